This design comes from an exercise in tuning for small area, a short achievable clock period and few clock cycles on the open sky130 flow, not from production work. In this exercise RTL edits were held to simulation tests only and were not proved equivalent to the original. Runs are listed by start time; runs that overlapped did not see each other's results, and the first one shown may already differ from the original design. Some runs may be left out. An edit can pass the tests and still lose a function that they never use. No activity file was given, so power comes from the tool's default toggle rates.

## design.v

```verilog
module multi_core_wb #(
    parameter N = 2,
    parameter IMG_SIZE = 64,
    parameter OUTPUT_SIZE = 32
)(
    input clk,
    input rst,
    input         i_wb_cyc,
    input         i_wb_stb,
    input         i_wb_we,
    input  [3:0]  i_wb_sel,
    input  [31:0] i_wb_addr,
    input  [31:0] i_wb_data,
    output reg [31:0] o_wb_data,
    output reg        o_wb_ack,
    output reg        o_wb_stall
);
reg [2:0] cnt;
always @(posedge clk) begin
  if (rst) cnt <= 3'd0;
  else     cnt <= cnt + 3'd1;
end
wire [2:0] cnt_n = cnt + 3'd1;
wire req       = i_wb_cyc & i_wb_stb & ~o_wb_stall;
wire a9        = i_wb_addr[9];
wire acc_pix   = req &  i_wb_we & ~a9;
wire acc_start = req &  i_wb_we &  a9;
wire acc_stat  = req & ~i_wb_we &  a9;
reg       busy;       
reg       done_flag;  
reg       st_wait;    
reg       waitst;     
reg       act;        
reg [1:0] rv;         
wire finish        = act & (rv == 2'd3) & (cnt == 3'd1);
wire start_pending = acc_start | waitst;
wire hold_stat     = acc_stat & busy & ~finish;
wire st_wait_n     = hold_stat | (st_wait & ~finish);
always @(posedge clk) begin
  if (rst) begin
    busy      <= 1'b0;
    done_flag <= 1'b0;
    st_wait   <= 1'b0;
    waitst    <= 1'b0;
    act       <= 1'b0;
  end else begin
    busy      <= (busy | acc_start) & ~finish;
    done_flag <= acc_start ? 1'b0 : (done_flag | finish);
    st_wait   <= st_wait_n;
    waitst    <= start_pending & (cnt != 3'd7);
    act       <= (start_pending & (cnt == 3'd7)) | (act & ~finish);
  end
end
always @(posedge clk) begin
  if (!act)            rv <= 2'd0;
  else if (cnt == 3'd7) rv <= rv + 2'd1;
end
reg        w_pend;
reg        w_core;
reg [2:0]  w_row;
reg [2:0]  w_col;
reg [31:0] w_data;
wire ins_now  = w_pend & (w_col == cnt);
wire w_pend_n = o_wb_stall ? (w_pend & ~ins_now) : acc_pix;
wire [2:0] w_col_n = o_wb_stall ? w_col : i_wb_addr[2:0];
always @(posedge clk) begin
  if (!o_wb_stall) begin
    w_core <= i_wb_addr[8];
    w_row  <= i_wb_addr[5:3];
    w_col  <= i_wb_addr[2:0];
    w_data <= i_wb_data;
  end
end
always @(posedge clk) begin
  if (rst) begin
    w_pend     <= 1'b0;
    o_wb_stall <= 1'b0;
    o_wb_ack   <= 1'b0;
  end else begin
    w_pend     <= w_pend_n;
    o_wb_stall <= st_wait_n | (w_pend_n & (w_col_n != cnt_n));
    o_wb_ack   <= (req & ~hold_stat) | (st_wait & finish);
  end
end
wire [31:0] tap [0:15];    
genvar k, i;
generate
for (k = 0; k < 2; k = k + 1) begin : core_mem
  for (i = 0; i < 8; i = i + 1) begin : row
    reg [255:0] r;
    wire ins = ins_now & (w_core == k) & (w_row == i);
    always @(posedge clk)
      r <= {r[223:0], ins ? w_data : r[255:224]};
    assign tap[8*k + i] = r[255:224];
  end
end
endgenerate
reg e_clr, e_x2, o_clr, o_x2;
reg f_selo;
always @(posedge clk) begin
  e_clr  <= (cnt_n == 3'd1) | (cnt_n == 3'd5);
  e_x2   <= cnt_n[1];                        
  o_clr  <= (cnt_n == 3'd3);
  o_x2   <= (cnt_n == 3'd4) | (cnt_n == 3'd5);
  f_selo <= (cnt_n == 3'd7);
end
wire f_en_c  = act & ((cnt == 3'd5) | (cnt == 3'd7) | ((cnt == 3'd1) & (rv != 2'd0)));
wire f_clr_c = (rv == 2'd0) & (cnt == 3'd5);
wire [31:0] pred [0:1];
generate
for (k = 0; k < 2; k = k + 1) begin : core
  reg [31:0] q0, q1, q2, q3;
  always @(*) begin
    case (rv)
      2'd0:    begin q0 = tap[8*k+0]; q1 = tap[8*k+1]; q2 = tap[8*k+2]; q3 = tap[8*k+3]; end
      2'd1:    begin q0 = tap[8*k+2]; q1 = tap[8*k+3]; q2 = tap[8*k+4]; q3 = tap[8*k+5]; end
      default: begin q0 = tap[8*k+4]; q1 = tap[8*k+5]; q2 = tap[8*k+6]; q3 = tap[8*k+7]; end
    endcase
  end
  wire [31:0] n0 = ~q0;
  wire [31:0] n1 = ~q1;
  wire [31:0] s1 = q2 ^ q3 ^ n0;
  wire [31:0] m1 = (q2 & q3) | (q2 & n0) | (q3 & n0);
  wire [31:0] c1 = {m1[30:0], 1'b1};
  wire [31:0] s2 = s1 ^ c1 ^ n1;
  wire [31:0] m2 = (s1 & c1) | (s1 & n1) | (c1 & n1);
  reg  [31:0] ts, tc;
  always @(posedge clk) begin
    ts <= s2;
    tc <= {m2[30:0], 1'b1};
  end
  reg  [31:0] E, O;
  wire [31:0] tse = e_x2 ? {ts[30:0], 1'b0} : ts;
  wire [31:0] tce = e_x2 ? {tc[30:0], 1'b0} : tc;
  wire [31:0] tso = o_x2 ? {ts[30:0], 1'b0} : ts;
  wire [31:0] tco = o_x2 ? {tc[30:0], 1'b0} : tc;
  wire [31:0] ea  = e_clr ? 32'd0 : E;
  wire [31:0] oa  = o_clr ? 32'd0 : O;
  wire [31:0] es  = ea ^ tse ^ tce;
  wire [31:0] em  = (ea & tse) | (ea & tce) | (tse & tce);
  wire [31:0] ec  = {em[30:0], 1'b0};
  wire [31:0] os  = oa ^ tso ^ tco;
  wire [31:0] om  = (oa & tso) | (oa & tco) | (tso & tco);
  wire [31:0] oc  = {om[30:0], 1'b0};
  always @(posedge clk) begin
    E <= es + ec;
    O <= os + oc;
  end
  reg  [31:0] F;
  reg  [31:0] P;
  wire [31:0] X   = f_selo ? O : E;
  wire [31:0] sum = (f_clr_c ? 32'd0 : F) + {{2{X[31]}}, X[31:2]};
  always @(posedge clk) begin
    if (f_en_c) F <= sum;
    if (finish) P <= sum[31] ? 32'd0 : sum;
  end
  assign pred[k] = P;
end
endgenerate
always @(posedge clk) begin
  if (st_wait)  o_wb_data <= 32'd1;
  else if (a9)  o_wb_data <= {31'b0, done_flag | finish};
  else          o_wb_data <= pred[i_wb_addr[0]];
end
endmodule
```

## run.sh

```bash
#!/bin/bash
# synth_recipe.tcl (not shown) runs the flow's synth.tcl, then flattens the netlist and writes it again
# the make line also repeats each setting of config.mk as NAME=value (left out here)
make -C /OpenROAD-flow-scripts/flow DESIGN_CONFIG=/design/flow/config.mk WORK_HOME=/design/flow/orfs CLKGATE_MAP_FILE= SYNTH_SCRIPT=/design/flow/synth_recipe.tcl finish
```

## config.mk

```make
export PLATFORM = sky130hd
export DESIGN_NAME = multi_core_wb
export DESIGN_NICKNAME = multi_core_wb
export VERILOG_FILES = /design/flow/design.v
export SDC_FILE = /design/flow/constraint.sdc
export NUM_CORES = 4
export LEC_CHECK = 0
export ABC_CLOCK_PERIOD_IN_PS = 3000
export CAP_MARGIN = 20
export CORE_MARGIN = 2
export CORE_UTILIZATION = 50
export PLACE_DENSITY = 0.65
export SETUP_SLACK_MARGIN = 5
export SLEW_MARGIN = 20
```

## constraint.sdc

```tcl
create_clock -name core_clock -period 10.0 [get_ports {clk}]
set_input_delay 2.0000 -clock core_clock [delete_from_list [all_inputs] [get_ports {clk}]]
set_output_delay 2.0000 -clock core_clock [all_outputs]
set_load 0.01 [all_outputs]
```

==> results of run 1 <==
timing repair:
item,in CTS,in global routing
setup buffers,5,0
resized for setup,7,12
setup endpoints to repair,41,49
gates cloned,0,1
logic make-up after synthesis:
kind of cell             share of synthesized area, %
AO/OA/AOI/OAI                                    5.21
XOR/XNOR                                         1.38
adder cells (fa/ha/maj)                          5.96
buffers and inverters                            1.68
flip-flops                                       74.6
multiplexers                                     7.37
other                                         0.00301
AND/OR/NAND/NOR                                  3.78
power groups by stage:
stage	sequential (mW)	clock [mW]	combinational (mW)
CTS	19.1	16.2	6.59
finish	19.1	15.9	6.68
global route	19.1	16.9	7.39
floorplan	19.4	0	4.96
global placement	19.5	0	6.45
detailed placement	19.5	0	6.54
flip-flops by register name (all words and copies together) (netlist names), 2 cells and up:
name	cells
cnt	3
core.E	64
core.F	64
core.O	64
core.P	62
core.tc	62
core.ts	64
core_mem.row.r	4096
o_wb_data	31
rv	2
w_col	3
w_data	32
w_row	3
final cells by class:
| class | instances | share of cell area, % |
|---|---|---|
| Sequential cell | 4564 | 65.0 |
| Clock buffer | 576 | 8.35 |
| Antenna cell | 4 | 0.00699 |
| Timing Repair Buffer | 134 | 0.921 |
| Inverter | 262 | 0.688 |
| Tap cell | 3330 | 2.91 |
| Multi-Input combinational cell | 3418 | 20.8 |
| Clock inverter | 163 | 1.39 |
layer usage:
layer / vias up / global-route usage, %
li1: 29000 / -
met1: 29700 / 29.0
met2: 1197 / 29.3
met3: 401 / 2.69
met4: 2 / 5.32
met5: - / 0
cell usage after synthesis (5+ instances only):
cell | number | share of area [%]
nor2b_1 | 47 | 0.24
o21ai_0 | 102 | 0.41
mux2i_1 | 244 | 2.0
a211o_1 | 8 | 0.056
nand3_1 | 43 | 0.17
a21oi_1 | 314 | 1.3
o221ai_1 | 5 | 0.035
buf_2 | 17 | 0.068
a21o_1 | 96 | 0.58
and3_1 | 16 | 0.080
a211oi_1 | 28 | 0.17
dfxtp_1 | 4402 | 71
ha_1 | 197 | 2.0
edfxtp_1 | 162 | 3.9
or3_1 | 6 | 0.030
a41oi_1 | 5 | 0.035
a22oi_1 | 125 | 0.75
and4_1 | 5 | 0.035
mux2_2 | 599 | 5.4
xnor2_1 | 140 | 0.98
o21bai_1 | 21 | 0.13
a22o_1 | 128 | 0.90
nand4_1 | 26 | 0.13
fa_1 | 248 | 4.0
nand2b_1 | 132 | 0.66
o21a_1 | 27 | 0.16
nand2_1 | 352 | 1.1
o31ai_1 | 13 | 0.078
or2_2 | 7 | 0.035
nor3_1 | 30 | 0.12
o211ai_1 | 10 | 0.060
xor2_1 | 55 | 0.39
buf_1 | 25 | 0.075
and2_1 | 128 | 0.64
a31oi_1 | 23 | 0.12
clkbuf_1 | 247 | 0.74
a221oi_1 | 5 | 0.035
inv_1 | 262 | 0.79
a21boi_0 | 8 | 0.048
nor2_1 | 152 | 0.46
metrics by stage:
stage	util, %	hold slack, ns	setup WS [ns]	std cells	power (mW)
global placement	52.0	0.310	4.47	11700	26.0
CTS	57.6	0.248	5.03	12400	41.9
floorplan	-	0.310	5.28	8534	24.3
global route	57.7	0.247	4.98	12400	43.5
finish	57.7	0.251	5.12	12500	41.7
detailed placement	52.0	0.312	4.43	11700	26.1
worst reg2reg max path: stages (launching register included):
cell	delay, ns
dfxtp_4	0.59
buf_6	0.63
mux2i_1	0.31
fa_1	0.58
inv_1	0.04
ha_1	0.41
nand3_1	0.11
nor3_1	0.29
nor4bb_1	0.69
o41ai_1	0.22
nand3b_1	0.29
nor4_1	0.38
a211oi_1	0.11
xnor2_1	0.13
worst max path at each step:
stage          startpoint             to  depth (start not counted)
6_report             e_x2  core[0].E[28]                         13
5_1_grt              e_x2  core[0].E[28]                         13
4_1_cts              o_x2  core[0].O[31]                         15
3_5_place_dp         o_x2  core[0].O[31]                         15
3_3_place_gp         o_x2  core[0].O[31]                         15
2_1_floorplan        e_x2  core[0].E[29]                         17
placed cells by master (no fill, tap or decap), types with 37 or more instances in the layout:
master / n
dfxtp_1: 4397
mux2_2: 599
clkbuf_16: 426
nand2_1: 351
a21oi_1: 314
inv_1: 261
fa_1: 248
mux2i_1: 244
ha_1: 195
edfxtp_1: 162
nor2_1: 142
xnor2_1: 140
nand2b_1: 132
and2_1: 128
a22o_1: 128
a22oi_1: 125
o21ai_0: 101
a21o_1: 96
clkinv_2: 78
clkbuf_8: 76
clkdlybuf4s50_1: 76
clkbuf_1: 75
xor2_1: 55
nor2b_1: 47
buf_4: 47
nand3_1: 42
bufinv_16: 37
==> summary.md, run 1 <==
| Metric | Value |
|---|---|
| CTS tree | `built` |
| Vias in the first global route | `about 62,000` |
| Remaining DRCs | `0` |
| H-tree depth | `5` |
| Worst hold endpoint | `core_mem[0].row[3].r[220]` |
| IO buf count | `slightly below 80` |
| Ys flop type | `dfxtp_1` |
| TNS Setup | `0 ns` |
| Fill cells | `around 19,000` |
| Worst hold-check path type | `reg -> reg` |
| Maximum clock insertion buffer count | `4` |
| Die Wd | `503 um` |
| Metal-1 WL | `125,000 um` |
| Post-DRT Antenna Nets | `0` |
| Endpoints failing setup | `0` |
| Power per cell area | `291 mW/mm2` |
| Startpoint types | `register` |
| Worst vdd ir | `0.204 mV` |
| R2R depth | `13` |
| RD Place Congestion | `0.873` |
| Syn avg cell area | `14.6 um2` |
| TritonCTS sink count | `between 4,000 and 5,000` |
| Initial drt markers | `roughly 3,800` |
| Slew Limit Headroom | `between 20% and 30%` |
| Initial cell density of the core | `approximately 50%` |
| Clock-pin transition on the worst setup and hold timing paths | `~0.06 ns` |
| Clk root buf | `clkbuf_16` |
| WL/cell | `19.6 um` |
| 1st-pass router iterations | `5` |
| Sw Ratio | `25.7%` |
| Max Fanout on Critical Path | `~60` |
| Met3 WL | `9380 um` |
| Slowest CP cell | `nor4bb_1` |
| Via count | `about 60,000` |
| Combinational Power Share | `roughly 16%` |
| Flop pwr share | `45.9%` |
| Clk Latency, worst-skew pair | `1.00 ns` |
| Final worst clock skew | `around 0.12 ns` |
| Hold wc startpoint | `core_mem[0].row[3].r[188]` |
| Synthesis-to-finish area growth | `14.8%` |
| Worst reg2reg path startpoint | `e_x2` |
| Row cnt | `around 180` |
| Core area | `0.248 mm2` |
| Vias per inst | `around 4.8` |
| Mapped Nets | `9,052` |
| P_sw | `about 11 mW` |
| Nets | `9,314` |
| Period Utilization, post-route | `around half` |
| Status | `no timing/DRC/antenna violations` |
| Full die area | `around 0.25 mm2` |
| Pin count of the biggest net entering global routing | `91` |
| Max-Cap Viols | `0` |
| Hold path depth | `0` |
| CP required | `10.80 ns` |
| Async SR Flop Fraction | `0%` |
| Chip Height | `503 um` |
| Post-Syn Instances | `8,534` |
| Minimum clock period | `4.88 ns` |
| CTS buffer count | `between 400 and 500` |
| Internal power | `31.0 mW` |
| F_max | `205 MHz` |
| Worst path buffer plus inverter count | `2` |
| Part of the Yosys area used for sequential elements | `74.6%` |
| Placed Area | `0.129 mm2` |
| Routed WL | `245,000 um` |
| Yosys reg bits | `about 4,600` |
| Critical R2R Capture | `core[0].E[28]` |
| Register area | `0.0930 mm2` |
| Max Slew Vio Count | `0` |
| Worst slew pin tran | `1.14 ns` |
| Clock share of power | `a little under two fifths` |
| Critical path cell sequence | `buf_6 -> mux2i_1 -> fa_1 -> inv_1 -> ha_1 -> nand3_1 -> nor3_1 -> nor4bb_1 -> o41ai_1 -> nand3b_1 -> nor4_1 -> a211oi_1 -> xnor2_1` |
| Setup crit end kind | `register` |
| Highest Signal Layer | `met5` |
| GRT Total Usage | `19.3%` |
| Post-route cell area | `between 0.1 and 0.15 mm2` |
| Area of the multi-input gates | `0.0297 mm2` |
| Hold Vio Cnt, Final | `0` |
| Post-CTS Hold Buffers | `0` |
| # IOs | `107` |
| Share of layout cells above drive strength 1 | `~15%` |
| Synth cell types | `between 70 and 80` |
| Grt ovf | `0` |
| Dpl hpwl | `155,000 um` |
| CP peak stage delay | `0.69 ns` |
| Top delay family on crit path | `simple AND/OR/NAND/NOR gates` |
| P_leak | `58.6 nW` |
| Mapped cell area | `between 0.1 and 0.15 mm2` |
| R2R Setup Slk | `5.12 ns` |
| Post-synth EDFFs | `162` |
| First-pass GRT wire length | `roughly 370,000 um` |
| Endpoint arrival time on the critical path | `5.68 ns` |
| Initial antenna violation count | `10` |
| Warnings, synthesis | `1` |
| RSZ-0062 raised after global routing | `true` |
| Met2 wire len | `105,000 um` |
| Critical path class | `reg -> reg` |
Testbench counts, summed over its fixed seeds: cycles 8,104.
==> run 2: changes to the inputs <==
--- a/design.v
+++ b/design.v
@@ -15,12 +15,18 @@
     output reg        o_wb_ack,
     output reg        o_wb_stall
 );
-reg [2:0] cnt;
+reg [3:0] cnt;    
+reg [2:0] cc;     
 always @(posedge clk) begin
-  if (rst) cnt <= 3'd0;
-  else     cnt <= cnt + 3'd1;
+  if (rst) begin
+    cnt <= 4'd7;
+    cc  <= 3'd6;
+  end else begin
+    cnt <= cnt + 4'd1;
+    cc  <= cnt[2:0];
+  end
 end
-wire [2:0] cnt_n = cnt + 3'd1;
+wire [3:0] cnt_n = cnt + 4'd1;
 wire req       = i_wb_cyc & i_wb_stb & ~o_wb_stall;
 wire a9        = i_wb_addr[9];
 wire acc_pix   = req &  i_wb_we & ~a9;
@@ -32,7 +38,7 @@
 reg       waitst;     
 reg       act;        
 reg [1:0] rv;         
-wire finish        = act & (rv == 2'd3) & (cnt == 3'd1);
+wire finish        = act & (rv == 2'd3) & (cc == 3'd1);
 wire start_pending = acc_start | waitst;
 wire hold_stat     = acc_stat & busy & ~finish;
 wire st_wait_n     = hold_stat | (st_wait & ~finish);
@@ -47,27 +53,27 @@
     busy      <= (busy | acc_start) & ~finish;
     done_flag <= acc_start ? 1'b0 : (done_flag | finish);
     st_wait   <= st_wait_n;
-    waitst    <= start_pending & (cnt != 3'd7);
-    act       <= (start_pending & (cnt == 3'd7)) | (act & ~finish);
+    waitst    <= start_pending & (cc != 3'd7);
+    act       <= (start_pending & (cc == 3'd7)) | (act & ~finish);
   end
 end
 always @(posedge clk) begin
   if (!act)            rv <= 2'd0;
-  else if (cnt == 3'd7) rv <= rv + 2'd1;
+  else if (cc == 3'd7) rv <= rv + 2'd1;
 end
 reg        w_pend;
 reg        w_core;
-reg [2:0]  w_row;
-reg [2:0]  w_col;
+reg [1:0]  w_pair;    
+reg [3:0]  w_slot;    
 reg [31:0] w_data;
-wire ins_now  = w_pend & (w_col == cnt);
+wire ins_now  = w_pend & (w_slot == cnt);
 wire w_pend_n = o_wb_stall ? (w_pend & ~ins_now) : acc_pix;
-wire [2:0] w_col_n = o_wb_stall ? w_col : i_wb_addr[2:0];
+wire [3:0] w_slot_n = o_wb_stall ? w_slot : i_wb_addr[3:0];
 always @(posedge clk) begin
   if (!o_wb_stall) begin
     w_core <= i_wb_addr[8];
-    w_row  <= i_wb_addr[5:3];
-    w_col  <= i_wb_addr[2:0];
+    w_pair <= i_wb_addr[5:4];
+    w_slot <= i_wb_addr[3:0];
     w_data <= i_wb_data;
   end
 end
@@ -78,7 +84,7 @@
     o_wb_ack   <= 1'b0;
   end else begin
     w_pend     <= w_pend_n;
-    o_wb_stall <= st_wait_n | (w_pend_n & (w_col_n != cnt_n));
+    o_wb_stall <= st_wait_n | (w_pend_n & (w_slot_n != cnt_n));
     o_wb_ack   <= (req & ~hold_stat) | (st_wait & finish);
   end
 end
@@ -86,26 +92,27 @@
 genvar k, i;
 generate
 for (k = 0; k < 2; k = k + 1) begin : core_mem
-  for (i = 0; i < 8; i = i + 1) begin : row
-    reg [255:0] r;
-    wire ins = ins_now & (w_core == k) & (w_row == i);
+  for (i = 0; i < 4; i = i + 1) begin : pair
+    reg [511:0] r;
+    wire ins = ins_now & (w_core == k) & (w_pair == i);
     always @(posedge clk)
-      r <= {r[223:0], ins ? w_data : r[255:224]};
-    assign tap[8*k + i] = r[255:224];
+      r <= {r[479:0], ins ? w_data : r[511:480]};
+    assign tap[8*k + 2*i]     = r[31:0];
+    assign tap[8*k + 2*i + 1] = r[287:256];
   end
 end
 endgenerate
 reg e_clr, e_x2, o_clr, o_x2;
 reg f_selo;
 always @(posedge clk) begin
-  e_clr  <= (cnt_n == 3'd1) | (cnt_n == 3'd5);
-  e_x2   <= cnt_n[1];                        
-  o_clr  <= (cnt_n == 3'd3);
-  o_x2   <= (cnt_n == 3'd4) | (cnt_n == 3'd5);
-  f_selo <= (cnt_n == 3'd7);
+  e_clr  <= (cnt[2:0] == 3'd1) | (cnt[2:0] == 3'd5);    
+  e_x2   <= cnt[1];                                     
+  o_clr  <= (cnt[2:0] == 3'd3);
+  o_x2   <= (cnt[2:0] == 3'd4) | (cnt[2:0] == 3'd5);
+  f_selo <= (cnt[2:0] == 3'd7);
 end
-wire f_en_c  = act & ((cnt == 3'd5) | (cnt == 3'd7) | ((cnt == 3'd1) & (rv != 2'd0)));
-wire f_clr_c = (rv == 2'd0) & (cnt == 3'd5);
+wire f_en_c  = act & ((cc == 3'd5) | (cc == 3'd7) | ((cc == 3'd1) & (rv != 2'd0)));
+wire f_clr_c = (rv == 2'd0) & (cc == 3'd5);
 wire [31:0] pred [0:1];
 generate
 for (k = 0; k < 2; k = k + 1) begin : core
@@ -147,14 +154,12 @@
     O <= os + oc;
   end
   reg  [31:0] F;
-  reg  [31:0] P;
   wire [31:0] X   = f_selo ? O : E;
   wire [31:0] sum = (f_clr_c ? 32'd0 : F) + {{2{X[31]}}, X[31:2]};
   always @(posedge clk) begin
     if (f_en_c) F <= sum;
-    if (finish) P <= sum[31] ? 32'd0 : sum;
   end
-  assign pred[k] = P;
+  assign pred[k] = F[31] ? 32'd0 : F;
 end
 endgenerate
 always @(posedge clk) begin
==> run 2 against run 1 <==
- critical path type unchanged
- critical path depth down 2
- die area down 4.5%
- via count down 5.8%
- sequential cell count down 58
- sequential power about the same
- hold slack better by 0.013 ns
- count of clock-buffer cells in the layout up 15
- first-iteration DRC count down 13%
- still clean on timing, DRC and antenna
==> summary.md, run 2 <==
| Metric | Value |
|---|---|
| CP required | `10.66 ns (was 10.80 ns)` |
| Adder-cell share of the synthesized area | `6.23% (was 5.96%)` |
| Synth cell types | `87 (was 76)` |
| Fill cells | `18,100 (was 19,200)` |
| Max-Cap Viols | `0 (unchanged)` |
| Post-route cell area | `0.137 mm2 (was 0.143 mm2)` |
| Dpl hpwl | `142,000 um (was 155,000 um)` |
| TritonCTS sink count | `4,506 (was 4,564)` |
| Mapped Nets | `8,547 (was 9,052)` |
| Clk Latency, worst-skew pair | `1.00 ns (about the same)` |
| Max Slew Vio Count | `0 (unchanged)` |
| Largest reg by FF count | `core_mem.pair.r (was core_mem.row.r)` |
| Worst vdd ir | `0.202 mV (was 0.204 mV)` |
| Row cnt | `179 (was 183)` |
| Ranking of synthesized cells by area | `dfxtp_1, fa_1, mux2_2, edfxtp_1, ha_1 (was dfxtp_1, mux2_2, fa_1, edfxtp_1, ha_1)` |
| First-pass GRT wire length | `342,000 um (was 374,000 um)` |
| Endpoint arrival time on the critical path | `5.36 ns (was 5.68 ns)` |
| Initial drt markers | `3,292 (was 3,771)` |
| Max reg flops | `4,096 (unchanged)` |
| Power per cell area | `301 mW/mm2 (was 291 mW/mm2)` |
| Final worst clock skew | `0.127 ns (was 0.122 ns)` |
| Compound-Gate Fraction of Synth Area | `5.45% (was 5.21%)` |
| TNS Setup | `0 ns (unchanged)` |
| Main combinational cell family by area after synthesis | `adder cells (was multiplexers)` |
| XOR/XNOR Fraction of Synth Area | `1.41% (was 1.38%)` |
| Status | `no timing/DRC/antenna violations (unchanged)` |
| RD Place Congestion | `0.876 (was 0.873)` |
| Syn avg cell area | `14.8 um2 (was 14.6 um2)` |
| Worst slew pin tran | `0.993 ns (was 1.14 ns)` |
| # IOs | `107 (unchanged)` |
| Full die area | `0.242 mm2 (was 0.253 mm2)` |
| Slew Limit Headroom | `33.8% (was 23.7%)` |
| Area of the multi-input gates | `0.0261 mm2 (was 0.0297 mm2)` |
| WL/cell | `18.9 um (was 19.6 um)` |
| H-tree depth | `5 (unchanged)` |
| Post-DRT Antenna Nets | `0 (unchanged)` |
| Post-synth EDFFs | `99 (was 162)` |
| Hold path depth | `0 (unchanged)` |
| Most frequent cell after synthesis | `dfxtp_1 (unchanged)` |
| Initial antenna violation count | `18 (was 10)` |
| RSZ-0062 raised after global routing | `false (was true)` |
| Routed WL | `224,000 um (was 245,000 um)` |
| Startpoint types | `register (unchanged)` |
| 1st-pass router iterations | `8 (was 5)` |
| CTS tree | `built (unchanged)` |
| Minimum clock period | `4.70 ns (was 4.88 ns)` |
| Period Utilization, post-route | `47.0% (was 48.8%)` |
| Setup crit end kind | `register (unchanged)` |
| F_max | `213 MHz (was 205 MHz)` |
| Vias per inst | `4.79 (was 4.84)` |
| Endpoints failing setup | `0 (unchanged)` |
| Synthesis-to-finish area growth | `15.3% (was 14.8%)` |
| Chip Height | `492 um (was 503 um)` |
| Core area | `0.237 mm2 (was 0.248 mm2)` |
| Critical path class | `reg -> reg (unchanged)` |
| Grt ovf | `0 (unchanged)` |
| CTS buffer count | `409 (was 416)` |
| Via count | `56,800 (was 60,300)` |
| Register area | `0.0912 mm2 (was 0.0930 mm2)` |
| Mapped cell area | `0.119 mm2 (was 0.125 mm2)` |
| Part of the Yosys area used for sequential elements | `76.6% (was 74.6%)` |
| Remaining DRCs | `0 (unchanged)` |
| Clock-pin transition on the worst setup and hold timing paths | `0.06 ns (about the same)` |
| IO buf count | `77 (unchanged)` |
| GRT Total Usage | `18.4% (was 19.3%)` |
| Vias in the first global route | `58,000 (was 61,600)` |
| Hold Vio Cnt, Final | `0 (unchanged)` |
| Pin count of the biggest net entering global routing | `145 (was 91)` |
| Nets | `8,875 (was 9,314)` |
| Async SR Flop Fraction | `0% (unchanged)` |
| Commonest cells after routing, fill and taps aside | `dfxtp_1, clkbuf_16, mux2_2 (was dfxtp_1, mux2_2, clkbuf_16)` |
| Commonest non-fill, non-tap cell in the layout | `dfxtp_1 (unchanged)` |
| Clk root buf | `clkbuf_16 (unchanged)` |
| Share of layout cells above drive strength 1 | `12.5% (was 15.0%)` |
| Warnings, synthesis | `1 (unchanged)` |
| Die Wd | `492 um (was 503 um)` |
| Top cell type by total area after synthesis | `dfxtp_1 (unchanged)` |
| R2R depth | `11 (was 13)` |
| Ys flop type | `dfxtp_1 (unchanged)` |
| Mux share of post-synthesis cell area | `5.08% (was 7.37%)` |
| Initial cell density of the core | `50.2% (about the same)` |
| Worst hold-check path type | `reg -> reg (unchanged)` |
| Max Fanout on Critical Path | `52 (was 61)` |
| Placed Area | `0.123 mm2 (was 0.129 mm2)` |
| Synth Area in Simple Gates | `3.64% (was 3.78%)` |
| Post-synth top area share | `74.1% (was 70.7%)` |
| Most instantiated cells after synthesis | `dfxtp_1, mux2_2, nand2_1, inv_1, a21oi_1 (was dfxtp_1, mux2_2, nand2_1, a21oi_1, inv_1)` |
| Maximum clock insertion buffer count | `4 (unchanged)` |
| P_leak | `56.6 nW (was 58.6 nW)` |
| Yosys reg bits | `4,506 (was 4,564)` |
| Post-Syn Instances | `8,030 (was 8,534)` |
## run 2: worst paths after layout
kind | from | to | slack, ns
setup reg to reg | f_selo | core[1].F[29] | 5.30
hold reg to reg | core_mem[1].pair[2].r[128] | core_mem[1].pair[2].r[160] | 0.26
setup / recovery | f_selo | core[1].F[29] | 5.30
hold / removal | core_mem[1].pair[2].r[128] | core_mem[1].pair[2].r[160] | 0.26
## run 2: worst max-delay path, stage by stage, from the launching register on
cell and delay [ns]:
dfxtp_2 0.53, buf_4 0.77, mux2_2 0.43, ha_1 0.34, a2111oi_0 0.44, o21ai_0 0.29, a32oi_1 0.45, o21ai_1 0.23
a21oi_1 0.48, nor3_1 0.13, nor3_1 0.23, xnor2_1 0.08
## run 2: metrics by stage
stage	hold slack, ns	cells	utilization [%]	power [mW]	setup WS (ns)
floorplan	0.310	8030	-	24.3	5.43
global placement	0.310	11100	52.0	25.8	4.61
detailed placement	0.312	11100	52.0	25.9	4.52
CTS	0.263	11800	57.8	41.5	5.02
global route	0.271	11800	57.9	43.1	5.05
finish	0.264	11900	57.9	41.3	5.30
## run 2: area by class of cell
cell class	instances	area share, %
Antenna cell	6	0.0109
Timing Repair Buffer	116	0.837
Sequential cell	4506	66.5
Clock inverter	142	1.30
Tap cell	3167	2.89
Multi-Input combinational cell	3039	19.0
Clock buffer	591	8.71
Inverter	286	0.783
## run 2: where the power goes
part	switching, mW	total (mW)	internal, mW
Clock	6.44	15.6	9.17
Combinational	3.99	6.91	2.92
Sequential	0.238	18.8	18.5
Total	10.7	41.3	30.6
## run 2: timing repair
action / 4_1_cts / 5_1_grt
gates resized for setup: 4 / 4
pin swaps: 0 / 1
buffers inserted: 1 / 4
endpoints found under the setup margin: 16 / 13
hold buffers: 0 / 0
hold endpoints to repair: 0 / 0
## run 2: cell families after synthesis
kind of cell | after synthesis
xor+xnor | 192
other cells | 1
mux | 561
compound gates | 941
flops | 4506
buf+inv | 485
fa+ha+maj | 444
simple gates | 900
## run 2: metal layers
metal	vias to the layer above	track usage [%]	wire, um
met4	0	5.47	5350
li1	27300	-	-
met1	27900	27.7	115000
met5	-	0	0
met2	1168	27.3	95400
met3	413	2.71	8640
Testbench counts for the RTL of run 2, summed over its fixed seeds: cycles 7,736.
==> run 3: changes to the inputs <==
==> design.v (replaced) <==
module multi_core_wb #(
    parameter N = 2,
    parameter IMG_SIZE = 64,
    parameter OUTPUT_SIZE = 32
)(
    input clk,
    input rst,
    input         i_wb_cyc,
    input         i_wb_stb,
    input         i_wb_we,
    input  [3:0]  i_wb_sel,
    input  [31:0] i_wb_addr,
    input  [31:0] i_wb_data,
    output reg [31:0] o_wb_data,
    output reg        o_wb_ack,
    output reg        o_wb_stall
);
reg [3:0] cnt;    
reg [2:0] cc;     
always @(posedge clk) begin
  if (rst) begin
    cnt <= 4'd7;
    cc  <= 3'd6;
  end else begin
    cnt <= cnt + 4'd1;
    cc  <= cnt[2:0];
  end
end
wire [3:0] cnt_n = cnt + 4'd1;
reg  stall_i, w_hold;
wire req       = i_wb_cyc & i_wb_stb & ~stall_i;
wire a9        = i_wb_addr[9];
wire acc_pix   = req &  i_wb_we & ~a9;
wire acc_start = req &  i_wb_we &  a9;
wire acc_stat  = req & ~i_wb_we &  a9;
reg       busy;       
reg       done_flag;  
reg       st_wait;    
reg       waitst;     
reg       act;        
reg [1:0] rv;         
wire finish        = act & (rv == 2'd3) & (cc == 3'd1);
wire start_pending = acc_start | waitst;
wire hold_stat     = acc_stat & busy & ~finish;
wire st_wait_n     = hold_stat | (st_wait & ~finish);
always @(posedge clk) begin
  if (rst) begin
    busy      <= 1'b0;
    done_flag <= 1'b0;
    st_wait   <= 1'b0;
    waitst    <= 1'b0;
    act       <= 1'b0;
  end else begin
    busy      <= (busy | acc_start) & ~finish;
    done_flag <= acc_start ? 1'b0 : (done_flag | finish);
    st_wait   <= st_wait_n;
    waitst    <= start_pending & (cc != 3'd7);
    act       <= act_n;
  end
end
wire       act_n = (start_pending & (cc == 3'd7)) | (act & ~finish);
wire [1:0] rv_n  = !act ? 2'd0 : (cc == 3'd7) ? rv + 2'd1 : rv;
always @(posedge clk) rv <= rv_n;
reg        w_pend;
reg        w_core;
reg [1:0]  w_pair;    
reg [3:0]  w_slot;    
reg [31:0] w_data;
wire ins_now  = w_pend & (w_slot == cnt);
wire w_pend_n = stall_i ? (w_pend & ~ins_now) : acc_pix;
wire [3:0] w_slot_n = w_hold ? w_slot : i_wb_addr[3:0];
wire w_mis_n  = w_slot_n != cnt_n;
always @(posedge clk) begin
  if (!w_hold) begin
    w_core <= i_wb_addr[8];
    w_pair <= i_wb_addr[5:4];
    w_slot <= i_wb_addr[3:0];
    w_data <= i_wb_data;
  end
end
always @(posedge clk) begin
  if (rst) begin
    w_pend     <= 1'b0;
    w_hold     <= 1'b0;
    stall_i    <= 1'b0;
    o_wb_stall <= 1'b0;
    o_wb_ack   <= 1'b0;
  end else begin
    w_pend     <= w_pend_n;
    w_hold     <= w_pend_n & w_mis_n;
    stall_i    <= (st_wait_n | w_pend_n) & (st_wait_n | w_mis_n);
    o_wb_stall <= st_wait_n | (w_pend_n & w_mis_n);
    o_wb_ack   <= (req & ~hold_stat) | (st_wait & finish);
  end
end
wire [31:0] tap [0:15];    
genvar k, i;
generate
for (k = 0; k < 2; k = k + 1) begin : core_mem
  for (i = 0; i < 4; i = i + 1) begin : pair
    reg [511:0] r;
    wire ins = ins_now & (w_core == k) & (w_pair == i);
    always @(posedge clk)
      r <= {r[479:0], ins ? w_data : r[511:480]};
    assign tap[8*k + 2*i]     = r[31:0];
    assign tap[8*k + 2*i + 1] = r[287:256];
  end
end
endgenerate
wire [31:0] pred [0:1];
wire f_en_c  = act & ((cc == 3'd5) | (cc == 3'd7) | ((cc == 3'd1) & (rv != 2'd0)));
wire f_clr_c = (rv == 2'd0) & (cc == 3'd5);
wire [2:0] cc_n = cnt[2:0];
generate
for (k = 0; k < 2; k = k + 1) begin : core
  localparam P = (k == 1);
  reg       oh0, oh1;    
  reg [1:0] rb;          
  reg       x2u;         
  reg       x2v;         
  reg       eclr, oclr;  
  reg       fso;         
  always @(posedge clk) begin
    oh0  <= (rv_n == 2'd0) ^ P;
    oh1  <= (rv_n == 2'd1) ^ P;
    rb   <= rv_n ^ {2{P}};
    x2u  <= (cc_n[0] ^ cc_n[1]) ^ P;
    x2v  <= P ? ~((cc_n == 3'd0) | (cc_n == 3'd3) | (cc_n == 3'd4))
              :  ((cc_n == 3'd3) | (cc_n == 3'd4));
    eclr <= ((cnt[2:0] == 3'd1) | (cnt[2:0] == 3'd5)) ^ P;
    oclr <= (cnt[2:0] == 3'd3) ^ P;
    fso  <= (cnt[2:0] == 3'd7) ^ P;
  end
  wire s0 = oh0 ^ P;
  wire s1 = oh1 ^ P;
  wire [1:0] r = rb ^ {2{P}};
  wire [31:0] q0 = s0 ? tap[8*k+0] : s1 ? tap[8*k+2] : tap[8*k+4];
  wire [31:0] q1 = s0 ? tap[8*k+1] : s1 ? tap[8*k+3] : tap[8*k+5];
  wire [31:0] q2 = r[1] ? tap[8*k+6] : r[0] ? tap[8*k+4] : tap[8*k+2];
  wire [31:0] q3 = r[1] ? tap[8*k+7] : r[0] ? tap[8*k+5] : tap[8*k+3];
  wire [31:0] n0 = ~q0;
  wire [31:0] n1 = ~q1;
  wire [31:0] s1v = q2 ^ q3 ^ n0;
  wire [31:0] m1  = (q2 & q3) | (q2 & n0) | (q3 & n0);
  wire [31:0] c1  = {m1[30:0], 1'b1};
  wire [31:0] ts  = s1v ^ c1 ^ n1;
  wire [31:0] m2  = (s1v & c1) | (s1v & n1) | (c1 & n1);
  wire [31:0] tc  = {m2[30:0], 1'b1};
  wire wu = x2u ^ P;
  wire wv = P ? ~x2v : x2v;
  reg  [31:0] us, uc, vs, vc;
  always @(posedge clk) begin
    us <= wu ? {ts[30:0], 1'b0} : ts;
    uc <= wu ? {tc[30:0], 1'b0} : tc;
    vs <= wv ? {ts[30:0], 1'b0} : ts;
    vc <= wv ? {tc[30:0], 1'b0} : tc;
  end
  reg  [31:0] E, O;
  wire [31:0] ea  = (eclr ^ P) ? 32'd0 : E;
  wire [31:0] oa  = (oclr ^ P) ? 32'd0 : O;
  wire [31:0] es  = ea ^ us ^ uc;
  wire [31:0] em  = (ea & us) | (ea & uc) | (us & uc);
  wire [31:0] os  = oa ^ vs ^ vc;
  wire [31:0] om  = (oa & vs) | (oa & vc) | (vs & vc);
  always @(posedge clk) begin
    E <= es + {em[30:0], 1'b0};
    O <= os + {om[30:0], 1'b0};
  end
  reg  [31:0] F;
  wire [31:0] X   = (fso ^ P) ? O : E;
  wire [31:0] sum = (f_clr_c ? 32'd0 : F) + {{2{X[31]}}, X[31:2]};
  always @(posedge clk) begin
    if (f_en_c) F <= sum;
  end
  assign pred[k] = F[31] ? 32'd0 : F;
end
endgenerate
always @(posedge clk) begin
  if (st_wait)  o_wb_data <= 32'd1;
  else if (a9)  o_wb_data <= {31'b0, done_flag | finish};
  else          o_wb_data <= pred[i_wb_addr[0]];
end
endmodule
--- a/config.mk
+++ b/config.mk
@@ -5,7 +5,7 @@
 export SDC_FILE = /design/flow/constraint.sdc
 export NUM_CORES = 4
 export LEC_CHECK = 0
-export ABC_CLOCK_PERIOD_IN_PS = 3000
+export ABC_CLOCK_PERIOD_IN_PS = 1500
 export CAP_MARGIN = 20
 export CORE_MARGIN = 2
 export CORE_UTILIZATION = 50
==> run 3 against run 2 <==
- still clean on timing, DRC and antenna
- sequential cell count increased by 143
- via count rose by 4.0%
- utilization rose by 0.063 points
==> summary.md, run 3 <==
| Metric | Value |
|---|---|
| WL/cell | `18.1 um (was 18.9 um)` |
| Slew Limit Headroom | `27.5% (was 33.8%)` |
| Main combinational cell family by area after synthesis | `multiplexers (was adder cells)` |
| Initial drt markers | `3,245 (was 3,292)` |
| Commonest non-fill, non-tap cell in the layout | `dfxtp_1 (unchanged)` |
| Startpoint types | `register (unchanged)` |
| Part of the Yosys area used for sequential elements | `75.6% (was 76.6%)` |
| Post-CTS Hold Buffers | `0 (unchanged)` |
| Core area | `0.248 mm2 (was 0.237 mm2)` |
| F_max | `222 MHz (was 213 MHz)` |
| RSZ-0062 raised after global routing | `false (unchanged)` |
| Share of layout cells above drive strength 1 | `14.2% (was 12.5%)` |
| Adder-cell share of the synthesized area | `5.98% (was 6.23%)` |
| Synth cell types | `78 (was 87)` |
| Top cell type by total area after synthesis | `dfxtp_1 (unchanged)` |
| Max-Cap Viols | `0 (unchanged)` |
| Post-synth EDFFs | `99 (unchanged)` |
| Metal-1 WL | `113,000 um (was 115,000 um)` |
| CP required | `10.68 ns (was 10.66 ns)` |
| Row cnt | `183 (was 179)` |
| Mapped cell area | `0.124 mm2 (was 0.119 mm2)` |
| Yosys reg bits | `4,649 (was 4,506)` |
| P_leak | `60.0 nW (was 56.6 nW)` |
| Clk root buf | `clkbuf_16 (unchanged)` |
| Worst slew pin tran | `1.09 ns (was 0.993 ns)` |
| Power per cell area | `301 mW/mm2 (about the same)` |
| Initial antenna violation count | `11 (was 18)` |
| Die Wd | `503 um (was 492 um)` |
| Critical path class | `reg -> reg (unchanged)` |
| Async SR Flop Fraction | `0% (unchanged)` |
| Met3 WL | `8650 um (was 8640 um)` |
| Pin count of the biggest net entering global routing | `83 (was 145)` |
| Minimum clock period | `4.51 ns (was 4.70 ns)` |
| Tot Pwr | `43.3 mW (was 41.3 mW)` |
| TritonCTS sink count | `4,649 (was 4,506)` |
| Nets | `9,497 (was 8,875)` |
| 1st-pass router iterations | `6 (was 8)` |
| Routed WL | `229,000 um (was 224,000 um)` |
| Max Slew Vio Count | `0 (unchanged)` |
| RD Place Congestion | `0.881 (was 0.876)` |
| Grt ovf | `0 (unchanged)` |
| Status | `no timing/DRC/antenna violations (unchanged)` |
| Max Fanout on Critical Path | `64 (was 52)` |
| Worst vdd ir | `0.215 mV (was 0.202 mV)` |
| Chip Height | `503 um (was 492 um)` |
| IO buf count | `77 (unchanged)` |
| Endpoint arrival time on the critical path | `5.19 ns (was 5.36 ns)` |
| Post-Syn Instances | `8,664 (was 8,030)` |
| Met2 wire len | `100,000 um (was 95,400 um)` |
| Warnings, synthesis | `1 (unchanged)` |
| CTS tree | `built (unchanged)` |
| Endpoints failing setup | `0 (unchanged)` |
| Mux share of post-synthesis cell area | `7.09% (was 5.08%)` |
| H-tree depth | `5 (unchanged)` |
| Final WS setup | `5.49 ns (was 5.30 ns)` |
| First-pass GRT wire length | `353,000 um (was 342,000 um)` |
| Post-synth top area share | `73.2% (was 74.1%)` |
| Max reg flops | `4,096 (unchanged)` |
| Commonest cells after routing, fill and taps aside | `dfxtp_1, inv_1, mux2_2 (was dfxtp_1, clkbuf_16, mux2_2)` |
| Vias per inst | `4.67 (was 4.79)` |
| Highest Signal Layer | `met4 (unchanged)` |
| Ys flop type | `dfxtp_1 (unchanged)` |
| Worst hold-check path type | `reg -> reg (unchanged)` |
| Most frequent cell after synthesis | `dfxtp_1 (unchanged)` |
| XOR/XNOR Fraction of Synth Area | `1.38% (was 1.41%)` |
| Period Utilization, post-route | `45.1% (was 47.0%)` |
| Setup crit end kind | `register (unchanged)` |
| Compound-Gate Fraction of Synth Area | `4.19% (was 5.45%)` |
| Clock-pin transition on the worst setup and hold timing paths | `0.07 ns (was 0.06 ns)` |
| CTS buffer count | `423 (was 409)` |
| Synthesis-to-finish area growth | `15.4% (was 15.3%)` |
| Min Hold Slack | `0.254 ns (was 0.264 ns)` |
| GRT Total Usage | `18.1% (was 18.4%)` |
| Clk Latency, worst-skew pair | `0.99 ns (was 1.00 ns)` |
| Full die area | `0.253 mm2 (was 0.242 mm2)` |
| Ranking of synthesized cells by area | `dfxtp_1, mux2_2, fa_1, edfxtp_1, mux2i_1 (was dfxtp_1, fa_1, mux2_2, edfxtp_1, ha_1)` |
| Mapped Nets | `9,180 (was 8,547)` |
| # IOs | `107 (unchanged)` |
| Pre-CTS setup slack | `5.19 ns (was 4.52 ns)` |
| Dpl hpwl | `146,000 um (was 142,000 um)` |
| Vias in the first global route | `60,400 (was 58,000)` |
| TNS Setup | `0 ns (unchanged)` |
| Initial cell density of the core | `50.2% (about the same)` |
| Largest reg by FF count | `core_mem.pair.r (unchanged)` |
| Post-DRT Antenna Nets | `0 (unchanged)` |
| Syn avg cell area | `14.4 um2 (was 14.8 um2)` |
| Most instantiated cells after synthesis | `dfxtp_1, inv_1, mux2_2, nand2_1, a21oi_1 (was dfxtp_1, mux2_2, nand2_1, inv_1, a21oi_1)` |
| Synth Area in Simple Gates | `3.43% (was 3.64%)` |
| Remaining DRCs | `0 (unchanged)` |
| Maximum clock insertion buffer count | `4 (unchanged)` |
| Final worst clock skew | `0.105 ns (was 0.127 ns)` |
| Via count | `59,100 (was 56,800)` |
| Hold Vio Cnt, Final | `0 (unchanged)` |
[run 3: cell count changes in the layout (fill, tap and decap cells not counted), sizes merged, moves of 17 or more]
cell and change:
a21oi +28, a22o -133, a22oi -124, bufinv +20
clkinv +17, dfxtp +143, inv +252, mux2 +197
mux2i +56, nand2b -54, nor2 +129, nor2b -27
o21ai +147
[run 3: final timing paths]
path,slack (ns),to,start,cells past startpoint
min,0.25,core_mem[1].pair[1].r[183],core_mem[1].pair[1].r[151],0
min reg2reg,0.25,core_mem[1].pair[1].r[183],core_mem[1].pair[1].r[151],0
max reg2reg,5.49,core[0].F[29],core[0].rb[1],14
max,5.49,core[0].F[29],core[0].rb[1],14
[run 3: cell type report]
cell class              instances  area, um2
fillers                     19200     104000
flip-flops and latches       4649      94100
multi-input cells            3247      27500
clock buffers                 579      12300
well taps                    3330       4170
clock inverters               176       2430
inverters                     546       2050
repair buffers                114       1060
diodes                          7       17.5
[run 3: per-layer routing]
metal	global-route usage (%)	vias up
met5	0	-
met4	5.71	0
met3	2.68	402
met2	27.9	1082
met1	26.3	28700
li1	-	28900
[run 3: cell families (layout without fill, tap and decap cells)]
logic type               Yosys count  after routing
multiplexers                     814            814
XOR/XNOR                         196            196
AO/OA/AOI/OAI                    857            857
AND/OR/NAND/NOR                  936            936
adder cells (fa/ha/maj)          443            443
buffers and inverters            768           1415
other                              1              8
flip-flops                      4649           4649
[run 3: timing repair]
item / 4_1_cts / 5_1_grt
gates resized for setup: 0 / 1
endpoints found under the setup margin: 0 / 7
setup buffers: 0 / 1
[run 3: power by group]
| group | leakage [nW] | total (mW) | internal, mW | switching, mW |
|---|---|---|---|---|
| sequential | 37.7 | 19.4 | 19.1 | 0.271 |
| combinational | 15.2 | 7.23 | 3.05 | 4.18 |
| clock | 7.23 | 16.6 | 9.98 | 6.66 |
| total | 60.0 | 43.3 | 32.2 | 11.1 |
[run 3: metrics by stage]
step,instances,util (%),area [um2]
after floorplan,8664,-,124000
after global placement,11900,52.0,129000
after detailed placement,11900,52.0,129000
after CTS,12600,57.9,144000
after global routing,12600,57.9,144000
final,12600,57.9,144000
[run 3: worst max-delay path, cell delays in order, from the launching register on]
cell	delay [ns]
dfxtp_4	0.76
inv_1	0.11
ha_1	0.22
nand4b_1	0.13
buf_6	0.38
and2_1	0.21
ha_1	0.19
nand2_1	0.12
o31ai_2	0.40
o2111ai_2	0.23
a21oi_1	0.22
o22ai_1	0.16
nor4_1	0.57
a221oi_1	0.24
xnor2_1	0.18
Testbench counts for the RTL of run 3, summed over its fixed seeds: cycles 7,736.
==> run 4: changes to the inputs <==
==> flow/run.sh (new file) <==
#!/bin/bash
set -euo pipefail
export SETUP_SLACK_MARGIN=6.6
export TNS_END_PERCENT=100
bash standard.sh > standard_flow.log 2>&1
==> standard.sh (new file) <==
#!/bin/bash
# synth_recipe.tcl (not shown) runs the flow's synth.tcl, then flattens the netlist and writes it again
# the make line also repeats each setting of config.mk as NAME=value (left out here)
make -C /OpenROAD-flow-scripts/flow DESIGN_CONFIG=/design/flow/config.mk WORK_HOME=/design/flow/orfs CLKGATE_MAP_FILE= SYNTH_SCRIPT=/design/flow/synth_recipe.tcl "${@:-finish}"
==> config.mk (replaced) <==
export PLATFORM = sky130hd
export DESIGN_NAME = multi_core_wb
export DESIGN_NICKNAME = multi_core_wb
export VERILOG_FILES = /design/flow/design.v
export SDC_FILE = /design/flow/constraint.sdc
export NUM_CORES = 4
export LEC_CHECK = 0
export CAP_MARGIN = 20
export CORE_MARGIN = 2
export CORE_UTILIZATION = 60
export CTS_BUF_LIST = sky130_fd_sc_hd__clkbuf_8
export CTS_CLUSTER_DIAMETER = 40
export CTS_CLUSTER_SIZE = 16
export PLACE_DENSITY = 0.7
export SLEW_MARGIN = 20
removed: run.sh
==> run 4 against run 3 <==
- design area is 1.7% lower
- die area is 17% lower
- still clean
- hold slack better by 0.024 ns
- count of clock-buffer cells in the layout is 85 lower
- first-iteration DRC count is 6.1% higher
- worst setup slack better by 0.90 ns
- non-clock buffer count is 105 higher
- sequential cell count stayed put
- synthesized cell count stayed put
- utilization is 10 points higher
- clock power is 23% lower
- critical path depth is 13 lower
==> summary.md, run 4 <==
| Metric | Value |
|---|---|
| Post-synth top area share | `73.2% (unchanged)` |
| Startpoint types | `register (unchanged)` |
| R2R depth | `15 (was 14)` |
| Slowest CP cell | `dfxtp_2 (was dfxtp_4)` |
| Clock share of power | `31.0% (was 38.4%)` |
| Post-DRT Antenna Nets | `0 (unchanged)` |
| Max reg flops | `4,096 (unchanged)` |
| Commonest cells after routing, fill and taps aside | `dfxtp_1, inv_1, mux2_2 (unchanged)` |
| RD Place Congestion | `0.898 (was 0.881)` |
| Hold Vio Cnt, Final | `0 (unchanged)` |
| Slew Limit Headroom | `28.4% (was 27.5%)` |
| Endpoints failing setup | `0 (unchanged)` |
| Power per cell area | `290 mW/mm2 (was 301 mW/mm2)` |
| Mapped Nets | `9,180 (unchanged)` |
| Hold path depth | `0 (unchanged)` |
| P_leak | `59.0 nW (was 60.0 nW)` |
| Initial cell density of the core | `60.2% (was 50.2%)` |
| Syn avg cell area | `14.4 um2 (unchanged)` |
| Final worst clock skew | `0.0715 ns (was 0.105 ns)` |
| Endpoint arrival time on the critical path | `1.60 ns (was 5.19 ns)` |
| Vias per inst | `4.93 (was 4.67)` |
| Setup crit end kind | `output pin (was register)` |
| Share of layout cells above drive strength 1 | `19.0% (was 14.2%)` |
| TNS Setup | `0 ns (unchanged)` |
| Remaining DRCs | `0 (unchanged)` |
| Clk Latency, worst-skew pair | `1.13 ns (was 0.99 ns)` |
| Yosys reg bits | `4,649 (unchanged)` |
| R2R Setup Slk | `6.46 ns (was 5.49 ns)` |
| GRT Total Usage | `22.7% (was 18.1%)` |
| Full die area | `0.211 mm2 (was 0.253 mm2)` |
| Sw Ratio | `29.0% (was 25.7%)` |
| CTS tree | `built (unchanged)` |
| Initial drt markers | `3,443 (was 3,245)` |
| Worst path buffer plus inverter count | `1 (was 2)` |
| Flop pwr share | `47.4% (was 44.9%)` |
| Maximum clock insertion buffer count | `4 (unchanged)` |
| Core area | `0.207 mm2 (was 0.248 mm2)` |
| Placed Area | `0.128 mm2 (was 0.129 mm2)` |
| CP Depth | `1 (was 14)` |
| Top delay family on crit path | `flip-flops (was compound AO/OA/AOI/OAI gates)` |
| Row cnt | `167 (was 183)` |
| Post-CTS Hold Buffers | `0 (unchanged)` |
| First-pass GRT wire length | `362,000 um (was 353,000 um)` |
| # IOs | `107 (unchanged)` |
| Period Utilization, post-route | `36.0% (was 45.1%)` |
| H-tree depth | `5 (unchanged)` |
| Max Slew Vio Count | `0 (unchanged)` |
| Top cell type by total area after synthesis | `dfxtp_1 (unchanged)` |
| Dpl hpwl | `151,000 um (was 146,000 um)` |
| Initial antenna violation count | `14 (was 11)` |
| Ranking of synthesized cells by area | `dfxtp_1, mux2_2, fa_1, edfxtp_1, mux2i_1 (unchanged)` |
| Async SR Flop Fraction | `0% (unchanged)` |
| Combinational Power Share | `21.6% (was 16.7%)` |
| WL/cell | `19.7 um (was 18.1 um)` |
| Grt ovf | `0 (unchanged)` |
| RSZ-0062 raised after global routing | `true (was false)` |
| CTS buffer count | `455 (was 423)` |
| TritonCTS sink count | `4,649 (unchanged)` |
| Clk root buf | `clkbuf_8 (was clkbuf_16)` |
| Pin count of the biggest net entering global routing | `97 (was 83)` |
| Vias in the first global route | `61,500 (was 60,400)` |
| Largest reg by FF count | `core_mem.pair.r (unchanged)` |
| Max Fanout on Critical Path | `1 (was 64)` |
| 1st-pass router iterations | `6 (unchanged)` |
| Worst vdd ir | `0.210 mV (was 0.215 mV)` |
| Worst hold-check path type | `reg -> reg (unchanged)` |
| Die Wd | `459 um (was 503 um)` |
| Warnings, synthesis | `1 (unchanged)` |
| Most frequent cell after synthesis | `dfxtp_1 (unchanged)` |
| Clock-pin transition on the worst setup and hold timing paths | `0.09 ns (was 0.07 ns)` |
| Synth cell types | `78 (unchanged)` |
| Max-Cap Viols | `0 (unchanged)` |
| Minimum clock period | `3.60 ns (was 4.51 ns)` |
| Chip Height | `459 um (was 503 um)` |
| Post-synth EDFFs | `99 (unchanged)` |
| Critical path cell sequence | `buf_6 (was inv_1 -> ha_1 -> nand4b_1 -> buf_6 -> and2_1 -> ha_1 -> nand2_1 -> o31ai_2 -> o2111ai_2 -> a21oi_1 -> o22ai_1 -> nor4_1 -> a221oi_1 -> xnor2_1)` |
| Commonest non-fill, non-tap cell in the layout | `dfxtp_1 (unchanged)` |
| Crit path to | `o_wb_data[0] (was core[0].F[29])` |
| Crit. Startpoint | `o_wb_data[0] (was core[0].rb[1])` |
| Worst reg2reg path startpoint | `core[0].eclr (was core[0].rb[1])` |
| Internal power | `29.1 mW (was 32.2 mW)` |
| CP required | `8.00 ns (was 10.68 ns)` |
| Min Hold Slack | `0.278 ns (was 0.254 ns)` |
| Critical path class | `reg -> out (was reg -> reg)` |
| Worst slew pin tran | `1.07 ns (was 1.09 ns)` |
| Ys flop type | `dfxtp_1 (unchanged)` |
| Post-route cell area | `0.141 mm2 (was 0.144 mm2)` |
| Routed WL | `240,000 um (was 229,000 um)` |
| F_max | `277 MHz (was 222 MHz)` |
| IO buf count | `77 (unchanged)` |
| Part of the Yosys area used for sequential elements | `75.6% (unchanged)` |
| Synthesis-to-finish area growth | `13.5% (was 15.4%)` |
| Post-Syn Instances | `8,664 (unchanged)` |
| Status | `no timing/DRC/antenna violations (unchanged)` |
| Critical R2R Capture | `core[0].E[25] (was core[0].F[29])` |
| Nets | `9,634 (was 9,497)` |
| P_sw | `11.9 mW (was 11.1 mW)` |
| Most instantiated cells after synthesis | `dfxtp_1, inv_1, mux2_2, nand2_1, a21oi_1 (unchanged)` |
| CP peak stage delay | `0.37 ns (was 0.76 ns)` |
| Mapped cell area | `0.124 mm2 (unchanged)` |
| Via count | `60,000 (was 59,100)` |
==> run 4: how the worst min path moves through the flow <==
stage          slack, ns                        from                          to
2_1_floorplan       0.31   core_mem[0].pair[0].r[68]  core_mem[0].pair[0].r[100]
3_3_place_gp        0.31  core_mem[0].pair[0].r[313]  core_mem[0].pair[0].r[345]
3_5_place_dp        0.31  core_mem[0].pair[0].r[466]  core_mem[0].pair[0].r[498]
4_1_cts             0.26   core_mem[1].pair[0].r[40]   core_mem[1].pair[0].r[72]
5_1_grt             0.28   core_mem[1].pair[0].r[40]   core_mem[1].pair[0].r[72]
6_report            0.28  core_mem[0].pair[1].r[206]  core_mem[0].pair[1].r[238]
==> run 4: cell type report <==
class,instances,area (um2)
tap,2704,3380
timing repair buffer,219,2250
clock buffer,494,6800
fill,14100,65400
sequential,4649,94100
antenna,2,5.00
inverter,546,2050
clock inverter,303,3580
multi-input combinational,3247,29000
==> run 4: through the flow <==
stage | total power [mW] | std cells | util [%] | setup WS (ns)
3_3_place_gp | 27.0 | 11300 | 62.0 | 5.19
6_report | 41.0 | 12200 | 68.4 | 6.40
3_5_place_dp | 27.1 | 11300 | 62.0 | 5.30
2_1_floorplan | 25.3 | 8664 | - | 6.60
4_1_cts | 40.3 | 12100 | 67.8 | 6.25
5_1_grt | 42.8 | 12200 | 68.4 | 6.30
==> run 4: logic make-up (layout without fill, tap and decap cells) <==
group	Yosys count	after routing	share of synthesized area, %
compound gates	857	857	4.19
xor+xnor	196	196	1.38
other cells	1	3	0.00301
flops	4649	4649	75.6
fa+ha+maj	443	443	5.98
simple gates	936	936	3.43
buf+inv	768	1562	2.32
mux	814	814	7.09
==> run 4: timing repair <==
item | CTS | global route
gates cloned | 4 | 0
gates resized for setup | 338 | 212
setup buffers | 73 | 31
pin swaps | 65 | 87
setup endpoints to repair | 326 | 138
==> run 4: power by group through the flow <==
stage | registers [mW] | clock network, mW | logic [mW]
4_1_cts | 19.4 | 13.0 | 7.94
3_3_place_gp | 19.8 | 0 | 7.14
3_5_place_dp | 19.8 | 0 | 7.26
5_1_grt | 19.4 | 13.7 | 9.65
6_report | 19.4 | 12.7 | 8.85
2_1_floorplan | 19.7 | 0 | 5.63
==> run 4: per-layer routing <==
layer / vias to the layer above / global-route usage (%) / wire length [um]
met5: - / 0 / 13
met4: 2 / 9.32 / 8990
met3: 363 / 3.69 / 10300
met2: 1246 / 35.1 / 107000
met1: 29200 / 32.2 / 114000
li1: 29100 / - / -
==> run 4: worst register-to-register path, cell delays in order (launching register included) <==
cell      delay, ns
dfxtp_4        0.37
buf_12         0.13
nand2b_4       0.13
fa_1           0.48
inv_1          0.05
ha_2           0.20
fa_2           0.38
a211oi_2       0.18
o21a_1         0.17
o31ai_1        0.07
buf_4          0.16
nand4_1        0.12
nand3_2        0.10
o41a_1         0.40
a311oi_2       0.35
xnor2_1        0.16
==> run 5: changes to the inputs <==
==> run.sh (new file) <==
#!/bin/bash
# synth_recipe.tcl (not shown) runs the flow's synth.tcl, then flattens the netlist and writes it again
# the make line also repeats each setting of config.mk as NAME=value (left out here)
make -C /OpenROAD-flow-scripts/flow DESIGN_CONFIG=/design/flow/config.mk WORK_HOME=/design/flow/orfs CLKGATE_MAP_FILE= SYNTH_SCRIPT=/design/flow/synth_recipe.tcl finish
--- a/config.mk
+++ b/config.mk
@@ -12,4 +12,5 @@
 export CTS_CLUSTER_DIAMETER = 40
 export CTS_CLUSTER_SIZE = 16
 export PLACE_DENSITY = 0.7
+export SETUP_SLACK_MARGIN = 5
 export SLEW_MARGIN = 20
removed: flow/run.sh
removed: standard.sh
==> run 5 against run 4 <==
- sequential cell count is the same
- combinational power shrank 18%
- count of clock-buffer cells in the layout shrank 19
- critical path depth grew 13
- via count shrank 1.6%
- sequential share of layout area grew 1.6 points
- design area shrank 2.4%
- register-to-register slack lost 1.1 ns
- fmax shrank 23%
- synthesized cell count is the same
- hold slack lost 0.026 ns
- critical path type is now reg -> reg
==> summary.md, run 5 <==
| Metric | Value |
|---|---|
| Status | `no timing/DRC/antenna violations (unchanged)` |
| Most instantiated cells after synthesis | `dfxtp_1, inv_1, mux2_2, nand2_1, a21oi_1 (unchanged)` |
| Warnings, synthesis | `1 (unchanged)` |
| Post-DRT Antenna Nets | `0 (unchanged)` |
| Mapped Nets | `9,180 (unchanged)` |
| Critical path class | `reg -> reg (was reg -> out)` |
| Post-Syn Instances | `8,664 (unchanged)` |
| Worst reg2reg path startpoint | `core[0].oclr (was core[0].eclr)` |
| 1st-pass router iterations | `5 (was 6)` |
| Synth cell types | `78 (unchanged)` |
| Core area | `0.207 mm2 (unchanged)` |
| GRT Total Usage | `21.7% (was 22.7%)` |
| Top cell type by total area after synthesis | `dfxtp_1 (unchanged)` |
| Syn avg cell area | `14.4 um2 (unchanged)` |
| Fill cells | `14,600 (was 14,100)` |
| Power per cell area | `281 mW/mm2 (was 290 mW/mm2)` |
| Worst hold endpoint | `core_mem[0].pair[0].r[255] (was core_mem[0].pair[1].r[238])` |
| Via count | `59,000 (was 60,000)` |
| Clk Latency, worst-skew pair | `1.15 ns (was 1.13 ns)` |
| Synthesis-to-finish area growth | `10.8% (was 13.5%)` |
| Ranking of synthesized cells by area | `dfxtp_1, mux2_2, fa_1, edfxtp_1, mux2i_1 (unchanged)` |
| Post-route cell area | `0.138 mm2 (was 0.141 mm2)` |
| First-pass GRT wire length | `348,000 um (was 362,000 um)` |
| Top delay family on crit path | `compound AO/OA/AOI/OAI gates (was flip-flops)` |
| Post-synth top area share | `73.2% (unchanged)` |
| F_max | `214 MHz (was 277 MHz)` |
| Worst hold-check path type | `reg -> reg (unchanged)` |
| Endpoint arrival time on the critical path | `5.64 ns (was 1.60 ns)` |
| R2R depth | `14 (was 15)` |
| Slowest CP cell | `a221oi_2 (was dfxtp_2)` |
| Grt ovf | `0 (unchanged)` |
| Async SR Flop Fraction | `0% (unchanged)` |
| Worst slew pin tran | `1.17 ns (was 1.07 ns)` |
| Utilization after layout | `66.7% (was 68.4%)` |
| Clock-pin transition on the worst setup and hold timing paths | `0.09 ns (about the same)` |
| Critical R2R Capture | `core[0].O[29] (was core[0].E[25])` |
| CP required | `10.96 ns (was 8.00 ns)` |
| Max reg flops | `4,096 (unchanged)` |
| Mapped cell area | `0.124 mm2 (unchanged)` |
| CTS buffer count | `442 (was 455)` |
| Hold path depth | `0 (unchanged)` |
| Critical path cell sequence | `buf_4 -> nand2b_1 -> fa_1 -> inv_1 -> ha_1 -> fa_1 -> a21o_1 -> a211oi_1 -> o31ai_1 -> a221oi_2 -> nor2_1 -> a31oi_1 -> o221ai_1 -> xnor2_1 (was buf_6)` |
| Crit-path most repeated cell | `fa_1` |
| Vias in the first global route | `59,800 (was 61,500)` |
| Most frequent cell after synthesis | `dfxtp_1 (unchanged)` |
| Post-synth EDFFs | `99 (unchanged)` |
| Placed Area | `0.128 mm2 (about the same)` |
| Chip Height | `459 um (unchanged)` |
| Pin count of the biggest net entering global routing | `73 (was 97)` |
| Part of the Yosys area used for sequential elements | `75.6% (unchanged)` |
| Max-Cap Viols | `0 (unchanged)` |
| P_leak | `57.9 nW (was 59.0 nW)` |
| Endpoints failing setup | `0 (unchanged)` |
| Worst vdd ir | `0.226 mV (was 0.210 mV)` |
| GR peak layer | `met2 (unchanged)` |
| Routed WL | `228,000 um (was 240,000 um)` |
| Tot Pwr | `38.8 mW (was 41.0 mW)` |
| TNS Setup | `0 ns (unchanged)` |
| Initial cell density of the core | `60.2% (unchanged)` |
| Max Fanout on Critical Path | `32 (was 1)` |
| Initial drt markers | `3,516 (was 3,443)` |
| Minimum clock period | `4.68 ns (was 3.60 ns)` |
| Worst path buffer plus inverter count | `2 (was 1)` |
| Initial antenna violation count | `14 (unchanged)` |
| R2R Setup Slk | `5.32 ns (was 6.46 ns)` |
| Ys flop type | `dfxtp_1 (unchanged)` |
| IO buf count | `77 (unchanged)` |
| CP peak stage delay | `0.61 ns (was 0.37 ns)` |
| Row cnt | `167 (unchanged)` |
| H-tree depth | `5 (unchanged)` |
| Nets | `9,513 (was 9,634)` |
| Period Utilization, post-route | `46.8% (was 36.0%)` |
| Full die area | `0.211 mm2 (unchanged)` |
| Die Wd | `459 um (unchanged)` |
| Share of layout cells above drive strength 1 | `14.3% (was 19.0%)` |
| Hold Vio Cnt, Final | `0 (unchanged)` |
| Largest reg by FF count | `core_mem.pair.r (unchanged)` |
| Met3 Track Usage GR | `3.57% (was 3.69%)` |
| Commonest non-fill, non-tap cell in the layout | `dfxtp_1 (unchanged)` |
| Clk root buf | `clkbuf_8 (unchanged)` |
| Commonest cells after routing, fill and taps aside | `dfxtp_1, inv_1, mux2_2 (unchanged)` |
| RD Place Congestion | `0.930 (was 0.898)` |
| Met2 Use GR | `33.7% (was 35.1%)` |
| Dpl hpwl | `150,000 um (was 151,000 um)` |
| TritonCTS sink count | `4,649 (unchanged)` |
| RSZ-0062 raised after global routing | `false (was true)` |
| Slew Limit Headroom | `21.9% (was 28.4%)` |
| Setup crit end kind | `register (was output pin)` |
| Yosys reg bits | `4,649 (unchanged)` |
| Remaining DRCs | `0 (unchanged)` |
| Vias per inst | `4.91 (was 4.93)` |
| # IOs | `107 (unchanged)` |
| CTS tree | `built (unchanged)` |
| Hold wc startpoint | `core_mem[0].pair[0].r[223] (was core_mem[0].pair[1].r[206])` |
| Maximum clock insertion buffer count | `4 (unchanged)` |
| WL/cell | `19.0 um (was 19.7 um)` |
| Final worst clock skew | `0.109 ns (was 0.0715 ns)` |
| Max Slew Vio Count | `0 (unchanged)` |
| Routing usage on met1 | `30.9% (was 32.2%)` |
| Startpoint types | `register (unchanged)` |
## run 5: cell counts after synthesis
Identical to the previous run, type by type.
## run 5: layout make-up
type	instances	area [um2]	area share, %
Antenna cell	12	30.0	0.0218
Tap cell	2704	3380	2.45
Clock inverter	282	3190	2.32
Inverter	546	2050	1.49
Clock buffer	475	6540	4.74
Timing Repair Buffer	111	1050	0.765
Sequential cell	4649	94100	68.2
Multi-Input combinational cell	3247	27500	20.0
## run 5: power by group
part	total [mW]	internal [mW]	switching, mW
clock network	12.2	5.82	6.37
registers	19.4	19.1	0.269
logic	7.23	3.06	4.18
total	38.8	28.0	10.8
## run 5: what timing repair did
action | in CTS | in global routing
setup buffers | 0 | 1
endpoints found under the setup margin | 0 | 3
hold buffers | 0 | 0
gates resized for setup | 0 | 1
## run 5: logic make-up after synthesis
family,after synthesis,share of synthesized area (%)
buf+inv,768,2.32
fa+ha+maj,443,5.98
simple gates,936,3.43
compound gates,857,4.19
xor+xnor,196,1.38
flops,4649,75.6
mux,814,7.09
other cells,1,0.00301
## run 5: metrics by stage
step,worst slack [ns],hold slack (ns),std cells
after floorplan,5.53,0.310,8664
after global placement,5.33,0.310,11300
after detailed placement,5.26,0.312,11300
after CTS,5.16,0.244,12000
after global routing,5.10,0.242,12000
final,5.32,0.253,12000
## run 5: worst max-delay path by stage
stage | startpoint | end | depth (start not counted)
after floorplan | core[0].rb[1] | core[0].F[0] | 7
after global placement | core[0].rb[0] | core[0].F[29] | 14
after detailed placement | core[0].rb[0] | core[0].F[29] | 14
after CTS | core[0].rb[0] | core[0].F[29] | 14
after global routing | core[0].rb[0] | core[0].F[29] | 14
final | core[0].oclr | core[0].O[29] | 14
## run 5: routing by layer
layer	vias up	wire [um]	part of all wire, %
li1	28900	-	-
met1	28500	110000	48
met2	1222	102000	45
met3	432	9630	4.2
met4	0	7280	3.2
met5	-	0	0
## run 5: worst reg2reg max path: stages (launching register included)
cell,delay [ns]
dfxtp_1,0.30
buf_4,0.23
nand2b_1,0.23
fa_1,0.50
inv_1,0.04
ha_1,0.23
fa_1,0.48
a21o_1,0.20
a211oi_1,0.41
o31ai_1,0.27
a221oi_2,0.61
nor2_1,0.24
a31oi_1,0.44
o221ai_1,0.20
xnor2_1,0.16
==> run 6: changes to the inputs <==
--- a/design.v
+++ b/design.v
@@ -16,33 +16,38 @@
     output reg        o_wb_stall
 );
 reg [3:0] cnt;    
-reg [2:0] cc;     
 always @(posedge clk) begin
-  if (rst) begin
-    cnt <= 4'd7;
-    cc  <= 3'd6;
-  end else begin
-    cnt <= cnt + 4'd1;
-    cc  <= cnt[2:0];
-  end
+  if (rst) cnt <= 4'd7;
+  else     cnt <= cnt + 4'd1;
 end
 wire [3:0] cnt_n = cnt + 4'd1;
+wire [2:0] cc    = cnt[2:0];      
+wire [2:0] cc_n  = cnt_n[2:0];    
 reg  stall_i, w_hold;
 wire req       = i_wb_cyc & i_wb_stb & ~stall_i;
 wire a9        = i_wb_addr[9];
 wire acc_pix   = req &  i_wb_we & ~a9;
 wire acc_start = req &  i_wb_we &  a9;
 wire acc_stat  = req & ~i_wb_we &  a9;
+reg        w_pend;
+reg        w_core;
+reg [1:0]  w_pair;    
+reg [3:0]  w_slot;    
+reg [31:0] w_data;
+wire ins_now  = w_pend & (w_slot == cnt);
 reg       busy;       
 reg       done_flag;  
 reg       st_wait;    
 reg       waitst;     
 reg       act;        
 reg [1:0] rv;         
-wire finish        = act & (rv == 2'd3) & (cc == 3'd1);
 wire start_pending = acc_start | waitst;
+wire k0            = start_pending & (cc == 3'd0) & ~ins_now;   
+wire finish        = act & (rv == 2'd3) & (cc == 3'd2);
 wire hold_stat     = acc_stat & busy & ~finish;
 wire st_wait_n     = hold_stat | (st_wait & ~finish);
+wire act_n         = k0 | (act & ~finish);
+wire [1:0] rv_n    = !act_n ? 2'd0 : (cc == 3'd7) ? rv + 2'd1 : rv;
 always @(posedge clk) begin
   if (rst) begin
     busy      <= 1'b0;
@@ -50,23 +55,16 @@
     st_wait   <= 1'b0;
     waitst    <= 1'b0;
     act       <= 1'b0;
+    rv        <= 2'd0;
   end else begin
     busy      <= (busy | acc_start) & ~finish;
     done_flag <= acc_start ? 1'b0 : (done_flag | finish);
     st_wait   <= st_wait_n;
-    waitst    <= start_pending & (cc != 3'd7);
+    waitst    <= start_pending & ~k0;
     act       <= act_n;
+    rv        <= rv_n;
   end
 end
-wire       act_n = (start_pending & (cc == 3'd7)) | (act & ~finish);
-wire [1:0] rv_n  = !act ? 2'd0 : (cc == 3'd7) ? rv + 2'd1 : rv;
-always @(posedge clk) rv <= rv_n;
-reg        w_pend;
-reg        w_core;
-reg [1:0]  w_pair;    
-reg [3:0]  w_slot;    
-reg [31:0] w_data;
-wire ins_now  = w_pend & (w_slot == cnt);
 wire w_pend_n = stall_i ? (w_pend & ~ins_now) : acc_pix;
 wire [3:0] w_slot_n = w_hold ? w_slot : i_wb_addr[3:0];
 wire w_mis_n  = w_slot_n != cnt_n;
@@ -102,15 +100,12 @@
     wire ins = ins_now & (w_core == k) & (w_pair == i);
     always @(posedge clk)
       r <= {r[479:0], ins ? w_data : r[511:480]};
-    assign tap[8*k + 2*i]     = r[31:0];
-    assign tap[8*k + 2*i + 1] = r[287:256];
+    assign tap[8*k + 2*i]     = r[511:480];
+    assign tap[8*k + 2*i + 1] = r[255:224];
   end
 end
 endgenerate
 wire [31:0] pred [0:1];
-wire f_en_c  = act & ((cc == 3'd5) | (cc == 3'd7) | ((cc == 3'd1) & (rv != 2'd0)));
-wire f_clr_c = (rv == 2'd0) & (cc == 3'd5);
-wire [2:0] cc_n = cnt[2:0];
 generate
 for (k = 0; k < 2; k = k + 1) begin : core
   localparam P = (k == 1);
@@ -120,6 +115,7 @@
   reg       x2v;         
   reg       eclr, oclr;  
   reg       fso;         
+  reg       fen, fclr;   
   always @(posedge clk) begin
     oh0  <= (rv_n == 2'd0) ^ P;
     oh1  <= (rv_n == 2'd1) ^ P;
@@ -127,9 +123,11 @@
     x2u  <= (cc_n[0] ^ cc_n[1]) ^ P;
     x2v  <= P ? ~((cc_n == 3'd0) | (cc_n == 3'd3) | (cc_n == 3'd4))
               :  ((cc_n == 3'd3) | (cc_n == 3'd4));
-    eclr <= ((cnt[2:0] == 3'd1) | (cnt[2:0] == 3'd5)) ^ P;
-    oclr <= (cnt[2:0] == 3'd3) ^ P;
-    fso  <= (cnt[2:0] == 3'd7) ^ P;
+    eclr <= ((cc_n == 3'd1) | (cc_n == 3'd5)) ^ P;
+    oclr <= (cc_n == 3'd3) ^ P;
+    fso  <= (cc_n == 3'd7) ^ P;
+    fen  <= (act_n & ((cc_n == 3'd6) | (((cc_n == 3'd0) | (cc_n == 3'd2)) & (rv_n != 2'd0)))) ^ P;
+    fclr <= ((rv_n == 2'd0) & (cc_n == 3'd6)) ^ P;
   end
   wire s0 = oh0 ^ P;
   wire s1 = oh1 ^ P;
@@ -138,8 +136,8 @@
   wire [31:0] q1 = s0 ? tap[8*k+1] : s1 ? tap[8*k+3] : tap[8*k+5];
   wire [31:0] q2 = r[1] ? tap[8*k+6] : r[0] ? tap[8*k+4] : tap[8*k+2];
   wire [31:0] q3 = r[1] ? tap[8*k+7] : r[0] ? tap[8*k+5] : tap[8*k+3];
-  wire [31:0] n0 = ~q0;
-  wire [31:0] n1 = ~q1;
+  wire [31:0] n0  = ~q0;
+  wire [31:0] n1  = ~q1;
   wire [31:0] s1v = q2 ^ q3 ^ n0;
   wire [31:0] m1  = (q2 & q3) | (q2 & n0) | (q3 & n0);
   wire [31:0] c1  = {m1[30:0], 1'b1};
@@ -155,22 +153,33 @@
     vs <= wv ? {ts[30:0], 1'b0} : ts;
     vc <= wv ? {tc[30:0], 1'b0} : tc;
   end
-  reg  [31:0] E, O;
-  wire [31:0] ea  = (eclr ^ P) ? 32'd0 : E;
-  wire [31:0] oa  = (oclr ^ P) ? 32'd0 : O;
-  wire [31:0] es  = ea ^ us ^ uc;
-  wire [31:0] em  = (ea & us) | (ea & uc) | (us & uc);
-  wire [31:0] os  = oa ^ vs ^ vc;
-  wire [31:0] om  = (oa & vs) | (oa & vc) | (vs & vc);
+  reg  [31:0] es, ec, os, oc;
+  wire [31:0] ea  = (eclr ^ P) ? 32'd0 : es;
+  wire [31:0] eb  = (eclr ^ P) ? 32'd0 : ec;
+  wire [31:0] oa  = (oclr ^ P) ? 32'd0 : os;
+  wire [31:0] ob  = (oclr ^ P) ? 32'd0 : oc;
+  wire [31:0] e1s = ea ^ eb ^ us;
+  wire [31:0] e1m = (ea & eb) | (ea & us) | (eb & us);
+  wire [31:0] e1c = {e1m[30:0], 1'b0};
+  wire [31:0] e2m = (e1s & e1c) | (e1s & uc) | (e1c & uc);
+  wire [31:0] o1s = oa ^ ob ^ vs;
+  wire [31:0] o1m = (oa & ob) | (oa & vs) | (ob & vs);
+  wire [31:0] o1c = {o1m[30:0], 1'b0};
+  wire [31:0] o2m = (o1s & o1c) | (o1s & vc) | (o1c & vc);
   always @(posedge clk) begin
-    E <= es + {em[30:0], 1'b0};
-    O <= os + {om[30:0], 1'b0};
+    es <= e1s ^ e1c ^ uc;
+    ec <= {e2m[30:0], 1'b0};
+    os <= o1s ^ o1c ^ vc;
+    oc <= {o2m[30:0], 1'b0};
   end
+  reg  [31:0] X;
+  wire [31:0] xs = (fso ^ P) ? os : es;
+  wire [31:0] xc = (fso ^ P) ? oc : ec;
+  always @(posedge clk) X <= xs + xc;
   reg  [31:0] F;
-  wire [31:0] X   = (fso ^ P) ? O : E;
-  wire [31:0] sum = (f_clr_c ? 32'd0 : F) + {{2{X[31]}}, X[31:2]};
+  wire [31:0] sum = ((fclr ^ P) ? 32'd0 : F) + {{2{X[31]}}, X[31:2]};
   always @(posedge clk) begin
-    if (f_en_c) F <= sum;
+    if (fen ^ P) F <= sum;
   end
   assign pred[k] = F[31] ? 32'd0 : F;
 end
==> flow/run.sh (new file) <==
#!/bin/bash
set -euo pipefail
export SETUP_SLACK_MARGIN=6.6
export TNS_END_PERCENT=100
bash standard.sh > standard_flow.log 2>&1
==> standard.sh (new file) <==
#!/bin/bash
# synth_recipe.tcl (not shown) runs the flow's synth.tcl, then flattens the netlist and writes it again
# the make line also repeats each setting of config.mk as NAME=value (left out here)
make -C /OpenROAD-flow-scripts/flow DESIGN_CONFIG=/design/flow/config.mk WORK_HOME=/design/flow/orfs CLKGATE_MAP_FILE= SYNTH_SCRIPT=/design/flow/synth_recipe.tcl "${@:-finish}"
--- a/config.mk
+++ b/config.mk
@@ -12,5 +12,4 @@
 export CTS_CLUSTER_DIAMETER = 40
 export CTS_CLUSTER_SIZE = 16
 export PLACE_DENSITY = 0.7
-export SETUP_SLACK_MARGIN = 5
 export SLEW_MARGIN = 20
removed: run.sh
==> run 6 against run 5 <==
- still clean
- clock power rose by 6%
- sequential cell count rose by 187
- total power rose by 4.7%
- sequential power rose by 7%
- first-iteration DRC count fell by 17%
- fmax rose by 29%
==> summary.md, run 6 <==
| Metric | Value |
|---|---|
| Status | `no timing/DRC/antenna violations (unchanged)` |
| Slew Limit Headroom | `20.7% (was 21.9%)` |
| Power per cell area | `282 mW/mm2 (was 281 mW/mm2)` |
| Mapped Nets | `9,113 (was 9,180)` |
| WL/cell | `18.8 um (was 19.0 um)` |
| Largest reg by FF count | `core_mem.pair.r (unchanged)` |
| Commonest non-fill, non-tap cell in the layout | `dfxtp_1 (unchanged)` |
| Vias in the first global route | `60,900 (was 59,800)` |
| Setup crit end kind | `output pin (was register)` |
| Most frequent cell after synthesis | `dfxtp_1 (unchanged)` |
| RD Place Congestion | `0.856 (was 0.930)` |
| Maximum clock insertion buffer count | `4 (unchanged)` |
| CP required | `8.00 ns (was 10.96 ns)` |
| Vias per inst | `4.85 (was 4.91)` |
| Most instantiated cells after synthesis | `dfxtp_1, mux2_2, inv_1, fa_1, nand2_1 (was dfxtp_1, inv_1, mux2_2, nand2_1, a21oi_1)` |
| Max Slew Vio Count | `0 (unchanged)` |
| Post-DRT Antenna Nets | `0 (unchanged)` |
| P_leak | `59.2 nW (was 57.9 nW)` |
| TritonCTS sink count | `4,836 (was 4,649)` |
| Remaining DRCs | `0 (unchanged)` |
| Register area | `0.0980 mm2 (was 0.0941 mm2)` |
| Clk root buf | `clkbuf_8 (unchanged)` |
| Ys flop type | `dfxtp_1 (unchanged)` |
| Die Wd | `466 um (was 459 um)` |
| Endpoints failing setup | `0 (unchanged)` |
| Minimum clock period | `3.62 ns (was 4.68 ns)` |
| Nets | `9,520 (was 9,513)` |
| H-tree depth | `5 (unchanged)` |
| Area of the multi-input gates | `0.0285 mm2 (was 0.0275 mm2)` |
| Routed WL | `228,000 um (about the same)` |
| Grt ovf | `0 (unchanged)` |
| Worst vdd ir | `0.210 mV (was 0.226 mV)` |
| Max-Cap Viols | `0 (unchanged)` |
| Clk Latency, worst-skew pair | `1.11 ns (was 1.15 ns)` |
| Startpoint types | `register (unchanged)` |
| Syn avg cell area | `15.0 um2 (was 14.4 um2)` |
| GRT Total Usage | `21.0% (was 21.7%)` |
| Synthesis-to-finish area growth | `12.4% (was 10.8%)` |
| Chip Height | `466 um (was 459 um)` |
| Initial cell density of the core | `60.4% (was 60.2%)` |
| # IOs | `107 (unchanged)` |
| Post-synth EDFFs | `99 (unchanged)` |
| 1st-pass router iterations | `5 (unchanged)` |
| Max reg flops | `4,096 (unchanged)` |
| Top delay family on crit path | `flip-flops (was compound AO/OA/AOI/OAI gates)` |
| Post-synth top area share | `74.1% (was 73.2%)` |
| Slowest CP cell | `dfxtp_4 (was a221oi_2)` |
| RSZ-0062 raised after global routing | `true (was false)` |
| Share of layout cells above drive strength 1 | `17.7% (was 14.3%)` |
| Dpl hpwl | `144,000 um (was 150,000 um)` |
| Fill cells | `14,400 (was 14,600)` |
| Core area | `0.212 mm2 (was 0.207 mm2)` |
| Synth cell types | `74 (was 78)` |
| First-pass GRT wire length | `351,000 um (was 348,000 um)` |
| Post-Syn Instances | `8,537 (was 8,664)` |
| Worst slew pin tran | `1.18 ns (was 1.17 ns)` |
| Top cell type by total area after synthesis | `dfxtp_1 (unchanged)` |
| Post-CTS Hold Buffers | `0 (unchanged)` |
| Via count | `58,800 (was 59,000)` |
| Max Fanout on Critical Path | `1 (was 32)` |
| Worst path buffer plus inverter count | `1 (was 2)` |
| Ranking of synthesized cells by area | `dfxtp_1, fa_1, mux2_2, edfxtp_1, mux2i_1 (was dfxtp_1, mux2_2, fa_1, edfxtp_1, mux2i_1)` |
| Final worst clock skew | `0.0767 ns (was 0.109 ns)` |
| Post-route cell area | `0.144 mm2 (was 0.138 mm2)` |
| Period Utilization, post-route | `36.2% (was 46.8%)` |
| Yosys reg bits | `4,836 (was 4,649)` |
| Worst hold-check path type | `reg -> reg (unchanged)` |
| Async SR Flop Fraction | `0% (unchanged)` |
| CTS buffer count | `458 (was 442)` |
| Critical path class | `reg -> out (was reg -> reg)` |
| Mapped cell area | `0.128 mm2 (was 0.124 mm2)` |
| Initial drt markers | `2,929 (was 3,516)` |
| Critical path cell sequence | `buf_6 (was buf_4 -> nand2b_1 -> fa_1 -> inv_1 -> ha_1 -> fa_1 -> a21o_1 -> a211oi_1 -> o31ai_1 -> a221oi_2 -> nor2_1 -> a31oi_1 -> o221ai_1 -> xnor2_1)` |
| Pin count of the biggest net entering global routing | `74 (was 73)` |
| Part of the Yosys area used for sequential elements | `76.4% (was 75.6%)` |
| Hold Vio Cnt, Final | `0 (unchanged)` |
| Endpoint arrival time on the critical path | `1.62 ns (was 5.64 ns)` |
| TNS Setup | `0 ns (unchanged)` |
| Initial antenna violation count | `5 (was 14)` |
| Clock-pin transition on the worst setup and hold timing paths | `0.09 ns (about the same)` |
| CP peak stage delay | `0.41 ns (was 0.61 ns)` |
| Warnings, synthesis | `1 (unchanged)` |
| Commonest cells after routing, fill and taps aside | `dfxtp_1, mux2_2, clkbuf_8 (was dfxtp_1, inv_1, mux2_2)` |
| Placed Area | `0.132 mm2 (was 0.128 mm2)` |
| Row cnt | `169 (was 167)` |
| F_max | `276 MHz (was 214 MHz)` |
| IO buf count | `77 (unchanged)` |
| CTS tree | `built (unchanged)` |
| Full die area | `0.217 mm2 (was 0.211 mm2)` |
==> run 6: cell families (layout without fill, tap and decap cells) <==
kind of cell / after synthesis / after routing / share of synthesized area, %
DFF: 4836 / 4836 / 76.4
and+or+nand+nor: 899 / 899 / 3.27
muxes: 857 / 857 / 7.28
AOI/OAI and AO/OA: 665 / 665 / 3.13
buffers and inverters: 627 / 1371 / 1.85
adders and majority gates: 503 / 503 / 7.06
xor gates and xnor gates: 149 / 149 / 1.02
other: 1 / 10 / 0.00293
==> run 6: final timing paths <==
kind | startpoint | end | slack [ns] | cells after the start
min | core_mem[1].pair[3].r[46] | core_mem[1].pair[3].r[78] | 0.29 | 0
max | o_wb_data[21] | o_wb_data[21] | 6.38 | 1
min reg2reg | core_mem[1].pair[3].r[46] | core_mem[1].pair[3].r[78] | 0.29 | 0
max reg2reg | core[1].fso | core[1].X[31] | 6.56 | 11
==> run 6: area by class of cell <==
class,count,share of cell area (%)
clock buffers,504,4.82
flip-flops and latches,4836,68.1
clock inverters,293,2.42
inverters,405,1.06
diodes,9,0.0156
repair buffers,169,1.35
multi-input cells,3074,19.8
well taps,2821,2.45
==> run 6: through the flow <==
stage	setup slack (ns)	utilization, %	power, mW	std cells	hold slack (ns)
after detailed placement	5.79	62.2	27.5	11200	0.312
final	6.38	67.9	40.7	12100	0.290
after global routing	6.28	67.9	42.7	12100	0.277
after floorplan	6.62	-	25.8	8537	0.310
after CTS	6.26	67.5	40.6	12100	0.271
after global placement	5.79	62.2	27.2	11200	0.310
==> run 6: repair_timing <==
| action | in CTS | in global routing |
|---|---|---|
| gates cloned | 6 | 4 |
| resized for setup | 302 | 77 |
| pin swaps | 15 | 33 |
| endpoints found under the setup margin | 324 | 131 |
| buffers inserted | 24 | 25 |
==> run 6: power breakdown <==
part	total, mW	internal [mW]	switching (mW)
sequential	20.8	20.3	0.535
clock	12.9	6.25	6.69
combinational	6.90	3.17	3.74
total	40.7	29.7	11.0
==> run 6: per-layer routing <==
layer	GRT usage, %	wire (um)	vias up
met1	30.2	111000	28800
met3	3.06	7990	460
met5	0	0	-
met2	32.7	102000	1052
li1	-	-	28400
met4	7.72	7260	0
Testbench counts for the RTL of run 6, summed over its fixed seeds: cycles 7,736.
==> run 7: changes to the inputs <==
==> flow/run.sh (replaced) <==
#!/bin/bash
set -euo pipefail
export SETUP_SLACK_MARGIN=7.2
export TNS_END_PERCENT=100
bash standard.sh > standard_flow.log 2>&1
==> run 7 against run 6 <==
- still clean
- first-iteration DRC count grew 17%
- sequential power is essentially flat
- synthesized cell count is the same
- sequential share of layout area shrank 1.4 points
- non-clock buffer count grew 168
- critical endpoint is now o_wb_data[3]
==> summary.md, run 7 <==
| Metric | Value |
|---|---|
| Period Utilization, post-route | `35.7% (was 36.2%)` |
| WL/cell | `19.6 um (was 18.8 um)` |
| R2R Setup Slk | `6.62 ns (was 6.56 ns)` |
| Power per cell area | `286 mW/mm2 (was 282 mW/mm2)` |
| Part of the Yosys area used for sequential elements | `76.4% (unchanged)` |
| CP required | `8.00 ns (about the same)` |
| Full die area | `0.217 mm2 (unchanged)` |
| Most instantiated cells after synthesis | `dfxtp_1, mux2_2, inv_1, fa_1, nand2_1 (unchanged)` |
| Final worst clock skew | `0.0732 ns (was 0.0767 ns)` |
| CTS buffer count | `461 (was 458)` |
| RD Place Congestion | `0.858 (was 0.856)` |
| Worst vdd ir | `0.198 mV (was 0.210 mV)` |
| Hold wc startpoint | `core_mem[1].pair[3].r[156] (was core_mem[1].pair[3].r[46])` |
| Slowest CP cell | `dfxtp_4 (unchanged)` |
| Nets | `9,691 (was 9,520)` |
| Core area | `0.212 mm2 (unchanged)` |
| Top cell type by total area after synthesis | `dfxtp_1 (unchanged)` |
| TNS Setup | `0 ns (unchanged)` |
| Tot Pwr | `42.1 mW (was 40.7 mW)` |
| Critical R2R Capture | `core[0].X[30] (was core[1].X[31])` |
| CTS tree | `built (unchanged)` |
| Critical path class | `reg -> out (unchanged)` |
| Vias per inst | `4.93 (was 4.85)` |
| Mapped Nets | `9,113 (unchanged)` |
| Vias in the first global route | `62,400 (was 60,900)` |
| Post-synth EDFFs | `99 (unchanged)` |
| GRT Total Usage | `22.0% (was 21.0%)` |
| Clk Latency, worst-skew pair | `1.09 ns (was 1.11 ns)` |
| Initial antenna violation count | `8 (was 5)` |
| Commonest non-fill, non-tap cell in the layout | `dfxtp_1 (unchanged)` |
| Hold path depth | `0 (unchanged)` |
| Worst hold-check path type | `reg -> reg (unchanged)` |
| Worst reg2reg path startpoint | `core[0].fso (was core[1].fso)` |
| 1st-pass router iterations | `6 (was 5)` |
| F_max | `280 MHz (was 276 MHz)` |
| Synthesis-to-finish area growth | `14.8% (was 12.4%)` |
| CP peak stage delay | `0.37 ns (was 0.41 ns)` |
| Clk root buf | `clkbuf_8 (unchanged)` |
| Ys flop type | `dfxtp_1 (unchanged)` |
| Endpoints failing setup | `0 (unchanged)` |
| Post-DRT Antenna Nets | `0 (unchanged)` |
| Yosys reg bits | `4,836 (unchanged)` |
| Routed WL | `241,000 um (was 228,000 um)` |
| Die Wd | `466 um (unchanged)` |
| Worst slew pin tran | `1.11 ns (was 1.18 ns)` |
| Top delay family on crit path | `flip-flops (unchanged)` |
| Worst path buffer plus inverter count | `1 (unchanged)` |
| Clock-pin transition on the worst setup and hold timing paths | `0.09 ns (about the same)` |
| Maximum clock insertion buffer count | `4 (unchanged)` |
| Pre-CTS setup slack | `5.63 ns (was 5.79 ns)` |
| Chip Height | `466 um (unchanged)` |
| Share of layout cells above drive strength 1 | `21.0% (was 17.7%)` |
| Setup crit end kind | `output pin (unchanged)` |
| H-tree depth | `5 (unchanged)` |
| # IOs | `107 (unchanged)` |
| Max reg flops | `4,096 (unchanged)` |
| Dpl hpwl | `145,000 um (was 144,000 um)` |
| Initial cell density of the core | `60.4% (unchanged)` |
| Hold Vio Cnt, Final | `0 (unchanged)` |
| Synth cell types | `74 (unchanged)` |
| Pin count of the biggest net entering global routing | `77 (was 74)` |
| Commonest cells after routing, fill and taps aside | `dfxtp_1, mux2_2, clkbuf_8 (unchanged)` |
| Via count | `60,500 (was 58,800)` |
| First-pass GRT wire length | `363,000 um (was 351,000 um)` |
| Warnings, synthesis | `1 (unchanged)` |
| Max Fanout on Critical Path | `1 (unchanged)` |
| Endpoint arrival time on the critical path | `1.57 ns (was 1.62 ns)` |
| R2R depth | `12 (was 11)` |
| Post-synth top area share | `74.1% (unchanged)` |
| Row cnt | `169 (unchanged)` |
| Syn avg cell area | `15.0 um2 (unchanged)` |
| Worst hold endpoint | `core_mem[1].pair[3].r[188] (was core_mem[1].pair[3].r[78])` |
| Max Slew Vio Count | `0 (unchanged)` |
| Largest reg by FF count | `core_mem.pair.r (unchanged)` |
| Critical path cell sequence | `buf_6 (unchanged)` |
| Final WS setup | `6.43 ns (was 6.38 ns)` |
| Placed Area | `0.132 mm2 (about the same)` |
| Slew Limit Headroom | `26.1% (was 20.7%)` |
| Post-CTS Hold Buffers | `0 (unchanged)` |
| TritonCTS sink count | `4,836 (unchanged)` |
| Initial drt markers | `3,438 (was 2,929)` |
| Status | `no timing/DRC/antenna violations (unchanged)` |
| Grt ovf | `0 (unchanged)` |
| Max-Cap Viols | `0 (unchanged)` |
| Mapped cell area | `0.128 mm2 (unchanged)` |
| Startpoint types | `register (unchanged)` |
| Post-route cell area | `0.147 mm2 (was 0.144 mm2)` |
| Ranking of synthesized cells by area | `dfxtp_1, fa_1, mux2_2, edfxtp_1, mux2i_1 (unchanged)` |
| Most frequent cell after synthesis | `dfxtp_1 (unchanged)` |
| Minimum clock period | `3.57 ns (was 3.62 ns)` |
| P_leak | `60.5 nW (was 59.2 nW)` |
| RSZ-0062 raised after global routing | `true (unchanged)` |
| Async SR Flop Fraction | `0% (unchanged)` |
| Post-Syn Instances | `8,537 (unchanged)` |
| IO buf count | `77 (unchanged)` |
| Remaining DRCs | `0 (unchanged)` |
-- run 7: cell counts after synthesis --
Identical to the previous run, type by type.
-- run 7: worst max path at each step --
stage / start / cells after the start / endpoint
floorplan: i_wb_cyc / 9 / core[1].fen
global placement: core[1].fso / 12 / core[1].X[29]
detailed placement: core[1].fso / 12 / core[1].X[29]
CTS: o_wb_data[3] / 1 / o_wb_data[3]
global route: o_wb_data[27] / 1 / o_wb_data[27]
finish: o_wb_data[3] / 1 / o_wb_data[3]
-- run 7: timing repair --
action | 4_1_cts | 5_1_grt
endpoints found under the setup margin | 506 | 307
resized for setup | 491 | 151
setup buffers | 148 | 60
gates cloned | 9 | 5
pin swaps | 111 | 115
-- run 7: cell families (layout without fill, tap and decap cells) --
kind of cell | Yosys count | after routing | share of synthesized area (%)
AOI/OAI and AO/OA | 665 | 665 | 3.13
and+or+nand+nor | 899 | 899 | 3.27
xor gates and xnor gates | 149 | 149 | 1.02
other | 1 | 6 | 0.00293
adders and majority gates | 503 | 503 | 7.06
muxes | 857 | 857 | 7.28
DFF | 4836 | 4836 | 76.4
buffers and inverters | 627 | 1547 | 1.85
-- run 7: per-stage QoR --
step / std cells / utilization (%) / hold slack, ns
detailed placement: 11300 / 62.4 / 0.312
CTS: 12200 / 68.6 / 0.297
global route: 12300 / 69.3 / 0.305
global placement: 11300 / 62.4 / 0.310
floorplan: 8537 / - / 0.310
finish: 12300 / 69.3 / 0.289
-- run 7: cell type report --
type / count / area [um2]
clock inverter: 295 / 3050
inverter: 405 / 1520
fill: 14100 / 65100
sequential: 4836 / 98000
tap: 2821 / 3530
clock buffer: 510 / 7020
antenna: 5 / 12.5
timing repair buffer: 337 / 3820
multi-input combinational: 3074 / 30000
-- run 7: power breakdown --
group | switching, mW | internal, mW | leakage [nW]
clock network | 6.72 | 5.83 | 5.24
registers | 0.588 | 20.3 | 39.2
logic | 4.49 | 4.18 | 16.0
total | 11.8 | 30.3 | 60.5
-- run 7: metal layers --
layer	up-vias	GRT usage [%]	routed length (um)
met2	1290	33.9	108000
met5	-	0	0
met3	469	3.52	11000
met1	30000	31.3	114000
met4	0	8.49	7850
li1	28800	-	-
==> run 8: changes to the inputs <==
--- a/design.v
+++ b/design.v
@@ -35,34 +35,39 @@
 reg [3:0]  w_slot;    
 reg [31:0] w_data;
 wire ins_now  = w_pend & (w_slot == cnt);
+reg  [1:0] lr;        
+wire [1:0] lr_n = (cc == 3'd7) ? ((lr == 2'd2) ? 2'd0 : lr + 2'd1) : lr;
+wire dirty_now  = ins_now & ({1'b0, w_pair} <= {1'b0, lr} + 3'd1);
+reg  clean;           
+reg  clean_done;      
+wire it_first   = (lr == 2'd0) & (cc == 3'd0);    
+wire it_end     = (lr == 2'd0) & (cc == 3'd2);    
+always @(posedge clk) begin
+  if (rst) begin
+    lr         <= 2'd2;
+    clean      <= 1'b0;
+    clean_done <= 1'b0;
+  end else begin
+    lr         <= lr_n;
+    clean      <= (it_first | clean) & ~dirty_now;
+    clean_done <= (it_first ? clean : clean_done) & ~ins_now;
+  end
+end
 reg       busy;       
 reg       done_flag;  
 reg       st_wait;    
-reg       waitst;     
-reg       act;        
-reg [1:0] rv;         
-wire start_pending = acc_start | waitst;
-wire k0            = start_pending & (cc == 3'd0) & ~ins_now;   
-wire finish        = act & (rv == 2'd3) & (cc == 3'd2);
+wire finish        = busy & it_end & clean_done & ~ins_now;
 wire hold_stat     = acc_stat & busy & ~finish;
 wire st_wait_n     = hold_stat | (st_wait & ~finish);
-wire act_n         = k0 | (act & ~finish);
-wire [1:0] rv_n    = !act_n ? 2'd0 : (cc == 3'd7) ? rv + 2'd1 : rv;
 always @(posedge clk) begin
   if (rst) begin
     busy      <= 1'b0;
     done_flag <= 1'b0;
     st_wait   <= 1'b0;
-    waitst    <= 1'b0;
-    act       <= 1'b0;
-    rv        <= 2'd0;
   end else begin
     busy      <= (busy | acc_start) & ~finish;
     done_flag <= acc_start ? 1'b0 : (done_flag | finish);
     st_wait   <= st_wait_n;
-    waitst    <= start_pending & ~k0;
-    act       <= act_n;
-    rv        <= rv_n;
   end
 end
 wire w_pend_n = stall_i ? (w_pend & ~ins_now) : acc_pix;
@@ -117,17 +122,17 @@
   reg       fso;         
   reg       fen, fclr;   
   always @(posedge clk) begin
-    oh0  <= (rv_n == 2'd0) ^ P;
-    oh1  <= (rv_n == 2'd1) ^ P;
-    rb   <= rv_n ^ {2{P}};
+    oh0  <= (lr_n == 2'd0) ^ P;
+    oh1  <= (lr_n == 2'd1) ^ P;
+    rb   <= lr_n ^ {2{P}};
     x2u  <= (cc_n[0] ^ cc_n[1]) ^ P;
     x2v  <= P ? ~((cc_n == 3'd0) | (cc_n == 3'd3) | (cc_n == 3'd4))
               :  ((cc_n == 3'd3) | (cc_n == 3'd4));
     eclr <= ((cc_n == 3'd1) | (cc_n == 3'd5)) ^ P;
     oclr <= (cc_n == 3'd3) ^ P;
     fso  <= (cc_n == 3'd7) ^ P;
-    fen  <= (act_n & ((cc_n == 3'd6) | (((cc_n == 3'd0) | (cc_n == 3'd2)) & (rv_n != 2'd0)))) ^ P;
-    fclr <= ((rv_n == 2'd0) & (cc_n == 3'd6)) ^ P;
+    fen  <= ((cc_n == 3'd6) | (cc_n == 3'd0) | (cc_n == 3'd2)) ^ P;
+    fclr <= ((lr_n == 2'd0) & (cc_n == 3'd6)) ^ P;
   end
   wire s0 = oh0 ^ P;
   wire s1 = oh1 ^ P;
@@ -176,12 +181,13 @@
   wire [31:0] xs = (fso ^ P) ? os : es;
   wire [31:0] xc = (fso ^ P) ? oc : ec;
   always @(posedge clk) X <= xs + xc;
-  reg  [31:0] F;
+  reg  [31:0] F, PR;
   wire [31:0] sum = ((fclr ^ P) ? 32'd0 : F) + {{2{X[31]}}, X[31:2]};
   always @(posedge clk) begin
-    if (fen ^ P) F <= sum;
+    if (fen ^ P) F  <= sum;
+    if (finish)  PR <= sum[31] ? 32'd0 : sum;
   end
-  assign pred[k] = F[31] ? 32'd0 : F;
+  assign pred[k] = PR;
 end
 endgenerate
 always @(posedge clk) begin
==> flow/run.sh (replaced) <==
#!/bin/bash
set -euo pipefail
export SETUP_SLACK_MARGIN=6.6
export TNS_END_PERCENT=100
bash standard.sh > standard_flow.log 2>&1
==> run 8 against run 7 <==
- still clean
- non-clock buffer count shrank 198
- via count shrank 1.5%
- worst setup slack gained 0.044 ns
- cell count grew 0.20%
- critical path depth is the same
- sequential cell count grew 62
- clock skew shrank 0.013 ns
- total power grew 9.9%
- sequential power grew 6%
- routed wire length shrank 7.4%
- global-route usage shrank 1.9 points
- critical path type unchanged
- critical endpoint is now o_wb_data[0]
==> summary.md, run 8 <==
| Metric | Value |
|---|---|
| Syn avg cell area | `15.0 um2 (about the same)` |
| Final worst clock skew | `0.0600 ns (was 0.0732 ns)` |
| Hold path depth | `0 (unchanged)` |
| Critical path class | `reg -> out (unchanged)` |
| Initial cell density of the core | `60.3% (was 60.4%)` |
| Slowest CP cell | `dfxtp_2 (was dfxtp_4)` |
| Max Slew Vio Count | `0 (unchanged)` |
| Part of the Yosys area used for sequential elements | `76.3% (was 76.4%)` |
| Endpoints failing setup | `0 (unchanged)` |
| Yosys reg bits | `4,898 (was 4,836)` |
| Max-Cap Viols | `0 (unchanged)` |
| Clk Latency, worst-skew pair | `1.10 ns (was 1.09 ns)` |
| Remaining DRCs | `0 (unchanged)` |
| Top cell type by total area after synthesis | `dfxtp_1 (unchanged)` |
| Chip Height | `471 um (was 466 um)` |
| Worst hold-check path type | `reg -> reg (unchanged)` |
| GRT Total Usage | `20.1% (was 22.0%)` |
| RSZ-0062 raised after global routing | `true (unchanged)` |
| Mapped cell area | `0.131 mm2 (was 0.128 mm2)` |
| R2R depth | `10 (was 12)` |
| Critical path cell sequence | `buf_6 (unchanged)` |
| Top delay family on crit path | `flip-flops (unchanged)` |
| Grt ovf | `0 (unchanged)` |
| Post-DRT Antenna Nets | `0 (unchanged)` |
| Clock-pin transition on the worst setup and hold timing paths | `0.09 ns (about the same)` |
| F_max | `283 MHz (was 280 MHz)` |
| Most frequent cell after synthesis | `dfxtp_1 (unchanged)` |
| Ranking of synthesized cells by area | `dfxtp_1, fa_1, mux2_2, edfxtp_1, mux2i_1 (unchanged)` |
| Routed WL | `223,000 um (was 241,000 um)` |
| Max Fanout on Critical Path | `1 (unchanged)` |
| Mapped Nets | `9,273 (was 9,113)` |
| H-tree depth | `5 (unchanged)` |
| Initial antenna violation count | `7 (was 8)` |
| Post-Syn Instances | `8,691 (was 8,537)` |
| Worst vdd ir | `0.160 mV (was 0.198 mV)` |
| CP peak stage delay | `0.33 ns (was 0.37 ns)` |
| Largest reg by FF count | `core_mem.pair.r (unchanged)` |
| Share of layout cells above drive strength 1 | `17.2% (was 21.0%)` |
| Post-CTS Hold Buffers | `0 (unchanged)` |
| Period Utilization, post-route | `35.3% (was 35.7%)` |
| Max reg flops | `4,096 (unchanged)` |
| Via count | `59,600 (was 60,500)` |
| Row cnt | `171 (was 169)` |
| Full die area | `0.221 mm2 (was 0.217 mm2)` |
| Mux share of post-synthesis cell area | `7.47% (was 7.28%)` |
| TritonCTS sink count | `4,898 (was 4,836)` |
| Vias per inst | `4.84 (was 4.93)` |
| Die Wd | `471 um (was 466 um)` |
| Endpoint arrival time on the critical path | `1.53 ns (was 1.57 ns)` |
| P_leak | `60.5 nW (about the same)` |
| Most instantiated cells after synthesis | `dfxtp_1, mux2_2, inv_1, fa_1, nand2_1 (unchanged)` |
| WL/cell | `18.1 um (was 19.6 um)` |
| Startpoint types | `register (unchanged)` |
| Maximum clock insertion buffer count | `4 (unchanged)` |
| TNS Setup | `0 ns (unchanged)` |
| 1st-pass router iterations | `5 (was 6)` |
| Placed Area | `0.135 mm2 (was 0.132 mm2)` |
| Compound-Gate Fraction of Synth Area | `2.80% (was 3.13%)` |
| Worst path buffer plus inverter count | `1 (unchanged)` |
| Clk root buf | `clkbuf_8 (unchanged)` |
| Dpl hpwl | `139,000 um (was 145,000 um)` |
| CTS tree | `built (unchanged)` |
| Slew Limit Headroom | `28.2% (was 26.1%)` |
| IO buf count | `77 (unchanged)` |
| Nets | `9,674 (was 9,691)` |
| Adder-cell share of the synthesized area | `6.98% (was 7.06%)` |
| Setup crit end kind | `output pin (unchanged)` |
| Commonest non-fill, non-tap cell in the layout | `dfxtp_1 (unchanged)` |
| Synth Area in Simple Gates | `3.67% (was 3.27%)` |
| XOR/XNOR Fraction of Synth Area | `0.931% (was 1.02%)` |
| Main combinational cell family by area after synthesis | `multiplexers (unchanged)` |
| Warnings, synthesis | `1 (unchanged)` |
| Async SR Flop Fraction | `0% (unchanged)` |
| Synth cell types | `79 (was 74)` |
| CP required | `8.00 ns (about the same)` |
| # IOs | `107 (unchanged)` |
| CTS buffer count | `472 (was 461)` |
| First-pass GRT wire length | `346,000 um (was 363,000 um)` |
| Post-route cell area | `0.146 mm2 (was 0.147 mm2)` |
| Power per cell area | `317 mW/mm2 (was 286 mW/mm2)` |
| Post-synth top area share | `72.6% (was 74.1%)` |
| Post-synth EDFFs | `161 (was 99)` |
| Core area | `0.217 mm2 (was 0.212 mm2)` |
| Status | `no timing/DRC/antenna violations (unchanged)` |
| CP Depth | `1 (unchanged)` |
| Ys flop type | `dfxtp_1 (unchanged)` |
| Pin count of the biggest net entering global routing | `69 (was 77)` |
| Synthesis-to-finish area growth | `11.7% (was 14.8%)` |
| Hold Vio Cnt, Final | `0 (unchanged)` |
| RD Place Congestion | `0.863 (was 0.858)` |
| Worst slew pin tran | `1.08 ns (was 1.11 ns)` |
| Initial drt markers | `3,256 (was 3,438)` |
| Minimum clock period | `3.53 ns (was 3.57 ns)` |
| Commonest cells after routing, fill and taps aside | `dfxtp_1, mux2_2, clkbuf_8 (unchanged)` |
| Vias in the first global route | `61,500 (was 62,400)` |
## run 8: cell types whose count changed after synthesis, sizes merged, moves of 13 or more
cell,change
nor3,+14
edfxtp,+62
mux2i,+27
a22oi,-30
inv,+18
a21o,-20
nor2b,+55
a21oi,-13
mux2,+15
## run 8: timing repair
action | CTS | global route
resized for setup | 191 | 86
buffers inserted | 8 | 13
pin swaps | 4 | 14
setup endpoints to repair | 320 | 188
gates cloned | 3 | 5
## run 8: logic make-up after synthesis
logic type               after synthesis
multiplexers                         899
AO/OA/AOI/OAI                        611
AND/OR/NAND/NOR                     1000
other                                  1
adder cells (fa/ha/maj)              509
XOR/XNOR                             138
flip-flops                          4898
buffers and inverters                635
## run 8: worst reg2reg max path, cell delays in order, from the launching register on
cell       delay (ns)
dfxtp_4          0.44
bufbuf_16        0.35
mux2_2           0.36
ha_1             0.24
a21o_1           0.22
or4_4            0.46
nand2_1          0.12
o21bai_1         0.12
a31o_2           0.30
a2111oi_1        0.54
nand3b_1         0.18
## run 8: stage by stage
stage | util (%) | worst slack, ns | hold WS [ns] | instances | total power, mW
6_report | 67.3 | 6.47 | 0.290 | 12300 | 46.2
2_1_floorplan | - | 6.50 | 0.310 | 8691 | 30.1
5_1_grt | 67.3 | 6.35 | 0.275 | 12300 | 48.9
4_1_cts | 67.1 | 6.33 | 0.276 | 12300 | 46.3
3_3_place_gp | 62.1 | 5.72 | 0.309 | 11400 | 32.8
3_5_place_dp | 62.1 | 5.74 | 0.312 | 11400 | 33.2
## run 8: area by class of cell
type / instances / area [um2]
inverter: 421 / 1580
timing repair buffer: 139 / 1590
tap: 2854 / 3570
clock buffer: 518 / 7130
fill: 15000 / 70800
multi-input combinational: 3160 / 28900
clock inverter: 310 / 3390
sequential: 4898 / 99700
antenna: 8 / 20.0
## run 8: power breakdown
group | leakage [nW] | internal [mW] | switching, mW | total, mW
combinational | 15.2 | 4.87 | 6.29 | 11.2
sequential | 39.9 | 21.3 | 0.803 | 22.1
clock | 5.42 | 6.10 | 6.85 | 13.0
total | 60.5 | 32.3 | 14.0 | 46.2
## run 8: per-layer routing
layer  vias to the layer above  part of all wire [%]  global-route usage [%]
met1                     29200                    50                    30.0
met4                         0                   3.0                    6.98
li1                      29000                     -                       -
met2                      1039                    43                    29.7
met5                         -                     0                       0
met3                       421                   4.1                    3.22
## run 8: worst paths after layout
check | startpoint | slack (ns) | endpoint
setup / recovery | o_wb_data[0] | 6.47 | o_wb_data[0]
hold / removal | core_mem[1].pair[0].r[169] | 0.29 | core_mem[1].pair[0].r[201]
setup reg to reg | core[1].fso | 6.59 | core[1].X[14]
hold reg to reg | core_mem[1].pair[0].r[169] | 0.29 | core_mem[1].pair[0].r[201]
Testbench counts for the RTL of run 8, summed over its fixed seeds: cycles 6,968.
==> run 9: changes to the inputs <==
==> config.mk (replaced) <==
export PLATFORM = sky130hd
export DESIGN_NAME = multi_core_wb
export DESIGN_NICKNAME = multi_core_wb
export VERILOG_FILES = /design/flow/design.v
export SDC_FILE = /design/flow/constraint.sdc
export NUM_CORES = 4
export LEC_CHECK = 0
export CAP_MARGIN = 20
export CORE_MARGIN = 2
export CORE_UTILIZATION = 72
export CTS_BUF_LIST = sky130_fd_sc_hd__clkbuf_16
export CTS_CLUSTER_DIAMETER = 60
export CTS_CLUSTER_SIZE = 30
export PLACE_DENSITY = 0.8
export SLEW_MARGIN = 20
==> run 9 against run 8 <==
- first-iteration DRC count up 18%
- global-route usage up 4.7 points
- sequential share of layout area up 2.5 points
- clock skew down 0.026 ns
- clock power down 24%
- die area down 17%
- design area down 3.5%
- fmax up 5.6%
- via count down 1.5%
- critical path type unchanged
- largest cell class unchanged
==> summary.md, run 9 <==
| Metric | Value |
|---|---|
| Status | `no timing/DRC/antenna violations (unchanged)` |
| Routed WL | `229,000 um (was 223,000 um)` |
| GRT Total Usage | `24.7% (was 20.1%)` |
| Largest reg by FF count | `core_mem.pair.r (unchanged)` |
| Chip Height | `430 um (was 471 um)` |
| First-pass GRT wire length | `350,000 um (was 346,000 um)` |
| Core area | `0.181 mm2 (was 0.217 mm2)` |
| Nets | `9,411 (was 9,674)` |
| P_sw | `13.0 mW (was 14.0 mW)` |
| Hold Vio Cnt, Final | `0 (unchanged)` |
| Yosys reg bits | `4,898 (unchanged)` |
| Hold wc startpoint | `core_mem[1].pair[2].r[24] (was core_mem[1].pair[0].r[169])` |
| Die Wd | `430 um (was 471 um)` |
| Commonest cells after routing, fill and taps aside | `dfxtp_1, mux2_2, inv_1 (was dfxtp_1, mux2_2, clkbuf_8)` |
| Vias per inst | `5.20 (was 4.84)` |
| Dpl hpwl | `142,000 um (was 139,000 um)` |
| CP required | `8.00 ns (about the same)` |
| TritonCTS sink count | `4,898 (unchanged)` |
| Worst slew pin tran | `1.05 ns (was 1.08 ns)` |
| Initial cell density of the core | `72.4% (was 60.3%)` |
| Worst vdd ir | `0.239 mV (was 0.160 mV)` |
| Power per cell area | `307 mW/mm2 (was 317 mW/mm2)` |
| Clk Latency, worst-skew pair | `0.90 ns (was 1.10 ns)` |
| P_leak | `58.2 nW (was 60.5 nW)` |
| Synth cell types | `79 (unchanged)` |
| R2R depth | `7 (was 10)` |
| Worst hold-check path type | `reg -> reg (unchanged)` |
| Top delay family on crit path | `flip-flops (unchanged)` |
| Clock share of power | `22.8% (was 28.0%)` |
| Via count | `58,700 (was 59,600)` |
| Share of layout cells above drive strength 1 | `12.3% (was 17.2%)` |
| WL/cell | `20.3 um (was 18.1 um)` |
| Internal power | `30.1 mW (was 32.3 mW)` |
| 1st-pass router iterations | `6 (was 5)` |
| Area of the multi-input gates | `0.0289 mm2 (about the same)` |
| Utilization after layout | `78.0% (was 67.3%)` |
| Max Slew Vio Count | `0 (unchanged)` |
| CTS tree | `built (unchanged)` |
| Slew Limit Headroom | `30.3% (was 28.2%)` |
| Endpoints failing setup | `0 (unchanged)` |
| Endpoint arrival time on the critical path | `1.34 ns (was 1.53 ns)` |
| Commonest non-fill, non-tap cell in the layout | `dfxtp_1 (unchanged)` |
| Most frequent cell after synthesis | `dfxtp_1 (unchanged)` |
| Warnings, synthesis | `1 (unchanged)` |
| Post-route cell area | `0.141 mm2 (was 0.146 mm2)` |
| Max Fanout on Critical Path | `1 (unchanged)` |
| Pre-CTS setup slack | `5.75 ns (was 5.74 ns)` |
| Flop pwr share | `51.1% (was 47.8%)` |
| Remaining DRCs | `0 (unchanged)` |
| Max-Cap Viols | `0 (unchanged)` |
| F_max | `299 MHz (was 283 MHz)` |
| Top cell type by total area after synthesis | `dfxtp_1 (unchanged)` |
| Startpoint types | `register (unchanged)` |
| Initial drt markers | `3,829 (was 3,256)` |
| Critical path cell sequence | `buf_2 (was buf_6)` |
| Mapped cell area | `0.131 mm2 (unchanged)` |
| Final WS setup | `6.66 ns (was 6.47 ns)` |
| RSZ-0062 raised after global routing | `true (unchanged)` |
| IO buf count | `77 (unchanged)` |
| Grt ovf | `0 (unchanged)` |
| Placed Area | `0.134 mm2 (was 0.135 mm2)` |
| Fill cells | `9,998 (was 15,000)` |
| Placed instance count | `11,000 (was 11,400)` |
| Mapped Nets | `9,273 (unchanged)` |
| Syn avg cell area | `15.0 um2 (unchanged)` |
| Post-DRT Antenna Nets | `0 (unchanged)` |
| Clock-pin transition on the worst setup and hold timing paths | `0.11 ns (was 0.09 ns)` |
| Post-Syn Instances | `8,691 (unchanged)` |
| Full die area | `0.185 mm2 (was 0.221 mm2)` |
| Hold path depth | `0 (unchanged)` |
| Critical path class | `reg -> out (unchanged)` |
| Register area | `0.0997 mm2 (about the same)` |
| R2R Setup Slk | `6.66 ns (was 6.59 ns)` |
| Worst reg2reg path startpoint | `core[0].rb[0] (was core[1].fso)` |
| Maximum clock insertion buffer count | `3 (was 4)` |
| Clk root buf | `clkbuf_16 (was clkbuf_8)` |
| RD Place Congestion | `0.886 (was 0.863)` |
| Async SR Flop Fraction | `0% (unchanged)` |
| Finished Layout Cells | `11,300 (was 12,300)` |
| Part of the Yosys area used for sequential elements | `76.3% (unchanged)` |
| Row cnt | `156 (was 171)` |
| Most instantiated cells after synthesis | `dfxtp_1, mux2_2, inv_1, fa_1, nand2_1 (unchanged)` |
| Worst path buffer plus inverter count | `1 (unchanged)` |
| CP peak stage delay | `0.33 ns (about the same)` |
| H-tree depth | `4 (was 5)` |
| Combinational Power Share | `26.1% (was 24.2%)` |
| Final worst clock skew | `0.0336 ns (was 0.0600 ns)` |
| Post-synth EDFFs | `161 (unchanged)` |
| Ranking of synthesized cells by area | `dfxtp_1, fa_1, mux2_2, edfxtp_1, mux2i_1 (unchanged)` |
| CTS buffer count | `201 (was 472)` |
| Minimum clock period | `3.34 ns (was 3.53 ns)` |
| Sw Ratio | `30.2% (about the same)` |
| Synthesis-to-finish area growth | `7.84% (was 11.7%)` |
| Initial antenna violation count | `8 (was 7)` |
| # IOs | `107 (unchanged)` |
| Pin count of the biggest net entering global routing | `80 (was 69)` |
| Worst hold endpoint | `core_mem[1].pair[2].r[56] (was core_mem[1].pair[0].r[201])` |
| Period Utilization, post-route | `33.4% (was 35.3%)` |
| Slowest CP cell | `dfxtp_2 (unchanged)` |
| Setup crit end kind | `output pin (unchanged)` |
| TNS Setup | `0 ns (unchanged)` |
| Vias in the first global route | `61,000 (was 61,500)` |
| Post-synth top area share | `72.6% (unchanged)` |
| Max reg flops | `4,096 (unchanged)` |
| Ys flop type | `dfxtp_1 (unchanged)` |
| Critical R2R Capture | `core[0].vs[26] (was core[1].X[14])` |
## run 9: cell counts after synthesis
Identical to the previous run, type by type.
## run 9: logic make-up after synthesis
| group | share of synthesized area [%] |
|---|---|
| compound gates | 2.80 |
| xor+xnor | 0.931 |
| fa+ha+maj | 6.98 |
| buf+inv | 1.85 |
| flops | 76.3 |
| mux | 7.47 |
| other cells | 0.00287 |
| simple gates | 3.67 |
## run 9: final cells by class
type | count | share of cell area (%)
timing repair buffer | 148 | 1.08
tap | 2370 | 2.10
clock inverter | 96 | 0.802
antenna | 1 | 0.00178
clock buffer | 203 | 3.61
sequential | 4898 | 70.8
multi-input combinational | 3159 | 20.5
inverter | 421 | 1.12
## run 9: worst max-delay path by stage
| stage | start | end | slack (ns) | cells past startpoint |
|---|---|---|---|---|
| final | o_wb_data[14] | o_wb_data[14] | 6.66 | 1 |
| after global routing | core[0].fso | core[0].X[28] | 6.56 | 11 |
| after CTS | o_wb_data[12] | o_wb_data[12] | 6.59 | 1 |
| after detailed placement | core[1].fclr | core[1].PR[10] | 5.75 | 10 |
| after global placement | core[1].fclr | core[1].PR[27] | 5.85 | 10 |
| after floorplan | i_wb_addr[0] | o_wb_stall | 6.50 | 7 |
## run 9: power by group through the flow
stage | logic (mW) | clock network [mW] | registers (mW)
floorplan | 8.02 | 0 | 22.1
global placement | 10.2 | 0 | 22.5
detailed placement | 10.7 | 0 | 22.6
CTS | 10.9 | 9.96 | 22.1
global route | 12.6 | 10.6 | 22.2
finish | 11.3 | 9.83 | 22.1
## run 9: stage by stage
step	hold slack, ns	power, mW
floorplan	0.310	30.1
global placement	0.310	32.7
detailed placement	0.312	33.2
CTS	0.312	43.0
global route	0.312	45.5
finish	0.308	43.2
## run 9: what timing repair did
action	CTS	global route
cloned	3	3
hold buffers	0	0
setup buffers	5	26
pin swaps	2	14
hold endpoints to repair	0	0
gates resized for setup	198	61
endpoints found under the setup margin	332	206
## run 9: layer usage
metal  up-vias  wire length (um)  GRT usage [%]
li1      28200                 -              -
met1     29100            109000           36.0
met2      1074            105000           39.5
met3       356              9380           3.32
met4         2              5840           6.87
met5         -                13              0
==> run 10: changes to the inputs <==
--- a/design.v
+++ b/design.v
@@ -125,9 +125,9 @@
     oh0  <= (lr_n == 2'd0) ^ P;
     oh1  <= (lr_n == 2'd1) ^ P;
     rb   <= lr_n ^ {2{P}};
-    x2u  <= (cc_n[0] ^ cc_n[1]) ^ P;
-    x2v  <= P ? ~((cc_n == 3'd0) | (cc_n == 3'd3) | (cc_n == 3'd4))
-              :  ((cc_n == 3'd3) | (cc_n == 3'd4));
+    x2u  <= (cc[0] ^ cc[1]) ^ P;
+    x2v  <= P ? ~((cc == 3'd0) | (cc == 3'd3) | (cc == 3'd4))
+              :  ((cc == 3'd3) | (cc == 3'd4));
     eclr <= ((cc_n == 3'd1) | (cc_n == 3'd5)) ^ P;
     oclr <= (cc_n == 3'd3) ^ P;
     fso  <= (cc_n == 3'd7) ^ P;
@@ -148,16 +148,17 @@
   wire [31:0] c1  = {m1[30:0], 1'b1};
   wire [31:0] ts  = s1v ^ c1 ^ n1;
   wire [31:0] m2  = (s1v & c1) | (s1v & n1) | (c1 & n1);
-  wire [31:0] tc  = {m2[30:0], 1'b1};
+  reg  [31:0] tsr, tcr;
+  always @(posedge clk) begin
+    tsr <= ts;
+    tcr <= {m2[30:0], 1'b1};
+  end
   wire wu = x2u ^ P;
   wire wv = P ? ~x2v : x2v;
-  reg  [31:0] us, uc, vs, vc;
-  always @(posedge clk) begin
-    us <= wu ? {ts[30:0], 1'b0} : ts;
-    uc <= wu ? {tc[30:0], 1'b0} : tc;
-    vs <= wv ? {ts[30:0], 1'b0} : ts;
-    vc <= wv ? {tc[30:0], 1'b0} : tc;
-  end
+  wire [31:0] us = wu ? {tsr[30:0], 1'b0} : tsr;
+  wire [31:0] uc = wu ? {tcr[30:0], 1'b0} : tcr;
+  wire [31:0] vs = wv ? {tsr[30:0], 1'b0} : tsr;
+  wire [31:0] vc = wv ? {tcr[30:0], 1'b0} : tcr;
   reg  [31:0] es, ec, os, oc;
   wire [31:0] ea  = (eclr ^ P) ? 32'd0 : es;
   wire [31:0] eb  = (eclr ^ P) ? 32'd0 : ec;
==> run 10 against run 9 <==
- register-to-register slack worse by 0.10 ns
- largest cell class unchanged
- synthesized cell count is 3.1% lower
- die area is 2.4% lower
- clock skew is 0.0013 ns higher
- combinational power hardly changed
- routed wire length is 0.98% lower
- non-clock buffer count is 16 higher
- via count is 1.8% lower
- first-iteration DRC count is 3.1% lower
- cell count is 2.5% lower
- sequential cell count is 130 lower
- fmax is 3.0% lower
==> summary.md, run 10 <==
| Metric | Value |
|---|---|
| Max Slew Vio Count | `0 (unchanged)` |
| Maximum clock insertion buffer count | `3 (unchanged)` |
| Share of layout cells above drive strength 1 | `11.9% (was 12.3%)` |
| Core area | `0.176 mm2 (was 0.181 mm2)` |
| R2R Setup Slk | `6.55 ns (was 6.66 ns)` |
| RSZ-0062 raised after global routing | `true (unchanged)` |
| # IOs | `107 (unchanged)` |
| Ant diodes | `0 (was 1)` |
| Clock-pin transition on the worst setup and hold timing paths | `0.10 ns (was 0.11 ns)` |
| WL/cell | `20.6 um (was 20.3 um)` |
| 1st-pass router iterations | `5 (was 6)` |
| Clk Latency, worst-skew pair | `0.88 ns (was 0.90 ns)` |
| Worst reg2reg path startpoint | `core[1].fso (was core[0].rb[0])` |
| Warnings, synthesis | `1 (unchanged)` |
| IO buf count | `77 (unchanged)` |
| Commonest non-fill, non-tap cell in the layout | `dfxtp_1 (unchanged)` |
| Yosys reg bits | `4,768 (was 4,898)` |
| Post-CTS Hold Buffers | `0 (unchanged)` |
| Commonest cells after routing, fill and taps aside | `dfxtp_1, mux2_2, mux2i_1 (was dfxtp_1, mux2_2, inv_1)` |
| Part of the Yosys area used for sequential elements | `76.2% (was 76.3%)` |
| CTS buffer count | `198 (was 201)` |
| Chip Height | `425 um (was 430 um)` |
| GRT Total Usage | `25.2% (was 24.7%)` |
| Setup crit end kind | `register (was output pin)` |
| Vias per inst | `5.23 (was 5.20)` |
| Die Wd | `425 um (was 430 um)` |
| Syn avg cell area | `15.1 um2 (was 15.0 um2)` |
| Largest reg by FF count | `core_mem.pair.r (unchanged)` |
| P_leak | `56.9 nW (was 58.2 nW)` |
| Minimum clock period | `3.45 ns (was 3.34 ns)` |
| Row cnt | `154 (was 156)` |
| Post-Syn Instances | `8,420 (was 8,691)` |
| Via count | `57,600 (was 58,700)` |
| Ys flop type | `dfxtp_1 (unchanged)` |
| Remaining DRCs | `0 (unchanged)` |
| Slew Limit Headroom | `23.3% (was 30.3%)` |
| Max-Cap Viols | `0 (unchanged)` |
| F_max | `290 MHz (was 299 MHz)` |
| Status | `no timing/DRC/antenna violations (unchanged)` |
| Mapped Nets | `9,003 (was 9,273)` |
| Mapped cell area | `0.127 mm2 (was 0.131 mm2)` |
| Initial cell density of the core | `72.4% (about the same)` |
| Initial antenna violation count | `4 (was 8)` |
| Met2 wire len | `105,000 um (about the same)` |
| Final worst clock skew | `0.0348 ns (was 0.0336 ns)` |
| Initial drt markers | `3,710 (was 3,829)` |
| Grt ovf | `0 (unchanged)` |
| Hold wc startpoint | `core_mem[0].pair[1].r[359] (was core_mem[1].pair[2].r[24])` |
| Worst hold endpoint | `core_mem[0].pair[1].r[391] (was core_mem[1].pair[2].r[56])` |
| Most frequent cell after synthesis | `dfxtp_1 (unchanged)` |
| Worst slew pin tran | `1.15 ns (was 1.05 ns)` |
| Pin count of the biggest net entering global routing | `83 (was 80)` |
| Post-synth EDFFs | `161 (unchanged)` |
| Period Utilization, post-route | `34.5% (was 33.4%)` |
| R2R depth | `14 (was 7)` |
| Hold path depth | `0 (unchanged)` |
| RD Place Congestion | `0.894 (was 0.886)` |
| Top cell type by total area after synthesis | `dfxtp_1 (unchanged)` |
| Critical R2R Capture | `core[1].X[26] (was core[0].vs[26])` |
| Max reg flops | `4,096 (unchanged)` |
| Endpoint arrival time on the critical path | `4.23 ns (was 1.34 ns)` |
| Nets | `9,155 (was 9,411)` |
| Power per cell area | `307 mW/mm2 (about the same)` |
| Startpoint types | `register (unchanged)` |
| Worst hold-check path type | `reg -> reg (unchanged)` |
| Dpl hpwl | `139,000 um (was 142,000 um)` |
| Most instantiated cells after synthesis | `dfxtp_1, mux2_2, mux2i_1, fa_1, nand2_1 (was dfxtp_1, mux2_2, inv_1, fa_1, nand2_1)` |
| Synthesis-to-finish area growth | `8.44% (was 7.84%)` |
| Met3 WL | `8680 um (was 9380 um)` |
| Critical path class | `reg -> reg (was reg -> out)` |
| Metal-1 WL | `105,000 um (was 109,000 um)` |
| Endpoints failing setup | `0 (unchanged)` |
| Clk root buf | `clkbuf_16 (unchanged)` |
| Highest Signal Layer | `met4 (was met5)` |
| Async SR Flop Fraction | `0% (unchanged)` |
| Post-DRT Antenna Nets | `0 (unchanged)` |
| Hold Vio Cnt, Final | `0 (unchanged)` |
| Full die area | `0.180 mm2 (was 0.185 mm2)` |
| Max Fanout on Critical Path | `8 (was 1)` |
| H-tree depth | `4 (unchanged)` |
| First-pass GRT wire length | `348,000 um (was 350,000 um)` |
| Post-synth top area share | `72.4% (was 72.6%)` |
| CP required | `10.78 ns (was 8.00 ns)` |
| Fill cells | `9,531 (was 9,998)` |
| CTS tree | `built (unchanged)` |
| TritonCTS sink count | `4,768 (was 4,898)` |
| Routed WL | `227,000 um (was 229,000 um)` |
| Worst vdd ir | `0.207 mV (was 0.239 mV)` |
| TNS Setup | `0 ns (unchanged)` |
| Vias in the first global route | `60,700 (was 61,000)` |
| Ranking of synthesized cells by area | `dfxtp_1, fa_1, mux2_2, edfxtp_1, mux2i_1 (unchanged)` |
| Tot Pwr | `42.4 mW (was 43.2 mW)` |
| Synth cell types | `85 (was 79)` |
==> run 10: routing by layer <==
| layer | GRT usage (%) | vias to the layer above |
|---|---|---|
| met5 | 0 | - |
| li1 | - | 27500 |
| met1 | 35.8 | 28600 |
| met3 | 3.21 | 394 |
| met2 | 40.7 | 1091 |
| met4 | 8.04 | 0 |
==> run 10: power breakdown <==
part           total, mW  leakage [nW]  switching (mW)  internal [mW]
logic               11.1          15.0            6.17           4.88
registers           21.5          38.8           0.896           20.7
clock network       9.76          3.12            5.75           4.01
total               42.4          56.9            12.8           29.5
==> run 10: layout make-up <==
class                   instances  area [um2]  area share [%]
well taps                    2340        2930            2.12
clock buffers                 202        5050            3.66
clock inverters                99        1180           0.856
repair buffers                164        1560            1.13
inverters                     306        1150           0.831
multi-input cells            3134       29100            21.1
flip-flops and latches       4768       97100            70.3
==> run 10: worst max-delay path by stage <==
stage | from | depth (start not counted) | slack (ns) | endpoint
floorplan | i_wb_addr[1] | 6 | 6.46 | o_wb_stall
global placement | core[1].fso | 12 | 5.85 | core[1].X[30]
detailed placement | core[1].fso | 12 | 5.73 | core[1].X[30]
CTS | core[1].fso | 13 | 6.60 | core[1].X[26]
global route | core[1].fclr | 13 | 6.47 | core[1].PR[19]
finish | core[1].fso | 14 | 6.55 | core[1].X[26]
==> run 10: what timing repair did <==
action / 4_1_cts / 5_1_grt
buffers inserted: 23 / 21
setup endpoints to repair: 167 / 117
gates cloned: 6 / 5
pin swaps: 12 / 47
gates resized for setup: 204 / 105
==> run 10: per-stage QoR <==
stage / hold WS [ns] / instances / util (%) / instance area (um2) / setup slack, ns
finish: 0.314 / 11000 / 78.5 / 138000 / 6.55
CTS: 0.314 / 11000 / 78.1 / 137000 / 6.60
global placement: 0.310 / 10700 / 74.3 / 131000 / 5.85
global route: 0.318 / 11000 / 78.5 / 138000 / 6.47
floorplan: 0.310 / 8420 / - / 127000 / 6.46
detailed placement: 0.312 / 10700 / 74.3 / 131000 / 5.73
==> run 10: logic make-up (layout without fill, tap and decap cells) <==
kind of cell	count (synthesis)	count (layout)	synth area share, %
flip-flops	4768	4768	76.2
AND/OR/NAND/NOR	959	959	3.62
multiplexers	905	905	7.60
AO/OA/AOI/OAI	619	619	2.90
buffers and inverters	518	771	1.55
adder cells (fa/ha/maj)	510	510	7.17
XOR/XNOR	140	140	0.973
other	1	1	0.00294
==> run 10: worst max-delay path: stages, from the launching register on <==
cell      delay [ns]
dfxtp_4         0.41
buf_12          0.14
buf_12          0.14
mux2_4          0.33
ha_4            0.26
a21bo_4         0.23
a211oi_4        0.28
o21bai_2        0.13
a311oi_2        0.24
buf_4           0.17
a221oi_4        0.09
o31a_1          0.33
buf_6           0.14
o41ai_4         0.32
xnor2_1         0.15
Testbench counts for the RTL of run 10, summed over its fixed seeds: cycles 6,968.
==> run 11: changes to the inputs <==
--- a/design.v
+++ b/design.v
@@ -125,9 +125,9 @@
     oh0  <= (lr_n == 2'd0) ^ P;
     oh1  <= (lr_n == 2'd1) ^ P;
     rb   <= lr_n ^ {2{P}};
-    x2u  <= (cc[0] ^ cc[1]) ^ P;
-    x2v  <= P ? ~((cc == 3'd0) | (cc == 3'd3) | (cc == 3'd4))
-              :  ((cc == 3'd3) | (cc == 3'd4));
+    x2u  <= (cc_n[0] ^ cc_n[1]) ^ P;
+    x2v  <= P ? ~((cc_n == 3'd0) | (cc_n == 3'd3) | (cc_n == 3'd4))
+              :  ((cc_n == 3'd3) | (cc_n == 3'd4));
     eclr <= ((cc_n == 3'd1) | (cc_n == 3'd5)) ^ P;
     oclr <= (cc_n == 3'd3) ^ P;
     fso  <= (cc_n == 3'd7) ^ P;
@@ -148,17 +148,16 @@
   wire [31:0] c1  = {m1[30:0], 1'b1};
   wire [31:0] ts  = s1v ^ c1 ^ n1;
   wire [31:0] m2  = (s1v & c1) | (s1v & n1) | (c1 & n1);
-  reg  [31:0] tsr, tcr;
-  always @(posedge clk) begin
-    tsr <= ts;
-    tcr <= {m2[30:0], 1'b1};
-  end
+  wire [31:0] tc  = {m2[30:0], 1'b1};
   wire wu = x2u ^ P;
   wire wv = P ? ~x2v : x2v;
-  wire [31:0] us = wu ? {tsr[30:0], 1'b0} : tsr;
-  wire [31:0] uc = wu ? {tcr[30:0], 1'b0} : tcr;
-  wire [31:0] vs = wv ? {tsr[30:0], 1'b0} : tsr;
-  wire [31:0] vc = wv ? {tcr[30:0], 1'b0} : tcr;
+  reg  [31:0] us, uc, vs, vc;
+  always @(posedge clk) begin
+    us <= wu ? {ts[30:0], 1'b0} : ts;
+    uc <= wu ? {tc[30:0], 1'b0} : tc;
+    vs <= wv ? {ts[30:0], 1'b0} : ts;
+    vc <= wv ? {tc[30:0], 1'b0} : tc;
+  end
   reg  [31:0] es, ec, os, oc;
   wire [31:0] ea  = (eclr ^ P) ? 32'd0 : es;
   wire [31:0] eb  = (eclr ^ P) ? 32'd0 : ec;
--- a/config.mk
+++ b/config.mk
@@ -8,8 +8,8 @@
 export CAP_MARGIN = 20
 export CORE_MARGIN = 2
 export CORE_UTILIZATION = 72
-export CTS_BUF_LIST = sky130_fd_sc_hd__clkbuf_16
-export CTS_CLUSTER_DIAMETER = 60
-export CTS_CLUSTER_SIZE = 30
+export CTS_BUF_LIST = sky130_fd_sc_hd__clkbuf_4 sky130_fd_sc_hd__clkbuf_8
+export CTS_CLUSTER_DIAMETER = 40
+export CTS_CLUSTER_SIZE = 12
 export PLACE_DENSITY = 0.8
 export SLEW_MARGIN = 20
==> run 11 against run 10 <==
- cell count grew 6.3%
- routed wire length grew 2.8%
- fmax shrank 1.4%
- critical path depth shrank 13
- register-to-register slack gained 0.13 ns
- hold slack lost 0.045 ns
- via count grew 5.1%
- non-clock buffer count shrank 28
- total power grew 7.4%
==> summary.md, run 11 <==
| Metric | Value |
|---|---|
| Async SR Flop Fraction | `0% (unchanged)` |
| Row cnt | `156 (was 154)` |
| RD Place Congestion | `0.886 (was 0.894)` |
| Syn avg cell area | `15.0 um2 (was 15.1 um2)` |
| Pre-CTS setup slack | `5.75 ns (was 5.73 ns)` |
| Final worst clock skew | `0.0706 ns (was 0.0348 ns)` |
| H-tree depth | `6 (was 4)` |
| Met3 Track Usage GR | `4.47% (was 3.21%)` |
| Utilization after layout | `79.7% (was 78.5%)` |
| Share of layout cells above drive strength 1 | `16.4% (was 11.9%)` |
| Post-synth EDFFs | `161 (unchanged)` |
| Max Fanout on Critical Path | `1 (was 8)` |
| Chip Height | `430 um (was 425 um)` |
| Most frequent cell after synthesis | `dfxtp_1 (unchanged)` |
| WL/cell | `19.9 um (was 20.6 um)` |
| Vias per inst | `5.18 (was 5.23)` |
| Critical path class | `reg -> out (was reg -> reg)` |
| Maximum clock insertion buffer count | `4 (was 3)` |
| Initial antenna violation count | `9 (was 4)` |
| Routed WL | `233,000 um (was 227,000 um)` |
| 1st-pass router iterations | `5 (unchanged)` |
| RSZ-0062 raised after global routing | `true (unchanged)` |
| Mapped Nets | `9,273 (was 9,003)` |
| Startpoint types | `register (unchanged)` |
| Core area | `0.181 mm2 (was 0.176 mm2)` |
| TritonCTS sink count | `4,898 (was 4,768)` |
| Clk Latency, worst-skew pair | `1.08 ns (was 0.88 ns)` |
| Power per cell area | `316 mW/mm2 (was 307 mW/mm2)` |
| F_max | `286 MHz (was 290 MHz)` |
| Slowest CP cell | `dfxtp_1 (was dfxtp_4)` |
| GRT Total Usage | `25.2% (about the same)` |
| Status | `no timing/DRC/antenna violations (unchanged)` |
| Nets | `9,728 (was 9,155)` |
| Max reg flops | `4,096 (unchanged)` |
| Synthesis-to-finish area growth | `10.2% (was 8.44%)` |
| Worst hold-check path type | `reg -> reg (unchanged)` |
| Commonest non-fill, non-tap cell in the layout | `dfxtp_1 (unchanged)` |
| Full die area | `0.185 mm2 (was 0.180 mm2)` |
| Critical path cell sequence | `buf_2 (was buf_12 -> buf_12 -> mux2_4 -> ha_4 -> a21bo_4 -> a211oi_4 -> o21bai_2 -> a311oi_2 -> buf_4 -> a221oi_4 -> o31a_1 -> buf_6 -> o41ai_4 -> xnor2_1)` |
| IO buf count | `77 (unchanged)` |
| Period Utilization, post-route | `34.9% (was 34.5%)` |
| Synth cell types | `79 (was 85)` |
| Post-DRT Antenna Nets | `0 (unchanged)` |
| Tot Pwr | `45.5 mW (was 42.4 mW)` |
| Grt ovf | `0 (unchanged)` |
| Most instantiated cells after synthesis | `dfxtp_1, mux2_2, inv_1, fa_1, nand2_1 (was dfxtp_1, mux2_2, mux2i_1, fa_1, nand2_1)` |
| Top delay family on crit path | `flip-flops (was compound AO/OA/AOI/OAI gates)` |
| Largest reg by FF count | `core_mem.pair.r (unchanged)` |
| Worst vdd ir | `0.256 mV (was 0.207 mV)` |
| Slew Limit Headroom | `28.7% (was 23.3%)` |
| Max Slew Vio Count | `0 (unchanged)` |
| CP required | `8.00 ns (was 10.78 ns)` |
| Endpoints failing setup | `0 (unchanged)` |
| Setup crit end kind | `output pin (was register)` |
| CTS buffer count | `530 (was 198)` |
| Max-Cap Viols | `0 (unchanged)` |
| Ys flop type | `dfxtp_1 (unchanged)` |
| Pin count of the biggest net entering global routing | `80 (was 83)` |
| Top cell type by total area after synthesis | `dfxtp_1 (unchanged)` |
| Hold Vio Cnt, Final | `0 (unchanged)` |
| Dpl hpwl | `142,000 um (was 139,000 um)` |
| Mapped cell area | `0.131 mm2 (was 0.127 mm2)` |
| Register area | `0.0997 mm2 (was 0.0971 mm2)` |
| Initial cell density of the core | `72.4% (about the same)` |
| Yosys reg bits | `4,898 (was 4,768)` |
| Area of the multi-input gates | `0.0289 mm2 (was 0.0291 mm2)` |
| Clk root buf | `clkbuf_8 (was clkbuf_16)` |
| CTS tree | `built (unchanged)` |
| Post-Syn Instances | `8,691 (was 8,420)` |
| Die Wd | `430 um (was 425 um)` |
| Commonest cells after routing, fill and taps aside | `dfxtp_1, mux2_2, clkbuf_8 (was dfxtp_1, mux2_2, mux2i_1)` |
| Final WS setup | `6.51 ns (was 6.55 ns)` |
| Warnings, synthesis | `1 (unchanged)` |
| Worst path buffer plus inverter count | `1 (was 4)` |
| Via count | `60,600 (was 57,600)` |
| Worst slew pin tran | `1.07 ns (was 1.15 ns)` |
| Min Hold Slack | `0.269 ns (was 0.314 ns)` |
| CP peak stage delay | `0.32 ns (was 0.41 ns)` |
| # IOs | `107 (unchanged)` |
| Ranking of synthesized cells by area | `dfxtp_1, fa_1, mux2_2, edfxtp_1, mux2i_1 (unchanged)` |
| Part of the Yosys area used for sequential elements | `76.3% (was 76.2%)` |
| First-pass GRT wire length | `357,000 um (was 348,000 um)` |
| Vias in the first global route | `64,100 (was 60,700)` |
| Routing usage on met1 | `35.7% (was 35.8%)` |
| Post-synth top area share | `72.6% (was 72.4%)` |
| Fill cells | `9,531 (unchanged)` |
| P_leak | `59.8 nW (was 56.9 nW)` |
| Met2 Use GR | `39.5% (was 40.7%)` |
| Minimum clock period | `3.49 ns (was 3.45 ns)` |
| Initial drt markers | `3,537 (was 3,710)` |
| TNS Setup | `0 ns (unchanged)` |
| Clock-pin transition on the worst setup and hold timing paths | `0.08 ns (was 0.10 ns)` |
| GR peak layer | `met2 (unchanged)` |
| Remaining DRCs | `0 (unchanged)` |
| Post-CTS Hold Buffers | `0 (unchanged)` |
| Endpoint arrival time on the critical path | `1.49 ns (was 4.23 ns)` |
[run 11: cell count changes after synthesis, sizes merged, moves of 11 or more]
cell	delta
mux2i	-116
inv	+115
nand2	+16
dfxtp	+130
mux2	+110
nor2	+11
[run 11: worst register-to-register path: cells and delay by family (launching register included)]
kind,cells,cell delay (ns)
flip-flops,1,0.81
multiplexers,2,0.63
AO/OA/AOI/OAI,1,0.13
adder cells (fa/ha/maj),2,1.11
buffers and inverters,1,0.50
[run 11: timing repair]
action                     CTS  global route
setup buffers                5            13
hold endpoints to repair     0             0
cloned                       3             4
setup endpoints to repair  323           253
pin swaps                    2            10
resized for setup          197            82
[run 11: kinds of logic after synthesis]
kind of cell	synth area share [%]
simple gates	3.67
buf+inv	1.85
xor+xnor	0.931
flops	76.3
mux	7.47
other cells	0.00287
fa+ha+maj	6.98
compound gates	2.80
[run 11: final cells by class]
| type | count | share of cell area, % |
|---|---|---|
| clock inverter | 94 | 0.719 |
| clock buffer | 616 | 5.70 |
| tap | 2370 | 2.06 |
| sequential | 4898 | 69.3 |
| multi-input combinational | 3159 | 20.1 |
| timing repair buffer | 136 | 1.06 |
| inverter | 421 | 1.10 |
| antenna | 9 | 0.0156 |
[run 11: power by group]
part	switching, mW	internal (mW)	total (mW)
Combinational	6.43	4.86	11.3
Sequential	0.781	21.3	22.1
Clock	6.30	5.77	12.1
Total	13.5	32.0	45.5
[run 11: per-stage QoR]
| stage | instances | area (um2) |
|---|---|---|
| after floorplan | 8691 | 131000 |
| after global placement | 11000 | 134000 |
| after detailed placement | 11000 | 134000 |
| after CTS | 11700 | 143000 |
| after global routing | 11700 | 144000 |
| final | 11700 | 144000 |
[run 11: path summary, 6_finish.rpt]
path                                                 from                   endpoint  slack [ns]  cells after the start
worst max-delay path                         o_wb_data[0]               o_wb_data[0]        6.51                      1
worst min-delay path            core_mem[1].pair[1].r[43]  core_mem[1].pair[1].r[75]        0.27                      0
worst max register to register              core[1].rb[0]             core[1].vs[14]        6.68                      6
worst min register to register  core_mem[1].pair[1].r[43]  core_mem[1].pair[1].r[75]        0.27                      0
[run 11: metal layers]
layer	up-vias	wire, um
met3	431	11000
met1	29900	108000
li1	28900	-
met5	-	0
met4	0	7450
met2	1405	106000
Testbench counts for the RTL of run 11, summed over its fixed seeds: cycles 6,968.
==> run 12: changes to the inputs <==
--- a/design.v
+++ b/design.v
@@ -116,21 +116,18 @@
   localparam P = (k == 1);
   reg       oh0, oh1;    
   reg [1:0] rb;          
-  reg       x2u;         
-  reg       x2v;         
-  reg       eclr, oclr;  
-  reg       fso;         
+  reg       aclr, amv, ax2;  
+  reg       bclr, bx2;       
   reg       fen, fclr;   
   always @(posedge clk) begin
     oh0  <= (lr_n == 2'd0) ^ P;
     oh1  <= (lr_n == 2'd1) ^ P;
     rb   <= lr_n ^ {2{P}};
-    x2u  <= (cc_n[0] ^ cc_n[1]) ^ P;
-    x2v  <= P ? ~((cc_n == 3'd0) | (cc_n == 3'd3) | (cc_n == 3'd4))
-              :  ((cc_n == 3'd3) | (cc_n == 3'd4));
-    eclr <= ((cc_n == 3'd1) | (cc_n == 3'd5)) ^ P;
-    oclr <= (cc_n == 3'd3) ^ P;
-    fso  <= (cc_n == 3'd7) ^ P;
+    aclr <= (cc == 3'd0) ^ P;
+    amv  <= ((cc == 3'd4) | (cc == 3'd6)) ^ P;
+    ax2  <= ((cc == 3'd1) | (cc == 3'd2) | (cc == 3'd4) | (cc == 3'd6)) ^ P;
+    bclr <= ((cc == 3'd2) | (cc == 3'd4)) ^ P;
+    bx2  <= P ? ~(cc[0] & (cc[1] | cc[2])) : (cc[0] & (cc[1] ^ cc[2]));   
     fen  <= ((cc_n == 3'd6) | (cc_n == 3'd0) | (cc_n == 3'd2)) ^ P;
     fclr <= ((lr_n == 2'd0) & (cc_n == 3'd6)) ^ P;
   end
@@ -148,39 +145,38 @@
   wire [31:0] c1  = {m1[30:0], 1'b1};
   wire [31:0] ts  = s1v ^ c1 ^ n1;
   wire [31:0] m2  = (s1v & c1) | (s1v & n1) | (c1 & n1);
-  wire [31:0] tc  = {m2[30:0], 1'b1};
-  wire wu = x2u ^ P;
-  wire wv = P ? ~x2v : x2v;
-  reg  [31:0] us, uc, vs, vc;
+  reg  [31:0] tsr, tcr;
   always @(posedge clk) begin
-    us <= wu ? {ts[30:0], 1'b0} : ts;
-    uc <= wu ? {tc[30:0], 1'b0} : tc;
-    vs <= wv ? {ts[30:0], 1'b0} : ts;
-    vc <= wv ? {tc[30:0], 1'b0} : tc;
+    tsr <= ts;
+    tcr <= {m2[30:0], 1'b1};
   end
-  reg  [31:0] es, ec, os, oc;
-  wire [31:0] ea  = (eclr ^ P) ? 32'd0 : es;
-  wire [31:0] eb  = (eclr ^ P) ? 32'd0 : ec;
-  wire [31:0] oa  = (oclr ^ P) ? 32'd0 : os;
-  wire [31:0] ob  = (oclr ^ P) ? 32'd0 : oc;
-  wire [31:0] e1s = ea ^ eb ^ us;
-  wire [31:0] e1m = (ea & eb) | (ea & us) | (eb & us);
-  wire [31:0] e1c = {e1m[30:0], 1'b0};
-  wire [31:0] e2m = (e1s & e1c) | (e1s & uc) | (e1c & uc);
-  wire [31:0] o1s = oa ^ ob ^ vs;
-  wire [31:0] o1m = (oa & ob) | (oa & vs) | (ob & vs);
-  wire [31:0] o1c = {o1m[30:0], 1'b0};
-  wire [31:0] o2m = (o1s & o1c) | (o1s & vc) | (o1c & vc);
+  wire wa = ax2 ^ P;
+  wire wb = bx2 ^ P;
+  wire [31:0] ua = wa ? {tsr[30:0], 1'b0} : tsr;
+  wire [31:0] va = wa ? {tcr[30:0], 1'b0} : tcr;
+  wire [31:0] ub = wb ? {tsr[30:0], 1'b0} : tsr;
+  wire [31:0] vb = wb ? {tcr[30:0], 1'b0} : tcr;
+  reg  [31:0] as, ac, bs, bc;
+  wire [31:0] a0s = (aclr ^ P) ? 32'd0 : (amv ^ P) ? bs : as;
+  wire [31:0] a0c = (aclr ^ P) ? 32'd0 : (amv ^ P) ? bc : ac;
+  wire [31:0] b0s = (bclr ^ P) ? 32'd0 : bs;
+  wire [31:0] b0c = (bclr ^ P) ? 32'd0 : bc;
+  wire [31:0] a1s = a0s ^ a0c ^ ua;
+  wire [31:0] a1m = (a0s & a0c) | (a0s & ua) | (a0c & ua);
+  wire [31:0] a1c = {a1m[30:0], 1'b0};
+  wire [31:0] a2m = (a1s & a1c) | (a1s & va) | (a1c & va);
+  wire [31:0] b1s = b0s ^ b0c ^ ub;
+  wire [31:0] b1m = (b0s & b0c) | (b0s & ub) | (b0c & ub);
+  wire [31:0] b1c = {b1m[30:0], 1'b0};
+  wire [31:0] b2m = (b1s & b1c) | (b1s & vb) | (b1c & vb);
   always @(posedge clk) begin
-    es <= e1s ^ e1c ^ uc;
-    ec <= {e2m[30:0], 1'b0};
-    os <= o1s ^ o1c ^ vc;
-    oc <= {o2m[30:0], 1'b0};
+    as <= a1s ^ a1c ^ va;
+    ac <= {a2m[30:0], 1'b0};
+    bs <= b1s ^ b1c ^ vb;
+    bc <= {b2m[30:0], 1'b0};
   end
   reg  [31:0] X;
-  wire [31:0] xs = (fso ^ P) ? os : es;
-  wire [31:0] xc = (fso ^ P) ? oc : ec;
-  always @(posedge clk) X <= xs + xc;
+  always @(posedge clk) X <= as + ac;
   reg  [31:0] F, PR;
   wire [31:0] sum = ((fclr ^ P) ? 32'd0 : F) + {{2{X[31]}}, X[31:2]};
   always @(posedge clk) begin
--- a/config.mk
+++ b/config.mk
@@ -8,8 +8,8 @@
 export CAP_MARGIN = 20
 export CORE_MARGIN = 2
 export CORE_UTILIZATION = 72
-export CTS_BUF_LIST = sky130_fd_sc_hd__clkbuf_4 sky130_fd_sc_hd__clkbuf_8
-export CTS_CLUSTER_DIAMETER = 40
-export CTS_CLUSTER_SIZE = 12
+export CTS_BUF_LIST = sky130_fd_sc_hd__clkbuf_16
+export CTS_CLUSTER_DIAMETER = 60
+export CTS_CLUSTER_SIZE = 30
 export PLACE_DENSITY = 0.8
 export SLEW_MARGIN = 20
==> run 12 against run 11 <==
- sequential power is 2% lower
- first-iteration DRC count is 0.37% lower
- clock power is about 20% lower
- total power is 7.5% lower
- utilization is 1.8 points lower
- combinational power is 4% lower
- area after synthesis is 2.9% lower
- fmax is 2.8% higher
- sequential cell count is 130 lower
- critical path depth is 9 higher
- design area is 5.0% lower
- critical endpoint is now core[0].X[30]
- highest routed layer is now met5
==> summary.md, run 12 <==
| Metric | Value |
|---|---|
| Worst hold-check path type | `reg -> reg (unchanged)` |
| Flop pwr share | `51.3% (was 48.6%)` |
| P_leak | `55.9 nW (was 59.8 nW)` |
| Clk Latency, worst-skew pair | `0.88 ns (was 1.08 ns)` |
| Most frequent cell after synthesis | `dfxtp_1 (unchanged)` |
| Minimum clock period | `3.40 ns (was 3.49 ns)` |
| Syn avg cell area | `15.3 um2 (was 15.0 um2)` |
| RD Place Congestion | `0.908 (was 0.886)` |
| Row cnt | `154 (was 156)` |
| Top cell type by total area after synthesis | `dfxtp_1 (unchanged)` |
| Post-DRT Antenna Nets | `0 (unchanged)` |
| Core area | `0.176 mm2 (was 0.181 mm2)` |
| Max Fanout on Critical Path | `5 (was 1)` |
| Endpoint arrival time on the critical path | `3.99 ns (was 1.49 ns)` |
| Max-Cap Viols | `0 (unchanged)` |
| Mapped cell area | `0.127 mm2 (was 0.131 mm2)` |
| Clock share of power | `22.9% (was 26.6%)` |
| Post-Syn Instances | `8,305 (was 8,691)` |
| Part of the Yosys area used for sequential elements | `76.5% (was 76.3%)` |
| Setup crit end kind | `register (was output pin)` |
| Clock-pin transition on the worst setup and hold timing paths | `0.10 ns (was 0.08 ns)` |
| Internal power | `29.1 mW (was 32.0 mW)` |
| Register area | `0.0971 mm2 (was 0.0997 mm2)` |
| Placed Area | `0.130 mm2 (was 0.134 mm2)` |
| WL/cell | `21.0 um (was 19.9 um)` |
| First-pass GRT wire length | `349,000 um (was 357,000 um)` |
| Async SR Flop Fraction | `0% (unchanged)` |
| Full die area | `0.180 mm2 (was 0.185 mm2)` |
| Mapped Nets | `8,888 (was 9,273)` |
| Period Utilization, post-route | `34.0% (was 34.9%)` |
| F_max | `294 MHz (was 286 MHz)` |
| Worst vdd ir | `0.216 mV (was 0.256 mV)` |
| Remaining DRCs | `0 (unchanged)` |
| Power per cell area | `308 mW/mm2 (was 316 mW/mm2)` |
| Combinational Power Share | `25.7% (was 24.8%)` |
| Chip Height | `424 um (was 430 um)` |
| Largest reg by FF count | `core_mem.pair.r (unchanged)` |
| Hold Vio Cnt, Final | `0 (unchanged)` |
| Initial drt markers | `3,524 (was 3,537)` |
| RSZ-0062 raised after global routing | `true (unchanged)` |
| Vias per inst | `5.23 (was 5.18)` |
| Maximum clock insertion buffer count | `3 (was 4)` |
| Slew Limit Headroom | `20.9% (was 28.7%)` |
| Endpoints failing setup | `0 (unchanged)` |
| Worst slew pin tran | `1.19 ns (was 1.07 ns)` |
| CTS buffer count | `198 (was 530)` |
| H-tree depth | `4 (was 6)` |
| Startpoint types | `register (unchanged)` |
| CTS tree | `built (unchanged)` |
| Critical path class | `reg -> reg (was reg -> out)` |
| Commonest non-fill, non-tap cell in the layout | `dfxtp_1 (unchanged)` |
| Die Wd | `424 um (was 430 um)` |
| Clk root buf | `clkbuf_16 (was clkbuf_8)` |
| Most instantiated cells after synthesis | `dfxtp_1, mux2i_1, mux2_2, fa_1, nor2_1 (was dfxtp_1, mux2_2, inv_1, fa_1, nand2_1)` |
| Vias in the first global route | `59,600 (was 64,100)` |
| P_sw | `12.9 mW (was 13.5 mW)` |
| Max reg flops | `4,096 (unchanged)` |
| Ys flop type | `dfxtp_1 (unchanged)` |
| IO buf count | `77 (unchanged)` |
| Pin count of the biggest net entering global routing | `98 (was 80)` |
| Post-synth top area share | `72.7% (was 72.6%)` |
| Final worst clock skew | `0.0366 ns (was 0.0706 ns)` |
| Yosys reg bits | `4,768 (was 4,898)` |
| Sw Ratio | `30.7% (was 29.7%)` |
| Warnings, synthesis | `1 (unchanged)` |
| TNS Setup | `0 ns (unchanged)` |
| Initial cell density of the core | `72.2% (was 72.4%)` |
| Post-route cell area | `0.137 mm2 (was 0.144 mm2)` |
| Synth cell types | `72 (was 79)` |
| TritonCTS sink count | `4,768 (was 4,898)` |
| Initial antenna violation count | `16 (was 9)` |
| CP required | `10.59 ns (was 8.00 ns)` |
| Status | `no timing/DRC/antenna violations (unchanged)` |
| Post-CTS Hold Buffers | `0 (unchanged)` |
| Commonest cells after routing, fill and taps aside | `dfxtp_1, mux2i_1, mux2_2 (was dfxtp_1, mux2_2, clkbuf_8)` |
| GRT Total Usage | `25.6% (was 25.2%)` |
| Ranking of synthesized cells by area | `dfxtp_1, fa_1, mux2_2, edfxtp_1, mux2i_1 (unchanged)` |
| Post-synth EDFFs | `161 (unchanged)` |
| Grt ovf | `0 (unchanged)` |
| Area of the multi-input gates | `0.0286 mm2 (was 0.0289 mm2)` |
| Routed WL | `228,000 um (was 233,000 um)` |
| Synthesis-to-finish area growth | `7.80% (was 10.2%)` |
| Fill cells | `9,746 (was 9,531)` |
| Via count | `56,900 (was 60,600)` |
| Max Slew Vio Count | `0 (unchanged)` |
| Nets | `9,020 (was 9,728)` |
| # IOs | `107 (unchanged)` |
| 1st-pass router iterations | `5 (unchanged)` |
| Dpl hpwl | `146,000 um (was 142,000 um)` |
| Share of layout cells above drive strength 1 | `10.6% (was 16.4%)` |
-- run 12: layer usage --
layer | vias to the layer above | GRT usage, % | share of wire (%)
li1 | 27200 | - | -
met1 | 28400 | 36.6 | 47
met2 | 1017 | 41.6 | 47
met3 | 304 | 3.42 | 3.9
met4 | 4 | 7.22 | 2.6
met5 | - | 0 | 0.012
-- run 12: kinds of logic (layout without fill, tap and decap cells) --
logic type                 after synthesis  after routing  synth area share (%)
AOI/OAI and AO/OA                      626            627                  2.95
xor gates and xnor gates               139            140                 0.960
adders and majority gates              510            510                  7.20
buffers and inverters                  406            637                  1.22
DFF                                   4768           4768                  76.5
muxes                                  907            907                  7.59
other                                    1              2               0.00296
and+or+nand+nor                        948            948                  3.54
-- run 12: what timing repair did --
action	in CTS	in global routing
setup buffers	9	20
endpoints found under the setup margin	247	121
cloned	2	1
gates resized for setup	179	39
pin swaps	12	26
-- run 12: final cells by class --
class	instances	share of cell area, %
multi-input cells	3133	20.9
clock buffers	201	3.68
clock inverters	100	0.770
flip-flops and latches	4768	71.1
inverters	192	0.527
diodes	1	0.00183
repair buffers	144	0.903
well taps	2340	2.14
-- run 12: power by group through the flow --
| stage | Clock [mW] | Sequential (mW) | Combinational (mW) |
|---|---|---|---|
| 6_report | 9.65 | 21.6 | 10.8 |
| 5_1_grt | 10.4 | 21.7 | 12.1 |
| 4_1_cts | 9.79 | 21.6 | 10.4 |
| 3_5_place_dp | 0 | 22.0 | 10.1 |
| 3_3_place_gp | 0 | 22.0 | 9.63 |
| 2_1_floorplan | 0 | 21.5 | 7.32 |
-- run 12: worst max-delay path, cell delays in order (launching register included) --
cell       delay (ns)
dfxtp_1          0.36
ha_1             0.38
a2111oi_0        0.48
o21ai_0          0.18
o2bb2ai_1        0.23
o21ai_1          0.20
nor3_1           0.24
nor2_1           0.12
a41oi_1          0.31
mux2i_1          0.24
o211ai_1         0.38
-- run 12: worst paths after layout --
| check | from | end | slack [ns] | cells after the start |
|---|---|---|---|---|
| setup / recovery | core[0].as[17] | core[0].X[30] | 6.60 | 10 |
| hold / removal | core_mem[0].pair[3].r[153] | core_mem[0].pair[3].r[185] | 0.31 | 0 |
| setup reg to reg | core[0].as[17] | core[0].X[30] | 6.60 | 10 |
| hold reg to reg | core_mem[0].pair[3].r[153] | core_mem[0].pair[3].r[185] | 0.31 | 0 |
-- run 12: metrics by stage --
| stage | power, mW | cells | utilization (%) | hold slack, ns | setup WS [ns] |
|---|---|---|---|---|---|
| 4_1_cts | 41.8 | 10900 | 77.7 | 0.313 | 6.59 |
| 2_1_floorplan | 28.8 | 8305 | - | 0.310 | 6.55 |
| 5_1_grt | 44.2 | 10900 | 77.9 | 0.319 | 6.50 |
| 3_5_place_dp | 32.1 | 10500 | 74.1 | 0.312 | 5.94 |
| 3_3_place_gp | 31.6 | 10500 | 74.1 | 0.310 | 5.96 |
| 6_report | 42.0 | 10900 | 77.9 | 0.309 | 6.60 |
Testbench counts for the RTL of run 12, summed over its fixed seeds: cycles 6,968.
==> run 13: changes to the inputs <==
--- a/config.mk
+++ b/config.mk
@@ -7,9 +7,9 @@
 export LEC_CHECK = 0
 export CAP_MARGIN = 20
 export CORE_MARGIN = 2
-export CORE_UTILIZATION = 72
+export CORE_UTILIZATION = 76
 export CTS_BUF_LIST = sky130_fd_sc_hd__clkbuf_16
 export CTS_CLUSTER_DIAMETER = 60
 export CTS_CLUSTER_SIZE = 30
-export PLACE_DENSITY = 0.8
+export PLACE_DENSITY = 0.84
 export SLEW_MARGIN = 20
==> run 13 against run 12 <==
- largest cell class unchanged
- utilization increased by 4.6 points
- highest routed layer unchanged
- fmax fell by 1.6%
- non-clock buffer count decreased by 4
- critical endpoint is now core[0].PR[28]
- clock skew increased by 0.0023 ns
- synthesized cell count stayed put
- clock power fell by 0.4%
- sequential share of layout area grew 0.19 points
- register-to-register slack lost 0.05 ns
- still clean on timing, DRC and antenna
==> summary.md, run 13 <==
| Metric | Value |
|---|---|
| Status | `no timing/DRC/antenna violations (unchanged)` |
| Worst slew pin tran | `1.15 ns (was 1.19 ns)` |
| Maximum clock insertion buffer count | `3 (unchanged)` |
| Via count | `58,400 (was 56,900)` |
| GRT Total Usage | `28.6% (was 25.6%)` |
| Hold Vio Cnt, Final | `0 (unchanged)` |
| Most frequent cell after synthesis | `dfxtp_1 (unchanged)` |
| Clock-pin transition on the worst setup and hold timing paths | `0.10 ns (about the same)` |
| Worst hold endpoint | `core_mem[0].pair[1].r[91] (was core_mem[0].pair[3].r[185])` |
| Utilization after layout | `82.4% (was 77.9%)` |
| Clk root buf | `clkbuf_16 (unchanged)` |
| Ys flop type | `dfxtp_1 (unchanged)` |
| Ranking of synthesized cells by area | `dfxtp_1, fa_1, mux2_2, edfxtp_1, mux2i_1 (unchanged)` |
| RD Place Congestion | `0.882 (was 0.908)` |
| Part of the Yosys area used for sequential elements | `76.5% (unchanged)` |
| CTS buffer count | `195 (was 198)` |
| Critical path cell sequence | `buf_12 -> nor2b_4 -> ha_4 -> fa_2 -> a211oi_2 -> o21ai_1 -> a31oi_2 -> o31ai_2 -> a221o_2 -> a22oi_2 -> buf_4 -> a21o_1 -> xnor2_2 -> nor2b_2 (was ha_1 -> a2111oi_0 -> o21ai_0 -> o2bb2ai_1 -> o21ai_1 -> nor3_1 -> nor2_1 -> a41oi_1 -> mux2i_1 -> o211ai_1)` |
| # IOs | `107 (unchanged)` |
| Full die area | `0.170 mm2 (was 0.180 mm2)` |
| R2R depth | `14 (was 10)` |
| TNS Setup | `0 ns (unchanged)` |
| TritonCTS sink count | `4,768 (unchanged)` |
| CTS tree | `built (unchanged)` |
| Vias per inst | `5.45 (was 5.23)` |
| Clk Latency, worst-skew pair | `0.88 ns (about the same)` |
| Minimum clock period | `3.45 ns (was 3.40 ns)` |
| 1st-pass router iterations | `7 (was 5)` |
| Max Fanout on Critical Path | `8 (was 5)` |
| Endpoint arrival time on the critical path | `4.08 ns (was 3.99 ns)` |
| Warnings, synthesis | `1 (unchanged)` |
| Worst hold-check path type | `reg -> reg (unchanged)` |
| Syn avg cell area | `15.3 um2 (unchanged)` |
| Worst vdd ir | `0.235 mV (was 0.216 mV)` |
| Critical R2R Capture | `core[0].PR[28] (was core[0].X[30])` |
| R2R Setup Slk | `6.55 ns (was 6.60 ns)` |
| Initial antenna violation count | `10 (was 16)` |
| Main combinational cell family by area after synthesis | `multiplexers (unchanged)` |
| Grt ovf | `0 (unchanged)` |
| Async SR Flop Fraction | `0% (unchanged)` |
| Dpl hpwl | `146,000 um (about the same)` |
| Post-CTS Hold Buffers | `0 (unchanged)` |
| Yosys reg bits | `4,768 (unchanged)` |
| Max Slew Vio Count | `0 (unchanged)` |
| Pin count of the biggest net entering global routing | `75 (was 98)` |
| Hold wc startpoint | `core_mem[0].pair[1].r[59] (was core_mem[0].pair[3].r[153])` |
| Row cnt | `149 (was 154)` |
| Adder-cell share of the synthesized area | `7.20% (unchanged)` |
| Vias in the first global route | `61,700 (was 59,600)` |
| Ant diodes | `0 (was 1)` |
| Nets | `9,013 (was 9,020)` |
| Startpoint types | `register (unchanged)` |
| Hold path depth | `0 (unchanged)` |
| Top cell type by total area after synthesis | `dfxtp_1 (unchanged)` |
| IO buf count | `77 (unchanged)` |
| CP peak stage delay | `0.43 ns (was 0.48 ns)` |
| Share of layout cells above drive strength 1 | `10.4% (was 10.6%)` |
| Mapped Nets | `8,888 (unchanged)` |
| Max reg flops | `4,096 (unchanged)` |
| CP required | `10.62 ns (was 10.59 ns)` |
| Max-Cap Viols | `0 (unchanged)` |
| Mux share of post-synthesis cell area | `7.59% (unchanged)` |
| Slew Limit Headroom | `23.1% (was 20.9%)` |
| RSZ-0062 raised after global routing | `true (unchanged)` |
| First-pass GRT wire length | `367,000 um (was 349,000 um)` |
| Commonest non-fill, non-tap cell in the layout | `dfxtp_1 (unchanged)` |
| Largest reg by FF count | `core_mem.pair.r (unchanged)` |
| Post-synth top area share | `72.7% (unchanged)` |
| Compound-Gate Fraction of Synth Area | `2.95% (unchanged)` |
| Power per cell area | `309 mW/mm2 (was 308 mW/mm2)` |
| Remaining DRCs | `0 (unchanged)` |
| P_leak | `55.8 nW (was 55.9 nW)` |
| H-tree depth | `4 (unchanged)` |
| Mapped cell area | `0.127 mm2 (unchanged)` |
| Initial cell density of the core | `76.7% (was 72.2%)` |
| Commonest cells after routing, fill and taps aside | `dfxtp_1, mux2i_1, mux2_2 (unchanged)` |
| Post-DRT Antenna Nets | `0 (unchanged)` |
| Post-synth EDFFs | `161 (unchanged)` |
| Critical path class | `reg -> reg (unchanged)` |
| WL/cell | `22.7 um (was 21.0 um)` |
| Final worst clock skew | `0.0389 ns (was 0.0366 ns)` |
| Most instantiated cells after synthesis | `dfxtp_1, mux2i_1, mux2_2, fa_1, nor2_1 (unchanged)` |
| Initial drt markers | `4,533 (was 3,524)` |
| Synth Area in Simple Gates | `3.54% (unchanged)` |
| Post-Syn Instances | `8,305 (unchanged)` |
| F_max | `290 MHz (was 294 MHz)` |
| Worst reg2reg path startpoint | `core[0].fclr (was core[0].as[17])` |
| Synth cell types | `72 (unchanged)` |
| Setup crit end kind | `register (unchanged)` |
| Chip Height | `412 um (was 424 um)` |
| Routed WL | `243,000 um (was 228,000 um)` |
| XOR/XNOR Fraction of Synth Area | `0.960% (unchanged)` |
| Die Wd | `412 um (was 424 um)` |
| Slowest CP cell | `fa_2 (was a2111oi_0)` |
| Endpoints failing setup | `0 (unchanged)` |
| Synthesis-to-finish area growth | `7.50% (was 7.80%)` |
| Period Utilization, post-route | `34.5% (was 34.0%)` |
| Core area | `0.165 mm2 (was 0.176 mm2)` |
## run 13: area by class of cell
cell class                 instances  area, um2
clock buffer                     200       5000
clock inverter                    90        976
fill                            7939      29000
inverter                         192        721
multi-input combinational       3133      28600
sequential                      4768      97100
tap                             2189       2740
timing repair buffer             140       1190
## run 13: timing repair
action | 4_1_cts | 5_1_grt
gates resized for setup | 159 | 42
setup buffers | 5 | 22
pin swaps | 5 | 26
setup endpoints to repair | 149 | 89
cloned | 1 | 3
## run 13: worst max-delay path: cells and delay by family (launching register included)
family,cells,cell delay (ns)
XOR/XNOR,1,0.09
adder cells (fa/ha/maj),2,0.60
AO/OA/AOI/OAI,7,1.66
buffers and inverters,2,0.29
AND/OR/NAND/NOR,2,0.20
flip-flops,1,0.38
## run 13: power by group
group | switching [mW] | internal (mW) | leakage, nW
Clock | 5.74 | 3.87 | 3.00
Sequential | 0.985 | 20.7 | 38.8
Combinational | 6.30 | 4.59 | 14.0
Total | 13.0 | 29.1 | 55.8
## run 13: worst max-delay path by stage
stage	slack, ns	end	from
after global placement	5.99	core[1].PR[26]	core[1].fclr
after floorplan	6.55	o_wb_stall	i_wb_addr[2]
final	6.55	core[0].PR[28]	core[0].fclr
after global routing	6.47	core[0].PR[24]	core[0].fclr
after detailed placement	5.94	core[1].PR[14]	core[1].fclr
after CTS	6.59	core[1].PR[28]	core[1].fclr
## run 13: cell families after synthesis
group,after synthesis
simple gates,948
mux,907
other cells,1
fa+ha+maj,510
xor+xnor,139
buf+inv,406
compound gates,626
flops,4768
## run 13: routing by layer
layer	global-route usage (%)	vias up	part of all wire [%]
li1	-	27200	-
met1	40.5	29200	45
met2	46.3	1466	47
met3	3.67	448	4.5
met4	9.67	6	3.4
met5	0	-	0.017
## run 13: per-stage QoR
stage          power, mW  setup slack, ns  instances  hold WS, ns  cell area, um2
3_3_place_gp        31.3             5.99      10400        0.310          130000
4_1_cts             41.6             6.59      10700        0.307          136000
5_1_grt             44.1             6.47      10700        0.308          136000
6_report            42.2             6.55      10700        0.309          136000
3_5_place_dp        31.9             5.94      10400        0.312          130000
2_1_floorplan       28.8             6.55       8305        0.310          127000
==> run 14: changes to the inputs <==
--- a/config.mk
+++ b/config.mk
@@ -7,9 +7,10 @@
 export LEC_CHECK = 0
 export CAP_MARGIN = 20
 export CORE_MARGIN = 2
-export CORE_UTILIZATION = 76
+export CORE_UTILIZATION = 72
 export CTS_BUF_LIST = sky130_fd_sc_hd__clkbuf_16
 export CTS_CLUSTER_DIAMETER = 60
 export CTS_CLUSTER_SIZE = 30
-export PLACE_DENSITY = 0.84
+export GPL_TIMING_DRIVEN = 1
+export PLACE_DENSITY = 0.8
 export SLEW_MARGIN = 20
==> run 14 against run 13 <==
- sequential power about the same
- first-iteration DRC count shrank 22%
- utilization shrank 4.6 points
- worst setup slack gained 0.054 ns
- register-to-register slack improved by 0.05 ns
- critical path type unchanged
- critical endpoint is now core[0].X[30]
==> summary.md, run 14 <==
| Metric | Value |
|---|---|
| Status | `no timing/DRC/antenna violations (unchanged)` |
| Final worst clock skew | `0.0366 ns (was 0.0389 ns)` |
| Via count | `56,900 (was 58,400)` |
| Chip Height | `424 um (was 412 um)` |
| RSZ-0062 raised after global routing | `true (unchanged)` |
| Commonest non-fill, non-tap cell in the layout | `dfxtp_1 (unchanged)` |
| Commonest cells after routing, fill and taps aside | `dfxtp_1, mux2i_1, mux2_2 (unchanged)` |
| Hold Vio Cnt, Final | `0 (unchanged)` |
| Critical path cell sequence | `ha_1 -> a2111oi_0 -> o21ai_0 -> o2bb2ai_1 -> o21ai_1 -> nor3_1 -> nor2_1 -> a41oi_1 -> mux2i_1 -> o211ai_1 (was buf_12 -> nor2b_4 -> ha_4 -> fa_2 -> a211oi_2 -> o21ai_1 -> a31oi_2 -> o31ai_2 -> a221o_2 -> a22oi_2 -> buf_4 -> a21o_1 -> xnor2_2 -> nor2b_2)` |
| F_max | `294 MHz (was 290 MHz)` |
| Worst hold-check path type | `reg -> reg (unchanged)` |
| Yosys reg bits | `4,768 (unchanged)` |
| Finished Layout Cells | `10,900 (was 10,700)` |
| Grt ovf | `0 (unchanged)` |
| Worst vdd ir | `0.216 mV (was 0.235 mV)` |
| Top delay family on crit path | `compound AO/OA/AOI/OAI gates (unchanged)` |
| TritonCTS sink count | `4,768 (unchanged)` |
| Remaining DRCs | `0 (unchanged)` |
| Min Hold Slack | `0.309 ns (about the same)` |
| Max reg flops | `4,096 (unchanged)` |
| Mapped cell area | `0.127 mm2 (unchanged)` |
| Slew Limit Headroom | `20.9% (was 23.1%)` |
| Warnings, synthesis | `1 (unchanged)` |
| Critical path class | `reg -> reg (unchanged)` |
| Row cnt | `154 (was 149)` |
| Top cell type by total area after synthesis | `dfxtp_1 (unchanged)` |
| Power per cell area | `308 mW/mm2 (was 309 mW/mm2)` |
| TNS Setup | `0 ns (unchanged)` |
| Vias per inst | `5.23 (was 5.45)` |
| Max Slew Vio Count | `0 (unchanged)` |
| Minimum clock period | `3.40 ns (was 3.45 ns)` |
| Final WS setup | `6.60 ns (was 6.55 ns)` |
| Period Utilization, post-route | `34.0% (was 34.5%)` |
| Synth cell types | `72 (unchanged)` |
| P_sw | `12.9 mW (was 13.0 mW)` |
| Vias in the first global route | `59,600 (was 61,700)` |
| Max Fanout on Critical Path | `5 (was 8)` |
| Initial antenna violation count | `16 (was 10)` |
| Post-Syn Instances | `8,305 (unchanged)` |
| Syn avg cell area | `15.3 um2 (unchanged)` |
| Ys flop type | `dfxtp_1 (unchanged)` |
| First-pass GRT wire length | `349,000 um (was 367,000 um)` |
| Endpoint arrival time on the critical path | `3.99 ns (was 4.08 ns)` |
| P_leak | `55.9 nW (was 55.8 nW)` |
| 1st-pass router iterations | `5 (was 7)` |
| WL/cell | `21.0 um (was 22.7 um)` |
| CTS tree | `built (unchanged)` |
| CP required | `10.59 ns (was 10.62 ns)` |
| GR peak layer | `met2 (unchanged)` |
| Part of the Yosys area used for sequential elements | `76.5% (unchanged)` |
| Nets | `9,020 (was 9,013)` |
| Routed WL | `228,000 um (was 243,000 um)` |
| Synthesis-to-finish area growth | `7.80% (was 7.50%)` |
| Setup crit end kind | `register (unchanged)` |
| Most frequent cell after synthesis | `dfxtp_1 (unchanged)` |
| Initial cell density of the core | `72.2% (was 76.7%)` |
| Routing usage on met1 | `36.6% (was 40.5%)` |
| Async SR Flop Fraction | `0% (unchanged)` |
| Combinational Power Share | `25.7% (was 25.8%)` |
| Pre-CTS setup slack | `5.94 ns (about the same)` |
| Clk root buf | `clkbuf_16 (unchanged)` |
| Post-synth EDFFs | `161 (unchanged)` |
| Share of layout cells above drive strength 1 | `10.6% (was 10.4%)` |
| Core area | `0.176 mm2 (was 0.165 mm2)` |
| Pin count of the biggest net entering global routing | `98 (was 75)` |
| Dpl hpwl | `146,000 um (about the same)` |
| Slowest CP cell | `a2111oi_0 (was fa_2)` |
| Most instantiated cells after synthesis | `dfxtp_1, mux2i_1, mux2_2, fa_1, nor2_1 (unchanged)` |
| GRT Total Usage | `25.6% (was 28.6%)` |
| Worst slew pin tran | `1.19 ns (was 1.15 ns)` |
| Placed instance count | `10,500 (was 10,400)` |
| Met3 Track Usage GR | `3.42% (was 3.67%)` |
| Maximum clock insertion buffer count | `3 (unchanged)` |
| Clock share of power | `22.9% (was 22.8%)` |
| Internal power | `29.1 mW (about the same)` |
| IO buf count | `77 (unchanged)` |
| CP peak stage delay | `0.48 ns (was 0.43 ns)` |
| Sw Ratio | `30.7% (was 30.9%)` |
| Full die area | `0.180 mm2 (was 0.170 mm2)` |
| # IOs | `107 (unchanged)` |
| CTS buffer count | `198 (was 195)` |
| Ranking of synthesized cells by area | `dfxtp_1, fa_1, mux2_2, edfxtp_1, mux2i_1 (unchanged)` |
| Startpoint types | `register (unchanged)` |
| Flop pwr share | `51.3% (was 51.4%)` |
| Post-DRT Antenna Nets | `0 (unchanged)` |
| Initial drt markers | `3,524 (was 4,533)` |
| Worst path buffer plus inverter count | `0 (was 2)` |
| Largest reg by FF count | `core_mem.pair.r (unchanged)` |
| Mapped Nets | `8,888 (unchanged)` |
| Post-synth top area share | `72.7% (unchanged)` |
| RD Place Congestion | `0.908 (was 0.882)` |
| Max-Cap Viols | `0 (unchanged)` |
| Clock-pin transition on the worst setup and hold timing paths | `0.10 ns (about the same)` |
| Utilization after layout | `77.9% (was 82.4%)` |
| Endpoints failing setup | `0 (unchanged)` |
| H-tree depth | `4 (unchanged)` |
| Clk Latency, worst-skew pair | `0.88 ns (about the same)` |
| Fill cells | `9,746 (was 7,939)` |
| Met2 Use GR | `41.6% (was 46.3%)` |
| Die Wd | `424 um (was 412 um)` |
[run 14: final cells by class]
class                      count  area, um2  area share [%]
sequential                  4768      97100            71.1
clock inverter               100       1050           0.770
antenna                        1       2.50         0.00183
inverter                     192        721           0.527
clock buffer                 201       5030            3.68
timing repair buffer         144       1230           0.903
tap                         2340       2930            2.14
multi-input combinational   3133      28600            20.9
[run 14: logic make-up after synthesis]
| group | after synthesis | synth area share [%] |
|---|---|---|
| simple gates | 948 | 3.54 |
| buf+inv | 406 | 1.22 |
| fa+ha+maj | 510 | 7.20 |
| other cells | 1 | 0.00296 |
| flops | 4768 | 76.5 |
| mux | 907 | 7.59 |
| compound gates | 626 | 2.95 |
| xor+xnor | 139 | 0.960 |
[run 14: per-layer routing]
| metal | routed length [um] | vias to the layer above |
|---|---|---|
| li1 | - | 27200 |
| met2 | 107000 | 1017 |
| met4 | 6040 | 4 |
| met1 | 106000 | 28400 |
| met3 | 8900 | 304 |
| met5 | 28 | - |
[run 14: timing repair]
action / 4_1_cts / 5_1_grt
resized for setup: 179 / 39
setup endpoints to repair: 247 / 121
hold buffers: 0 / 0
gates cloned: 2 / 1
setup buffers: 9 / 20
pin swaps: 12 / 26
[run 14: path summary, 6_finish.rpt]
path	startpoint	endpoint	slack (ns)	cells past startpoint
worst max-delay path	core[0].as[17]	core[0].X[30]	6.60	10
worst min-delay path	core_mem[0].pair[3].r[153]	core_mem[0].pair[3].r[185]	0.31	0
worst max register to register	core[0].as[17]	core[0].X[30]	6.60	10
worst min register to register	core_mem[0].pair[3].r[153]	core_mem[0].pair[3].r[185]	0.31	0
[run 14: power by group through the flow]
| stage | clock, mW | combinational (mW) | sequential (mW) |
|---|---|---|---|
| floorplan | 0 | 7.32 | 21.5 |
| global placement | 0 | 9.63 | 22.0 |
| detailed placement | 0 | 10.1 | 22.0 |
| CTS | 9.79 | 10.4 | 21.6 |
| global route | 10.4 | 12.1 | 21.7 |
| finish | 9.65 | 10.8 | 21.6 |
[run 14: metrics by stage]
step / instance area (um2) / power, mW
floorplan: 127000 / 28.8
global placement: 130000 / 31.6
detailed placement: 130000 / 32.1
CTS: 136000 / 41.8
global route: 137000 / 44.2
finish: 137000 / 42.0
==> run 15: changes to the inputs <==
--- a/design.v
+++ b/design.v
@@ -156,7 +156,15 @@
   wire [31:0] va = wa ? {tcr[30:0], 1'b0} : tcr;
   wire [31:0] ub = wb ? {tsr[30:0], 1'b0} : tsr;
   wire [31:0] vb = wb ? {tcr[30:0], 1'b0} : tcr;
-  reg  [31:0] as, ac, bs, bc;
+  reg  [31:0] as, bs, bc;
+  reg  [14:0] ag;
+  wire [31:0] ac;
+  genvar g;
+  for (g = 0; g < 16; g = g + 1) begin : agrp
+    if (g < 15) assign ac[2*g+2] = ag[g];
+    if (g < 15) assign ac[2*g+3] = 1'b0;
+  end
+  assign ac[1:0] = 2'b00;
   wire [31:0] a0s = (aclr ^ P) ? 32'd0 : (amv ^ P) ? bs : as;
   wire [31:0] a0c = (aclr ^ P) ? 32'd0 : (amv ^ P) ? bc : ac;
   wire [31:0] b0s = (bclr ^ P) ? 32'd0 : bs;
@@ -169,9 +177,18 @@
   wire [31:0] b1m = (b0s & b0c) | (b0s & ub) | (b0c & ub);
   wire [31:0] b1c = {b1m[30:0], 1'b0};
   wire [31:0] b2m = (b1s & b1c) | (b1s & vb) | (b1c & vb);
-  always @(posedge clk) begin
-    as <= a1s ^ a1c ^ va;
-    ac <= {a2m[30:0], 1'b0};
+  wire [31:0] a2s = a1s ^ a1c ^ va;
+  wire [31:0] a2c = {a2m[30:0], 1'b0};
+  wire [47:0] a2g;    
+  for (g = 0; g < 16; g = g + 1) begin : agsum
+    assign a2g[3*g+2:3*g] = {1'b0, a2s[2*g+1:2*g]} + {1'b0, a2c[2*g+1:2*g]};
+  end
+  always @(posedge clk) begin
+    as <= {a2g[46:45], a2g[43:42], a2g[40:39], a2g[37:36], a2g[34:33], a2g[31:30],
+           a2g[28:27], a2g[25:24], a2g[22:21], a2g[19:18], a2g[16:15], a2g[13:12],
+           a2g[10:9], a2g[7:6], a2g[4:3], a2g[1:0]};
+    ag <= {a2g[44], a2g[41], a2g[38], a2g[35], a2g[32], a2g[29], a2g[26], a2g[23],
+           a2g[20], a2g[17], a2g[14], a2g[11], a2g[8], a2g[5], a2g[2]};
     bs <= b1s ^ b1c ^ vb;
     bc <= {b2m[30:0], 1'b0};
   end
--- a/config.mk
+++ b/config.mk
@@ -11,6 +11,5 @@
 export CTS_BUF_LIST = sky130_fd_sc_hd__clkbuf_16
 export CTS_CLUSTER_DIAMETER = 60
 export CTS_CLUSTER_SIZE = 30
-export GPL_TIMING_DRIVEN = 1
 export PLACE_DENSITY = 0.8
 export SLEW_MARGIN = 20
==> run 15 against run 14 <==
- worst setup slack gained 0.037 ns
- via count shrank 0.86%
- total power decreased by 2.3%
- die area down 0.54%
- clock power hardly changed
- sequential share of layout area decreased by 0.10 points
- area after synthesis decreased by 0.54%
- design area fell by 0.52%
- combinational power down 6%
- critical endpoint is now core[0].PR[24]
- largest power group unchanged
==> summary.md, run 15 <==
| Metric | Value |
|---|---|
| Status | `no timing/DRC/antenna violations (unchanged)` |
| Hold wc startpoint | `core_mem[0].pair[0].r[419] (was core_mem[0].pair[3].r[153])` |
| Commonest non-fill, non-tap cell in the layout | `dfxtp_1 (unchanged)` |
| Max Slew Vio Count | `0 (unchanged)` |
| Async SR Flop Fraction | `0% (unchanged)` |
| Commonest cells after routing, fill and taps aside | `dfxtp_1, mux2i_1, mux2_2 (unchanged)` |
| Initial drt markers | `3,881 (was 3,524)` |
| Worst path buffer plus inverter count | `2 (was 0)` |
| Chip Height | `423 um (was 424 um)` |
| Post-synth top area share | `72.6% (was 72.7%)` |
| Power per cell area | `302 mW/mm2 (was 308 mW/mm2)` |
| Post-Syn Instances | `8,221 (was 8,305)` |
| Full die area | `0.179 mm2 (was 0.180 mm2)` |
| Hold Vio Cnt, Final | `0 (unchanged)` |
| Pin count of the biggest net entering global routing | `69 (was 98)` |
| Final worst clock skew | `0.0534 ns (was 0.0366 ns)` |
| Clock-pin transition on the worst setup and hold timing paths | `0.10 ns (about the same)` |
| Row cnt | `153 (was 154)` |
| Critical path cell sequence | `buf_12 -> nor2b_1 -> ha_1 -> fa_2 -> a211oi_2 -> o211ai_1 -> buf_4 -> a21oi_2 -> nor2b_2 -> o31ai_1 -> a221o_1 -> a21oi_2 -> xnor2_1 -> nor2b_2 (was ha_1 -> a2111oi_0 -> o21ai_0 -> o2bb2ai_1 -> o21ai_1 -> nor3_1 -> nor2_1 -> a41oi_1 -> mux2i_1 -> o211ai_1)` |
| Warnings, synthesis | `1 (unchanged)` |
| H-tree depth | `4 (unchanged)` |
| Syn avg cell area | `15.3 um2 (about the same)` |
| Grt ovf | `0 (unchanged)` |
| RD Place Congestion | `0.896 (was 0.908)` |
| R2R depth | `14 (was 10)` |
| Hold path depth | `0 (unchanged)` |
| RSZ-0062 raised after global routing | `true (unchanged)` |
| Die Wd | `423 um (was 424 um)` |
| Placed Area | `0.129 mm2 (was 0.130 mm2)` |
| Utilization after layout | `78.2% (was 77.9%)` |
| CTS buffer count | `195 (was 198)` |
| Slowest CP cell | `a221o_1 (was a2111oi_0)` |
| CP peak stage delay | `0.43 ns (was 0.48 ns)` |
| Share of layout cells above drive strength 1 | `11.2% (was 10.6%)` |
| R2R Setup Slk | `6.64 ns (was 6.60 ns)` |
| Max-Cap Viols | `0 (unchanged)` |
| Vias in the first global route | `59,600 (about the same)` |
| Slew Limit Headroom | `33.1% (was 20.9%)` |
| Clk Latency, worst-skew pair | `0.88 ns (about the same)` |
| Worst hold-check path type | `reg -> reg (unchanged)` |
| TritonCTS sink count | `4,736 (was 4,768)` |
| Synthesis-to-finish area growth | `7.83% (was 7.80%)` |
| WL/cell | `21.1 um (was 21.0 um)` |
| Core area | `0.174 mm2 (was 0.176 mm2)` |
| Mapped Nets | `8,835 (was 8,888)` |
| Initial antenna violation count | `7 (was 16)` |
| Critical path class | `reg -> reg (unchanged)` |
| Mapped cell area | `0.126 mm2 (was 0.127 mm2)` |
| Maximum clock insertion buffer count | `3 (unchanged)` |
| CTS tree | `built (unchanged)` |
| Max reg flops | `4,096 (unchanged)` |
| Setup crit end kind | `register (unchanged)` |
| Post-CTS Hold Buffers | `0 (unchanged)` |
| Post-route cell area | `0.136 mm2 (was 0.137 mm2)` |
| F_max | `297 MHz (was 294 MHz)` |
| Yosys reg bits | `4,736 (was 4,768)` |
| TNS Setup | `0 ns (unchanged)` |
| Part of the Yosys area used for sequential elements | `76.4% (was 76.5%)` |
| Via count | `56,400 (was 56,900)` |
| Period Utilization, post-route | `33.6% (was 34.0%)` |
| Routed WL | `227,000 um (was 228,000 um)` |
| Fill cells | `9,380 (was 9,746)` |
| Ranking of synthesized cells by area | `dfxtp_1, fa_1, edfxtp_1, mux2i_1, mux2_2 (was dfxtp_1, fa_1, mux2_2, edfxtp_1, mux2i_1)` |
| Clk root buf | `clkbuf_16 (unchanged)` |
| Worst vdd ir | `0.242 mV (was 0.216 mV)` |
| Top delay family on crit path | `compound AO/OA/AOI/OAI gates (unchanged)` |
| Vias per inst | `5.24 (was 5.23)` |
| Minimum clock period | `3.36 ns (was 3.40 ns)` |
| Startpoint types | `register (unchanged)` |
| GRT Total Usage | `25.7% (was 25.6%)` |
| Max Fanout on Critical Path | `16 (was 5)` |
| Most frequent cell after synthesis | `dfxtp_1 (unchanged)` |
| Post-DRT Antenna Nets | `0 (unchanged)` |
| First-pass GRT wire length | `349,000 um (about the same)` |
| Dpl hpwl | `140,000 um (was 146,000 um)` |
| Endpoints failing setup | `0 (unchanged)` |
| Critical R2R Capture | `core[0].PR[24] (was core[0].X[30])` |
| P_leak | `55.9 nW (about the same)` |
| # IOs | `107 (unchanged)` |
| IO buf count | `77 (unchanged)` |
| CP required | `10.61 ns (was 10.59 ns)` |
| Nets | `8,967 (was 9,020)` |
| Synth cell types | `81 (was 72)` |
| Ant diodes | `0 (was 1)` |
| Initial cell density of the core | `72.5% (was 72.2%)` |
| Ys flop type | `dfxtp_1 (unchanged)` |
| Worst slew pin tran | `1.00 ns (was 1.19 ns)` |
| Top cell type by total area after synthesis | `dfxtp_1 (unchanged)` |
| Largest reg by FF count | `core_mem.pair.r (unchanged)` |
| Remaining DRCs | `0 (unchanged)` |
| Worst reg2reg path startpoint | `core[0].fclr (was core[0].as[17])` |
| Most instantiated cells after synthesis | `dfxtp_1, mux2i_1, mux2_2, fa_1, nand2_1 (was dfxtp_1, mux2i_1, mux2_2, fa_1, nor2_1)` |
| Worst hold endpoint | `core_mem[0].pair[0].r[451] (was core_mem[0].pair[3].r[185])` |
| Endpoint arrival time on the critical path | `3.98 ns (was 3.99 ns)` |
| Post-synth EDFFs | `161 (unchanged)` |
| 1st-pass router iterations | `5 (unchanged)` |
[run 15: cell types whose count changed in the layout (fill, tap and decap cells not counted), moves of 37 or more]
cell     change
nor2b_1     -54
a21oi_1     -37
nor2_1      -66
nand2_1     +49
or2_2       +37
inv_1       +65
[run 15: layout make-up]
| class | count | area [um2] | area share (%) |
|---|---|---|---|
| timing repair buffer | 143 | 1360 | 1.00 |
| tap | 2325 | 2910 | 2.14 |
| clock buffer | 197 | 4930 | 3.62 |
| inverter | 264 | 991 | 0.729 |
| multi-input combinational | 3013 | 28100 | 20.7 |
| sequential | 4736 | 96500 | 70.9 |
| clock inverter | 92 | 1180 | 0.868 |
[run 15: worst max path at each step]
stage	from	to	slack [ns]	cells past startpoint
6_report	core[0].fclr	core[0].PR[24]	6.64	14
2_1_floorplan	i_wb_addr[2]	o_wb_stall	6.55	6
5_1_grt	core[0].fclr	core[0].PR[24]	6.47	14
4_1_cts	core[0].fclr	core[0].PR[16]	6.59	13
3_5_place_dp	cnt[0]	core_mem[0].pair[2].r[25]	5.89	7
3_3_place_gp	cnt[0]	core_mem[0].pair[2].r[20]	5.97	7
[run 15: worst reg2reg max path: stages, from the launching register on]
cell and delay (ns):
dfxtp_4 0.37, buf_12 0.15, nor2b_1 0.06, ha_1 0.23, fa_2 0.41, a211oi_2 0.24, o211ai_1 0.13, buf_4 0.16
a21oi_2 0.13, nor2b_2 0.19, o31ai_1 0.14, a221o_1 0.43, a21oi_2 0.16, xnor2_1 0.11, nor2b_2 0.17
[run 15: logic make-up after synthesis]
family	share of synthesized area, %
other cells	0.00297
mux	7.41
xor+xnor	1.01
flops	76.4
buf+inv	1.46
compound gates	2.41
simple gates	3.56
fa+ha+maj	7.70
[run 15: metal layers]
metal | routed length, um | up-vias | global-route usage (%)
met5 | 0 | - | 0
met4 | 6640 | 0 | 7.80
met3 | 8300 | 324 | 3.09
met2 | 107000 | 1065 | 41.8
met1 | 105000 | 28300 | 36.6
li1 | - | 26700 | -
[run 15: stage by stage]
step                setup WS (ns)  hold WS (ns)  power [mW]  cells
floorplan                    6.55         0.310        28.6   8221
global placement             5.97         0.310        30.8  10500
detailed placement           5.89         0.312        31.3  10500
CTS                          6.59         0.288        41.1  10800
global route                 6.47         0.293        43.3  10800
finish                       6.64         0.294        41.1  10800
[run 15: what timing repair did]
action                                  in CTS  in global routing
pin swaps                                    7                 18
cloned                                       2                  0
endpoints found under the setup margin     250                174
gates resized for setup                    182                 43
buffers inserted                            14                 12
[run 15: power breakdown]
group	switching (mW)	internal (mW)	leakage, nW
Clock	5.73	3.92	3.04
Sequential	0.871	20.5	38.6
Combinational	5.60	4.50	14.3
Total	12.2	28.9	55.9
Testbench counts for the RTL of run 15, summed over its fixed seeds: cycles 6,968.
==> run 16: changes to the inputs <==
--- a/design.v
+++ b/design.v
@@ -36,7 +36,8 @@
 reg [31:0] w_data;
 wire ins_now  = w_pend & (w_slot == cnt);
 reg  [1:0] lr;        
-wire [1:0] lr_n = (cc == 3'd7) ? ((lr == 2'd2) ? 2'd0 : lr + 2'd1) : lr;
+wire [1:0] lr_n  = (cc == 3'd7) ? ((lr == 2'd2) ? 2'd0 : lr + 2'd1) : lr;
+wire [1:0] lr_nn = (cc_n == 3'd7) ? ((lr_n == 2'd2) ? 2'd0 : lr_n + 2'd1) : lr_n;
 wire dirty_now  = ins_now & ({1'b0, w_pair} <= {1'b0, lr} + 3'd1);
 reg  clean;           
 reg  clean_done;      
@@ -116,6 +117,8 @@
   localparam P = (k == 1);
   reg       oh0, oh1;    
   reg [1:0] rb;          
+  reg       ph0, ph1, ph0d, ph1d;
+  reg [1:0] pb, pbd;
   reg       aclr, amv, ax2;  
   reg       bclr, bx2;       
   reg       fen, fclr;   
@@ -123,6 +126,12 @@
     oh0  <= (lr_n == 2'd0) ^ P;
     oh1  <= (lr_n == 2'd1) ^ P;
     rb   <= lr_n ^ {2{P}};
+    ph0  <= (lr_nn == 2'd0) ^ P;
+    ph1  <= (lr_nn == 2'd1) ^ P;
+    pb   <= lr_nn ^ {2{P}};
+    ph0d <= ph0;
+    ph1d <= ph1;
+    pbd  <= pb;
     aclr <= (cc == 3'd0) ^ P;
     amv  <= ((cc == 3'd4) | (cc == 3'd6)) ^ P;
     ax2  <= ((cc == 3'd1) | (cc == 3'd2) | (cc == 3'd4) | (cc == 3'd6)) ^ P;
@@ -134,10 +143,13 @@
   wire s0 = oh0 ^ P;
   wire s1 = oh1 ^ P;
   wire [1:0] r = rb ^ {2{P}};
+  wire t0 = ph0d ^ P;
+  wire t1 = ph1d ^ P;
+  wire [1:0] u = pbd ^ {2{P}};
   wire [31:0] q0 = s0 ? tap[8*k+0] : s1 ? tap[8*k+2] : tap[8*k+4];
-  wire [31:0] q1 = s0 ? tap[8*k+1] : s1 ? tap[8*k+3] : tap[8*k+5];
+  wire [31:0] q1 = t0 ? tap[8*k+1] : t1 ? tap[8*k+3] : tap[8*k+5];
   wire [31:0] q2 = r[1] ? tap[8*k+6] : r[0] ? tap[8*k+4] : tap[8*k+2];
-  wire [31:0] q3 = r[1] ? tap[8*k+7] : r[0] ? tap[8*k+5] : tap[8*k+3];
+  wire [31:0] q3 = u[1] ? tap[8*k+7] : u[0] ? tap[8*k+5] : tap[8*k+3];
   wire [31:0] n0  = ~q0;
   wire [31:0] n1  = ~q1;
   wire [31:0] s1v = q2 ^ q3 ^ n0;
@@ -198,9 +210,9 @@
   wire [31:0] sum = ((fclr ^ P) ? 32'd0 : F) + {{2{X[31]}}, X[31:2]};
   always @(posedge clk) begin
     if (fen ^ P) F  <= sum;
-    if (finish)  PR <= sum[31] ? 32'd0 : sum;
-  end
-  assign pred[k] = PR;
+    if (finish)  PR <= sum;
+  end
+  assign pred[k] = PR[31] ? 32'd0 : PR;    
 end
 endgenerate
 always @(posedge clk) begin
==> run 16 against run 15 <==
- hold slack improved by 0.021 ns
- worst setup slack got worse by 0.035 ns
- cell count is 0.24% higher
- critical path depth decreased by 13
- utilization is essentially flat
- fmax is 1.0% lower
- global-route usage up 0.66 points
- non-clock buffer count decreased by 18
- critical endpoint is now o_wb_ack
- highest routed layer is now met5
==> summary.md, run 16 <==
| Metric | Value |
|---|---|
| Status | `no timing/DRC/antenna violations (unchanged)` |
| Post-DRT Antenna Nets | `0 (unchanged)` |
| Critical R2R Capture | `core[1].PR[24] (was core[0].PR[24])` |
| Initial antenna violation count | `13 (was 7)` |
| Top cell type by total area after synthesis | `dfxtp_1 (unchanged)` |
| CP Depth | `1 (was 14)` |
| Nets | `8,979 (was 8,967)` |
| Critical path cell sequence | `buf_6 (was buf_12 -> nor2b_1 -> ha_1 -> fa_2 -> a211oi_2 -> o211ai_1 -> buf_4 -> a21oi_2 -> nor2b_2 -> o31ai_1 -> a221o_1 -> a21oi_2 -> xnor2_1 -> nor2b_2)` |
| Ranking of synthesized cells by area | `dfxtp_1, fa_1, edfxtp_1, mux2i_1, mux2_2 (unchanged)` |
| Pin count of the biggest net entering global routing | `68 (was 69)` |
| Adder-cell share of the synthesized area | `7.67% (was 7.70%)` |
| Startpoint types | `register (unchanged)` |
| # IOs | `107 (unchanged)` |
| Hold Vio Cnt, Final | `0 (unchanged)` |
| Synth Area in Simple Gates | `3.33% (was 3.56%)` |
| RSZ-0062 raised after global routing | `true (unchanged)` |
| Endpoints failing setup | `0 (unchanged)` |
| Power per cell area | `302 mW/mm2 (about the same)` |
| Worst path buffer plus inverter count | `1 (was 2)` |
| Mapped cell area | `0.127 mm2 (was 0.126 mm2)` |
| Initial cell density of the core | `72.6% (was 72.5%)` |
| Dpl hpwl | `144,000 um (was 140,000 um)` |
| Worst slew pin tran | `1.16 ns (was 1.00 ns)` |
| GRT Total Usage | `26.3% (was 25.7%)` |
| Worst vdd ir | `0.205 mV (was 0.242 mV)` |
| Most instantiated cells after synthesis | `dfxtp_1, mux2i_1, fa_1, mux2_2, nand2_1 (was dfxtp_1, mux2i_1, mux2_2, fa_1, nand2_1)` |
| R2R Setup Slk | `6.65 ns (was 6.64 ns)` |
| Worst hold endpoint | `core_mem[0].pair[1].r[82] (was core_mem[0].pair[0].r[451])` |
| Clock-pin transition on the worst setup and hold timing paths | `0.11 ns (was 0.10 ns)` |
| Commonest non-fill, non-tap cell in the layout | `dfxtp_1 (unchanged)` |
| Mapped Nets | `8,870 (was 8,835)` |
| Clk root buf | `clkbuf_16 (unchanged)` |
| Period Utilization, post-route | `34.0% (was 33.6%)` |
| Yosys reg bits | `4,754 (was 4,736)` |
| Post-synth EDFFs | `163 (was 161)` |
| Synthesis-to-finish area growth | `7.59% (was 7.83%)` |
| Final worst clock skew | `0.0403 ns (was 0.0534 ns)` |
| Commonest cells after routing, fill and taps aside | `dfxtp_1, mux2i_1, fa_1 (was dfxtp_1, mux2i_1, mux2_2)` |
| P_leak | `56.0 nW (was 55.9 nW)` |
| Vias per inst | `5.30 (was 5.24)` |
| First-pass GRT wire length | `356,000 um (was 349,000 um)` |
| Endpoint arrival time on the critical path | `1.40 ns (was 3.98 ns)` |
| Part of the Yosys area used for sequential elements | `76.5% (was 76.4%)` |
| Remaining DRCs | `0 (unchanged)` |
| Initial drt markers | `3,788 (was 3,881)` |
| CTS buffer count | `197 (was 195)` |
| Top delay family on crit path | `flip-flops (was compound AO/OA/AOI/OAI gates)` |
| Max Slew Vio Count | `0 (unchanged)` |
| Core area | `0.174 mm2 (about the same)` |
| Hold wc startpoint | `core_mem[0].pair[1].r[50] (was core_mem[0].pair[0].r[419])` |
| Synth cell types | `77 (was 81)` |
| Maximum clock insertion buffer count | `3 (unchanged)` |
| Post-synth top area share | `72.6% (about the same)` |
| Share of layout cells above drive strength 1 | `10.5% (was 11.2%)` |
| Full die area | `0.179 mm2 (about the same)` |
| Main combinational cell family by area after synthesis | `adder cells (unchanged)` |
| Routed WL | `234,000 um (was 227,000 um)` |
| Syn avg cell area | `15.3 um2 (about the same)` |
| Max Fanout on Critical Path | `1 (was 16)` |
| Worst hold-check path type | `reg -> reg (unchanged)` |
| Max-Cap Viols | `0 (unchanged)` |
| RD Place Congestion | `0.902 (was 0.896)` |
| Async SR Flop Fraction | `0% (unchanged)` |
| Slowest CP cell | `dfxtp_4 (was a221o_1)` |
| H-tree depth | `4 (unchanged)` |
| Ys flop type | `dfxtp_1 (unchanged)` |
| CP required | `8.00 ns (was 10.61 ns)` |
| Warnings, synthesis | `1 (unchanged)` |
| Largest reg by FF count | `core_mem.pair.r (unchanged)` |
| Critical path class | `reg -> out (was reg -> reg)` |
| Clk Latency, worst-skew pair | `0.88 ns (about the same)` |
| Most frequent cell after synthesis | `dfxtp_1 (unchanged)` |
| Grt ovf | `0 (unchanged)` |
| Setup crit end kind | `output pin (was register)` |
| Chip Height | `423 um (about the same)` |
| Hold path depth | `0 (unchanged)` |
| WL/cell | `21.6 um (was 21.1 um)` |
| R2R depth | `11 (was 14)` |
| Final WS setup | `6.60 ns (was 6.64 ns)` |
| IO buf count | `77 (unchanged)` |
| Mux share of post-synthesis cell area | `7.25% (was 7.41%)` |
| Minimum clock period | `3.40 ns (was 3.36 ns)` |
| Post-CTS Hold Buffers | `0 (unchanged)` |
| Worst reg2reg path startpoint | `core[1].fclr (was core[0].fclr)` |
| Row cnt | `153 (unchanged)` |
| F_max | `294 MHz (was 297 MHz)` |
| XOR/XNOR Fraction of Synth Area | `0.990% (was 1.01%)` |
| TritonCTS sink count | `4,754 (was 4,736)` |
| Max reg flops | `4,096 (unchanged)` |
| Via count | `57,200 (was 56,400)` |
| Pre-CTS setup slack | `5.78 ns (was 5.89 ns)` |
| Vias in the first global route | `59,900 (was 59,600)` |
| Compound-Gate Fraction of Synth Area | `2.76% (was 2.41%)` |
| TNS Setup | `0 ns (unchanged)` |
| 1st-pass router iterations | `6 (was 5)` |
| Slew Limit Headroom | `22.9% (was 33.1%)` |
| CTS tree | `built (unchanged)` |
| Die Wd | `423 um (about the same)` |
| CP peak stage delay | `0.41 ns (was 0.43 ns)` |
| Post-Syn Instances | `8,256 (was 8,221)` |
run 16: final cells by class:
| class | instances | area, um2 |
|---|---|---|
| Antenna cell | 3 | 7.51 |
| Clock buffer | 202 | 5050 |
| Timing Repair Buffer | 125 | 1110 |
| Inverter | 274 | 1030 |
| Clock inverter | 100 | 1180 |
| Sequential cell | 4754 | 96900 |
| Tap cell | 2325 | 2910 |
| Fill cell | 9642 | 38100 |
| Multi-Input combinational cell | 3013 | 28000 |
run 16: kinds of logic after synthesis:
family / after synthesis
buffers and inverters: 489
AOI/OAI and AO/OA: 584
xor gates and xnor gates: 143
and+or+nand+nor: 890
DFF: 4754
adders and majority gates: 541
muxes: 854
other: 1
run 16: worst max-delay path by stage:
stage,start,end,slack (ns)
global placement,i_wb_addr[2],o_wb_stall,5.78
detailed placement,i_wb_addr[9],o_wb_data[0],5.78
global route,o_wb_stall,o_wb_stall,6.56
finish,o_wb_ack,o_wb_ack,6.60
CTS,o_wb_stall,o_wb_stall,6.40
floorplan,i_wb_addr[2],o_wb_stall,6.55
run 16: through the flow:
step | utilization, % | hold WS, ns | power (mW) | instance area (um2) | instances
final | 78.2 | 0.315 | 41.1 | 136000 | 10800
after global routing | 78.2 | 0.319 | 43.2 | 136000 | 10800
after CTS | 78.1 | 0.317 | 41.2 | 136000 | 10800
after detailed placement | 74.5 | 0.312 | 31.5 | 130000 | 10500
after global placement | 74.5 | 0.309 | 31.0 | 130000 | 10500
after floorplan | - | 0.310 | 28.4 | 127000 | 8256
run 16: report_power, final:
part | switching (mW) | internal [mW] | total (mW)
registers | 0.858 | 20.6 | 21.4
clock network | 5.77 | 3.98 | 9.75
logic | 5.83 | 4.09 | 9.92
total | 12.5 | 28.7 | 41.1
run 16: what timing repair did:
action,in CTS,in global routing
buffers inserted,3,1
endpoints found under the setup margin,102,71
gates resized for setup,178,25
pin swaps,3,6
cloned,0,0
endpoints found under the hold margin,0,0
run 16: routing by layer:
metal  up-vias  part of all wire [%]  GRT usage [%]
met2      1262                    46           42.3
met5         -                 0.010              0
li1      26900                     -              -
met1     28600                    46           37.7
met3       387                   4.3           3.31
met4         4                   3.4           8.68
Testbench counts for the RTL of run 16, summed over its fixed seeds: cycles 6,968.
==> run 17: changes to the inputs <==
==> flow/run.sh (replaced) <==
#!/bin/bash
set -euo pipefail
export SETUP_SLACK_MARGIN=7.2
export TNS_END_PERCENT=100
bash standard.sh > standard_flow.log 2>&1
==> run 17 against run 16 <==
- combinational power is 22% higher
- first-iteration DRC count is 13% higher
- cell count is 1.6% higher
- area after synthesis stayed put
- design area is 3.2% higher
- utilization is 2.5 points higher
==> summary.md, run 17 <==
| Metric | Value |
|---|---|
| Row cnt | `153 (unchanged)` |
| Ys flop type | `dfxtp_1 (unchanged)` |
| Critical path cell sequence | `buf_6 (unchanged)` |
| Critical path class | `reg -> out (unchanged)` |
| Initial cell density of the core | `72.6% (unchanged)` |
| Yosys reg bits | `4,754 (unchanged)` |
| Grt ovf | `0 (unchanged)` |
| Post-route cell area | `0.141 mm2 (was 0.136 mm2)` |
| RD Place Congestion | `0.859 (was 0.902)` |
| Syn avg cell area | `15.3 um2 (unchanged)` |
| Finished Layout Cells | `11,000 (was 10,800)` |
| F_max | `296 MHz (was 294 MHz)` |
| Endpoints failing setup | `0 (unchanged)` |
| Pin count of the biggest net entering global routing | `65 (was 68)` |
| # IOs | `107 (unchanged)` |
| WL/cell | `22.8 um (was 21.6 um)` |
| IO buf count | `77 (unchanged)` |
| Status | `no timing/DRC/antenna violations (unchanged)` |
| Die Wd | `423 um (unchanged)` |
| Endpoint arrival time on the critical path | `1.38 ns (was 1.40 ns)` |
| Post-DRT Antenna Nets | `0 (unchanged)` |
| Worst vdd ir | `0.191 mV (was 0.205 mV)` |
| CTS tree | `built (unchanged)` |
| First-pass GRT wire length | `369,000 um (was 356,000 um)` |
| Post-Syn Instances | `8,256 (unchanged)` |
| Worst hold-check path type | `reg -> reg (unchanged)` |
| Top delay family on crit path | `flip-flops (unchanged)` |
| Clk Latency, worst-skew pair | `0.89 ns (was 0.88 ns)` |
| Mapped cell area | `0.127 mm2 (unchanged)` |
| H-tree depth | `4 (unchanged)` |
| Full die area | `0.179 mm2 (unchanged)` |
| TNS Setup | `0 ns (unchanged)` |
| Core area | `0.174 mm2 (unchanged)` |
| 1st-pass router iterations | `6 (unchanged)` |
| Post-synth EDFFs | `163 (unchanged)` |
| Top cell type by total area after synthesis | `dfxtp_1 (unchanged)` |
| Clk root buf | `clkbuf_16 (unchanged)` |
| TritonCTS sink count | `4,754 (unchanged)` |
| Tot Pwr | `43.3 mW (was 41.1 mW)` |
| Worst slew pin tran | `1.16 ns (about the same)` |
| Async SR Flop Fraction | `0% (unchanged)` |
| Worst reg2reg path startpoint | `core[0].amv (was core[1].fclr)` |
| Dpl hpwl | `142,000 um (was 144,000 um)` |
| Placed Area | `0.130 mm2 (about the same)` |
| Mapped Nets | `8,870 (unchanged)` |
| Post-synth top area share | `72.6% (unchanged)` |
| Utilization after layout | `80.7% (was 78.2%)` |
| Post-CTS Hold Buffers | `0 (unchanged)` |
| Hold wc startpoint | `core_mem[0].pair[0].r[86] (was core_mem[0].pair[1].r[50])` |
| Part of the Yosys area used for sequential elements | `76.5% (unchanged)` |
| Warnings, synthesis | `1 (unchanged)` |
| Commonest cells after routing, fill and taps aside | `dfxtp_1, mux2i_1, mux2_2 (was dfxtp_1, mux2i_1, fa_1)` |
| Minimum clock period | `3.38 ns (was 3.40 ns)` |
| CTS buffer count | `194 (was 197)` |
| Power per cell area | `308 mW/mm2 (was 302 mW/mm2)` |
| Maximum clock insertion buffer count | `3 (unchanged)` |
| Max-Cap Viols | `0 (unchanged)` |
| Slowest CP cell | `dfxtp_4 (unchanged)` |
| Most frequent cell after synthesis | `dfxtp_1 (unchanged)` |
| Placed instance count | `10,500 (about the same)` |
| Hold Vio Cnt, Final | `0 (unchanged)` |
| Final worst clock skew | `0.0365 ns (was 0.0403 ns)` |
| Initial drt markers | `4,293 (was 3,788)` |
| Routed WL | `250,000 um (was 234,000 um)` |
| GRT Total Usage | `27.4% (was 26.3%)` |
| Vias in the first global route | `60,800 (was 59,900)` |
| Ranking of synthesized cells by area | `dfxtp_1, fa_1, edfxtp_1, mux2i_1, mux2_2 (unchanged)` |
| Chip Height | `423 um (unchanged)` |
| Initial antenna violation count | `12 (was 13)` |
| Crit. Startpoint | `o_wb_data[27] (was o_wb_ack)` |
| Via count | `58,700 (was 57,200)` |
| RSZ-0062 raised after global routing | `true (unchanged)` |
| CP required | `8.00 ns (about the same)` |
| P_leak | `57.6 nW (was 56.0 nW)` |
| Startpoint types | `register (unchanged)` |
| Max Slew Vio Count | `0 (unchanged)` |
| Vias per inst | `5.36 (was 5.30)` |
| Setup crit end kind | `output pin (unchanged)` |
| Worst path buffer plus inverter count | `1 (unchanged)` |
| Nets | `9,145 (was 8,979)` |
| Commonest non-fill, non-tap cell in the layout | `dfxtp_1 (unchanged)` |
| CP peak stage delay | `0.40 ns (was 0.41 ns)` |
| Synthesis-to-finish area growth | `11.0% (was 7.59%)` |
| Largest reg by FF count | `core_mem.pair.r (unchanged)` |
| Most instantiated cells after synthesis | `dfxtp_1, mux2i_1, fa_1, mux2_2, nand2_1 (unchanged)` |
| Period Utilization, post-route | `33.8% (was 34.0%)` |
| Synth cell types | `77 (unchanged)` |
| Remaining DRCs | `0 (unchanged)` |
| Share of layout cells above drive strength 1 | `16.2% (was 10.5%)` |
| Max reg flops | `4,096 (unchanged)` |
| Clock-pin transition on the worst setup and hold timing paths | `0.10 ns (was 0.11 ns)` |
| Max Fanout on Critical Path | `1 (unchanged)` |
| Slew Limit Headroom | `22.3% (was 22.9%)` |
[run 17: cell counts after synthesis]
No cell type changed its count.
[run 17: area by class of cell]
type / count / area, um2
well taps: 2325 / 2910
inverters: 274 / 1030
multi-input cells: 3014 / 29900
fillers: 8959 / 33700
clock buffers: 200 / 5000
clock inverters: 98 / 1020
flip-flops and latches: 4754 / 96900
diodes: 9 / 22.5
repair buffers: 293 / 3690
[run 17: repair_timing]
item                       4_1_cts  5_1_grt
setup endpoints to repair      433      327
buffers inserted                88       62
resized for setup              547      305
pin swaps                      145      163
cloned                          25        1
[run 17: worst paths after layout]
check | end | slack, ns | cells past startpoint
setup reg to reg | core[0].as[19] | 6.91 | 10
hold reg to reg | core_mem[0].pair[0].r[118] | 0.32 | 0
setup / recovery | o_wb_data[27] | 6.62 | 1
hold / removal | core_mem[0].pair[0].r[118] | 0.32 | 0
[run 17: cell families after synthesis]
group	after synthesis	share of synthesized area, %
buf+inv	489	1.50
simple gates	890	3.33
flops	4754	76.5
mux	854	7.25
other cells	1	0.00296
fa+ha+maj	541	7.67
compound gates	584	2.76
xor+xnor	143	0.990
[run 17: power by group]
group | total [mW] | leakage, nW | switching [mW] | internal [mW]
registers | 21.6 | 38.7 | 0.996 | 20.6
logic | 12.1 | 15.8 | 6.67 | 5.44
clock network | 9.60 | 3.03 | 5.71 | 3.89
[run 17: per-stage QoR]
stage / setup WS (ns) / hold WS [ns]
2_1_floorplan: 6.55 / 0.310
3_3_place_gp: 5.75 / 0.310
3_5_place_dp: 5.75 / 0.312
4_1_cts: 6.57 / 0.312
5_1_grt: 6.58 / 0.317
6_report: 6.62 / 0.316
[run 17: layer usage]
metal / up-vias / wire length (um) / GRT usage, %
met5: - / 39 / 0
met4: 6 / 11100 / 10.9
met3: 522 / 11700 / 3.66
met2: 1519 / 116000 / 43.5
met1: 29400 / 111000 / 38.7
li1: 27300 / - / -
==> run 18: changes to the inputs <==
==> flow/run.sh (replaced) <==
#!/bin/bash
set -euo pipefail
export SETUP_SLACK_MARGIN=6.9
export TNS_END_PERCENT=100
bash standard.sh > standard_flow.log 2>&1
==> run 18 against run 17 <==
- die area is the same
- worst setup slack lost 0.0071 ns
- cell count shrank 1.4%
- global-route usage shrank 1.2 points
- combinational power shrank 18%
- first-iteration DRC count shrank 11%
==> summary.md, run 18 <==
| Metric | Value |
|---|---|
| RSZ-0062 raised after global routing | `true (unchanged)` |
| Remaining DRCs | `0 (unchanged)` |
| CP required | `8.00 ns (about the same)` |
| WL/cell | `21.9 um (was 22.8 um)` |
| Clk root buf | `clkbuf_16 (unchanged)` |
| Worst hold-check path type | `reg -> reg (unchanged)` |
| Utilization after layout | `78.6% (was 80.7%)` |
| Tot Pwr | `41.1 mW (was 43.3 mW)` |
| Worst vdd ir | `0.226 mV (was 0.191 mV)` |
| Worst path buffer plus inverter count | `1 (unchanged)` |
| Setup crit end kind | `output pin (unchanged)` |
| Full die area | `0.179 mm2 (unchanged)` |
| Startpoint types | `register (unchanged)` |
| Mapped cell area | `0.127 mm2 (unchanged)` |
| Minimum clock period | `3.39 ns (was 3.38 ns)` |
| Vias in the first global route | `59,800 (was 60,800)` |
| TritonCTS sink count | `4,754 (unchanged)` |
| Mux share of post-synthesis cell area | `7.25% (unchanged)` |
| Most frequent cell after synthesis | `dfxtp_1 (unchanged)` |
| Vias per inst | `5.30 (was 5.36)` |
| CTS tree | `built (unchanged)` |
| Hold Vio Cnt, Final | `0 (unchanged)` |
| Post-synth top area share | `72.6% (unchanged)` |
| Sw Ratio | `30.1% (was 30.9%)` |
| Row cnt | `153 (unchanged)` |
| Internal power | `28.7 mW (was 29.9 mW)` |
| Mapped Nets | `8,870 (unchanged)` |
| First-pass GRT wire length | `354,000 um (was 369,000 um)` |
| 1st-pass router iterations | `5 (was 6)` |
| Top delay family on crit path | `flip-flops (unchanged)` |
| CP peak stage delay | `0.41 ns (was 0.40 ns)` |
| Endpoint arrival time on the critical path | `1.39 ns (was 1.38 ns)` |
| Worst slew pin tran | `1.19 ns (was 1.16 ns)` |
| Slew Limit Headroom | `20.9% (was 22.3%)` |
| Initial antenna violation count | `10 (was 12)` |
| Critical path class | `reg -> out (unchanged)` |
| P_leak | `56.2 nW (was 57.6 nW)` |
| Largest reg by FF count | `core_mem.pair.r (unchanged)` |
| Maximum clock insertion buffer count | `3 (unchanged)` |
| P_sw | `12.4 mW (was 13.4 mW)` |
| Clock share of power | `23.6% (was 22.2%)` |
| H-tree depth | `4 (unchanged)` |
| Post-Syn Instances | `8,256 (unchanged)` |
| Async SR Flop Fraction | `0% (unchanged)` |
| Commonest non-fill, non-tap cell in the layout | `dfxtp_1 (unchanged)` |
| Initial cell density of the core | `72.6% (unchanged)` |
| Status | `no timing/DRC/antenna violations (unchanged)` |
| Main combinational cell family by area after synthesis | `adder cells (unchanged)` |
| Part of the Yosys area used for sequential elements | `76.5% (unchanged)` |
| Final worst clock skew | `0.0350 ns (was 0.0365 ns)` |
| Compound-Gate Fraction of Synth Area | `2.76% (unchanged)` |
| Post-synth EDFFs | `163 (unchanged)` |
| Core area | `0.174 mm2 (unchanged)` |
| Commonest cells after routing, fill and taps aside | `dfxtp_1, mux2i_1, fa_1 (was dfxtp_1, mux2i_1, mux2_2)` |
| Via count | `57,300 (was 58,700)` |
| Post-route cell area | `0.137 mm2 (was 0.141 mm2)` |
| Period Utilization, post-route | `33.9% (was 33.8%)` |
| TNS Setup | `0 ns (unchanged)` |
| Slowest CP cell | `dfxtp_4 (unchanged)` |
| Syn avg cell area | `15.3 um2 (unchanged)` |
| Placed Area | `0.130 mm2 (about the same)` |
| Min Hold Slack | `0.301 ns (was 0.316 ns)` |
| Finished Layout Cells | `10,800 (was 11,000)` |
| # IOs | `107 (unchanged)` |
| Flop pwr share | `52.2% (was 49.9%)` |
| Warnings, synthesis | `1 (unchanged)` |
| Max Slew Vio Count | `0 (unchanged)` |
| CTS buffer count | `196 (was 194)` |
| Initial drt markers | `3,821 (was 4,293)` |
| Max Fanout on Critical Path | `1 (unchanged)` |
| Power per cell area | `300 mW/mm2 (was 308 mW/mm2)` |
| Combinational Power Share | `24.2% (was 28.0%)` |
| Max-Cap Viols | `0 (unchanged)` |
| Share of layout cells above drive strength 1 | `11.2% (was 16.2%)` |
| Endpoints failing setup | `0 (unchanged)` |
| XOR/XNOR Fraction of Synth Area | `0.990% (unchanged)` |
| RD Place Congestion | `0.889 (was 0.859)` |
| Die Wd | `423 um (unchanged)` |
| Chip Height | `423 um (unchanged)` |
| Critical path cell sequence | `buf_6 (unchanged)` |
| Synth cell types | `77 (unchanged)` |
| Pin count of the biggest net entering global routing | `65 (unchanged)` |
| Ys flop type | `dfxtp_1 (unchanged)` |
| Most instantiated cells after synthesis | `dfxtp_1, mux2i_1, fa_1, mux2_2, nand2_1 (unchanged)` |
| Yosys reg bits | `4,754 (unchanged)` |
| Post-DRT Antenna Nets | `0 (unchanged)` |
| Final WS setup | `6.61 ns (was 6.62 ns)` |
| Top cell type by total area after synthesis | `dfxtp_1 (unchanged)` |
| Max reg flops | `4,096 (unchanged)` |
| Adder-cell share of the synthesized area | `7.67% (unchanged)` |
| Clk Latency, worst-skew pair | `0.88 ns (was 0.89 ns)` |
| GRT Total Usage | `26.2% (was 27.4%)` |
| Synth Area in Simple Gates | `3.33% (unchanged)` |
| Nets | `8,998 (was 9,145)` |
| IO buf count | `77 (unchanged)` |
| Placed instance count | `10,500 (about the same)` |
| Routed WL | `237,000 um (was 250,000 um)` |
| Pre-CTS setup slack | `5.76 ns (was 5.75 ns)` |
| F_max | `295 MHz (was 296 MHz)` |
| Ranking of synthesized cells by area | `dfxtp_1, fa_1, edfxtp_1, mux2i_1, mux2_2 (unchanged)` |
| Grt ovf | `0 (unchanged)` |
| Synthesis-to-finish area growth | `8.14% (was 11.0%)` |
| Clock-pin transition on the worst setup and hold timing paths | `0.10 ns (about the same)` |
| Dpl hpwl | `141,000 um (was 142,000 um)` |
[run 18: per-layer routing]
metal / track usage, % / part of all wire [%]
met4: 10.3 / 4.1
met1: 36.6 / 45
met2: 42.1 / 46
met5: 0 / 0.013
met3: 3.53 / 4.4
[run 18: final timing paths]
path / start / endpoint / slack, ns / depth (start not counted)
setup / recovery: o_wb_data[21] / o_wb_data[21] / 6.61 / 1
hold / removal: core_mem[0].pair[2].r[87] / core_mem[0].pair[2].r[119] / 0.30 / 0
setup reg to reg: core[0].fclr / core[0].F[18] / 6.92 / 11
hold reg to reg: core_mem[0].pair[2].r[87] / core_mem[0].pair[2].r[119] / 0.30 / 0
[run 18: final cells by class]
type	instances	area, um2
antenna	3	7.51
clock buffer	200	5000
clock inverter	101	1130
fill	9577	37300
inverter	274	1030
multi-input combinational	3015	28200
sequential	4754	97000
tap	2325	2910
timing repair buffer	143	1610
[run 18: repair_timing]
item / in CTS / in global routing
setup endpoints to repair: 237 / 192
hold buffers: 0 / 0
buffers inserted: 8 / 12
pin swaps: 8 / 25
cloned: 2 / 7
gates resized for setup: 277 / 49
[run 18: power groups by stage]
| stage | logic (mW) | registers [mW] | clock network (mW) |
|---|---|---|---|
| finish | 9.93 | 21.5 | 9.70 |
| global route | 11.2 | 21.5 | 10.5 |
| CTS | 9.74 | 21.4 | 9.84 |
| detailed placement | 9.49 | 21.9 | 0 |
| global placement | 8.97 | 21.8 | 0 |
| floorplan | 6.97 | 21.4 | 0 |
[run 18: cells by family after synthesis]
| family | Yosys count |
|---|---|
| fa+ha+maj | 541 |
| xor+xnor | 143 |
| other cells | 1 |
| compound gates | 584 |
| buf+inv | 489 |
| flops | 4754 |
| mux | 854 |
| simple gates | 890 |
==> run 19: changes to the inputs <==
--- a/config.mk
+++ b/config.mk
@@ -9,7 +9,7 @@
 export CORE_MARGIN = 2
 export CORE_UTILIZATION = 72
 export CTS_BUF_LIST = sky130_fd_sc_hd__clkbuf_16
-export CTS_CLUSTER_DIAMETER = 60
-export CTS_CLUSTER_SIZE = 30
+export CTS_CLUSTER_DIAMETER = 50
+export CTS_CLUSTER_SIZE = 20
 export PLACE_DENSITY = 0.8
 export SLEW_MARGIN = 20
==> run 19 against run 18 <==
- combinational power about the same
- non-clock buffer count up 14
- first-iteration DRC count up 8.0%
- cell count up 1.0%
- clock skew up 0.013 ns
- synthesized cell count unchanged
- area after synthesis unchanged
- count of clock-buffer cells in the layout up 112
- design area up 1.9%
- still clean on timing, DRC and antenna
- critical path depth unchanged
==> summary.md, run 19 <==
| Metric | Value |
|---|---|
| Status | `no timing/DRC/antenna violations (unchanged)` |
| H-tree depth | `5 (was 4)` |
| Row cnt | `153 (unchanged)` |
| Syn avg cell area | `15.3 um2 (unchanged)` |
| Most frequent cell after synthesis | `dfxtp_1 (unchanged)` |
| Most instantiated cells after synthesis | `dfxtp_1, mux2i_1, fa_1, mux2_2, nand2_1 (unchanged)` |
| Warnings, synthesis | `1 (unchanged)` |
| Max reg flops | `4,096 (unchanged)` |
| CTS tree | `built (unchanged)` |
| CP required | `8.00 ns (about the same)` |
| Share of layout cells above drive strength 1 | `12.4% (was 11.2%)` |
| Ranking of synthesized cells by area | `dfxtp_1, fa_1, edfxtp_1, mux2i_1, mux2_2 (unchanged)` |
| Max-Cap Viols | `0 (unchanged)` |
| Slew Limit Headroom | `18.3% (was 20.9%)` |
| Core area | `0.174 mm2 (unchanged)` |
| Hold Vio Cnt, Final | `0 (unchanged)` |
| CP peak stage delay | `0.40 ns (was 0.41 ns)` |
| Remaining DRCs | `0 (unchanged)` |
| GRT Total Usage | `27.3% (was 26.2%)` |
| Hold wc startpoint | `core_mem[0].pair[1].r[16] (was core_mem[0].pair[2].r[87])` |
| Chip Height | `423 um (unchanged)` |
| Yosys reg bits | `4,754 (unchanged)` |
| Critical path class | `reg -> out (unchanged)` |
| Largest reg by FF count | `core_mem.pair.r (unchanged)` |
| Clk root buf | `clkbuf_16 (unchanged)` |
| Async SR Flop Fraction | `0% (unchanged)` |
| Initial antenna violation count | `8 (was 10)` |
| Endpoints failing setup | `0 (unchanged)` |
| Synthesis-to-finish area growth | `10.2% (was 8.14%)` |
| Dpl hpwl | `141,000 um (unchanged)` |
| Vias in the first global route | `61,800 (was 59,800)` |
| R2R depth | `13 (was 11)` |
| TritonCTS sink count | `4,754 (unchanged)` |
| Via count | `58,700 (was 57,300)` |
| WL/cell | `22.5 um (was 21.9 um)` |
| P_leak | `57.5 nW (was 56.2 nW)` |
| Worst vdd ir | `0.218 mV (was 0.226 mV)` |
| Final WS setup | `6.57 ns (was 6.61 ns)` |
| Ys flop type | `dfxtp_1 (unchanged)` |
| Slowest CP cell | `dfxtp_4 (unchanged)` |
| Critical R2R Capture | `core[1].PR[29] (was core[0].F[18])` |
| Clk Latency, worst-skew pair | `0.95 ns (was 0.88 ns)` |
| Endpoint arrival time on the critical path | `1.43 ns (was 1.39 ns)` |
| Post-Syn Instances | `8,256 (unchanged)` |
| Top cell type by total area after synthesis | `dfxtp_1 (unchanged)` |
| Hold path depth | `0 (unchanged)` |
| Period Utilization, post-route | `34.3% (was 33.9%)` |
| CTS buffer count | `305 (was 196)` |
| Minimum clock period | `3.43 ns (was 3.39 ns)` |
| Pin count of the biggest net entering global routing | `65 (unchanged)` |
| Full die area | `0.179 mm2 (unchanged)` |
| Maximum clock insertion buffer count | `4 (was 3)` |
| Max Fanout on Critical Path | `1 (unchanged)` |
| Synth cell types | `77 (unchanged)` |
| Clock-pin transition on the worst setup and hold timing paths | `0.08 ns (was 0.10 ns)` |
| Pre-CTS setup slack | `5.76 ns (unchanged)` |
| Post-synth top area share | `72.6% (unchanged)` |
| Top delay family on crit path | `flip-flops (unchanged)` |
| Vias per inst | `5.37 (was 5.30)` |
| Post-CTS Hold Buffers | `0 (unchanged)` |
| Worst path buffer plus inverter count | `1 (unchanged)` |
| Mapped cell area | `0.127 mm2 (unchanged)` |
| Mapped Nets | `8,870 (unchanged)` |
| 1st-pass router iterations | `5 (unchanged)` |
| F_max | `291 MHz (was 295 MHz)` |
| Min Hold Slack | `0.301 ns (about the same)` |
| Routed WL | `245,000 um (was 237,000 um)` |
| Post-synth EDFFs | `163 (unchanged)` |
| First-pass GRT wire length | `368,000 um (was 354,000 um)` |
| RSZ-0062 raised after global routing | `true (unchanged)` |
| Worst hold endpoint | `core_mem[0].pair[1].r[48] (was core_mem[0].pair[2].r[119])` |
| Commonest non-fill, non-tap cell in the layout | `dfxtp_1 (unchanged)` |
| Initial drt markers | `4,126 (was 3,821)` |
| Post-DRT Antenna Nets | `0 (unchanged)` |
| Worst reg2reg path startpoint | `core[1].fclr (was core[0].fclr)` |
| Die Wd | `423 um (unchanged)` |
| Critical path cell sequence | `buf_6 (unchanged)` |
| Utilization after layout | `80.0% (was 78.6%)` |
| Part of the Yosys area used for sequential elements | `76.5% (unchanged)` |
| Final worst clock skew | `0.0477 ns (was 0.0350 ns)` |
| Commonest cells after routing, fill and taps aside | `dfxtp_1, mux2i_1, fa_1 (unchanged)` |
| Worst hold-check path type | `reg -> reg (unchanged)` |
| Worst slew pin tran | `1.23 ns (was 1.19 ns)` |
| R2R Setup Slk | `6.83 ns (was 6.92 ns)` |
| Max Slew Vio Count | `0 (unchanged)` |
| Nets | `9,121 (was 8,998)` |
| Setup crit end kind | `output pin (unchanged)` |
| Initial cell density of the core | `72.6% (unchanged)` |
| IO buf count | `77 (unchanged)` |
| Power per cell area | `311 mW/mm2 (was 300 mW/mm2)` |
| Startpoint types | `register (unchanged)` |
| RD Place Congestion | `0.889 (unchanged)` |
| Crit. Startpoint | `o_wb_stall (was o_wb_data[21])` |
| TNS Setup | `0 ns (unchanged)` |
| # IOs | `107 (unchanged)` |
| Grt ovf | `0 (unchanged)` |
## run 19: cell counts after synthesis
Identical to the previous run, type by type.
## run 19: timing repair
action                     4_1_cts  5_1_grt
setup endpoints to repair      198      163
pin swaps                        8       27
buffers inserted                10       22
cloned                           3        8
resized for setup              281       56
## run 19: logic make-up (layout without fill, tap and decap cells)
family | count (synthesis) | count (layout) | synth area share [%]
adder cells (fa/ha/maj) | 541 | 541 | 7.67
other | 1 | 4 | 0.00296
multiplexers | 854 | 854 | 7.25
flip-flops | 4754 | 4754 | 76.5
AO/OA/AOI/OAI | 584 | 584 | 2.76
XOR/XNOR | 143 | 143 | 0.990
buffers and inverters | 489 | 829 | 1.50
AND/OR/NAND/NOR | 890 | 892 | 3.33
## run 19: worst max path at each step
stage,to,cells past startpoint
after global placement,o_wb_data[0],4
final,o_wb_stall,1
after global routing,o_wb_data[16],1
after CTS,o_wb_data[0],1
after floorplan,o_wb_stall,6
after detailed placement,o_wb_stall,7
## run 19: cell type report
type | instances | area [um2]
clock inverter | 86 | 702
fill | 9164 | 34800
tap | 2325 | 2910
sequential | 4754 | 97000
timing repair buffer | 157 | 1760
multi-input combinational | 3015 | 28300
clock buffer | 312 | 7810
inverter | 274 | 1030
antenna | 3 | 7.51
## run 19: power by group
part / switching (mW) / internal (mW) / leakage [nW]
logic: 5.86 / 4.28 / 14.6
registers: 0.879 / 20.6 / 38.7
clock network: 6.01 / 5.75 / 4.28
total: 12.8 / 30.6 / 57.5
## run 19: through the flow
step | instance area [um2] | power (mW) | std cells
2_1_floorplan | 127000 | 28.4 | 8256
3_3_place_gp | 130000 | 30.8 | 10500
3_5_place_dp | 130000 | 31.3 | 10500
4_1_cts | 139000 | 43.2 | 10900
5_1_grt | 139000 | 45.5 | 10900
6_report | 139000 | 43.4 | 10900
## run 19: layer usage
metal	part of all wire [%]	track usage, %
met2	46	43.5
met4	4.3	11.8
met1	45	37.8
met5	0.013	0
met3	4.6	3.83
==> run 20: changes to the inputs <==
--- a/config.mk
+++ b/config.mk
@@ -7,9 +7,9 @@
 export LEC_CHECK = 0
 export CAP_MARGIN = 20
 export CORE_MARGIN = 2
-export CORE_UTILIZATION = 72
+export CORE_UTILIZATION = 76
 export CTS_BUF_LIST = sky130_fd_sc_hd__clkbuf_16
-export CTS_CLUSTER_DIAMETER = 50
-export CTS_CLUSTER_SIZE = 20
-export PLACE_DENSITY = 0.8
+export CTS_CLUSTER_DIAMETER = 60
+export CTS_CLUSTER_SIZE = 30
+export PLACE_DENSITY = 0.84
 export SLEW_MARGIN = 20
==> run 20 against run 19 <==
- total power is 4.6% lower
- still clean
- critical endpoint is now o_wb_data[18]
- critical path type unchanged
- sequential share of layout area is 1.6 points higher
- highest routed layer unchanged
- utilization is 2.4 points higher
==> summary.md, run 20 <==
| Metric | Value |
|---|---|
| Clk Latency, worst-skew pair | `0.88 ns (was 0.95 ns)` |
| Tot Pwr | `41.4 mW (was 43.4 mW)` |
| CTS buffer count | `192 (was 305)` |
| Period Utilization, post-route | `33.3% (was 34.3%)` |
| Critical R2R Capture | `core_mem[1].pair[3].r[6] (was core[1].PR[29])` |
| TNS Setup | `0 ns (unchanged)` |
| 1st-pass router iterations | `7 (was 5)` |
| Worst hold endpoint | `core_mem[0].pair[3].r[213] (was core_mem[0].pair[1].r[48])` |
| Most instantiated cells after synthesis | `dfxtp_1, mux2i_1, fa_1, mux2_2, nand2_1 (unchanged)` |
| Hold Vio Cnt, Final | `0 (unchanged)` |
| Yosys reg bits | `4,754 (unchanged)` |
| Row cnt | `149 (was 153)` |
| Main combinational cell family by area after synthesis | `adder cells (unchanged)` |
| Endpoints failing setup | `0 (unchanged)` |
| Status | `no timing/DRC/antenna violations (unchanged)` |
| CTS tree | `built (unchanged)` |
| First-pass GRT wire length | `372,000 um (was 368,000 um)` |
| Post-DRT Antenna Nets | `0 (unchanged)` |
| XOR/XNOR Fraction of Synth Area | `0.990% (unchanged)` |
| Post-synth EDFFs | `163 (unchanged)` |
| Power per cell area | `304 mW/mm2 (was 311 mW/mm2)` |
| Worst path buffer plus inverter count | `1 (unchanged)` |
| Fill cells | `8,005 (was 9,164)` |
| Pin count of the biggest net entering global routing | `68 (was 65)` |
| Commonest non-fill, non-tap cell in the layout | `dfxtp_1 (unchanged)` |
| CP required | `8.00 ns (about the same)` |
| Critical path cell sequence | `buf_6 (unchanged)` |
| Post-CTS Hold Buffers | `0 (unchanged)` |
| Syn avg cell area | `15.3 um2 (unchanged)` |
| Initial cell density of the core | `76.6% (was 72.6%)` |
| Compound-Gate Fraction of Synth Area | `2.76% (unchanged)` |
| Part of the Yosys area used for sequential elements | `76.5% (unchanged)` |
| Adder-cell share of the synthesized area | `7.67% (unchanged)` |
| Largest reg by FF count | `core_mem.pair.r (unchanged)` |
| Ys flop type | `dfxtp_1 (unchanged)` |
| Synth Area in Simple Gates | `3.33% (unchanged)` |
| Startpoint types | `register (unchanged)` |
| Routed WL | `251,000 um (was 245,000 um)` |
| Area of the multi-input gates | `0.0282 mm2 (was 0.0283 mm2)` |
| Dpl hpwl | `149,000 um (was 141,000 um)` |
| RD Place Congestion | `0.890 (was 0.889)` |
| Worst reg2reg path startpoint | `cnt[1] (was core[1].fclr)` |
| Synth cell types | `77 (unchanged)` |
| Vias per inst | `5.52 (was 5.37)` |
| Die Wd | `412 um (was 423 um)` |
| Worst slew pin tran | `1.16 ns (was 1.23 ns)` |
| Max Fanout on Critical Path | `1 (unchanged)` |
| Slowest CP cell | `dfxtp_2 (was dfxtp_4)` |
| Full die area | `0.170 mm2 (was 0.179 mm2)` |
| F_max | `301 MHz (was 291 MHz)` |
| R2R Setup Slk | `6.69 ns (was 6.83 ns)` |
| Final worst clock skew | `0.0389 ns (was 0.0477 ns)` |
| Mapped cell area | `0.127 mm2 (unchanged)` |
| Commonest cells after routing, fill and taps aside | `dfxtp_1, mux2i_1, fa_1 (unchanged)` |
| IO buf count | `77 (unchanged)` |
| Worst hold-check path type | `reg -> reg (unchanged)` |
| CP peak stage delay | `0.34 ns (was 0.40 ns)` |
| Ant diodes | `0 (was 3)` |
| Via count | `58,700 (about the same)` |
| Nets | `8,994 (was 9,121)` |
| TritonCTS sink count | `4,754 (unchanged)` |
| Initial antenna violation count | `6 (was 8)` |
| Post-synth top area share | `72.6% (unchanged)` |
| Top cell type by total area after synthesis | `dfxtp_1 (unchanged)` |
| Endpoint arrival time on the critical path | `1.33 ns (was 1.43 ns)` |
| Utilization after layout | `82.4% (was 80.0%)` |
| Maximum clock insertion buffer count | `3 (was 4)` |
| R2R depth | `5 (was 13)` |
| Initial drt markers | `4,947 (was 4,126)` |
| Setup crit end kind | `output pin (unchanged)` |
| RSZ-0062 raised after global routing | `true (unchanged)` |
| Clk root buf | `clkbuf_16 (unchanged)` |
| Hold path depth | `0 (unchanged)` |
| Worst vdd ir | `0.229 mV (was 0.218 mV)` |
| Mux share of post-synthesis cell area | `7.25% (unchanged)` |
| Warnings, synthesis | `1 (unchanged)` |
| Register area | `0.0969 mm2 (was 0.0970 mm2)` |
| # IOs | `107 (unchanged)` |
| Slew Limit Headroom | `22.8% (was 18.3%)` |
| Chip Height | `412 um (was 423 um)` |
| Most frequent cell after synthesis | `dfxtp_1 (unchanged)` |
| Critical path class | `reg -> out (unchanged)` |
| Async SR Flop Fraction | `0% (unchanged)` |
| Clock-pin transition on the worst setup and hold timing paths | `0.12 ns (was 0.08 ns)` |
| P_leak | `56.1 nW (was 57.5 nW)` |
| GRT Total Usage | `29.4% (was 27.3%)` |
| H-tree depth | `4 (was 5)` |
| Minimum clock period | `3.33 ns (was 3.43 ns)` |
| Ranking of synthesized cells by area | `dfxtp_1, fa_1, edfxtp_1, mux2i_1, mux2_2 (unchanged)` |
| Hold wc startpoint | `core_mem[0].pair[3].r[181] (was core_mem[0].pair[1].r[16])` |
| Max Slew Vio Count | `0 (unchanged)` |
| Core area | `0.165 mm2 (was 0.174 mm2)` |
| Top delay family on crit path | `flip-flops (unchanged)` |
| Vias in the first global route | `61,200 (was 61,800)` |
| Post-Syn Instances | `8,256 (unchanged)` |
| Grt ovf | `0 (unchanged)` |
| Remaining DRCs | `0 (unchanged)` |
| Synthesis-to-finish area growth | `7.59% (was 10.2%)` |
| Mapped Nets | `8,870 (unchanged)` |
| Max reg flops | `4,096 (unchanged)` |
| Share of layout cells above drive strength 1 | `10.9% (was 12.4%)` |
| Max-Cap Viols | `0 (unchanged)` |
| WL/cell | `23.6 um (was 22.5 um)` |
==> run 20: cell counts after synthesis <==
No cell type changed its count.
==> run 20: logic make-up (layout without fill, tap and decap cells) <==
group                      count (synthesis)  after routing
adders and majority gates                541            541
xor gates and xnor gates                 143            143
muxes                                    854            854
and+or+nand+nor                          890            892
other                                      1              1
AOI/OAI and AO/OA                        584            584
DFF                                     4754           4754
buffers and inverters                    489            692
==> run 20: area by class of cell <==
class | count | area share [%]
multi-input combinational | 3015 | 20.7
tap | 2189 | 2.01
inverter | 274 | 0.755
clock inverter | 78 | 0.587
timing repair buffer | 143 | 1.18
clock buffer | 197 | 3.62
sequential | 4754 | 71.2
==> run 20: power breakdown <==
| group | total, mW | internal [mW] | switching [mW] |
|---|---|---|---|
| clock | 9.39 | 3.77 | 5.63 |
| combinational | 10.4 | 4.27 | 6.14 |
| sequential | 21.6 | 20.6 | 0.987 |
| total | 41.4 | 28.6 | 12.8 |
==> run 20: what timing repair did <==
action | 4_1_cts | 5_1_grt
resized for setup | 211 | 48
buffers inserted | 15 | 6
setup endpoints to repair | 249 | 234
hold endpoints to repair | 0 | 0
cloned | 2 | 8
pin swaps | 5 | 10
==> run 20: how the worst max path moves through the flow <==
stage / startpoint / to / cells after the start
floorplan: i_wb_addr[2] / o_wb_stall / 6
global placement: i_wb_addr[2] / o_wb_stall / 7
detailed placement: i_wb_addr[2] / stall_i / 7
CTS: o_wb_data[18] / o_wb_data[18] / 1
global route: o_wb_data[12] / o_wb_data[12] / 1
finish: o_wb_data[18] / o_wb_data[18] / 1
==> run 20: per-stage QoR <==
| stage | instances | setup WS (ns) | hold slack, ns | cell area [um2] |
|---|---|---|---|---|
| 6_report | 10700 | 6.67 | 0.310 | 136000 |
| 5_1_grt | 10700 | 6.63 | 0.313 | 136000 |
| 4_1_cts | 10600 | 6.61 | 0.312 | 136000 |
| 3_5_place_dp | 10300 | 5.98 | 0.312 | 130000 |
| 3_3_place_gp | 10300 | 6.03 | 0.310 | 130000 |
| 2_1_floorplan | 8256 | 6.55 | 0.310 | 127000 |
==> run 20: routing by layer <==
layer | GRT usage [%] | part of all wire [%] | vias up | wire length, um
met3 | 4.35 | 5.8 | 509 | 14600
met1 | 41.5 | 44 | 29500 | 110000
li1 | - | - | 26900 | -
met4 | 9.77 | 3.5 | 4 | 8840
met2 | 47.5 | 47 | 1832 | 118000
met5 | 0 | 0.011 | - | 27
==> run 21: changes to the inputs <==
==> flow/run.sh (replaced) <==
#!/bin/bash
set -euo pipefail
export SETUP_SLACK_MARGIN=7.0
export TNS_END_PERCENT=100
bash standard.sh > standard_flow.log 2>&1
--- a/config.mk
+++ b/config.mk
@@ -7,9 +7,9 @@
 export LEC_CHECK = 0
 export CAP_MARGIN = 20
 export CORE_MARGIN = 2
-export CORE_UTILIZATION = 76
+export CORE_UTILIZATION = 72
 export CTS_BUF_LIST = sky130_fd_sc_hd__clkbuf_16
 export CTS_CLUSTER_DIAMETER = 60
 export CTS_CLUSTER_SIZE = 30
-export PLACE_DENSITY = 0.84
+export PLACE_DENSITY = 0.8
 export SLEW_MARGIN = 20
==> run 21 against run 20 <==
- still clean on timing, DRC and antenna
- largest cell class unchanged
- first-iteration DRC count is 18% lower
- critical path type unchanged
- highest routed layer is now met4
- combinational power about the same
- routed wire length shrank 4.9%
- design area grew 1.1%
- largest power group unchanged
- critical endpoint is now o_wb_stall
==> summary.md, run 21 <==
| Metric | Value |
|---|---|
| P_leak | `56.6 nW (was 56.1 nW)` |
| Async SR Flop Fraction | `0% (unchanged)` |
| Share of layout cells above drive strength 1 | `12.0% (was 10.9%)` |
| Core area | `0.174 mm2 (was 0.165 mm2)` |
| Finished Layout Cells | `10,900 (was 10,700)` |
| Syn avg cell area | `15.3 um2 (unchanged)` |
| Status | `no timing/DRC/antenna violations (unchanged)` |
| IO buf count | `77 (unchanged)` |
| Pin count of the biggest net entering global routing | `65 (was 68)` |
| Period Utilization, post-route | `33.9% (was 33.3%)` |
| CP required | `8.00 ns (about the same)` |
| CTS tree | `built (unchanged)` |
| Maximum clock insertion buffer count | `3 (unchanged)` |
| Hold Vio Cnt, Final | `0 (unchanged)` |
| WL/cell | `22.0 um (was 23.6 um)` |
| Final worst clock skew | `0.0260 ns (was 0.0389 ns)` |
| Worst hold-check path type | `reg -> reg (unchanged)` |
| TritonCTS sink count | `4,754 (unchanged)` |
| RSZ-0062 raised after global routing | `true (unchanged)` |
| Remaining DRCs | `0 (unchanged)` |
| Full die area | `0.179 mm2 (was 0.170 mm2)` |
| Placed instance count | `10,500 (was 10,300)` |
| Startpoint types | `register (unchanged)` |
| Nets | `9,041 (was 8,994)` |
| Row cnt | `153 (was 149)` |
| R2R depth | `7 (was 5)` |
| RD Place Congestion | `0.870 (was 0.890)` |
| Critical R2R Capture | `core_mem[1].pair[1].r[3] (was core_mem[1].pair[3].r[6])` |
| Clk Latency, worst-skew pair | `0.87 ns (was 0.88 ns)` |
| Placed Area | `0.130 mm2 (about the same)` |
| Warnings, synthesis | `1 (unchanged)` |
| Initial cell density of the core | `72.6% (was 76.6%)` |
| Die Wd | `423 um (was 412 um)` |
| Ys flop type | `dfxtp_1 (unchanged)` |
| Routed WL | `239,000 um (was 251,000 um)` |
| Clk root buf | `clkbuf_16 (unchanged)` |
| # IOs | `107 (unchanged)` |
| Slew Limit Headroom | `22.6% (was 22.8%)` |
| H-tree depth | `4 (unchanged)` |
| Chip Height | `423 um (was 412 um)` |
| Largest reg by FF count | `core_mem.pair.r (unchanged)` |
| Most frequent cell after synthesis | `dfxtp_1 (unchanged)` |
| Slowest CP cell | `dfxtp_4 (was dfxtp_2)` |
| Top cell type by total area after synthesis | `dfxtp_1 (unchanged)` |
| Vias in the first global route | `60,000 (was 61,200)` |
| First-pass GRT wire length | `359,000 um (was 372,000 um)` |
| Max reg flops | `4,096 (unchanged)` |
| Endpoint arrival time on the critical path | `1.39 ns (was 1.33 ns)` |
| Max-Cap Viols | `0 (unchanged)` |
| Dpl hpwl | `143,000 um (was 149,000 um)` |
| Setup crit end kind | `output pin (unchanged)` |
| Worst slew pin tran | `1.16 ns (about the same)` |
| Mapped Nets | `8,870 (unchanged)` |
| Max Fanout on Critical Path | `1 (unchanged)` |
| Post-Syn Instances | `8,256 (unchanged)` |
| Initial antenna violation count | `4 (was 6)` |
| Post-route cell area | `0.138 mm2 (was 0.136 mm2)` |
| Most instantiated cells after synthesis | `dfxtp_1, mux2i_1, fa_1, mux2_2, nand2_1 (unchanged)` |
| Part of the Yosys area used for sequential elements | `76.5% (unchanged)` |
| CTS buffer count | `199 (was 192)` |
| Post-DRT Antenna Nets | `0 (unchanged)` |
| Post-synth EDFFs | `163 (unchanged)` |
| Synthesis-to-finish area growth | `8.76% (was 7.59%)` |
| Worst reg2reg path startpoint | `cnt[2] (was cnt[1])` |
| Commonest non-fill, non-tap cell in the layout | `dfxtp_1 (unchanged)` |
| Ranking of synthesized cells by area | `dfxtp_1, fa_1, edfxtp_1, mux2i_1, mux2_2 (unchanged)` |
| GRT Total Usage | `26.6% (was 29.4%)` |
| F_max | `295 MHz (was 301 MHz)` |
| Worst path buffer plus inverter count | `1 (unchanged)` |
| Yosys reg bits | `4,754 (unchanged)` |
| Grt ovf | `0 (unchanged)` |
| Critical path class | `reg -> out (unchanged)` |
| Mapped cell area | `0.127 mm2 (unchanged)` |
| Crit path to | `o_wb_stall (was o_wb_data[18])` |
| Initial drt markers | `4,075 (was 4,947)` |
| Vias per inst | `5.32 (was 5.52)` |
| Power per cell area | `303 mW/mm2 (was 304 mW/mm2)` |
| Post-synth top area share | `72.6% (unchanged)` |
| R2R Setup Slk | `7.02 ns (was 6.69 ns)` |
| CP peak stage delay | `0.41 ns (was 0.34 ns)` |
| CP Depth | `1 (unchanged)` |
| Clock-pin transition on the worst setup and hold timing paths | `0.10 ns (was 0.12 ns)` |
| Critical path cell sequence | `buf_6 (unchanged)` |
| Fill cells | `9,436 (was 8,005)` |
| Worst vdd ir | `0.228 mV (was 0.229 mV)` |
| Via count | `57,800 (was 58,700)` |
| Crit. Startpoint | `o_wb_stall (was o_wb_data[18])` |
| Synth cell types | `77 (unchanged)` |
| Top delay family on crit path | `flip-flops (unchanged)` |
| 1st-pass router iterations | `5 (was 7)` |
| Max Slew Vio Count | `0 (unchanged)` |
| Endpoints failing setup | `0 (unchanged)` |
| Minimum clock period | `3.39 ns (was 3.33 ns)` |
| Post-CTS Hold Buffers | `0 (unchanged)` |
| Commonest cells after routing, fill and taps aside | `dfxtp_1, mux2i_1, fa_1 (unchanged)` |
| TNS Setup | `0 ns (unchanged)` |
run 21: cell count changes in the layout (fill, tap and decap cells not counted), sizes merged, moves of 2 or more:
cell	before	now
buf	91	132
clkbuf	204	212
inv	327	334
clkinv	20	26
bufbuf	1	5
diode	0	2
run 21: routing by layer:
| layer | global-route usage (%) | part of all wire, % |
|---|---|---|
| met1 | 38.3 | 46 |
| met2 | 41.0 | 45 |
| met3 | 3.60 | 4.6 |
| met4 | 11.0 | 4.4 |
| met5 | 0 | 0 |
run 21: layout make-up:
class | count | area [um2] | share of cell area (%)
Sequential cell | 4754 | 96900 | 70.4
Multi-Input combinational cell | 3014 | 28300 | 20.6
Clock buffer | 208 | 5200 | 3.78
Tap cell | 2325 | 2910 | 2.11
Timing Repair Buffer | 184 | 2120 | 1.54
Clock inverter | 93 | 1120 | 0.817
Inverter | 274 | 1030 | 0.747
Antenna cell | 2 | 5.00 | 0.00364
run 21: what timing repair did:
item | 4_1_cts | 5_1_grt
setup buffers | 19 | 33
hold endpoints to repair | 0 | 0
gates resized for setup | 244 | 97
endpoints found under the setup margin | 299 | 233
pin swaps | 10 | 26
cloned | 10 | 4
run 21: worst min path at each step:
stage	from	end	slack, ns	cells after the start
after detailed placement	core[1].pb[1]	core[1].pbd[1]	0.31	0
after global placement	core_mem[1].pair[3].r[114]	core_mem[1].pair[3].r[146]	0.31	0
after global routing	core_mem[0].pair[1].r[380]	core_mem[0].pair[1].r[412]	0.32	0
after CTS	core_mem[0].pair[1].r[380]	core_mem[0].pair[1].r[412]	0.32	0
after floorplan	core[0].pb[0]	core[0].pbd[0]	0.31	0
final	core_mem[0].pair[1].r[380]	core_mem[0].pair[1].r[412]	0.31	0
run 21: power breakdown:
group	switching [mW]	leakage (nW)	internal [mW]
Clock	5.79	3.15	4.06
Sequential	0.929	38.7	20.6
Combinational	5.92	14.8	4.39
Total	12.6	56.6	29.0
run 21: logic make-up (layout without fill, tap and decap cells):
logic type | count (synthesis) | count (layout) | synth area share (%)
other cells | 1 | 3 | 0.00296
mux | 854 | 854 | 7.25
flops | 4754 | 4754 | 76.5
fa+ha+maj | 541 | 541 | 7.67
xor+xnor | 143 | 143 | 0.990
buf+inv | 489 | 759 | 1.50
compound gates | 584 | 584 | 2.76
simple gates | 890 | 891 | 3.33
run 21: through the flow:
| step | hold WS [ns] | setup WS, ns | total power, mW | util (%) |
|---|---|---|---|---|
| 2_1_floorplan | 0.310 | 6.55 | 28.4 | - |
| 3_3_place_gp | 0.309 | 5.75 | 30.9 | 74.5 |
| 3_5_place_dp | 0.312 | 5.70 | 31.4 | 74.5 |
| 4_1_cts | 0.315 | 6.56 | 41.4 | 78.5 |
| 5_1_grt | 0.316 | 6.58 | 43.8 | 79.0 |
| 6_report | 0.315 | 6.61 | 41.7 | 79.0 |

## afterwards: timing with drivers on the ports
How much do the figures lean on ideal ports? The routed layouts below were timed once more, with nothing changed but the port constraints. Step 1 assumes that a clkbuf_16 drives the clock port and a buf_2 every other input. Step 2 also shifts input and output timing later by t, the mid clock arrival at the registers, as if the neighbouring blocks saw the same clock. a / b / c = no drivers / after step 1 / after step 2; a / b = the first two.
run	t (ns)	slack for setup (ns)	hold WS [ns]	worst setup path after step 2	worst data-port slew with drivers (ns)
run 1	1.028	5.120 / 5.120 / 5.120	0.251 / 0.251 / 0.251	register to register	0.11
run 2	1.024	5.303 / 5.303 / 5.303	0.264 / 0.264 / 0.264	register to register	0.24
run 3	1.034	5.494 / 5.494 / 5.494	0.254 / 0.254 / 0.254	register to register	0.13
run 4	1.183	6.395 / 6.313 / 5.582	0.278 / 0.278 / 0.278	input to register	0.06
run 5	1.183	5.321 / 5.321 / 5.321	0.253 / 0.253 / 0.253	register to register	0.29
run 6	1.159	6.382 / 6.295 / 5.834	0.290 / 0.290 / 0.290	input to register	0.06
run 7	1.147	6.427 / 6.338 / 6.138	0.289 / 0.289 / 0.289	input to register	0.07
run 8	1.158	6.471 / 6.384 / 5.714	0.290 / 0.290 / 0.290	input to register	0.08
run 9	0.959	6.657 / 6.575 / 5.917	0.308 / 0.308 / 0.308	input to register	0.04
run 10	0.952	6.555 / 6.555 / 5.763	0.314 / 0.314 / 0.314	input to register	0.09
run 11	1.129	6.507 / 6.427 / 5.901	0.269 / 0.269 / 0.269	input to register	0.05
run 12	0.950	6.600 / 6.584 / 5.972	0.309 / 0.309 / 0.309	input to register	0.09
run 13	0.949	6.547 / 6.547 / 5.959	0.309 / 0.309 / 0.309	input to register	0.05
run 14	0.950	6.600 / 6.584 / 5.972	0.309 / 0.309 / 0.309	input to register	0.09
run 15	0.942	6.637 / 6.580 / 5.940	0.294 / 0.294 / 0.294	input to register	0.06
run 16	0.950	6.602 / 6.512 / 5.748	0.315 / 0.315 / 0.315	input to register	0.14
run 17	0.964	6.619 / 6.525 / 6.203	0.316 / 0.316 / 0.316	input to register	0.18
run 18	0.949	6.612 / 6.525 / 5.983	0.301 / 0.301 / 0.301	input to register	0.16
run 19	1.014	6.569 / 6.479 / 6.015	0.301 / 0.301 / 0.301	input to register	0.18
run 20	0.948	6.673 / 6.583 / 5.986	0.310 / 0.310 / 0.310	input to register	0.06
run 21	0.941	6.615 / 6.534 / 6.084	0.315 / 0.315 / 0.315	input to register	0.15
After both steps setup and hold are still met in every run listed. The setup slack of run 16, which loses most, moves by -0.090 ns with the drivers and by -0.854 ns with both steps.
